What follows belongs to an exercise in optimizing a design on an open flow for small area; a production flow would make more cautious choices. RTL that was checked went through simulation tests only; none was proved equivalent to the original. Runs are listed by start time; runs that overlapped did not see each other's results, and the first one shown may already differ from the original design. Some runs may be left out. An edit can pass the tests and still lose a function that they never use. Only the layout flow was run in runs 4 to 8 and 17; the RTL was not checked for function there. The clock cells of runs 4 and 6 to 18 come from the design's own scripts or RTL, not from TritonCTS. No driver is modelled on the clock port, so clock power and skew are understated where the tree is cut down; a real chip needs a root buffer or a tree.

==> design.v <==
`timescale 1ns / 1ps
module i2c_master
#(
parameter input_clk = 25_000_000,       
parameter bus_clk   = 400_000     
)(
input           clk         ,                 
input           reset_n     ,                 
input           ena         ,                 
input     [6:0] addr        ,     
input           rw          ,                         
input     [7:0] data_wr     ,           
output reg      busy        ,                      
output reg[7:0] data_rd     ,         
output reg      ack_error   ,      
input           sda_i       ,                 
input           scl_i       ,                 
output          sda_oe      ,                 
output          scl_oe                        
    );
reg data_clk                ;                       
reg data_clk_prev           ;                       
reg scl_clk                 ;                       
reg scl_ena                 ;                      
reg sda_int                 ;                       
reg sda_ena_n               ;                       
reg[7:0] addr_rw            ;                      
reg[7:0] data_tx            ;                        
reg[7:0] data_rx            ;                       
reg[3:0] bit_cnt            ;                       
reg stretch                 ;                        
reg [31:0] count;
 reg [3:0] state;   
localparam ready    = 4'b0000;
localparam start    = 4'b0001;    
localparam command  = 4'b0010;
localparam slv_ack1 = 4'b0011;
localparam wr       = 4'b0100;
localparam rd       = 4'b0101;
localparam slv_ack2 = 4'b0110;
localparam mstr_ack = 4'b0111;
localparam stop     = 4'b1000;
localparam divider = (input_clk/bus_clk)/4;
  wire scl = scl_i;
  wire sda = sda_i;
  assign scl_oe     = scl_ena & ~scl_clk;
  assign sda_oe     = (sda_ena_n == 1'b0);
  always @(posedge clk, negedge reset_n) begin
    if (~reset_n) begin     
      stretch <= 1'b0;
      count = 0;
    end else begin
      data_clk_prev <= data_clk;
      if (count == divider*4-1) begin   
        count = 0;
      end else if (stretch == 1'b0) begin   
        count = count + 1;
      end
      if(count >= 0 && count <= divider -1) begin 
        scl_clk <= 1'b0;
        data_clk <= 1'b0;
      end else if(count >= divider && count <= divider*2-1) begin
        scl_clk <= 1'b0;
        data_clk <= 1'b1;
      end else if(count >= divider*2 && count <= divider*3-1) begin
        scl_clk <= 1'b1;
        if(scl == 0) begin
          stretch <= 1'b1;
        end else begin
          stretch <= 1'b0;
        end
        data_clk <= 1'b1;
      end else begin  
        scl_clk <= 1'b1;
        data_clk <= 1'b0;
      end
    end
  end
  always @(posedge clk or negedge reset_n) begin
  if (~reset_n) begin                  
    state <= ready;                    
    busy <= 1'b0;                      
    scl_ena <= 1'b0;                   
    sda_int <= 1'b1;                   
    ack_error <= 1'b0;                 
    bit_cnt <= 3'b111;                 
    data_rd <= 8'b00000000;            
  end else begin
    if ((data_clk & !data_clk_prev)) begin   
      case (state)
        ready: begin                    
          if (ena) begin                
            busy <= 1'b1;               
            addr_rw <= {addr, rw};      
            data_tx <= data_wr;         
            state <= start;             
          end else begin                
            busy <= 1'b0;               
            state <= ready;             
          end
        end
        start: begin                    
          busy <= 1'b1;                 
          sda_int <= addr_rw[bit_cnt];  
          state <= command;             
        end
        command: begin                  
          if (bit_cnt == 3'b000) begin  
            sda_int <= 1'b1;            
            bit_cnt <= 3'b111;          
            state <= slv_ack1;          
          end else begin                
            bit_cnt <= bit_cnt - 1;     
            sda_int <= addr_rw[bit_cnt-1];  
            state <= command;           
          end
        end
        slv_ack1: begin                
          if (addr_rw[0] == 1'b0) begin  
            sda_int <= data_tx[bit_cnt];  
            state <= wr;                
          end else begin                
            sda_int <= 1'b1;            
            state <= rd;                
          end
        end
        wr: begin                      
          busy <= 1'b1;                
          if (bit_cnt == 3'b000) begin  
            sda_int <= 1'b1;            
            bit_cnt <= 3'b111;          
            state <= slv_ack2;          
          end else begin                
            bit_cnt <= bit_cnt - 1;     
            sda_int <= data_tx[bit_cnt-1];  
            state <= wr;                
          end
        end
        rd: begin                      
          busy <= 1'b1;                
          if (bit_cnt == 3'b000) begin  
            if (ena & (addr_rw == {addr, rw})) begin  
              sda_int <= 1'b0;          
            end else begin              
              sda_int <= 1'b1;          
            end
            bit_cnt <= 3'b111;          
            data_rd <= data_rx;         
            state <= mstr_ack;          
          end else begin                
            bit_cnt <= bit_cnt - 1;     
            state <= rd;                
          end
        end
        slv_ack2: begin                
          if (ena) begin                
            busy <= 1'b0;               
            addr_rw <= {addr, rw};      
            data_tx <= data_wr;         
            if (addr_rw == {addr, rw}) begin  
              sda_int <= data_wr[bit_cnt];  
              state <= wr;              
            end else begin              
              state <= start;           
            end
          end else begin                
            state <= stop;              
          end
        end
        mstr_ack: begin                
          if (ena) begin                
            busy <= 1'b0;               
            addr_rw <= {addr, rw};      
            data_tx <= data_wr;         
            if (addr_rw == {addr, rw}) begin  
              sda_int <= 1'b1;          
              state <= rd;              
            end else begin              
              state <= start;           
            end
          end else begin                
            state <= stop;              
          end
        end
        stop: begin                    
          busy <= 1'b0;                
          state <= ready;              
        end
      endcase
    end else if ((!data_clk & data_clk_prev)) begin   
      case (state)
        start: begin
          if (!scl_ena) begin                 
            scl_ena <= 1'b1;                  
            ack_error <= 1'b0;                
          end
        end
        slv_ack1: begin                       
          if ((sda != 1'b0) | ack_error) begin   
            ack_error <= 1'b1;                  
          end
        end
        rd: begin                             
          data_rx[bit_cnt] <= sda;            
        end
        slv_ack2: begin                       
          if ((sda != 1'b0) | ack_error) begin   
            ack_error <= 1'b1;                  
          end
        end
        stop: begin
          scl_ena <= 1'b0;                     
        end
      endcase
    end
  end
end
always @(*) begin
  case (state)
    start: sda_ena_n <= data_clk_prev;  
    stop: sda_ena_n <= ~data_clk_prev;  
    default: sda_ena_n <= sda_int;      
  endcase
end
endmodule
==> run.sh <==
#!/bin/bash
# synth_recipe.tcl (not shown) runs the flow's synth.tcl, then flattens the netlist and writes it again
# the make line also repeats each setting of config.mk as NAME=value (left out here)
make -C /OpenROAD-flow-scripts/flow DESIGN_CONFIG=/design/flow/config.mk WORK_HOME=/design/flow/orfs CLKGATE_MAP_FILE= SYNTH_SCRIPT=/design/flow/synth_recipe.tcl finish
==> config.mk <==
export PLATFORM = sky130hd
export DESIGN_NAME = i2c_master
export DESIGN_NICKNAME = i2c_master
export VERILOG_FILES = /design/flow/design.v
export SDC_FILE = /design/flow/constraint.sdc
export NUM_CORES = 4
export LEC_CHECK = 0
export CAP_MARGIN = 20
export CORE_MARGIN = 2
export CORE_UTILIZATION = 40
export SLEW_MARGIN = 20
==> constraint.sdc <==
create_clock -name core_clock -period 40.0 [get_ports {clk}]
set_input_delay 8.0000 -clock core_clock [delete_from_list [all_inputs] [get_ports {clk}]]
set_output_delay 8.0000 -clock core_clock [all_outputs]
set_load 0.01 [all_outputs]
==> out/results.ini, run 1 <==
[outcome]
status=no timing/DRC/antenna violations

[critical_path]
required_ps=32000
cp-start-kind=flip-flop
critPathCaptureType=primary output
cp_slowest_cell=clkdlybuf4s50_1
cp_max_fo=15
worstSetupPathType=flip-flop to primary output
crit_arrival_ps=2200
critPathMaxStageDelay_ps=580
cp_cell_sequence=or2_2, nor3_1, o21ai_0, o221ai_1, clkdlybuf4s50_1
cp_num_buf_inv=1
crit_family=buffers and inverters

[clock_network]
postCtsHoldBufs=0
cts_made_buffers=9
clkSlewWorstSetupHoldPaths_ps=60
cts_resized=0
cts_tree=yes
htreeDepth=3
clock-root-buffer=clkbuf_16
clock_path_buffers=2
clk_latency_ps=350
post_cts_buffers=0
clock-sinks=80

[timing]
holdWs_ps=501
worst_slew_pin_slew_ps=887
fmax_ghz=0.0981
rsz0062_at_grt=false
final-setup-viol-count=0
skew_ps=7.36
fin_crit_ps=10200
timing.final.crit_share=0.255
relSlewSlack=0.408
finalSetupTns_ps=0
slew_viol_final=0
hold_viol=0

[drt]
first_iter_violations=368
avgViaCountPerCell=5.87
wl_um=11200
drtAntennaViolNets=0
num_vias=3830
drc=0
wl_per_cell_um=17.1
dr.pass1.iters=5

[logic_synthesis]
synth_largest_area_cell=dfrtp_1
synth_area_um2=4910
synthesis.instances=486
ys_seq_elements=80
syn-num-nets=512
ys.flop_type=dfrtp_1
ys_warn_count=1
yosysUniqueCellTypes=62
synth_area_leaders=dfrtp_1 25%, edfxtp_1 17%, mux4_2 5.0%
yosysMostFrequentCell=dfrtp_1
ys_top_cells_by_count=49 x dfrtp_1, 37 x nand2_1, 31 x nor2_1
synth-edff-count=27
synth_area_per_cell_um2=10.1
ys_seq_area_frac=0.436
synth_top_cell_area_share=0.250
ys_async_sr_fraction=0.663

[floorplanning]
ios=33
die_y_um=115
rows=40
coreArea_um2=12000
start_util=0.409
die_x_um=115
dieArea_um2=13200

[run]
drv_cap=0

[final_layout]
diodes=0
syn_to_final_growth_pct=13.6
drive_gt1_frac=0.117
nets=526
final_core_util=0.465

[worst_hold_path]
hp-class=flip-flop to flip-flop

[global_route]
antenna_found_initial=0
grt_usage=0.184
gr-total-overflow=0
grt_pass1_wl_um=18800
grt_pass1_vias=3616
grt_max_degree=59

[placed_design]
hpwl_um=7840
placement.io_buffers=32
gp_congestion=0.888

stage by stage:
stage / area, um2 / worst slack (ps) / std cells
finish: 5580 / 29800 / 652
global route: 5580 / 29640 / 652
CTS: 5580 / 29790 / 652
detailed placement: 5290 / 29810 / 636
global placement: 5290 / 29970 / 636
floorplan: 4910 / 30670 / 486
cell type report:
cell class | count | area [um2]
clock buffer | 10 | 229
inverter | 14 | 52.6
tap | 147 | 184
multi-input combinational | 360 | 2570
timing repair buffer | 35 | 338
sequential | 80 | 2140
clock inverter | 6 | 60.1
fill | 1126 | 6430
cell families after synthesis:
family / share of synthesized area
buf+inv: 0.0395
compound gates: 0.0999
fa+ha+maj: 0.0127
mux: 0.0922
xor+xnor: 0.0803
simple gates: 0.239
flops: 0.436
worst paths after layout:
check,depth (start not counted),start,slack [ps],to
max,5,state[1],29800,sda_oe
max in group asynchronous,2,reset_n,31690,count[1]
max reg2reg,7,count[2],36450,scl_clk
min,1,data_rd[4],500,data_rd[4]
min in group asynchronous,2,reset_n,7800,data_rd[0]
min reg2reg,1,data_rd[4],500,data_rd[4]
per-layer routing:
metal / track usage / up-vias / wire length, um
li1: - / 1852 / -
met2: 0.282 / 115 / 5090
met4: 0.0635 / 0 / 184
met3: 0.0538 / 15 / 703
met1: 0.252 / 1848 / 5190
met5: 0 / - / 0
cells in the final DEF (no fill, tap or decap), types with 13 or more instances in the layout:
cell and instances:
dfrtp_1 49, nand2_1 37, nor2_1 31, clkdlybuf4s50_1 31
edfxtp_1 27, xor2_1 25, nor3_1 23, nand3_1 21
xnor2_1 20, a21oi_1 17, or3_1 14, o21ai_0 14
nand4_1 13, nor4_1 13
state kept, by name, indices dropped and copies added, names as in the netlist, 4 cells and up:
signal and flops:
bit_cnt 4, data_rx 8, count 32, state 4
data_rd 8, addr_rw 8, data_tx 8
Power of run 1 is not shown: the default activity estimate is doubtful for this run.
==> inputs of run 2 (changes only) <==
==> design.v (replaced) <==
module i2c_master
#(
parameter input_clk = 25_000_000,
parameter bus_clk   = 400_000
)(
input           clk         ,
input           reset_n     ,
input           ena         ,
input     [6:0] addr        ,
input           rw          ,
input     [7:0] data_wr     ,
output reg      busy        ,
output reg[7:0] data_rd     ,
output reg      ack_error   ,
input           sda_i       ,
input           scl_i       ,
output          sda_oe      ,
output          scl_oe
);
localparam divider = (input_clk/bus_clk)/4;
localparam [3:0] ready    = 4'd0;
localparam [3:0] start    = 4'd1;
localparam [3:0] command  = 4'd2;
localparam [3:0] slv_ack1 = 4'd3;
localparam [3:0] wr       = 4'd4;
localparam [3:0] rd       = 4'd5;
localparam [3:0] slv_ack2 = 4'd6;
localparam [3:0] mstr_ack = 4'd7;
localparam [3:0] stop     = 4'd8;
reg [1:0] ph;         
reg [3:0] sub;        
reg       stretch;
reg [3:0] state;
reg [2:0] bit_cnt;
reg       scl_ena;
reg       ack_bit;    
reg [7:0] addr_rw;
reg [7:0] data_tx;
reg [7:0] data_rx;
wire sub0   = (sub == 4'd0);
wire wrap   = (sub == divider-1);
wire q1     = (ph == 2'b01);
wire q2     = (ph == 2'b11);
wire q3     = (ph == 2'b10);
wire rise   = sub0 & q1;           
wire fall   = sub0 & q3;           
wire dclk_p = sub0 ? ph[1] : ph[0];    
wire step   = ~stretch;
wire nq2    = step ? (wrap ? q1 : q2) : q2;
always @(posedge clk or negedge reset_n) begin
  if (~reset_n) begin
    ph <= 2'b00;
    sub <= 4'd0;
    stretch <= 1'b0;
  end else begin
    if (step) begin
      if (wrap) begin
        sub <= 4'd0;
        ph <= {ph[0], ~ph[1]};
      end else begin
        sub <= sub + 4'd1;
      end
    end
    stretch <= nq2 & ~scl_i;
  end
end
wire match    = (addr_rw == {addr, rw});
wire st_ready = (state == ready);
wire st_start = (state == start);
wire st_cmd   = (state == command);
wire st_ack1  = (state == slv_ack1);
wire st_wr    = (state == wr);
wire st_rd    = (state == rd);
wire st_ack2  = (state == slv_ack2);
wire st_mack  = (state == mstr_ack);
wire st_stop  = (state == stop);
wire shifting = st_cmd | st_wr | st_rd;
wire last     = (bit_cnt == 3'd0);
wire load     = rise & ena & (st_ready | st_ack2 | st_mack);
always @(posedge clk) begin
  if (load) begin
    addr_rw <= {addr, rw};
    data_tx <= data_wr;
  end
  if (fall & st_rd)
    data_rx <= {data_rx[6:0], sda_i};
end
always @(posedge clk or negedge reset_n) begin
  if (~reset_n) begin
    state <= ready;
    busy <= 1'b0;
    scl_ena <= 1'b0;
    ack_bit <= 1'b1;
    ack_error <= 1'b0;
    bit_cnt <= 3'd7;
    data_rd <= 8'd0;
  end else if (rise) begin
    if (shifting) begin
      bit_cnt <= bit_cnt - 3'd1;
      if (last)
        ack_bit <= ~(st_rd & ena & match);
    end
    if (st_rd & last)
      data_rd <= data_rx;
    case (state)
      ready: begin
        busy <= ena;
        if (ena) state <= start;
      end
      start: begin
        busy <= 1'b1;
        state <= command;
      end
      command: if (last) state <= slv_ack1;
      slv_ack1: state <= addr_rw[0] ? rd : wr;
      wr: begin
        busy <= 1'b1;
        if (last) state <= slv_ack2;
      end
      rd: begin
        busy <= 1'b1;
        if (last) state <= mstr_ack;
      end
      slv_ack2, mstr_ack: begin
        if (ena) begin
          busy <= 1'b0;
          state <= match ? (st_ack2 ? wr : rd) : start;
        end else begin
          state <= stop;
        end
      end
      stop: begin
        busy <= 1'b0;
        state <= ready;
      end
      default: ;
    endcase
  end else if (fall) begin
    if (st_start & ~scl_ena) begin
      scl_ena <= 1'b1;
      ack_error <= 1'b0;
    end
    if (st_ack1 | st_ack2)
      ack_error <= ack_error | sda_i;
    if (st_stop)
      scl_ena <= 1'b0;
  end
end
reg sda_ena_n;
always @(*) begin
  case (state)
    start:    sda_ena_n = dclk_p;
    stop:     sda_ena_n = ~dclk_p;
    command:  sda_ena_n = addr_rw[bit_cnt];
    wr:       sda_ena_n = data_tx[bit_cnt];
    ready, mstr_ack: sda_ena_n = ack_bit;
    default:  sda_ena_n = 1'b1;
  endcase
end
assign scl_oe = scl_ena & ~ph[1];
assign sda_oe = ~sda_ena_n;
endmodule
==> run 2 against run 1 <==
  * Critical path depth grew 1
  * Flip-flop and latch count down 30
  * Wire length is 59% lower
  * Sequential share of layout area up 7.9 points
  * Clock skew grew 7.8 ps
  * Cell area decreased by 47%
  * Critical endpoint unchanged
==> out/results.ini, run 2 <==
[drt]
dr.pass1.iters=4  ; -1
drtAntennaViolNets=0  ; unchanged
wl_per_cell_um=14.7  ; -14%
first_iter_violations=72  ; -80%
num_vias=1639  ; -57%
avgViaCountPerCell=5.24  ; -11%
wl_um=4590  ; -59%
drc=0  ; unchanged

[logic_synthesis]
ys_warn_count=1  ; unchanged
ys_seq_elements=50  ; -38%
ys_top_cells_by_count=24 x edfxtp_1, 22 x dfrtp_1, 16 x o21ai_0
synth_mux_area_frac=0.0944  ; +0.00213
ys.flop_type=edfxtp_1
synth_top_family_by_area=simple AND/OR/NAND/NOR gates
synth-simple-area-share=0.137  ; -0.102
yosysMostFrequentCell=edfxtp_1
synth_area_um2=2510  ; -49%
ys_seq_area_frac=0.549  ; +0.113
synth_area_leaders=edfxtp_1 29%, dfrtp_1 22%, mux2_4 4.8%
synth_top_cell_area_share=0.288  ; +0.0379
yosysUniqueCellTypes=49  ; -21%
synth_fa_ha_area_frac=0.00999  ; -0.00275
synth_largest_area_cell=edfxtp_1
syn-num-nets=230  ; -55%
synthXorXnorAreaFrac=0.0454  ; -0.0348
synth-edff-count=24  ; -11%
ys_async_sr_fraction=0.520  ; -0.142
synth_area_per_cell_um2=12.1  ; +20%
synth-compound-area-share=0.125  ; +0.0249
synthesis.instances=207  ; -57%

[critical_path]
cp_max_fo=20  ; +5
critPathMaxStageDelay_ps=630  ; +50 ps
critPathCaptureType=primary output
cp-start-kind=flip-flop
worstSetupPathType=flip-flop to primary output
r2r_cells=5  ; -2
cp_slowest_cell=dfrtp_1
cp_cell_sequence=nor4b_4, nor2_1, a31o_2, a221oi_1, o31a_1, clkdlybuf4s50_1
required_ps=32000  ; about the same
crit_arrival_ps=2870  ; +670 ps

[placed_design]
gp_congestion=0.839  ; -5.5%
placement.io_buffers=32  ; unchanged
place_area_um2=2880  ; -46%
hpwl_um=3370  ; -57%

[final_layout]
nFillCells=540  ; -52%
layout_common_cells=32 x clkdlybuf4s50_1, 24 x edfxtp_1, 22 x dfrtp_1
drive_gt1_frac=0.151  ; +0.0344
register_area_um2=1380  ; -36%
design_area_um2=2970  ; -47%
nets=260  ; -51%
final_common_cell=clkdlybuf4s50_1
syn_to_final_growth_pct=18.6
diodes=0  ; unchanged
multi_input_area_um2=1040  ; -60%

[timing]
relSlewSlack=0.532  ; +0.125
final-setup-viol-count=0  ; unchanged
rsz0062_at_grt=false
timing.final.crit_share=0.272  ; +0.0169
finalSetupTns_ps=0  ; unchanged
hold_viol=0  ; unchanged
worst_slew_pin_slew_ps=702  ; -185 ps
slew_viol_final=0  ; unchanged
skew_ps=15.2  ; +7.83 ps
fin_crit_ps=10870  ; +677 ps
fmax_ghz=0.0920  ; -6.2%

[clock_network]
clock-root-buffer=clkbuf_8
postCtsHoldBufs=0  ; unchanged
clk_latency_ps=310  ; -40 ps
clock-sinks=50  ; -38%
cts_made_buffers=5  ; -4
cts_tree=yes
clock_path_buffers=2  ; unchanged
clkSlewWorstSetupHoldPaths_ps=90  ; +30 ps
post_cts_buffers=0  ; unchanged
htreeDepth=2  ; -1
cts_resized=0  ; unchanged

[floorplanning]
dieArea_um2=6910  ; -48%
die_y_um=83.2  ; -28%
rows=28  ; -30%
start_util=0.418  ; +0.00948
ios=33  ; unchanged
coreArea_um2=5990  ; -50%
die_x_um=83.2  ; -28%

[global_route]
grt_pass1_vias=1622  ; -55%
grt_pass1_wl_um=7860  ; -58%
antenna_found_initial=0  ; unchanged
grt_max_degree=27  ; -54%
gr-total-overflow=0  ; unchanged
grt_usage=0.141  ; -0.0436

[worst_hold_path]
hp-class=flip-flop to flip-flop
hold-path-cell-count=0  ; -1

[outcome]
status=no timing/DRC/antenna violations

[run]
drv_cap=0  ; unchanged

run 2: cell types whose count changed in the layout (fill, tap and decap cells not counted), moves of 9 or more:
cell	change
a21oi_1	-9
clkbuf_16	-9
dfrtp_1	-27
mux2_2	-11
mux4_2	-9
nand2_1	-25
nand3_1	-16
nand4_1	-11
nor2_1	-19
nor3_1	-16
nor4_1	-11
or3_1	-13
xor2_1	-24
run 2: cell families (layout without fill, tap and decap cells):
logic type | after synthesis | count (layout)
simple gates | 58 | 58
compound gates | 47 | 47
fa+ha+maj | 2 | 2
xor+xnor | 13 | 13
buf+inv | 20 | 51
flops | 50 | 50
mux | 17 | 17
run 2: metrics by stage:
step	worst slack (ps)	hold slack (ps)	utilization	cells
global placement	29490	433	0.480	305
floorplan	29840	427	-	207
finish	29130	463	0.496	313
global route	28890	491	0.496	313
detailed placement	29480	450	0.480	305
CTS	29120	474	0.496	313
run 2: final timing paths:
kind	from	to	slack [ps]
hold reg to reg	data_rx[6]	data_rx[7]	460
max in group asynchronous	reset_n	bit_cnt[1]	31620
hold / removal	data_rx[6]	data_rx[7]	460
min in group asynchronous	reset_n	data_rd[0]	8060
setup reg to reg	state[2]	data_rd[7]	37680
setup / recovery	state[1]	sda_oe	29130
run 2: layout make-up:
cell class | count | share of cell area
Multi-Input combinational cell | 137 | 0.349
Inverter | 9 | 0.0114
Clock inverter | 3 | 0.00884
Clock buffer | 5 | 0.0232
Tap cell | 75 | 0.0316
Timing Repair Buffer | 34 | 0.113
Sequential cell | 50 | 0.463
run 2: metal layers:
| layer | global-route usage | share of wire | vias to the layer above | routed length (um) |
|---|---|---|---|---|
| met1 | 0.193 | 0.50 | 774 | 2320 |
| met4 | 0.0417 | 0.013 | 0 | 59 |
| met2 | 0.216 | 0.44 | 31 | 2030 |
| met5 | 0 | 0 | - | 0 |
| li1 | - | - | 828 | - |
| met3 | 0.0427 | 0.039 | 6 | 177 |
run 2: critical path: cells and delay by family, from the launching register on:
kind	cells	cell delay, ps
AO/OA/AOI/OAI	3	690
buffers and inverters	1	540
AND/OR/NAND/NOR	2	700
flip-flops	1	630
Power of run 2 is not shown: the default activity estimate is doubtful for this run.
==> inputs of run 3 (changes only) <==
--- a/design.v
+++ b/design.v
@@ -37,4 +37,3 @@
 reg [7:0] addr_rw;
-reg [7:0] data_tx;
-reg [7:0] data_rx;
+reg [7:0] data_tx;    
 wire sub0   = (sub == 4'd0);
@@ -80,8 +79,8 @@
 always @(posedge clk) begin
-  if (load) begin
+  if (load)
     addr_rw <= {addr, rw};
+  if (load)
     data_tx <= data_wr;
-  end
-  if (fall & st_rd)
-    data_rx <= {data_rx[6:0], sda_i};
+  else if ((rise & st_wr) | (fall & st_rd))
+    data_tx <= {data_tx[6:0], sda_i};
 end
@@ -103,3 +102,3 @@
     if (st_rd & last)
-      data_rd <= data_rx;
+      data_rd <= data_tx;
     case (state)
@@ -154,3 +153,3 @@
     command:  sda_ena_n = addr_rw[bit_cnt];
-    wr:       sda_ena_n = data_tx[bit_cnt];
+    wr:       sda_ena_n = data_tx[7];
     ready, mstr_ack: sda_ena_n = ack_bit;
==> flow/run.sh (new file) <==
#!/bin/bash
# Own layout flow: the standard ORFS flow (via standard.sh) with
#  - the standard synthesis script, except that ABC maps the logic with an
#    area-oriented script (abc_area.abc) instead of ORFS's;
#  - port buffers of the smallest buffer cell;
#  - a clock tree of small clock buffers without dummy loads.
set -eo pipefail
W=$PWD
F=$W/flow
# synthesis: the standard flow's script with ABC's -script argument replaced
{
  head -n 1 synth_recipe.tcl
  cat <<TCL
proc abc {args} {
  set i [lsearch -exact \$args -script]
  if { \$i >= 0 } { set args [lreplace \$args [expr {\$i + 1}] [expr {\$i + 1}] $F/abc_area.abc] }
  yosys abc {*}\$args
}
TCL
  tail -n +2 synth_recipe.tcl
} > own_synth.tcl
export BUFFER_PORTS_ARGS="-buffer_cell sky130_fd_sc_hd__buf_1"
export CTS_ARGS="-sink_clustering_enable -repair_clock_nets -dont_use_dummy_load -buf_list {sky130_fd_sc_hd__clkbuf_2 sky130_fd_sc_hd__clkbuf_4 sky130_fd_sc_hd__clkbuf_8}"
bash standard.sh SYNTH_SCRIPT=$W/own_synth.tcl finish > standard.log 2>&1
==> flow/abc_area.abc (new file) <==
strash
&get -n
&deepsyn -T 30
&put
dch -f
amap
topo
==> standard.sh (new file) <==
#!/bin/bash
# synth_recipe.tcl (not shown) runs the flow's synth.tcl, then flattens the netlist and writes it again
# the make line also repeats each setting of config.mk as NAME=value (left out here)
make -C /OpenROAD-flow-scripts/flow DESIGN_CONFIG=/design/flow/config.mk WORK_HOME=/design/flow/orfs CLKGATE_MAP_FILE= SYNTH_SCRIPT=/design/flow/synth_recipe.tcl "${@:-finish}"
removed: run.sh
==> run 3 against run 2 <==
  * Via count down 12%
  * Synthesized cell count down 11%
  * Clock skew up 2.3 ps
  * Hold slack better by 29 ps
  * Final cell count down 11%
  * Non-clock buffer count unchanged
  * Cell area down 26%
  * Critical path depth up 1
  * Flip-flop and latch count down 8
  * Global-route usage up 2.4 points
  * Clock-buffer cell count unchanged
  * Highest routed layer unchanged
==> out/results.ini, run 3 <==
[critical_path]
worstSetupPathType=flip-flop to primary output
crit_family=compound AO/OA/AOI/OAI gates
r2r_cells=9  ; +4
rrSetupSlack_ps=36570  ; -1110 ps
crit_arrival_ps=2170  ; -700 ps
cp_num_buf_inv=2  ; +1
cp.depth=7  ; +1
critPathMaxStageDelay_ps=420  ; -210 ps
critPathCaptureType=primary output
cp_slowest_cell=nor4_1
cp_max_fo=4  ; -80%
cp-start-kind=flip-flop
required_ps=32000  ; about the same
cp_cell_sequence=nor4_1, nand2_1, o21ai_0, clkinv_1, a2111oi_0, o22ai_1, buf_1

[final_layout]
diodes=0  ; unchanged
design_area_um2=2180  ; -26%
top_regs=addr_rw: 8 flops, data_rd: 8 flops, data_tx: 8 flops
nets=249  ; -4.2%
fin_cells=278  ; -11%
nFillCells=452  ; -16%
syn_to_final_growth_pct=14.5
layout_common_cells=32 x nor2_1, 32 x buf_1, 28 x clkinv_1
drive_gt1_frac=0.0536  ; -0.0977

[floorplanning]
rows=25  ; -11%
die_x_um=73.1  ; -12%
dieArea_um2=5340  ; -23%
coreArea_um2=4660  ; -22%
ios=33  ; unchanged
start_util=0.409  ; -0.00894
die_y_um=73.1  ; -12%

[clock_network]
clock-root-buffer=clkbuf_8
cts_tree=yes
clock-sinks=42  ; -16%
htreeDepth=2  ; unchanged
clkSlewWorstSetupHoldPaths_ps=70  ; -20 ps
post_cts_buffers=0  ; unchanged
clk_latency_ps=300  ; about the same
cts_resized=0  ; unchanged
cts_made_buffers=5  ; unchanged
clock_path_buffers=2  ; unchanged
postCtsHoldBufs=0  ; unchanged

[global_route]
gr-total-overflow=0  ; unchanged
grt_pass1_wl_um=6620  ; -16%
grt_max_degree=27  ; unchanged
grt_usage=0.165  ; +0.0244
antenna_found_initial=0  ; unchanged
grt_pass1_vias=1424  ; -12%

[placed_design]
hpwl_um=2940  ; -13%
place_area_um2=2120  ; -26%
placement.io_buffers=32  ; unchanged
dp.cells=273  ; -10%
gp_congestion=0.902  ; +7.5%

[drt]
dr_wl_met2_um=1650  ; -19%
drc=0  ; unchanged
avgViaCountPerCell=5.21  ; -0.60%
wl_met3_um=164  ; -7.3%
wl_per_cell_um=14.2  ; -3.4%
dr.pass1.iters=4  ; unchanged
num_vias=1447  ; -12%
top_layer=met4
drtAntennaViolNets=0  ; unchanged
wirelength_met1_um=2070  ; -11%
wl_um=3940  ; -14%
first_iter_violations=68  ; -5.6%

[logic_synthesis]
syn-num-nets=208  ; -9.6%
ys_warn_count=1  ; unchanged
yosysMostFrequentCell=nor2_1
synth_area_per_cell_um2=10.3  ; -15%
synth_top_cell_area_share=0.289  ; +0.000956
synth_area_leaders=dfrtp_1 29%, edfxtp_1 25%, o22a_1 7.3%
yosysUniqueCellTypes=27  ; -45%
synth_area_um2=1910  ; -24%
synth-edff-count=16  ; -33%
ys.flop_type=dfrtp_1
ys_async_sr_fraction=0.619  ; +0.0990
synth_largest_area_cell=dfrtp_1
ys_seq_elements=42  ; -16%
synthesis.instances=185  ; -11%
ys_top_cells_by_count=32 x nor2_1, 28 x clkinv_1, 22 x dfrtp_1
ys_seq_area_frac=0.595  ; +0.0462

[timing]
timing.final.crit_share=0.254  ; -0.0175
worst_slew_pin_slew_ps=750  ; +48.1 ps
fmax_ghz=0.0983  ; +6.9%
rsz0062_at_grt=false
relSlewSlack=0.498  ; -0.0339
finalSetupTns_ps=0  ; unchanged
slew_viol_final=0  ; unchanged
final-setup-viol-count=0  ; unchanged
hold_viol=0  ; unchanged
fin_crit_ps=10170  ; -702 ps
skew_ps=17.4  ; +2.26 ps

[worst_hold_path]
hold-path-cell-count=2  ; +2
hp-class=flip-flop to flip-flop

[run]
drv_cap=0  ; unchanged

[outcome]
status=no timing/DRC/antenna violations

==> run 3: cell types whose count changed after synthesis, moves of 7 or more <==
cell and change:
clkinv_1 +28, edfxtp_1 -8, inv_1 -9, mux2_4 -8, nor2_1 +20, o21ai_0 -7
o22a_1 +16, xnor2_1 -12
==> run 3: cells by family (layout without fill, tap and decap cells) <==
group / after synthesis / after routing / share of synthesized area
AOI/OAI and AO/OA: 58 / 58 / 0.216
and+or+nand+nor: 55 / 55 / 0.121
DFF: 42 / 42 / 0.595
buffers and inverters: 28 / 67 / 0.0551
adders and majority gates: 2 / 2 / 0.0131
==> run 3: path summary, 6_finish.rpt <==
check | from | endpoint
worst max-delay path | sub[0] | sda_oe
worst min-delay path | ack_bit | ack_bit
worst max register to register | sub[0] | data_rd[0]
worst min register to register | ack_bit | ack_bit
max in group asynchronous | reset_n | ack_bit
min in group asynchronous | reset_n | data_rd[3]
==> run 3: layer usage <==
metal  track usage  up-vias
li1              -      748
met1         0.244      663
met2         0.232       29
met3        0.0470        7
met4        0.0556        0
met5             0        -
==> run 3: tightest hold or removal path, cell delays in order (launching register included) <==
cell and delay [ps]:
dfstp_2 380, clkinv_1 40, a22oi_1 60
==> run 3: layout make-up <==
type	instances	area, um2	share of cell area
flip-flops and latches	42	1140	0.520
multi-input cells	115	672	0.308
repair buffers	34	135	0.0619
inverters	28	105	0.0481
clock buffers	5	68.8	0.0315
well taps	54	67.6	0.0309
==> run 3: stage by stage <==
step                      utilization  hold slack, ps  setup slack, ps
after global placement          0.454             477            29950
after floorplan                     -             456            29140
after detailed placement        0.454             476            29870
after global routing            0.469             511            29500
final                           0.469             492            29830
after CTS                       0.469             488            29800
Power of run 3 is not shown: the default activity estimate is doubtful for this run.
==> inputs of run 4 (changes only) <==
--- a/design.v
+++ b/design.v
@@ -33,5 +33,5 @@
 reg [3:0] state;
-reg [2:0] bit_cnt;
+reg [2:0] bit_num;    
 reg       scl_ena;
-reg       ack_bit;    
+reg       ack_low;    
 reg [7:0] addr_rw;
@@ -76,3 +76,3 @@
 wire shifting = st_cmd | st_wr | st_rd;
-wire last     = (bit_cnt == 3'd0);
+wire last     = (bit_num == 3'd7);
 wire load     = rise & ena & (st_ready | st_ack2 | st_mack);
@@ -91,5 +91,5 @@
     scl_ena <= 1'b0;
-    ack_bit <= 1'b1;
+    ack_low <= 1'b0;
     ack_error <= 1'b0;
-    bit_cnt <= 3'd7;
+    bit_num <= 3'd0;
     data_rd <= 8'd0;
@@ -97,5 +97,5 @@
     if (shifting) begin
-      bit_cnt <= bit_cnt - 3'd1;
+      bit_num <= bit_num + 3'd1;
       if (last)
-        ack_bit <= ~(st_rd & ena & match);
+        ack_low <= st_rd & ena & match;
     end
@@ -152,5 +152,5 @@
     stop:     sda_ena_n = ~dclk_p;
-    command:  sda_ena_n = addr_rw[bit_cnt];
+    command:  sda_ena_n = addr_rw[~bit_num];
     wr:       sda_ena_n = data_tx[7];
-    ready, mstr_ack: sda_ena_n = ack_bit;
+    ready, mstr_ack: sda_ena_n = ~ack_low;
     default:  sda_ena_n = 1'b1;
--- a/flow/run.sh
+++ b/flow/run.sh
@@ -5,3 +5,3 @@
 #  - port buffers of the smallest buffer cell;
-#  - a clock tree of small clock buffers without dummy loads.
+#  - a clock tree of K leaf buffers fed by the clock port (mycts.tcl).
 set -eo pipefail
@@ -9,3 +9,3 @@
 F=$W/flow
-# synthesis: the standard flow's script with ABC's -script argument replaced
+export OWN_FLOW_DIR=$F
 {
@@ -22,3 +22,5 @@
 export BUFFER_PORTS_ARGS="-buffer_cell sky130_fd_sc_hd__buf_1"
-export CTS_ARGS="-sink_clustering_enable -repair_clock_nets -dont_use_dummy_load -buf_list {sky130_fd_sc_hd__clkbuf_2 sky130_fd_sc_hd__clkbuf_4 sky130_fd_sc_hd__clkbuf_8}"
+export PRE_CTS_TCL=$F/cts_hook.tcl
+export MY_CTS_K=3
+export MY_CTS_CELL=sky130_fd_sc_hd__clkbuf_8
 bash standard.sh SYNTH_SCRIPT=$W/own_synth.tcl finish > standard.log 2>&1
==> flow/cts_hook.tcl (new file) <==
# PRE_CTS_TCL hook: replace TritonCTS with my_cts (see mycts.tcl).
source $::env(OWN_FLOW_DIR)/mycts.tcl
rename clock_tree_synthesis triton_clock_tree_synthesis
proc clock_tree_synthesis { args } {
  my_cts $::env(MY_CTS_K) $::env(MY_CTS_CELL)
}
==> flow/mycts.tcl (new file) <==
proc my_cts { k leaf_cell } {
  set pins {}
  foreach p [get_pins -hier */CLK] {
    set inst [[sta::sta_to_db_pin $p] getInst]
    set bb [$inst getBBox]
    lappend pins [list [expr {([$bb xMin] + [$bb xMax]) / 2000.0}] \
                       [expr {([$bb yMin] + [$bb yMax]) / 2000.0}] [get_full_name $p]]
  }
  set xs [lmap e $pins {lindex $e 0}]
  set ys [lmap e $pins {lindex $e 1}]
  set wx [expr {[tcl::mathfunc::max {*}$xs] - [tcl::mathfunc::min {*}$xs]}]
  set wy [expr {[tcl::mathfunc::max {*}$ys] - [tcl::mathfunc::min {*}$ys]}]
  set idx [expr {$wx >= $wy ? 0 : 1}]
  set pins [lsort -real -index $idx $pins]
  set n [llength $pins]
  for {set g 0} {$g < $k} {incr g} {
    set grp [lrange $pins [expr {$g * $n / $k}] [expr {($g + 1) * $n / $k - 1}]]
    set cx 0
    set cy 0
    foreach e $grp {
      set cx [expr {$cx + [lindex $e 0]}]
      set cy [expr {$cy + [lindex $e 1]}]
    }
    set m [llength $grp]
    set loads [lmap e $grp {get_pins [lindex $e 2]}]
    puts "my_cts: leaf buffer $g ($leaf_cell) drives $m clock pins"
    insert_buffer -buffer_cell $leaf_cell -net clk -load_pins $loads \
      -location [list [expr {$cx / $m}] [expr {$cy / $m}]] \
      -buffer_name clkbuf_leaf_${g} -net_name clknet_leaf_${g}
  }
  set_propagated_clock [all_clocks]
}
--- a/config.mk
+++ b/config.mk
@@ -9,3 +9,3 @@
 export CORE_MARGIN = 2
-export CORE_UTILIZATION = 40
+export CORE_UTILIZATION = 65
 export SLEW_MARGIN = 20
==> run 4 against run 3 <==
  * Hold slack better by 23 ps
  * Wire length is 2.6% lower
  * First-iteration DRC count is 87% higher
  * Die area is 37% lower
  * Final cell count is 9.7% lower
  * Setup slack better by 150 ps
  * Flip-flop and latch count stayed put
  * Sequential share of layout area is 1.4 points higher
  * Clock skew is 11 ps lower
  * Synthesized cell count is 0.54% lower
  * Cell area is 3.0% lower
  * Global-route usage is 7.6 points higher
  * Critical endpoint unchanged
==> out/results.ini, run 4 <==
[global_route]
grt_pass1_wl_um=6530  ; -1.4%
grt_pass1_vias=1454  ; +2.1%
grt_max_degree=27  ; unchanged
antenna_found_initial=0  ; unchanged
gr-total-overflow=0  ; unchanged
grt_usage=0.241  ; +0.0757

[drt]
drtAntennaViolNets=0  ; unchanged
dr.pass1.iters=4  ; unchanged
drc=0  ; unchanged
wl_um=3840  ; -2.6%
wl_per_cell_um=15.3  ; +7.9%
num_vias=1523  ; +5.3%
avgViaCountPerCell=6.07  ; +17%
first_iter_violations=127  ; +87%

[floorplanning]
start_util=0.687  ; +0.278
die_y_um=58.2  ; -20%
coreArea_um2=2780  ; -40%
ios=33  ; unchanged
rows=19  ; -24%
die_x_um=58.2  ; -20%
dieArea_um2=3390  ; -37%

[critical_path]
crit_arrival_ps=2020  ; -150 ps
critPathCaptureType=primary output
critPathMaxStageDelay_ps=450  ; +30 ps
cp_cell_sequence=nor4_1, nand2_1, o21ai_0, nor2_1, a2111oi_0, o22ai_1, buf_1
cp_slowest_cell=nor4_1
worstSetupPathType=flip-flop to primary output
cp_max_fo=6  ; +2
required_ps=32000  ; about the same
cp-start-kind=flip-flop

[timing]
fin_ws_ps=29980  ; +149 ps
skew_ps=5.96  ; -11.5 ps
fin_crit_ps=10020  ; -149 ps
worst_slew_pin_slew_ps=740  ; -9.97 ps
rsz0062_at_grt=false
timing.final.crit_share=0.251  ; -0.00372
slew_viol_final=0  ; unchanged
hold_viol=0  ; unchanged
finalSetupTns_ps=0  ; unchanged
final-setup-viol-count=0  ; unchanged
fmax_ghz=0.0998  ; +1.5%
relSlewSlack=0.505  ; +0.00667

[logic_synthesis]
synth-edff-count=16  ; unchanged
ys_seq_elements=42  ; unchanged
ys_async_sr_fraction=0.619  ; unchanged
yosysUniqueCellTypes=31  ; +15%
synth_area_um2=1910  ; +0.13%
yosysMostFrequentCell=nor2_1
syn-num-nets=207  ; -0.48%
ys_top_cells_by_count=34 x nor2_1, 26 x dfrtp_1, 25 x clkinv_1
synthesis.instances=184  ; -0.54%
ys_warn_count=1  ; unchanged
synth_top_cell_area_share=0.341  ; +0.0520
synth_area_per_cell_um2=10.4  ; +0.68%
ys.flop_type=dfrtp_1
ys_seq_area_frac=0.592  ; -0.00340
synth_largest_area_cell=dfrtp_1
synth_area_leaders=dfrtp_1 34%, edfxtp_1 25%, o22a_1 8.3%

[final_layout]
nets=245  ; -1.6%
register_area_um2=1130  ; -0.44%
layout_common_cells=34 x nor2_1, 32 x buf_1, 26 x dfrtp_1
design_area_um2=2120  ; -3.0%
final_common_cell=nor2_1
multi_input_area_um2=686  ; +2.0%
final_core_util=0.762  ; +0.293
diodes=0  ; unchanged
top_regs=addr_rw: 8 flops, data_rd: 8 flops, data_tx: 8 flops
drive_gt1_frac=0.0182  ; -0.0354
syn_to_final_growth_pct=10.9
nFillCells=212  ; -53%

[worst_hold_path]
hp-class=flip-flop to flip-flop

[clock_network]
post_cts_buffers=0  ; unchanged
postCtsHoldBufs=0  ; unchanged
clkSlewWorstSetupHoldPaths_ps=90  ; +20 ps
cts_resized=0  ; unchanged
clk_latency_ps=150  ; -150 ps

[run]
drv_cap=0  ; unchanged

[placed_design]
placement.io_buffers=32  ; unchanged
gp_congestion=0.968  ; +7.3%
post-place-ws_ps=30030  ; +161 ps
hpwl_um=2900  ; -1.6%
place_area_um2=2080  ; -1.8%

[outcome]
status=no timing/DRC/antenna violations

[run 4: changes by cell type in the layout (fill, tap and decap cells not counted), moves of 3 or more]
cell	delta
a21oi_1	-4
dfrtp_1	+4
dfstp_2	-4
clkinv_1	-3
[run 4: worst paths after layout]
| kind | from | end | slack, ps | cells past startpoint |
|---|---|---|---|---|
| setup / recovery | sub[0] | sda_oe | 29980 | 7 |
| hold / removal | data_rd[3] | data_rd[3] | 510 | 1 |
| setup reg to reg | sub[0] | data_rd[4] | 36480 | 11 |
| hold reg to reg | data_rd[3] | data_rd[3] | 510 | 1 |
| max in group asynchronous | reset_n | data_rd[6] | 31920 | 2 |
| min in group asynchronous | reset_n | bit_num[2] | 7820 | 2 |
[run 4: metal layers]
layer / vias up / part of all wire / track usage
met2: 53 / 0.49 / 0.417
li1: 741 / - / -
met4: 0 / 0.0018 / 0.0199
met1: 727 / 0.45 / 0.351
met5: - / 0 / 0
met3: 2 / 0.056 / 0.0201
[run 4: worst max-delay path, delay by kind of cell (launching register included)]
kind / cells / cell delay, ps
and+or+nand+nor: 3 / 620
buffers and inverters: 1 / 140
AOI/OAI and AO/OA: 3 / 670
DFF: 1 / 440
[run 4: logic make-up after synthesis]
kind of cell | synth area share
AND/OR/NAND/NOR | 0.146
adder cells (fa/ha/maj) | 0.0131
AO/OA/AOI/OAI | 0.200
flip-flops | 0.592
buffers and inverters | 0.0491
[run 4: per-stage QoR]
step / hold slack [ps] / instances
global placement: 488 / 248
global route: 534 / 251
floorplan: 465 / 184
CTS: 517 / 251
detailed placement: 496 / 248
finish: 515 / 251
[run 4: layout make-up, clock buffers not listed]
cell class | count | area share
inverter | 25 | 0.0443
multi-input combinational | 117 | 0.324
sequential | 42 | 0.534
timing repair buffer | 33 | 0.0602
tap | 31 | 0.0183
Power of run 4 is not shown: the default activity estimate is doubtful for this run.
==> inputs of run 5 (changes only) <==
==> design.v (replaced) <==
module i2c_master
#(
parameter input_clk = 25_000_000,
parameter bus_clk   = 400_000
)(
input           clk         ,
input           reset_n     ,
input           ena         ,
input     [6:0] addr        ,
input           rw          ,
input     [7:0] data_wr     ,
output reg      busy        ,
output reg[7:0] data_rd     ,
output reg      ack_error   ,
input           sda_i       ,
input           scl_i       ,
output          sda_oe      ,
output          scl_oe
);
localparam divider = (input_clk/bus_clk)/4;
localparam [1:0] T_CTRL = 2'b00;
localparam [1:0] T_CMD  = 2'b01;
localparam [1:0] T_WR   = 2'b10;
localparam [1:0] T_RD   = 2'b11;
localparam [2:0] C_READY = 3'b000;
localparam [2:0] C_START = 3'b001;
localparam [2:0] C_STOP  = 3'b010;
localparam [2:0] C_RSTART = 3'b011;
localparam [2:0] C_ACK1  = 3'b101;
localparam [2:0] C_ACK2  = 3'b110;
localparam [2:0] C_MACK  = 3'b111;
reg [1:0] ph;         
reg [3:0] sub;        
reg       stretch;
reg [1:0] typ;
reg [2:0] cnt;
reg [7:0] addr_rw;
reg [7:0] data_tx;    
wire sub0   = (sub == 4'd0);
wire wrap   = (sub == divider-1);
wire q1     = (ph == 2'b01);
wire q2     = (ph == 2'b11);
wire q3     = (ph == 2'b10);
wire rise   = sub0 & q1;               
wire fall   = sub0 & q3;               
wire dclk_p = sub0 ? ph[1] : ph[0];    
wire step   = ~stretch;
wire nq2    = step ? (wrap ? q1 : q2) : q2;
always @(posedge clk or negedge reset_n) begin
  if (~reset_n) begin
    ph <= 2'b00;
    sub <= 4'd0;
    stretch <= 1'b0;
  end else begin
    if (step) begin
      if (wrap) begin
        sub <= 4'd0;
        ph <= {ph[0], ~ph[1]};
      end else begin
        sub <= sub + 4'd1;
      end
    end
    stretch <= nq2 & ~scl_i;
  end
end
wire match    = (addr_rw == {addr, rw});
wire ctrl     = (typ == T_CTRL);
wire st_ready = ctrl & (cnt == C_READY);
wire st_start = ctrl & (cnt == C_START);
wire st_rstart = ctrl & (cnt == C_RSTART);
wire st_stop  = ctrl & (cnt == C_STOP);
wire st_ack1  = ctrl & (cnt == C_ACK1);
wire st_ack2  = ctrl & (cnt == C_ACK2);
wire st_mack  = ctrl & (cnt == C_MACK);
wire st_cmd   = (typ == T_CMD);
wire st_wr    = (typ == T_WR);
wire st_rd    = (typ == T_RD);
wire last     = (cnt == 3'd7);
wire load     = rise & ena & (st_ready | st_ack2 | st_mack);
wire tx_shift = (rise & st_wr) | (fall & st_rd);
wire rd_end   = rise & st_rd & last;
always @(posedge clk) begin
  if (load)
    addr_rw <= {addr, rw};
  if (load)
    data_tx[6:0] <= data_wr[6:0];
  else if (tx_shift)
    data_tx[6:0] <= {data_tx[5:0], st_wr | sda_i};
end
always @(posedge clk or negedge reset_n) begin
  if (~reset_n)
    data_tx[7] <= 1'b1;
  else if (load)
    data_tx[7] <= data_wr[7];
  else if (rd_end)
    data_tx[7] <= ~(ena & match);
  else if (tx_shift)
    data_tx[7] <= data_tx[6];
end
always @(posedge clk or negedge reset_n) begin
  if (~reset_n) begin
    typ <= T_CTRL;
    cnt <= C_READY;
    busy <= 1'b0;
    ack_error <= 1'b0;
    data_rd <= 8'd0;
  end else if (rise) begin
    if (!ctrl) begin
      if (st_wr | st_rd)
        busy <= 1'b1;
      if (last) begin
        typ <= T_CTRL;
        cnt <= {1'b1, typ};
        if (st_rd)
          data_rd <= data_tx;
      end else begin
        cnt <= cnt + 3'd1;
      end
    end else begin
      case (cnt)
        C_READY: begin
          busy <= ena;
          if (ena) cnt <= C_START;
        end
        C_START, C_RSTART: begin
          busy <= 1'b1;
          typ <= T_CMD;
          cnt <= 3'd0;
        end
        C_ACK1: begin
          typ <= addr_rw[0] ? T_RD : T_WR;
          cnt <= 3'd0;
        end
        C_ACK2, C_MACK: begin
          if (ena) begin
            busy <= 1'b0;
            if (match) begin
              typ <= cnt[1:0];
              cnt <= 3'd0;
            end else begin
              cnt <= C_RSTART;
            end
          end else begin
            cnt <= C_STOP;
          end
        end
        C_STOP: begin
          busy <= 1'b0;
          cnt <= C_READY;
        end
        default: ;
      endcase
    end
  end else if (fall) begin
    if (st_start)
      ack_error <= 1'b0;
    if (st_ack1 | st_ack2)
      ack_error <= ack_error | sda_i;
  end
end
reg sda_ena_n;
always @(*) begin
  case (typ)
    T_CMD:   sda_ena_n = addr_rw[~cnt];
    T_WR:    sda_ena_n = data_tx[7];
    T_RD:    sda_ena_n = 1'b1;
    default:
      case (cnt)
        C_START, C_RSTART: sda_ena_n = dclk_p;
        C_STOP:           sda_ena_n = ~dclk_p;
        C_ACK1:           sda_ena_n = 1'b1;
        default:          sda_ena_n = data_tx[7];
      endcase
  endcase
end
wire scl_ena = ~(st_ready | (st_start & dclk_p) | (st_stop & ~dclk_p));
assign scl_oe = scl_ena & ~ph[1];
assign sda_oe = ~sda_ena_n;
endmodule
--- a/flow/run.sh
+++ b/flow/run.sh
@@ -23,4 +23,2 @@
 export PRE_CTS_TCL=$F/cts_hook.tcl
-export MY_CTS_K=3
-export MY_CTS_CELL=sky130_fd_sc_hd__clkbuf_8
 bash standard.sh SYNTH_SCRIPT=$W/own_synth.tcl finish > standard.log 2>&1
--- a/flow/cts_hook.tcl
+++ b/flow/cts_hook.tcl
@@ -4,3 +4,10 @@
 proc clock_tree_synthesis { args } {
-  my_cts $::env(MY_CTS_K) $::env(MY_CTS_CELL)
+  my_cts {
+    {3 sky130_fd_sc_hd__clkbuf_4}
+    {2 sky130_fd_sc_hd__clkbuf_8}
+    {4 sky130_fd_sc_hd__clkbuf_4}
+    {2 sky130_fd_sc_hd__clkbuf_16}
+    {3 sky130_fd_sc_hd__clkbuf_8}
+    {4 sky130_fd_sc_hd__clkbuf_8}
+  } 0.110
 }
--- a/flow/mycts.tcl
+++ b/flow/mycts.tcl
@@ -1,2 +1,3 @@
-proc my_cts { k leaf_cell } {
+
+proc my_cts_pins {} {
   set pins {}
@@ -8,2 +9,7 @@
   }
+  return $pins
+}
+
+proc my_cts_split { pins parts } {
+  # split pins into `parts` groups of equal size along their wider side
   set xs [lmap e $pins {lindex $e 0}]
@@ -15,4 +21,25 @@
   set n [llength $pins]
-  for {set g 0} {$g < $k} {incr g} {
-    set grp [lrange $pins [expr {$g * $n / $k}] [expr {($g + 1) * $n / $k - 1}]]
+  set groups {}
+  for {set g 0} {$g < $parts} {incr g} {
+    lappend groups [lrange $pins [expr {$g * $n / $parts}] [expr {($g + 1) * $n / $parts - 1}]]
+  }
+  return $groups
+}
+
+proc my_cts_groups { k } {
+  set pins [my_cts_pins]
+  if { $k == 4 } {
+    set groups {}
+    foreach half [my_cts_split $pins 2] {
+      lappend groups {*}[my_cts_split $half 2]
+    }
+    return $groups
+  }
+  return [my_cts_split $pins $k]
+}
+
+proc my_cts_insert { k cell tag } {
+  set bufs {}
+  set g 0
+  foreach grp [my_cts_groups $k] {
     set cx 0
@@ -25,8 +52,39 @@
     set loads [lmap e $grp {get_pins [lindex $e 2]}]
-    puts "my_cts: leaf buffer $g ($leaf_cell) drives $m clock pins"
-    insert_buffer -buffer_cell $leaf_cell -net clk -load_pins $loads \
+    set name clkbuf_${tag}_${g}
+    insert_buffer -buffer_cell $cell -net clk -load_pins $loads \
       -location [list [expr {$cx / $m}] [expr {$cy / $m}]] \
-      -buffer_name clkbuf_leaf_${g} -net_name clknet_leaf_${g}
+      -buffer_name $name -net_name clknet_${tag}_${g}
+    lappend bufs $name
+    incr g
   }
+  return $bufs
+}
+
+proc my_cts_max_slew {} {
+  set mx 0
+  foreach p [get_pins -hier */CLK] {
+    set s [get_property $p slew_max]
+    if { $s > $mx } { set mx $s }
+  }
+  return $mx
+}
+
+proc my_cts { choices limit } {
   set_propagated_clock [all_clocks]
+  set tag 0
+  foreach c $choices {
+    lassign $c k cell
+    set bufs [my_cts_insert $k $cell $tag]
+    detailed_placement
+    estimate_parasitics -placement
+    set s [my_cts_max_slew]
+    puts "my_cts: $k x $cell: largest clock-pin slew estimate [format %.4f $s] ns"
+    if { $s <= $limit } {
+      puts "my_cts: keeping $k x $cell"
+      return
+    }
+    remove_buffers [get_cells $bufs]
+    incr tag
+  }
+  error "my_cts: no choice meets the slew limit"
 }
--- a/config.mk
+++ b/config.mk
@@ -9,3 +9,3 @@
 export CORE_MARGIN = 2
-export CORE_UTILIZATION = 65
+export CORE_UTILIZATION = 80
 export SLEW_MARGIN = 20
==> run 5 against run 4 <==
  * Area after synthesis shrank 2.0%
  * The flow now stops in global placement (3_3_place_gp)
  * Synthesized cell count increased by 3.3%
==> out/results.ini, run 5 <==
[logic_synthesis]
synth_area_per_cell_um2=9.86  ; -5.1%
syn-num-nets=215  ; +3.9%
synth_top_cell_area_share=0.294  ; -0.0466
synth-edff-count=15  ; -1
synth_area_um2=1870  ; -2.0%
synth_largest_area_cell=dfrtp_1
synthesis.instances=190  ; +3.3%
ys_async_sr_fraction=0.605  ; -0.0138
ys_seq_area_frac=0.548  ; -0.0436
yosysMostFrequentCell=clkinv_1
synth_area_leaders=dfrtp_1 29%, edfxtp_1 24%, o22a_1 7.5%
ys_top_cells_by_count=30 x clkinv_1, 28 x nor2_1, 22 x dfrtp_1
ys_seq_elements=38  ; -9.5%
ys.flop_type=dfrtp_1
ys_warn_count=1  ; unchanged
yosysUniqueCellTypes=29  ; -6.5%

[floorplanning]
die_y_um=52.4  ; -10%
ios=33  ; unchanged
die_x_um=52.4  ; -10%
start_util=0.847  ; +0.160
rows=17  ; -2

[placed_design]
placement.io_buffers=32  ; unchanged

[outcome]
status=stopped before the end
error=[ERROR GPL-0301] Utilization 100.378 % exceeds 100%.
lastStage=global placement (3_3_place_gp)

[run 5: cell types whose count changed after synthesis, sizes merged, moves of 3 or more]
cell    delta
a21oi      +6
nor2       -6
clkinv     +5
dfrtp      -4
nor2b      -4
nor3       +4
o221ai     +4
a22oi      +3
[run 5: kinds of logic after synthesis]
| family | Yosys count | synth area share |
|---|---|---|
| buf+inv | 30 | 0.0601 |
| compound gates | 63 | 0.238 |
| simple gates | 55 | 0.126 |
| fa+ha+maj | 4 | 0.0267 |
| flops | 38 | 0.548 |
==> inputs of run 6 (changes only) <==
--- a/design.v
+++ b/design.v
@@ -107,5 +107,6 @@
   end else if (rise) begin
+    busy <= ctrl ? (cnt[2] ? ~(cnt[1] & ena) :
+                    (cnt == C_READY) ? ena :
+                    (cnt != C_STOP)) : 1'b1;
     if (!ctrl) begin
-      if (st_wr | st_rd)
-        busy <= 1'b1;
       if (last) begin
@@ -121,3 +122,2 @@
         C_READY: begin
-          busy <= ena;
           if (ena) cnt <= C_START;
@@ -125,3 +125,2 @@
         C_START, C_RSTART: begin
-          busy <= 1'b1;
           typ <= T_CMD;
@@ -135,3 +134,2 @@
           if (ena) begin
-            busy <= 1'b0;
             if (match) begin
@@ -147,3 +145,2 @@
         C_STOP: begin
-          busy <= 1'b0;
           cnt <= C_READY;
--- a/flow/run.sh
+++ b/flow/run.sh
@@ -2,4 +2,5 @@
 # Own layout flow: the standard ORFS flow (via standard.sh) with
-#  - the standard synthesis script, except that ABC maps the logic with an
-#    area-oriented script (abc_area.abc) instead of ORFS's;
+#  - the standard synthesis script, except that adders are not mapped to
+#    adder cells and ABC maps the logic with an area-oriented script
+#    (abc_area.abc) instead of ORFS's;
 #  - port buffers of the smallest buffer cell;
@@ -10,4 +11,7 @@
 export OWN_FLOW_DIR=$F
+export OWN_FLOW_LOG_DIR=$W
 {
   head -n 1 synth_recipe.tcl
+  # no adder cells: ABC maps the small counters better from plain logic
+  echo 'set ::env(ADDER_MAP_FILE) ""'
   cat <<TCL
==> flow/abc_area.abc (replaced) <==
strash
&get -n
&deepsyn -I 4 -J 50
&put
dch -f
amap
topo
--- a/flow/cts_hook.tcl
+++ b/flow/cts_hook.tcl
@@ -8,6 +8,5 @@
     {4 sky130_fd_sc_hd__clkbuf_4}
-    {2 sky130_fd_sc_hd__clkbuf_16}
     {3 sky130_fd_sc_hd__clkbuf_8}
     {4 sky130_fd_sc_hd__clkbuf_8}
-  } 0.110
+  } 0.112
 }
==> flow/my_cts_trial.tcl (new file) <==
# One trial of my_cts: load the placed design, buffer the clock with
# MY_CTS_K x MY_CTS_CELL (from the environment) and print the largest clock-pin slew
# estimated from placement.
set k $::env(MY_CTS_K)
set cell $::env(MY_CTS_CELL)
foreach lib $::env(LIB_FILES) { read_liberty $lib }
read_db $::env(RESULTS_DIR)/3_place.odb
read_sdc $::env(RESULTS_DIR)/3_place.sdc
source $::env(PLATFORM_DIR)/setRC.tcl
source $::env(OWN_FLOW_DIR)/mycts.tcl
set_propagated_clock [all_clocks]
my_cts_insert $k $cell 0
detailed_placement
estimate_parasitics -placement
puts "MY_CTS_SLEW [my_cts_max_slew]"
--- a/flow/mycts.tcl
+++ b/flow/mycts.tcl
@@ -56,4 +56,9 @@
       -buffer_name $name -net_name clknet_${tag}_${g}
-    lappend bufs $name
     incr g
+  }
+  # the clock net now drives only the new buffers (insert_buffer may make
+  # their names unique, so take them from the net)
+  set block [ord::get_db_block]
+  foreach it [[$block findNet clk] getITerms] {
+    lappend bufs [[$it getInst] getName]
   }
@@ -72,10 +77,12 @@
 proc my_cts { choices limit } {
+  # each choice is tried on the placed design in a separate OpenROAD run
+  # (my_cts_trial.tcl), so that a rejected trial leaves nothing behind
   set_propagated_clock [all_clocks]
-  set tag 0
   foreach c $choices {
     lassign $c k cell
-    set bufs [my_cts_insert $k $cell $tag]
-    detailed_placement
-    estimate_parasitics -placement
-    set s [my_cts_max_slew]
+    set out [exec env MY_CTS_K=$k MY_CTS_CELL=$cell openroad -no_init -exit $::env(OWN_FLOW_DIR)/my_cts_trial.tcl \
+      |& tee -a $::env(OWN_FLOW_LOG_DIR)/my_cts_trials.log]
+    if { ![regexp {MY_CTS_SLEW ([0-9.eE+-]+)} $out -> s] } {
+      error "my_cts: trial $k x $cell failed"
+    }
     puts "my_cts: $k x $cell: largest clock-pin slew estimate [format %.4f $s] ns"
@@ -83,6 +90,5 @@
       puts "my_cts: keeping $k x $cell"
+      my_cts_insert $k $cell 0
       return
     }
-    remove_buffers [get_cells $bufs]
-    incr tag
   }
--- a/config.mk
+++ b/config.mk
@@ -7,5 +7,5 @@
 export LEC_CHECK = 0
-export CAP_MARGIN = 20
+export CAP_MARGIN = 0
 export CORE_MARGIN = 2
-export CORE_UTILIZATION = 80
-export SLEW_MARGIN = 20
+export CORE_UTILIZATION = 65
+export SLEW_MARGIN = 0
==> run 6 against run 5 <==
  * Now clean on timing, DRC and antenna
  * Synthesized cell count shrank 11%
  * Area after synthesis fell by 6.7%
==> out/results.ini, run 6 <==
[logic_synthesis]
synth_largest_area_cell=dfrtp_1
synth_top_cell_area_share=0.315  ; +0.0213
yosysUniqueCellTypes=27  ; -6.9%
synth-edff-count=15  ; unchanged
ys_top_cells_by_count=24 x nor2_1, 23 x clkinv_1, 22 x dfrtp_1
ys_warn_count=1  ; unchanged
yosysMostFrequentCell=nor2_1
syn-num-nets=190  ; -12%
synth_area_leaders=dfrtp_1 32%, edfxtp_1 26%, o22a_1 5.5%
ys_async_sr_fraction=0.605  ; unchanged
ys_seq_area_frac=0.588  ; +0.0397
synth_area_per_cell_um2=10.3  ; +4.8%
ys.flop_type=dfrtp_1
ys_seq_elements=38  ; unchanged
synthesis.instances=169  ; -11%
synth_area_um2=1750  ; -6.7%

[critical_path]
cp_max_fo=7
cp_slowest_cell=dfrtp_1
cp-start-kind=flip-flop
critPathMaxStageDelay_ps=470
crit_arrival_ps=1940
cpMostUsedCell=o21ai_0
required_ps=32000
worstSetupPathType=flip-flop to primary output
cp_cell_sequence=clkinv_1, nand2_1, o22ai_1, a2111oi_0, nor3_1, o21ai_0, o21ai_0, buf_1
critPathCaptureType=primary output

[drt]
drc=0
first_iter_violations=100
dr.pass1.iters=4
drtAntennaViolNets=0
avgViaCountPerCell=6.34
num_vias=1490
wl_per_cell_um=16.0
wl_um=3770

[final_layout]
diodes=0
design_area_um2=1950
nets=228
nFillCells=177
fin_cells=235
top_regs=addr_rw: 8 flops, data_rd: 8 flops, data_tx: 8 flops
drive_gt1_frac=0.0293
syn_to_final_growth_pct=11.8
final_common_cell=buf_1
layout_common_cells=32 x buf_1, 24 x nor2_1, 23 x clkinv_1

[worst_hold_path]
hp-class=flip-flop to flip-flop

[placed_design]
gp_congestion=0.921
hpwl_um=2830
place_area_um2=1930
dp.cells=233
placement.io_buffers=32  ; unchanged

[timing]
timing.final.crit_share=0.248
skew_ps=9.54
rsz0062_at_grt=false
finalSetupTns_ps=0
fmax_ghz=0.101
final-setup-viol-count=0
slew_viol_final=0
fin_crit_ps=9940
relSlewSlack=0.525
hold_viol=0
worst_slew_pin_slew_ps=710

[floorplanning]
rows=18  ; +1
die_x_um=55.8  ; +6.6%
dieArea_um2=3120
start_util=0.692  ; -0.154
die_y_um=55.8  ; +6.6%
coreArea_um2=2520
ios=33  ; unchanged

[global_route]
grt_pass1_wl_um=6290
grt_usage=0.250
antenna_found_initial=0
gr-total-overflow=0
grt_util_met2=0.427
gr-usage-met3=0.0186
grt_max_degree=21
busiest_layer=met2
grt_use_met1=0.367
grt_pass1_vias=1363

[clock_network]
post_cts_buffers=0
cts_resized=0
clk_latency_ps=170
postCtsHoldBufs=0
clkSlewWorstSetupHoldPaths_ps=110

[outcome]
status=no timing/DRC/antenna violations

[run]
drv_cap=0

[run 6: cell types whose count changed after synthesis, sizes merged, moves of 4 or more]
| cell | previous run | this run |
|---|---|---|
| a22o | 0 | 6 |
| o221ai | 5 | 0 |
| ha | 4 | 0 |
| nor2 | 28 | 24 |
| nor3 | 9 | 5 |
| nand2 | 10 | 16 |
| clkinv | 30 | 23 |
| o22a | 16 | 11 |
[run 6: path summary, 6_finish.rpt]
kind / startpoint / endpoint / slack (ps) / cells past startpoint
setup reg to reg: sub[0] / data_rd[3] / 36690 / 9
hold / removal: data_rd[5] / data_rd[5] / 520 / 1
setup / recovery: cnt[0] / sda_oe / 30060 / 8
max in group asynchronous: reset_n / data_tx[7] / 31810 / 2
hold reg to reg: data_rd[5] / data_rd[5] / 520 / 1
min in group asynchronous: reset_n / busy / 7620 / 1
[run 6: cell families (layout without fill, tap and decap cells)]
logic type	Yosys count	in the layout	share of synthesized area
compound gates	56	56	0.235
buf+inv	23	59	0.0494
flops	38	38	0.588
simple gates	52	52	0.128
[run 6: area by class of cell, clock buffers not listed]
type,count,area (um2),share of cell area
inverters,23,86.3,0.0442
multi-input cells,108,639,0.327
repair buffers,34,135,0.0692
flip-flops and latches,38,1030,0.526
well taps,30,37.5,0.0192
[run 6: critical path, delay by kind of cell, from the launching register on]
family | cells | cell delay [ps]
buf+inv | 2 | 310
simple gates | 2 | 230
compound gates | 4 | 760
flops | 1 | 470
[run 6: routing by layer]
layer  wire [um]  share of wire
met1        1620           0.43
met2        1780           0.47
met3         332          0.088
met4          39          0.010
met5           0              0
[run 6: stage by stage]
step | worst slack (ps) | hold slack, ps | utilization
floorplan | 27750 | 476 | -
global placement | 30260 | 484 | 0.763
detailed placement | 30160 | 498 | 0.763
CTS | 30110 | 521 | 0.774
global route | 29920 | 540 | 0.774
finish | 30060 | 516 | 0.774
Power of run 6 is not shown: the default activity estimate is doubtful for this run.
==> inputs of run 7 (changes only) <==
--- a/config.mk
+++ b/config.mk
@@ -7,5 +7,5 @@
 export LEC_CHECK = 0
-export CAP_MARGIN = 0
-export CORE_MARGIN = 2
-export CORE_UTILIZATION = 65
-export SLEW_MARGIN = 0
+export CAP_MARGIN = 20
+export CORE_AREA = 2 2 60 60
+export DIE_AREA = 0 0 62 62
+export SLEW_MARGIN = 20
==> run 7 against run 6 <==
  * Critical path type unchanged
  * Clock skew decreased by 7.1 ps
  * Still clean on timing, DRC and antenna
  * Flip-flop and latch count stayed put
  * Via count is 3.0% lower
  * Synthesized cell count is the same
  * First-iteration DRC count increased by 20%
  * Maximum frequency decreased by 0.83%
  * Global-route usage is 4.8 points lower
  * Cell area grew 1.7%
  * Critical path depth unchanged
==> out/results.ini, run 7 <==
[timing]
rsz0062_at_grt=false
finalSetupTns_ps=0  ; unchanged
slew_viol_final=0  ; unchanged
fmax_ghz=0.0998  ; -0.83%
skew_ps=2.40  ; -7.14 ps
fin_crit_ps=10020  ; +83.2 ps
final-setup-viol-count=0  ; unchanged
worst_slew_pin_slew_ps=749  ; +39.7 ps
relSlewSlack=0.499  ; -0.0265
timing.final.crit_share=0.251  ; +0.00208
hold_viol=0  ; unchanged

[drt]
dr.pass1.iters=4  ; unchanged
first_iter_violations=120  ; +20%
drtAntennaViolNets=0  ; unchanged
num_vias=1445  ; -3.0%
wl_um=3690  ; -2.1%
wl_per_cell_um=14.6  ; -8.7%
avgViaCountPerCell=5.73  ; -9.6%
drc=0  ; unchanged

[floorplanning]
coreArea_um2=3280  ; +30%
rows=21  ; +3
start_util=0.532  ; -0.161
die_y_um=62  ; +11%
ios=33  ; unchanged
dieArea_um2=3840  ; +23%
die_x_um=62  ; +11%

[logic_synthesis]
ys_seq_elements=38  ; unchanged
syn-num-nets=190  ; unchanged
synth_largest_area_cell=dfrtp_1
synth_area_um2=1750  ; unchanged
ys_top_cells_by_count=24 x nor2_1, 23 x clkinv_1, 22 x dfrtp_1
ys_warn_count=1  ; unchanged
ys.flop_type=dfrtp_1
ys_seq_area_frac=0.588  ; unchanged
synth-edff-count=15  ; unchanged
yosysMostFrequentCell=nor2_1
synth_top_cell_area_share=0.315  ; unchanged
synth_area_per_cell_um2=10.3  ; unchanged
synth_area_leaders=dfrtp_1 32%, edfxtp_1 26%, o22a_1 5.5%
ys_async_sr_fraction=0.605  ; unchanged
yosysUniqueCellTypes=27  ; unchanged
synthesis.instances=169  ; unchanged

[final_layout]
top_regs=addr_rw: 8 flops, data_rd: 8 flops, data_tx: 8 flops
syn_to_final_growth_pct=13.8
diodes=0  ; unchanged
nFillCells=298  ; +68%
drive_gt1_frac=0.0340  ; +0.00471
register_area_um2=1030  ; unchanged
multi_input_area_um2=639  ; unchanged
nets=229  ; +0.44%
final_common_cell=buf_1
layout_common_cells=32 x buf_1, 24 x nor2_1, 23 x clkinv_1

[run]
drv_cap=0  ; unchanged

[worst_hold_path]
hold-path-cell-count=1  ; unchanged
hp-start=data_tx[6]
hp-class=flip-flop to flip-flop
min_to=data_rd[6]

[critical_path]
r2r_cells=9  ; unchanged
cp_num_buf_inv=2  ; unchanged
cp_cell_sequence=clkinv_1, nand2_1, o22ai_1, a2111oi_0, nor3_1, o21ai_0, o21ai_0, buf_1
cpMostUsedCell=o21ai_0
critPathMaxStageDelay_ps=480  ; about the same
worstSetupPathType=flip-flop to primary output
r2r_end=data_rd[5]
r2r_start=sub[0]
cp-start-kind=flip-flop
required_ps=32000  ; about the same
cp_max_fo=7  ; unchanged
crit_arrival_ps=2020  ; +80 ps
crit_family=compound AO/OA/AOI/OAI gates
cp_slowest_cell=dfrtp_1
critPathCaptureType=primary output
rrSetupSlack_ps=36700  ; about the same

[placed_design]
placement.io_buffers=32  ; unchanged
hpwl_um=2870  ; +1.7%
gp_congestion=0.846  ; -8.2%

[global_route]
antenna_found_initial=0  ; unchanged
grt_usage=0.201  ; -0.0481
grt_pass1_wl_um=5890  ; -6.5%
grt_max_degree=20  ; -4.8%
grt_pass1_vias=1322  ; -3.0%
gr-total-overflow=0  ; unchanged

[clock_network]
clkSlewWorstSetupHoldPaths_ps=80  ; -30 ps
cts_resized=0  ; unchanged
postCtsHoldBufs=0  ; unchanged
clk_latency_ps=140  ; -30 ps
post_cts_buffers=0  ; unchanged

[outcome]
status=no timing/DRC/antenna violations

## run 7: cells by family after synthesis
family / Yosys count / synth area share
AOI/OAI and AO/OA: 56 / 0.235
and+or+nand+nor: 52 / 0.128
DFF: 38 / 0.588
buffers and inverters: 23 / 0.0494
## run 7: per-layer routing
| layer | global-route usage | routed length, um |
|---|---|---|
| met2 | 0.348 | 1820 |
| met1 | 0.293 | 1660 |
| met4 | 0.0182 | 36 |
| met5 | 0 | 0 |
| met3 | 0.0104 | 169 |
## run 7: how the worst max path moves through the flow
stage	start	to	slack, ps	cells past startpoint
after CTS	cnt[0]	sda_oe	29990	8
after floorplan	ena	data_tx[0]	27750	4
after global routing	cnt[0]	sda_oe	29730	8
after detailed placement	cnt[0]	sda_oe	30180	8
after global placement	cnt[0]	sda_oe	30180	8
final	cnt[0]	sda_oe	29980	8
## run 7: stage by stage
stage,utilization,setup slack (ps),instance area (um2),instances,hold slack [ps]
CTS,0.605,29990,1990,252,514
detailed placement,0.592,30180,1950,249,490
global placement,0.592,30180,1950,249,482
global route,0.605,29730,1990,252,536
finish,0.605,29980,1990,252,504
floorplan,-,27750,1750,169,476
## run 7: layout make-up, clock buffers not listed
| class | instances | area share |
|---|---|---|
| multi-input combinational | 108 | 0.322 |
| timing repair buffer | 34 | 0.0680 |
| inverter | 23 | 0.0435 |
| sequential | 38 | 0.517 |
| tap | 46 | 0.0290 |
## run 7: worst register-to-register path, stage by stage (launching register included)
cell	delay [ps]
dfrtp_1	410
nor4_1	380
o21ai_0	190
nor2_1	370
nand2_1	200
nor2_1	230
clkinv_1	120
nor2_1	590
clkinv_1	430
o22a_1	270
Power of run 7 is not shown: the default activity estimate is doubtful for this run.
==> inputs of run 8 (changes only) <==
--- a/config.mk
+++ b/config.mk
@@ -10,2 +10,3 @@
 export DIE_AREA = 0 0 62 62
+export GPL_TIMING_DRIVEN = 0
 export SLEW_MARGIN = 20
==> run 8 against run 7 <==
  * Maximum frequency is 1.7% lower
  * Area after synthesis unchanged
  * Critical endpoint is now data_tx[0]
  * Flip-flop and latch count is the same
  * Sequential share of layout area is 0.098 points higher
  * Via count down 2.6%
  * First-iteration DRC count decreased by 42%
  * Critical path depth is 3 lower
  * Hold slack gained 9.1 ps
  * Wire length rose by 0.84%
  * Synthesized cell count is the same
==> out/results.ini, run 8 <==
[outcome]
status=no timing/DRC/antenna violations

[drt]
wl_per_cell_um=14.8  ; +0.84%
drc=0  ; unchanged
first_iter_violations=70  ; -42%
avgViaCountPerCell=5.58  ; -2.6%
num_vias=1407  ; -2.6%
wl_um=3720  ; +0.84%
dr.pass1.iters=4  ; unchanged
drtAntennaViolNets=0  ; unchanged

[placed_design]
gp_congestion=0.917  ; +8.5%
post-place-ws_ps=29580  ; -600 ps
placement.io_buffers=32  ; unchanged
hpwl_um=2820  ; -1.8%
dp.cells=249  ; unchanged

[floorplanning]
coreArea_um2=3280  ; unchanged
start_util=0.532  ; unchanged
dieArea_um2=3840  ; unchanged
die_x_um=62  ; unchanged
ios=33  ; unchanged
die_y_um=62  ; unchanged
rows=21  ; unchanged

[timing]
fin_ws_ps=29810  ; -171 ps
relSlewSlack=0.425  ; -0.0741
worst_slew_pin_slew_ps=862  ; +112 ps
fin_crit_ps=10190  ; +171 ps
skew_ps=2.52  ; +0.123 ps
hold_viol=0  ; unchanged
slew_viol_final=0  ; unchanged
rsz0062_at_grt=false
timing.final.crit_share=0.255  ; +0.00428
fmax_ghz=0.0981  ; -1.7%
final-setup-viol-count=0  ; unchanged
finalSetupTns_ps=0  ; unchanged

[global_route]
gr-total-overflow=0  ; unchanged
grt_pass1_wl_um=5780  ; -1.9%
antenna_found_initial=0  ; unchanged
grt_max_degree=24  ; +20%
grt_usage=0.199  ; -0.00226
grt_pass1_vias=1234  ; -6.7%

[final_layout]
layout_common_cells=31 x buf_1, 24 x nor2_1, 23 x clkinv_1
syn_to_final_growth_pct=13.5
top_regs=addr_rw: 8 flops, data_rd: 8 flops, data_tx: 8 flops
drive_gt1_frac=0.0388  ; +0.00485
final_common_cell=buf_1
diodes=0  ; unchanged
nets=229  ; unchanged
fin_cells=252  ; unchanged

[critical_path]
r2r_cells=7  ; -2
cp_max_fo=10  ; +3
cp-start-kind=primary input
crit_arrival_ps=10010  ; +7990 ps
critPathCaptureType=flip-flop
required_ps=39820  ; +7820 ps
cp_slowest_cell=a2111oi_2
critPathMaxStageDelay_ps=820  ; +340 ps
cp_num_buf_inv=3  ; +1
rrSetupSlack_ps=36450  ; -250 ps
worstSetupPathType=primary input to flip-flop
r2r_start=sub[0]
r2r_end=data_tx[0]
cp_cell_sequence=buf_1, clkinv_1, a2111oi_2, clkinv_1, nand2_1
crit_family=compound AO/OA/AOI/OAI gates
cpMostUsedCell=clkinv_1
timing.critical_path.from=ena

[logic_synthesis]
synthesis.instances=169  ; unchanged
synth-edff-count=15  ; unchanged
ys_seq_elements=38  ; unchanged
synth_area_um2=1750  ; unchanged
ys_async_sr_fraction=0.605  ; unchanged
yosysMostFrequentCell=nor2_1
synth_area_leaders=dfrtp_1 32%, edfxtp_1 26%, o22a_1 5.5%
ys_seq_area_frac=0.588  ; unchanged
synth_largest_area_cell=dfrtp_1
yosysUniqueCellTypes=27  ; unchanged
synth_top_cell_area_share=0.315  ; unchanged
ys_top_cells_by_count=24 x nor2_1, 23 x clkinv_1, 22 x dfrtp_1
ys_warn_count=1  ; unchanged
ys.flop_type=dfrtp_1
synth_area_per_cell_um2=10.3  ; unchanged
syn-num-nets=190  ; unchanged

[clock_network]
cts_resized=0  ; unchanged
post_cts_buffers=0  ; unchanged
clk_latency_ps=140  ; about the same
postCtsHoldBufs=0  ; unchanged
clkSlewWorstSetupHoldPaths_ps=80  ; about the same

[worst_hold_path]
hp-start=data_rd[5]
hp-class=flip-flop to flip-flop
hold-path-cell-count=1  ; unchanged
min_to=data_rd[5]

[run]
drv_cap=0  ; unchanged

[run 8: layout make-up, clock buffers not listed]
cell class,instances,area [um2]
Multi-Input combinational cell,108,639
Fill cell,296,1300
Inverter,23,86.3
Sequential cell,38,1030
Tap cell,46,57.6
Timing Repair Buffer,34,131
[run 8: worst reg2reg max path: cells and delay by family (launching register included)]
| family | cells | cell delay (ps) |
|---|---|---|
| flops | 1 | 400 |
| compound gates | 2 | 910 |
| buf+inv | 1 | 520 |
| simple gates | 4 | 1400 |
[run 8: cell families after synthesis]
group | count (synthesis) | share of synthesized area
compound gates | 56 | 0.235
flops | 38 | 0.588
simple gates | 52 | 0.128
buf+inv | 23 | 0.0494
[run 8: worst max-delay path by stage]
stage                  to  depth (start not counted)
2_1_floorplan  data_tx[0]                          4
3_3_place_gp   data_tx[3]                          5
3_5_place_dp   data_tx[3]                          5
4_1_cts        data_tx[1]                          5
5_1_grt        data_tx[6]                          5
6_report       data_tx[0]                          5
[run 8: stage by stage]
| step | area [um2] | hold WS, ps | utilization |
|---|---|---|---|
| 3_5_place_dp | 1940 | 496 | 0.591 |
| 5_1_grt | 1980 | 541 | 0.604 |
| 3_3_place_gp | 1920 | 485 | 0.586 |
| 2_1_floorplan | 1750 | 476 | - |
| 4_1_cts | 1980 | 517 | 0.604 |
| 6_report | 1980 | 513 | 0.604 |
[run 8: layer usage]
| layer | share of wire | up-vias | GRT usage |
|---|---|---|---|
| li1 | - | 701 | - |
| met2 | 0.48 | 44 | 0.336 |
| met5 | 0 | - | 0 |
| met1 | 0.46 | 660 | 0.299 |
| met4 | 0.0038 | 0 | 0.0122 |
| met3 | 0.054 | 2 | 0.0124 |
Power of run 8 is not shown: the default activity estimate is doubtful for this run.
==> inputs of run 9 (changes only) <==
--- a/design.v
+++ b/design.v
@@ -38,4 +38,4 @@
 reg [7:0] data_tx;    
-wire sub0   = (sub == 4'd0);
-wire wrap   = (sub == divider-1);
+wire sub0   = (sub == 4'd1);
+wire wrap   = (sub == divider);
 wire q1     = (ph == 2'b01);
@@ -51,3 +51,3 @@
     ph <= 2'b00;
-    sub <= 4'd0;
+    sub <= 4'd1;
     stretch <= 1'b0;
@@ -55,8 +55,5 @@
     if (step) begin
-      if (wrap) begin
-        sub <= 4'd0;
+      sub <= (sub + 4'd1) | {3'b000, wrap};
+      if (wrap)
         ph <= {ph[0], ~ph[1]};
-      end else begin
-        sub <= sub + 4'd1;
-      end
     end
==> run 9 against run 8 <==
  * Highest routed layer unchanged
  * Utilization fell by 0.84 points
  * Wire length fell by 1.9%
  * Critical endpoint is now sda_oe
  * Critical path type is now flip-flop to primary output
  * Still clean
  * Cell area fell by 1.4%
  * Flip-flop and latch count did not move
==> out/results.ini, run 9 <==
[global_route]
grt_pass1_vias=1334  ; +8.1%
grt_util_met2=0.354  ; +0.0179
gr-usage-met3=0.0228  ; +0.0104
grt_max_degree=24  ; unchanged
busiest_layer=met2
grt_use_met1=0.262  ; -0.0365
antenna_found_initial=0  ; unchanged
grt_pass1_wl_um=5840  ; +1.2%
grt_usage=0.200  ; +0.000525
gr-total-overflow=0  ; unchanged

[drt]
num_vias=1412  ; +0.36%
drc=0  ; unchanged
first_iter_violations=83  ; +19%
wl_um=3650  ; -1.9%
avgViaCountPerCell=5.60  ; +0.36%
wl_per_cell_um=14.5  ; -1.9%
drtAntennaViolNets=0  ; unchanged
dr.pass1.iters=4  ; unchanged

[logic_synthesis]
ys_warn_count=1  ; unchanged
synth_area_leaders=dfrtp_1 30%, edfxtp_1 26%, nor2_1 5.8%
synth_area_per_cell_um2=10.3  ; -0.72%
synthesis.instances=169  ; unchanged
ys_async_sr_fraction=0.605  ; unchanged
ys.flop_type=dfrtp_1
synth-edff-count=15  ; unchanged
yosysMostFrequentCell=nor2_1
synth_top_cell_area_share=0.303  ; -0.0122
ys_seq_elements=38  ; unchanged
syn-num-nets=190  ; unchanged
yosysUniqueCellTypes=28  ; +3.7%
ys_top_cells_by_count=27 x nor2_1, 25 x clkinv_1, 21 x dfrtp_1
synth_largest_area_cell=dfrtp_1
synth_area_um2=1730  ; -0.72%
ys_seq_area_frac=0.593  ; +0.00496

[critical_path]
crit_arrival_ps=2020  ; -7990 ps
critPathMaxStageDelay_ps=530  ; -290 ps
cp-start-kind=flip-flop
required_ps=32000  ; -7820 ps
worstSetupPathType=flip-flop to primary output
cp_slowest_cell=dfstp_2
critPathCaptureType=primary output
cpMostUsedCell=o21ai_0
crit_family=simple AND/OR/NAND/NOR gates
cp_num_buf_inv=2  ; -1
r2r_start=sub[0]
cp_cell_sequence=clkinv_1, nor4_1, nand2_1, o21ai_0, o21ai_0, nor3_1, a21oi_1, o41ai_1, buf_1
timing.critical_path.from=sub[0]
cp_max_fo=3  ; -7

[clock_network]
clk_latency_ps=160  ; +20 ps
cts_resized=0  ; unchanged
postCtsHoldBufs=0  ; unchanged
clkSlewWorstSetupHoldPaths_ps=90  ; about the same
post_cts_buffers=0  ; unchanged

[timing]
relSlewSlack=0.518  ; +0.0937
finalSetupTns_ps=0  ; unchanged
skew_ps=3.39  ; +0.869 ps
worst_slew_pin_slew_ps=720  ; -141 ps
timing.final.crit_share=0.251  ; -0.00429
fin_crit_ps=10020  ; -172 ps
hold_viol=0  ; unchanged
final-setup-viol-count=0  ; unchanged
rsz0062_at_grt=false
fmax_ghz=0.0998  ; +1.7%
slew_viol_final=0  ; unchanged

[final_layout]
nets=229  ; unchanged
drive_gt1_frac=0.0437  ; +0.00485
layout_common_cells=31 x buf_1, 27 x nor2_1, 25 x clkinv_1
final_common_cell=buf_1
nFillCells=316  ; +6.8%
syn_to_final_growth_pct=12.8
top_regs=addr_rw: 8 flops, data_rd: 8 flops, data_tx: 8 flops
diodes=0  ; unchanged

[floorplanning]
ios=33  ; unchanged
die_x_um=62  ; unchanged
die_y_um=62  ; unchanged
start_util=0.528  ; -0.00381
rows=21  ; unchanged
coreArea_um2=3280  ; unchanged
dieArea_um2=3840  ; unchanged

[placed_design]
hpwl_um=2810  ; -0.23%
placement.io_buffers=32  ; unchanged
gp_congestion=0.858  ; -6.5%

[outcome]
status=no timing/DRC/antenna violations

[worst_hold_path]
hp-start=data_rd[1]
hp-class=flip-flop to flip-flop

[run]
drv_cap=0  ; unchanged

run 9: cell count changes in the layout (fill, tap and decap cells not counted), moves of 3 or more:
cell	before	now
nand2_1	16	11
o21ai_0	7	12
clkbuf_4	0	4
a21oi_1	11	8
a22oi_1	0	3
clkbuf_8	3	0
nor2_1	24	27
run 9: through the flow:
stage           util  instances  setup WS (ps)  hold slack, ps  area (um2)
4_1_cts        0.595        252          29910             519        1960
2_1_floorplan      -        169          29620             476        1730
6_report       0.595        252          29980             516        1960
3_5_place_dp   0.586        248          30050             498        1930
5_1_grt        0.595        252          29690             549        1960
3_3_place_gp   0.582        247          28500             488        1910
run 9: area by class of cell, clock buffers not listed:
cell class	instances	area (um2)	share of cell area
inverter	25	93.8	0.0480
multi-input combinational	106	617	0.315
sequential	38	1030	0.526
tap	46	57.6	0.0294
timing repair buffer	33	129	0.0659
run 9: worst paths after layout:
check / depth (start not counted) / endpoint / slack (ps)
worst max-delay path: 9 / sda_oe / 29980
worst min register to register: 1 / data_rd[1] / 520
worst min-delay path: 1 / data_rd[1] / 520
worst max register to register: 12 / data_rd[4] / 36240
max in group asynchronous: 1 / sub[0] / 31840
min in group asynchronous: 1 / data_rd[0] / 7800
run 9: routing by layer:
| layer | vias to the layer above | part of all wire |
|---|---|---|
| met3 | 4 | 0.047 |
| met2 | 39 | 0.49 |
| li1 | 694 | - |
| met4 | 0 | 0.015 |
| met5 | - | 0 |
| met1 | 675 | 0.45 |
run 9: cell families (layout without fill, tap and decap cells):
family                 Yosys count  count (layout)  synth area share
AOI/OAI and AO/OA               55              55             0.226
and+or+nand+nor                 51              51             0.127
DFF                             38              38             0.593
buffers and inverters           25              62            0.0541
Power of run 9 is not shown: the default activity estimate is doubtful for this run.
==> inputs of run 10 (changes only) <==
==> flow/cts_hook.tcl (replaced) <==
# PRE_CTS_TCL hook: replace TritonCTS with my_cts (see mycts.tcl).
source $::env(OWN_FLOW_DIR)/mycts.tcl
rename clock_tree_synthesis triton_clock_tree_synthesis
proc clock_tree_synthesis { args } {
  my_cts {
    {3 sky130_fd_sc_hd__clkbuf_4 strips}
    {3 sky130_fd_sc_hd__clkbuf_4 kmeans}
    {2 sky130_fd_sc_hd__clkbuf_8 strips}
    {2 sky130_fd_sc_hd__clkbuf_8 kmeans}
    {4 sky130_fd_sc_hd__clkbuf_4 strips}
    {4 sky130_fd_sc_hd__clkbuf_4 kmeans}
    {3 sky130_fd_sc_hd__clkbuf_8 strips}
    {3 sky130_fd_sc_hd__clkbuf_8 kmeans}
    {4 sky130_fd_sc_hd__clkbuf_8 kmeans}
  } 0.112
}
--- a/flow/my_cts_trial.tcl
+++ b/flow/my_cts_trial.tcl
@@ -1,4 +1,4 @@
 # One trial of my_cts: load the placed design, buffer the clock with
-# MY_CTS_K x MY_CTS_CELL (from the environment) and print the largest clock-pin slew
-# estimated from placement.
+# MY_CTS_K x MY_CTS_CELL grouped by MY_CTS_METHOD (from the environment) and
+# print the largest clock-pin slew estimated from placement.
 set k $::env(MY_CTS_K)
@@ -11,3 +11,3 @@
 set_propagated_clock [all_clocks]
-my_cts_insert $k $cell 0
+my_cts_insert $k $cell $::env(MY_CTS_METHOD) 0
 detailed_placement
--- a/flow/mycts.tcl
+++ b/flow/mycts.tcl
@@ -28,4 +28,43 @@
 
-proc my_cts_groups { k } {
+proc my_cts_kmeans { pins k } {
+  # Lloyd's k-means on pin positions, seeded with the strip split
+  set groups [my_cts_split $pins $k]
+  for {set it 0} {$it < 50} {incr it} {
+    set cents {}
+    foreach grp $groups {
+      set cx 0
+      set cy 0
+      foreach e $grp {
+        set cx [expr {$cx + [lindex $e 0]}]
+        set cy [expr {$cy + [lindex $e 1]}]
+      }
+      set m [expr {max(1, [llength $grp])}]
+      lappend cents [list [expr {$cx / $m}] [expr {$cy / $m}]]
+    }
+    set new {}
+    for {set g 0} {$g < $k} {incr g} { lappend new {} }
+    foreach e $pins {
+      set best 0
+      set bd 1e18
+      for {set g 0} {$g < $k} {incr g} {
+        lassign [lindex $cents $g] cx cy
+        set d [expr {abs([lindex $e 0] - $cx) + abs([lindex $e 1] - $cy)}]
+        if { $d < $bd } {
+          set bd $d
+          set best $g
+        }
+      }
+      lset new $best [concat [lindex $new $best] [list $e]]
+    }
+    if { $new eq $groups } { break }
+    set groups $new
+  }
+  return $groups
+}
+
+proc my_cts_groups { k method } {
   set pins [my_cts_pins]
+  if { $method eq "kmeans" } {
+    return [my_cts_kmeans $pins $k]
+  }
   if { $k == 4 } {
@@ -40,6 +79,6 @@
 
-proc my_cts_insert { k cell tag } {
+proc my_cts_insert { k cell method tag } {
   set bufs {}
   set g 0
-  foreach grp [my_cts_groups $k] {
+  foreach grp [my_cts_groups $k $method] {
     set cx 0
@@ -51,2 +90,5 @@
     set m [llength $grp]
+    if { $m == 0 } {
+      continue
+    }
     set loads [lmap e $grp {get_pins [lindex $e 2]}]
@@ -81,12 +123,12 @@
   foreach c $choices {
-    lassign $c k cell
-    set out [exec env MY_CTS_K=$k MY_CTS_CELL=$cell openroad -no_init -exit $::env(OWN_FLOW_DIR)/my_cts_trial.tcl \
+    lassign $c k cell method
+    set out [exec env MY_CTS_K=$k MY_CTS_CELL=$cell MY_CTS_METHOD=$method openroad -no_init -exit $::env(OWN_FLOW_DIR)/my_cts_trial.tcl \
       |& tee -a $::env(OWN_FLOW_LOG_DIR)/my_cts_trials.log]
     if { ![regexp {MY_CTS_SLEW ([0-9.eE+-]+)} $out -> s] } {
-      error "my_cts: trial $k x $cell failed"
+      error "my_cts: trial $k x $cell ($method) failed"
     }
-    puts "my_cts: $k x $cell: largest clock-pin slew estimate [format %.4f $s] ns"
+    puts "my_cts: $k x $cell ($method): largest clock-pin slew estimate [format %.4f $s] ns"
     if { $s <= $limit } {
-      puts "my_cts: keeping $k x $cell"
-      my_cts_insert $k $cell 0
+      puts "my_cts: keeping $k x $cell ($method)"
+      my_cts_insert $k $cell $method 0
       return
==> run 10 against run 9 <==
  * Still clean
  * Utilization is the same
  * Clock skew is the same
  * Setup slack unchanged
  * Synthesized cell count is the same
  * Sequential share of layout area is the same
  * Die area is the same
  * Cell area unchanged
  * Global-route usage stayed put
  * Via count did not move
  * Critical path depth unchanged
  * Hold slack is the same
  * Largest cell class unchanged
==> out/results.ini, run 10 <==
[timing]
fmax_ghz=0.0998  ; unchanged
finalSetupTns_ps=0  ; unchanged
final-setup-viol-count=0  ; unchanged
hold_viol=0  ; unchanged
worst_slew_pin_slew_ps=720  ; unchanged
relSlewSlack=0.518  ; unchanged
skew_ps=3.39  ; unchanged
timing.final.crit_share=0.251  ; unchanged
rsz0062_at_grt=false
slew_viol_final=0  ; unchanged
fin_crit_ps=10020  ; unchanged

[logic_synthesis]
yosysUniqueCellTypes=28  ; unchanged
ys_async_sr_fraction=0.605  ; unchanged
ys_seq_elements=38  ; unchanged
synthesis.instances=169  ; unchanged
synth_fa_ha_area_frac=0  ; unchanged
ys_seq_area_frac=0.593  ; unchanged
synth-compound-area-share=0.226  ; unchanged
ys_top_cells_by_count=27 x nor2_1, 25 x clkinv_1, 21 x dfrtp_1
synthXorXnorAreaFrac=0  ; unchanged
synth-edff-count=15  ; unchanged
synth_top_family_by_area=compound AO/OA/AOI/OAI gates
synth-simple-area-share=0.127  ; unchanged
synth_area_um2=1730  ; unchanged
ys.flop_type=dfrtp_1
synth_top_cell_area_share=0.303  ; unchanged
yosysMostFrequentCell=nor2_1
synth_mux_area_frac=0  ; unchanged
synth_area_per_cell_um2=10.3  ; unchanged
synth_largest_area_cell=dfrtp_1
synth_area_leaders=dfrtp_1 30%, edfxtp_1 26%, nor2_1 5.8%
ys_warn_count=1  ; unchanged
syn-num-nets=190  ; unchanged

[clock_network]
clkSlewWorstSetupHoldPaths_ps=90  ; about the same
post_cts_buffers=0  ; unchanged
cts_resized=0  ; unchanged
clk_latency_ps=160  ; about the same
postCtsHoldBufs=0  ; unchanged

[run]
drv_cap=0  ; unchanged

[floorplanning]
rows=21  ; unchanged
start_util=0.528  ; unchanged
ios=33  ; unchanged
die_x_um=62  ; unchanged
coreArea_um2=3280  ; unchanged
die_y_um=62  ; unchanged
dieArea_um2=3840  ; unchanged

[placed_design]
hpwl_um=2810  ; unchanged
dp.cells=248  ; unchanged
gp_congestion=0.858  ; unchanged
placement.io_buffers=32  ; unchanged

[critical_path]
cp_max_fo=3  ; unchanged
r2r_start=sub[0]
timing.critical_path.from=sub[0]
crit_end=sda_oe
cp_cell_sequence=clkinv_1, nor4_1, nand2_1, o21ai_0, o21ai_0, nor3_1, a21oi_1, o41ai_1, buf_1
cpMostUsedCell=o21ai_0
cp-start-kind=flip-flop
r2r_cells=12  ; unchanged
cp_slowest_cell=dfstp_2
required_ps=32000  ; about the same
crit_arrival_ps=2020  ; about the same
critPathMaxStageDelay_ps=530  ; about the same
rrSetupSlack_ps=36240  ; about the same
r2r_end=data_rd[4]
critPathCaptureType=primary output
worstSetupPathType=flip-flop to primary output

[global_route]
grt_usage=0.200  ; unchanged
gr-total-overflow=0  ; unchanged
grt_pass1_vias=1334  ; unchanged
grt_pass1_wl_um=5840  ; unchanged
antenna_found_initial=0  ; unchanged
grt_max_degree=24  ; unchanged

[drt]
first_iter_violations=83  ; unchanged
drtAntennaViolNets=0  ; unchanged
num_vias=1412  ; unchanged
drc=0  ; unchanged
dr.pass1.iters=4  ; unchanged
avgViaCountPerCell=5.60  ; unchanged
wl_um=3650  ; unchanged
wl_per_cell_um=14.5  ; unchanged

[final_layout]
final_common_cell=buf_1
register_area_um2=1030  ; unchanged
drive_gt1_frac=0.0437  ; unchanged
layout_common_cells=31 x buf_1, 27 x nor2_1, 25 x clkinv_1
syn_to_final_growth_pct=12.8  ; unchanged
multi_input_area_um2=617  ; unchanged
top_regs=addr_rw: 8 flops, data_rd: 8 flops, data_tx: 8 flops
fin_cells=252  ; unchanged
nFillCells=316  ; unchanged
final_core_util=0.595  ; unchanged
diodes=0  ; unchanged
nets=229  ; unchanged

[worst_hold_path]
hp-class=flip-flop to flip-flop

[outcome]
status=no timing/DRC/antenna violations

## run 10: how the worst min path moves through the flow
stage	depth (start not counted)	endpoint	from	slack (ps)
2_1_floorplan	1	data_rd[6]	data_tx[6]	480
3_3_place_gp	1	data_rd[3]	data_rd[3]	490
3_5_place_dp	1	data_rd[1]	data_rd[1]	500
4_1_cts	1	data_rd[1]	data_rd[1]	520
5_1_grt	1	data_rd[0]	data_tx[0]	550
6_report	1	data_rd[1]	data_rd[1]	520
## run 10: kinds of logic (layout without fill, tap and decap cells)
group,after synthesis,count (layout)
buf+inv,25,62
compound gates,55,55
flops,38,38
simple gates,51,51
## run 10: area by class of cell, clock buffers not listed
| type | instances | share of cell area |
|---|---|---|
| repair buffers | 33 | 0.0659 |
| multi-input cells | 106 | 0.315 |
| flip-flops and latches | 38 | 0.526 |
| well taps | 46 | 0.0294 |
| inverters | 25 | 0.0480 |
## run 10: worst max-delay path, delay by kind of cell (launching register included)
kind,cells,cell delay (ps)
and+or+nand+nor,3,610
DFF,1,530
AOI/OAI and AO/OA,4,440
buffers and inverters,2,280
## run 10: stage by stage
| step | setup slack, ps | hold WS, ps | instance area, um2 |
|---|---|---|---|
| after global placement | 28500 | 488 | 1910 |
| after floorplan | 29620 | 476 | 1730 |
| after detailed placement | 30050 | 498 | 1930 |
| final | 29980 | 516 | 1960 |
| after CTS | 29910 | 519 | 1960 |
| after global routing | 29690 | 549 | 1960 |
## run 10: layer usage
layer / part of all wire / wire length (um) / global-route usage
met2: 0.49 / 1800 / 0.354
met5: 0 / 0 / 0
met1: 0.45 / 1630 / 0.262
met3: 0.047 / 170 / 0.0228
met4: 0.015 / 56 / 0.0426
Power of run 10 is not shown: the default activity estimate is doubtful for this run.
==> inputs of run 11 (changes only) <==
--- a/config.mk
+++ b/config.mk
@@ -11,2 +11,3 @@
 export GPL_TIMING_DRIVEN = 0
+export PLACE_DENSITY = 0.85
 export SLEW_MARGIN = 20
==> run 11 against run 10 <==
  * Still clean on timing, DRC and antenna
  * Flip-flop and latch count unchanged
  * First-iteration DRC count down 36%
  * Cell area up 0.19%
  * Largest cell class unchanged
  * Highest routed layer unchanged
==> out/results.ini, run 11 <==
[logic_synthesis]
synthesis.instances=169  ; unchanged
ys_warn_count=1  ; unchanged
synth-edff-count=15  ; unchanged
synth_area_leaders=dfrtp_1 30%, edfxtp_1 26%, nor2_1 5.8%
synth_area_um2=1730  ; unchanged
ys_top_cells_by_count=27 x nor2_1, 25 x clkinv_1, 21 x dfrtp_1
yosysUniqueCellTypes=28  ; unchanged
ys_seq_area_frac=0.593  ; unchanged
synth_top_cell_area_share=0.303  ; unchanged
ys_async_sr_fraction=0.605  ; unchanged
synth_area_per_cell_um2=10.3  ; unchanged
syn-num-nets=190  ; unchanged
yosysMostFrequentCell=nor2_1
synth_largest_area_cell=dfrtp_1
ys_seq_elements=38  ; unchanged
ys.flop_type=dfrtp_1

[critical_path]
required_ps=32000  ; about the same
cp_slowest_cell=dfstp_2
cp_max_fo=3  ; unchanged
cp-start-kind=flip-flop
crit_arrival_ps=2100  ; +80 ps
cp_cell_sequence=clkinv_1, nor4_1, nand2_1, o21ai_0, o21ai_0, nor3_1, a21oi_1, o41ai_1, buf_1
r2r_cells=12  ; unchanged
critPathMaxStageDelay_ps=530  ; about the same
cpMostUsedCell=o21ai_0
crit_family=simple AND/OR/NAND/NOR gates
rrSetupSlack_ps=36360  ; +120 ps
r2r_start=sub[0]
cp_num_buf_inv=2  ; unchanged
r2r_end=data_rd[0]
critPathCaptureType=primary output
worstSetupPathType=flip-flop to primary output

[timing]
fmax_ghz=0.0991  ; -0.73%
timing.final.crit_share=0.252  ; +0.00184
fin_ws_ps=29900  ; -73.6 ps
final-setup-viol-count=0  ; unchanged
relSlewSlack=0.531  ; +0.0128
rsz0062_at_grt=false
fin_crit_ps=10100  ; +73.6 ps
skew_ps=14.5  ; +11.1 ps
finalSetupTns_ps=0  ; unchanged
worst_slew_pin_slew_ps=701  ; -19.2 ps
slew_viol_final=0  ; unchanged
hold_viol=0  ; unchanged

[placed_design]
post-place-ws_ps=30070  ; +19.3 ps
placement.io_buffers=32  ; unchanged
gp_congestion=0.924  ; +7.8%
hpwl_um=2640  ; -6.1%

[floorplanning]
dieArea_um2=3840  ; unchanged
die_x_um=62  ; unchanged
ios=33  ; unchanged
die_y_um=62  ; unchanged
coreArea_um2=3280  ; unchanged
rows=21  ; unchanged
start_util=0.528  ; unchanged

[run]
drv_cap=0  ; unchanged

[global_route]
grt_pass1_wl_um=5710  ; -2.2%
grt_usage=0.194  ; -0.00531
gr-total-overflow=0  ; unchanged
antenna_found_initial=0  ; unchanged
grt_max_degree=24  ; unchanged
grt_pass1_vias=1290  ; -3.3%

[drt]
avgViaCountPerCell=5.56  ; -0.85%
wl_um=3460  ; -5.3%
dr.pass1.iters=4  ; unchanged
drtAntennaViolNets=0  ; unchanged
wl_per_cell_um=13.7  ; -5.3%
first_iter_violations=53  ; -36%
drc=0  ; unchanged
num_vias=1400  ; -0.85%

[outcome]
status=no timing/DRC/antenna violations

[final_layout]
layout_common_cells=31 x buf_1, 27 x nor2_1, 25 x clkinv_1
nets=229  ; unchanged
final_common_cell=buf_1
syn_to_final_growth_pct=13.0
drive_gt1_frac=0.0437  ; unchanged
diodes=0  ; unchanged
top_regs=addr_rw: 8 flops, data_rd: 8 flops, data_tx: 8 flops

[clock_network]
post_cts_buffers=0  ; unchanged
clk_latency_ps=170  ; about the same
clkSlewWorstSetupHoldPaths_ps=110  ; +20 ps
postCtsHoldBufs=0  ; unchanged
cts_resized=0  ; unchanged

[worst_hold_path]
hold-path-cell-count=1  ; unchanged
hp-class=flip-flop to flip-flop
hp-start=data_tx[1]
min_to=data_rd[1]

[run 11: cell types whose count changed in the layout (fill, tap and decap cells not counted)]
cell and change:
buf_6 +1, buf_4 -1
[run 11: logic make-up (layout without fill, tap and decap cells)]
family / count (synthesis) / count (layout) / synth area share
compound gates: 55 / 55 / 0.226
simple gates: 51 / 51 / 0.127
buf+inv: 25 / 62 / 0.0541
flops: 38 / 38 / 0.593
[run 11: final cells by class, clock buffers not listed]
class | count | area [um2]
inverters | 25 | 93.8
flip-flops and latches | 38 | 1030
fillers | 310 | 1330
repair buffers | 33 | 133
multi-input cells | 106 | 617
well taps | 46 | 57.6
[run 11: worst max-delay path by stage]
| stage | from | to | cells after the start |
|---|---|---|---|
| after floorplan | ena | data_tx[0] | 4 |
| after global placement | ena | data_tx[0] | 5 |
| after detailed placement | ena | data_tx[0] | 5 |
| after CTS | sub[0] | sda_oe | 9 |
| after global routing | sub[0] | scl_oe | 7 |
| final | sub[0] | sda_oe | 9 |
[run 11: worst register-to-register path: stages, from the launching register on]
cell and delay (ps):
dfstp_2 530, clkinv_1 80, nor4_1 340, o21ai_0 200, nor2_1 300, nand2_1 150, nor2_1 150, clkinv_1 110
o21ai_0 210, o21ai_0 140, nor2_1 560, clkinv_1 470, o22a_1 270
[run 11: per-layer routing]
layer,track usage,part of all wire,wire length (um)
met2,0.332,0.47,1610
met5,0,0,0
met4,0.0486,0.029,99
met1,0.267,0.46,1590
met3,0.0186,0.047,164
[run 11: through the flow]
step	hold slack, ps	utilization	std cells	area (um2)
final	500	0.597	252	1960
after detailed placement	491	0.587	248	1930
after global placement	488	0.582	247	1910
after floorplan	476	-	169	1730
after global routing	527	0.597	252	1960
after CTS	502	0.597	252	1960
Power of run 11 is not shown: the default activity estimate is doubtful for this run.
==> inputs of run 12 (changes only) <==
--- a/design.v
+++ b/design.v
@@ -78,2 +78,6 @@
 wire rd_end   = rise & st_rd & last;
+wire       tx_hold = ~(load | tx_shift);
+wire [6:0] tx_next = ({7{load}} & data_wr[6:0]) |
+                     ({7{tx_shift & ~load}} & {data_tx[5:0], st_wr | sda_i}) |
+                     ({7{tx_hold}} & data_tx[6:0]);
 always @(posedge clk) begin
@@ -81,6 +85,3 @@
     addr_rw <= {addr, rw};
-  if (load)
-    data_tx[6:0] <= data_wr[6:0];
-  else if (tx_shift)
-    data_tx[6:0] <= {data_tx[5:0], st_wr | sda_i};
+  data_tx[6:0] <= tx_next;
 end
--- a/config.mk
+++ b/config.mk
@@ -11,3 +11,2 @@
 export GPL_TIMING_DRIVEN = 0
-export PLACE_DENSITY = 0.85
 export SLEW_MARGIN = 20
==> run 12 against run 11 <==
  * Critical endpoint unchanged
  * Flip-flop and latch count did not move
  * Still clean
  * Via count grew 3.9%
  * Utilization is 0.91 points lower
==> out/results.ini, run 12 <==
[outcome]
status=no timing/DRC/antenna violations

[floorplanning]
die_x_um=62  ; unchanged
coreArea_um2=3280  ; unchanged
ios=33  ; unchanged
start_util=0.520  ; -0.00762
dieArea_um2=3840  ; unchanged
rows=21  ; unchanged
die_y_um=62  ; unchanged

[worst_hold_path]
hold-path-cell-count=2  ; +1
min_to=data_rd[5]
hp-start=data_tx[5]
hp-class=flip-flop to flip-flop

[global_route]
grt_pass1_wl_um=6070  ; +6.2%
grt_usage=0.205  ; +0.0110
antenna_found_initial=0  ; unchanged
grt_max_degree=24  ; unchanged
grt_pass1_vias=1363  ; +5.7%
gr-total-overflow=0  ; unchanged

[timing]
fmax_ghz=0.0986  ; -0.46%
hold_viol=0  ; unchanged
rsz0062_at_grt=false
fin_crit_ps=10140  ; +46.4 ps
timing.final.crit_share=0.254  ; +0.00116
slew_viol_final=0  ; unchanged
finalSetupTns_ps=0  ; unchanged
final-setup-viol-count=0  ; unchanged
relSlewSlack=0.646  ; +0.115
skew_ps=4.42  ; -10.0 ps
worst_slew_pin_slew_ps=528  ; -173 ps

[critical_path]
r2r_cells=11  ; -1
required_ps=32000  ; about the same
cp_max_fo=3  ; unchanged
r2r_start=sub[0]
r2r_end=data_tx[2]
cp-start-kind=flip-flop
worstSetupPathType=flip-flop to primary output
critPathCaptureType=primary output
rrSetupSlack_ps=36820  ; +460 ps
crit_arrival_ps=2140  ; +40 ps

[final_layout]
drive_gt1_frac=0.0278  ; -0.0159
final_common_cell=nor2_1
top_regs=addr_rw: 8 flops, data_rd: 8 flops, data_tx: 8 flops
multi_input_area_um2=634  ; +2.8%
syn_to_final_growth_pct=12.9  ; about the same
register_area_um2=958  ; -6.8%
diodes=0  ; unchanged
nets=239  ; +4.4%
nFillCells=319  ; +2.9%
layout_common_cells=32 x nor2_1, 31 x clkinv_1, 31 x buf_1

[drt]
first_iter_violations=86  ; +62%
num_vias=1455  ; +3.9%
drc=0  ; unchanged
drtAntennaViolNets=0  ; unchanged
dr.pass1.iters=5  ; +1
wl_per_cell_um=13.9  ; +1.5%
avgViaCountPerCell=5.55  ; about the same
wl_um=3650  ; +5.6%

[logic_synthesis]
synth_area_leaders=dfrtp_1 31%, edfxtp_1 14%, dfxtp_1 8.2%
synth_area_per_cell_um2=9.44  ; -8.0%
yosysMostFrequentCell=nor2_1
syn-num-nets=202  ; +6.3%
ys.flop_type=dfrtp_1
synthesis.instances=181  ; +7.1%
ys_async_sr_fraction=0.605  ; unchanged
ys_seq_elements=38  ; unchanged
synth_largest_area_cell=dfrtp_1
synth-edff-count=8  ; -7
yosysUniqueCellTypes=29  ; +3.6%
ys_seq_area_frac=0.561  ; -0.0323
synth_area_um2=1710  ; -1.4%
ys_warn_count=1  ; unchanged
synth_top_cell_area_share=0.307  ; +0.00444
ys_top_cells_by_count=32 x nor2_1, 31 x clkinv_1, 21 x dfrtp_1

[clock_network]
clk_latency_ps=150  ; -20 ps
post_cts_buffers=0  ; unchanged
cts_resized=0  ; unchanged
postCtsHoldBufs=0  ; unchanged
clkSlewWorstSetupHoldPaths_ps=90  ; -20 ps

[placed_design]
gp_congestion=0.886  ; -4.2%
hpwl_um=2660  ; +0.77%
placement.io_buffers=32  ; unchanged

[run]
drv_cap=0  ; unchanged

==> run 12: cell types whose count changed after synthesis, moves of 4 or more <==
cell      previous run  this run
o22ai_1              2         6
edfxtp_1            15         8
a21oi_1              8        13
clkinv_1            25        31
dfxtp_1              0         7
a222oi_1             0         4
o22a_1              11         6
a22o_1               6         0
o21ai_0             12         5
nor2_1              27        32
==> run 12: worst max path at each step <==
stage	depth (start not counted)	endpoint	start
4_1_cts	9	sda_oe	sub[0]
3_5_place_dp	9	sda_oe	sub[0]
2_1_floorplan	8	sda_oe	sub[0]
6_report	9	sda_oe	sub[0]
3_3_place_gp	9	sda_oe	sub[0]
5_1_grt	9	sda_oe	sub[0]
==> run 12: critical path, stage by stage, from the launching register on <==
cell	delay [ps]
dfstp_2	530
clkinv_1	80
nor4_1	350
nand2_1	110
o21ai_0	150
o21ai_0	170
nor3_1	190
a21oi_1	60
o32ai_1	150
buf_1	190
==> run 12: layout make-up, clock buffers not listed <==
class | count | share of cell area
inverter | 31 | 0.0603
multi-input combinational | 112 | 0.329
tap | 46 | 0.0298
timing repair buffer | 32 | 0.0629
sequential | 38 | 0.497
==> run 12: per-stage QoR <==
| step | cells | hold WS, ps | worst slack, ps | utilization | instance area, um2 |
|---|---|---|---|---|---|
| 3_5_place_dp | 259 | 450 | 30040 | 0.575 | 1890 |
| 5_1_grt | 262 | 483 | 29640 | 0.587 | 1930 |
| 6_report | 262 | 458 | 29860 | 0.587 | 1930 |
| 2_1_floorplan | 181 | 424 | 30440 | - | 1710 |
| 3_3_place_gp | 259 | 440 | 30110 | 0.574 | 1890 |
| 4_1_cts | 262 | 463 | 29850 | 0.587 | 1930 |
==> run 12: logic make-up after synthesis <==
| family | synth area share |
|---|---|
| AOI/OAI and AO/OA | 0.217 |
| buffers and inverters | 0.0681 |
| DFF | 0.561 |
| and+or+nand+nor | 0.154 |
==> run 12: per-layer routing <==
metal | part of all wire | GRT usage
met4 | 0.017 | 0.0456
met5 | 0 | 0
met3 | 0.059 | 0.0186
met2 | 0.45 | 0.315
met1 | 0.48 | 0.315
Power of run 12 is not shown: the default activity estimate is doubtful for this run.
==> inputs of run 13 (changes only) <==
==> flow/cts_hook.tcl (replaced) <==
# PRE_CTS_TCL hook: replace TritonCTS with my_cts (see mycts.tcl).
source $::env(OWN_FLOW_DIR)/mycts.tcl
rename clock_tree_synthesis triton_clock_tree_synthesis
proc clock_tree_synthesis { args } {
  my_cts {
    {3 sky130_fd_sc_hd__clkbuf_4}
    {2 sky130_fd_sc_hd__clkbuf_8}
    {4 sky130_fd_sc_hd__clkbuf_4}
    {3 sky130_fd_sc_hd__clkbuf_8}
    {4 sky130_fd_sc_hd__clkbuf_8}
  } 0.116
}
--- a/flow/mycts.tcl
+++ b/flow/mycts.tcl
@@ -12,10 +12,5 @@
 
-proc my_cts_split { pins parts } {
-  # split pins into `parts` groups of equal size along their wider side
-  set xs [lmap e $pins {lindex $e 0}]
-  set ys [lmap e $pins {lindex $e 1}]
-  set wx [expr {[tcl::mathfunc::max {*}$xs] - [tcl::mathfunc::min {*}$xs]}]
-  set wy [expr {[tcl::mathfunc::max {*}$ys] - [tcl::mathfunc::min {*}$ys]}]
-  set idx [expr {$wx >= $wy ? 0 : 1}]
-  set pins [lsort -real -index $idx $pins]
+proc my_cts_split { pins parts axis } {
+  # split pins into `parts` groups of equal size along x (axis 0) or y (1)
+  set pins [lsort -real -index $axis $pins]
   set n [llength $pins]
@@ -28,5 +23,18 @@
 
-proc my_cts_kmeans { pins k } {
-  # Lloyd's k-means on pin positions, seeded with the strip split
-  set groups [my_cts_split $pins $k]
+proc my_cts_strips { pins k axis } {
+  # k strips along one axis; for k = 4 a 2 x 2 grid, split along `axis`
+  # first
+  if { $k == 4 } {
+    set groups {}
+    foreach half [my_cts_split $pins 2 $axis] {
+      lappend groups {*}[my_cts_split $half 2 [expr {1 - $axis}]]
+    }
+    return $groups
+  }
+  return [my_cts_split $pins $k $axis]
+}
+
+proc my_cts_kmeans { pins groups } {
+  # Lloyd's k-means on pin positions, started from the given groups
+  set k [llength $groups]
   for {set it 0} {$it < 50} {incr it} {
@@ -65,14 +73,11 @@
 proc my_cts_groups { k method } {
+  # method: sx / sy = strips (grid for k = 4) split along x / y first;
+  # kx / ky = k-means started from them
   set pins [my_cts_pins]
-  if { $method eq "kmeans" } {
-    return [my_cts_kmeans $pins $k]
+  set axis [expr {[string index $method 1] eq "x" ? 0 : 1}]
+  set groups [my_cts_strips $pins $k $axis]
+  if { [string index $method 0] eq "k" } {
+    set groups [my_cts_kmeans $pins $groups]
   }
-  if { $k == 4 } {
-    set groups {}
-    foreach half [my_cts_split $pins 2] {
-      lappend groups {*}[my_cts_split $half 2]
-    }
-    return $groups
-  }
-  return [my_cts_split $pins $k]
+  return $groups
 }
@@ -120,15 +125,25 @@
   # each choice is tried on the placed design in a separate OpenROAD run
-  # (my_cts_trial.tcl), so that a rejected trial leaves nothing behind
+  # (my_cts_trial.tcl), so that a rejected trial leaves nothing behind;
+  # for each (K, cell) the grouping with the smallest slew is taken
   set_propagated_clock [all_clocks]
   foreach c $choices {
-    lassign $c k cell method
-    set out [exec env MY_CTS_K=$k MY_CTS_CELL=$cell MY_CTS_METHOD=$method openroad -no_init -exit $::env(OWN_FLOW_DIR)/my_cts_trial.tcl \
-      |& tee -a $::env(OWN_FLOW_LOG_DIR)/my_cts_trials.log]
-    if { ![regexp {MY_CTS_SLEW ([0-9.eE+-]+)} $out -> s] } {
-      error "my_cts: trial $k x $cell ($method) failed"
+    lassign $c k cell
+    set best_s 1e9
+    set best_m ""
+    foreach method {sx sy kx ky} {
+      set out [exec env MY_CTS_K=$k MY_CTS_CELL=$cell MY_CTS_METHOD=$method \
+        openroad -no_init -exit $::env(OWN_FLOW_DIR)/my_cts_trial.tcl \
+        |& tee -a $::env(OWN_FLOW_LOG_DIR)/my_cts_trials.log]
+      if { ![regexp {MY_CTS_SLEW ([0-9.eE+-]+)} $out -> s] } {
+        error "my_cts: trial $k x $cell ($method) failed"
+      }
+      puts "my_cts: $k x $cell ($method): largest clock-pin slew estimate [format %.4f $s] ns"
+      if { $s < $best_s } {
+        set best_s $s
+        set best_m $method
+      }
     }
-    puts "my_cts: $k x $cell ($method): largest clock-pin slew estimate [format %.4f $s] ns"
-    if { $s <= $limit } {
-      puts "my_cts: keeping $k x $cell ($method)"
-      my_cts_insert $k $cell $method 0
+    if { $best_s <= $limit } {
+      puts "my_cts: keeping $k x $cell ($best_m)"
+      my_cts_insert $k $cell $best_m 0
       return
==> run 13 against run 12 <==
  * Via count increased by 0.82%
  * Register-to-register slack improved by 20 ps
  * First-iteration DRC count increased by 14%
  * Maximum frequency about the same
  * Sequential share of layout area increased by 0.29 points
  * Die area unchanged
  * Still clean on timing, DRC and antenna
  * Hold slack improved by 1.5 ps
==> out/results.ini, run 13 <==
[outcome]
status=no timing/DRC/antenna violations

[critical_path]
cp_num_buf_inv=2  ; unchanged
r2r_cells=11  ; unchanged
rrSetupSlack_ps=36840  ; +20 ps
critPathMaxStageDelay_ps=540  ; about the same
cp-start-kind=flip-flop
cp_cell_sequence=clkinv_1, nor4_1, nand2_1, o21ai_0, o21ai_0, nor3_1, a21oi_1, o32ai_1, buf_1
crit_arrival_ps=2130  ; about the same
r2r_end=data_tx[1]
crit_family=simple AND/OR/NAND/NOR gates
cp_slowest_cell=dfstp_2
cp_max_fo=3  ; unchanged
r2r_start=sub[0]
critPathCaptureType=primary output
required_ps=32000  ; about the same
worstSetupPathType=flip-flop to primary output
cpMostUsedCell=o21ai_0

[final_layout]
drive_gt1_frac=0.0323  ; +0.00448
final_core_util=0.584  ; -0.00343
final_common_cell=nor2_1
syn_to_final_growth_pct=12.2
top_regs=addr_rw: 8 flops, data_rd: 8 flops, data_tx: 8 flops
nets=240  ; +0.42%
layout_common_cells=32 x nor2_1, 31 x clkinv_1, 31 x buf_1
diodes=0  ; unchanged

[timing]
hold_viol=0  ; unchanged
relSlewSlack=0.646  ; about the same
fmax_ghz=0.0987  ; about the same
timing.final.crit_share=0.253  ; about the same
final-setup-viol-count=0  ; unchanged
rsz0062_at_grt=false
fin_crit_ps=10130  ; -8.50 ps
finalSetupTns_ps=0  ; unchanged
worst_slew_pin_slew_ps=528  ; +0.606 ps
slew_viol_final=0  ; unchanged
skew_ps=4.00  ; -0.418 ps
holdWs_ps=459  ; +1.49 ps

[logic_synthesis]
ys_async_sr_fraction=0.605  ; unchanged
synthesis.instances=181  ; unchanged
ys_top_cells_by_count=32 x nor2_1, 31 x clkinv_1, 21 x dfrtp_1
syn-num-nets=202  ; unchanged
ys_warn_count=1  ; unchanged
yosysMostFrequentCell=nor2_1
ys.flop_type=dfrtp_1
synth_largest_area_cell=dfrtp_1
ys_seq_elements=38  ; unchanged
synth_area_um2=1710  ; unchanged
yosysUniqueCellTypes=29  ; unchanged
synth_area_leaders=dfrtp_1 31%, edfxtp_1 14%, dfxtp_1 8.2%
synth_top_cell_area_share=0.307  ; unchanged
synth_area_per_cell_um2=9.44  ; unchanged
synth-edff-count=8  ; unchanged
ys_seq_area_frac=0.561  ; unchanged

[drt]
avgViaCountPerCell=5.58  ; +0.44%
drtAntennaViolNets=0  ; unchanged
dr.pass1.iters=4  ; -1
first_iter_violations=98  ; +14%
wl_per_cell_um=13.5  ; -3.4%
drc=0  ; unchanged
num_vias=1467  ; +0.82%
wl_um=3540  ; -3.0%

[worst_hold_path]
hp-class=flip-flop to flip-flop
hold-path-cell-count=2  ; unchanged
min_to=data_rd[6]
hp-start=data_tx[6]

[global_route]
busiest_layer=met2
gr-total-overflow=0  ; unchanged
grt_util_met2=0.315  ; unchanged
gr-usage-met3=0.0207  ; +0.00207
grt_pass1_vias=1374  ; +0.81%
grt_usage=0.203  ; -0.00259
grt_pass1_wl_um=6020  ; -0.81%
grt_use_met1=0.299  ; -0.0157
antenna_found_initial=0  ; unchanged
grt_max_degree=24  ; unchanged

[floorplanning]
ios=33  ; unchanged
die_y_um=62  ; unchanged
dieArea_um2=3840  ; unchanged
start_util=0.520  ; unchanged
rows=21  ; unchanged
die_x_um=62  ; unchanged
coreArea_um2=3280  ; unchanged

[clock_network]
clkSlewWorstSetupHoldPaths_ps=100  ; about the same
cts_resized=0  ; unchanged
clk_latency_ps=160  ; about the same
postCtsHoldBufs=0  ; unchanged
post_cts_buffers=0  ; unchanged

[placed_design]
hpwl_um=2660  ; unchanged
gp_congestion=0.886  ; unchanged
placement.io_buffers=32  ; unchanged

[run]
drv_cap=0  ; unchanged

==> run 13: area by class of cell, clock buffers not listed <==
type | count | area, um2
Sequential cell | 38 | 958
Tap cell | 46 | 57.6
Inverter | 31 | 116
Multi-Input combinational cell | 112 | 634
Timing Repair Buffer | 32 | 121
Fill cell | 329 | 1370
==> run 13: cells by family (layout without fill, tap and decap cells) <==
group,Yosys count,after routing,share of synthesized area
simple gates,61,61,0.154
compound gates,51,51,0.217
buf+inv,31,67,0.0681
flops,38,38,0.561
==> run 13: worst max-delay path by stage <==
stage / start / end / slack, ps / depth (start not counted)
final: sub[0] / sda_oe / 29870 / 9
after global routing: sub[0] / sda_oe / 29610 / 9
after CTS: sub[0] / sda_oe / 29830 / 9
after detailed placement: sub[0] / sda_oe / 30040 / 9
after global placement: sub[0] / sda_oe / 30110 / 9
after floorplan: sub[0] / sda_oe / 30440 / 8
==> run 13: worst reg2reg max path, stage by stage (launching register included) <==
cell	delay (ps)
dfstp_2	540
clkinv_1	80
nor4_1	350
o21ai_0	200
nor2_1	240
clkinv_1	170
nor2_1	260
nand3_1	170
clkinv_1	340
nor2_1	200
a222oi_1	380
clkinv_1	110
==> run 13: routing by layer <==
metal,up-vias,wire [um]
li1,729,-
met1,669,1630
met2,62,1600
met3,7,228
met4,0,85
met5,-,0
==> run 13: through the flow <==
step / setup slack [ps] / cell area [um2] / instances
after global routing: 29610 / 1920 / 263
after floorplan: 30440 / 1710 / 181
after detailed placement: 30040 / 1890 / 259
after CTS: 29830 / 1920 / 263
final: 29870 / 1920 / 263
after global placement: 30110 / 1890 / 259
Power of run 13 is not shown: the default activity estimate is doubtful for this run.
==> inputs of run 14 (changes only) <==
--- a/design.v
+++ b/design.v
@@ -82,5 +82,9 @@
                      ({7{tx_hold}} & data_tx[6:0]);
+wire       aw_rot  = rise & st_cmd;
+wire       aw_hold = ~(load | aw_rot);
+wire [7:0] aw_next = ({8{load}} & {addr, rw}) |
+                     ({8{aw_rot}} & {addr_rw[6:0], addr_rw[7]}) |
+                     ({8{aw_hold}} & addr_rw);
 always @(posedge clk) begin
-  if (load)
-    addr_rw <= {addr, rw};
+  addr_rw <= aw_next;
   data_tx[6:0] <= tx_next;
@@ -158,3 +162,3 @@
   case (typ)
-    T_CMD:   sda_ena_n = addr_rw[~cnt];
+    T_CMD:   sda_ena_n = addr_rw[7];
     T_WR:    sda_ena_n = data_tx[7];
==> run 14 against run 13 <==
  * Setup slack got worse by 5.6 ps
  * Area after synthesis fell by 1.1%
  * Sequential share of layout area fell by 4.1 points
  * First-iteration DRC count rose by 9.2%
  * Global-route usage fell by 1.1 points
  * Register-to-register slack got worse by 770 ps
  * Flip-flop and latch count did not move
  * Maximum frequency barely moved
  * Cell area fell by 0.13%
  * Largest cell class unchanged
==> out/results.ini, run 14 <==
[timing]
fin_crit_ps=10140  ; +5.60 ps
slew_viol_final=0  ; unchanged
rsz0062_at_grt=false
worst_slew_pin_slew_ps=776  ; +247 ps
fmax_ghz=0.0986  ; about the same
timing.final.crit_share=0.253  ; about the same
skew_ps=6.45  ; +2.45 ps
final-setup-viol-count=0  ; unchanged
relSlewSlack=0.477  ; -0.168
finalSetupTns_ps=0  ; unchanged
hold_viol=0  ; unchanged
holdWs_ps=450  ; -9.63 ps

[critical_path]
required_ps=32000  ; about the same
cp_max_fo=4  ; +1
critPathCaptureType=primary output
worstSetupPathType=flip-flop to primary output
cp-start-kind=flip-flop
crit_arrival_ps=2140  ; about the same

[drt]
drc=0  ; unchanged
drtAntennaViolNets=0  ; unchanged
wl_per_cell_um=13.2  ; -1.8%
num_vias=1503  ; +2.5%
wl_um=3630  ; +2.3%
avgViaCountPerCell=5.49  ; -1.7%
first_iter_violations=107  ; +9.2%
dr.pass1.iters=5  ; +1

[logic_synthesis]
ys_seq_elements=38  ; unchanged
yosysUniqueCellTypes=30  ; +3.4%
syn-num-nets=211  ; +4.5%
ys_warn_count=1  ; unchanged
ys_async_sr_fraction=0.605  ; unchanged
yosysMostFrequentCell=nor2_1
synth_top_cell_area_share=0.311  ; +0.00341
ys_top_cells_by_count=34 x nor2_1, 33 x clkinv_1, 21 x dfrtp_1
synth_area_per_cell_um2=8.90  ; -5.8%
synth_area_leaders=dfrtp_1 31%, dfxtp_1 18%, nor2_1 7.5%
ys_seq_area_frac=0.520  ; -0.0411
ys.flop_type=dfrtp_1
synth-edff-count=0  ; -8
synthesis.instances=190  ; +5.0%
synth_area_um2=1690  ; -1.1%
synth_largest_area_cell=dfrtp_1

[floorplanning]
rows=21  ; unchanged
start_util=0.515  ; -0.00571
coreArea_um2=3280  ; unchanged
die_x_um=62  ; unchanged
ios=33  ; unchanged
dieArea_um2=3840  ; unchanged
die_y_um=62  ; unchanged

[clock_network]
clk_latency_ps=160  ; about the same
clkSlewWorstSetupHoldPaths_ps=100  ; about the same
post_cts_buffers=0  ; unchanged
cts_resized=0  ; unchanged
postCtsHoldBufs=0  ; unchanged

[global_route]
antenna_found_initial=0  ; unchanged
gr-total-overflow=0  ; unchanged
grt_pass1_vias=1295  ; -5.7%
grt_usage=0.192  ; -0.0112
grt_max_degree=24  ; unchanged
grt_pass1_wl_um=5710  ; -5.0%

[final_layout]
design_area_um2=1920  ; -0.13%
final_core_util=0.583  ; -0.000762
diodes=0  ; unchanged
final_common_cell=nor2_1
drive_gt1_frac=0.0439  ; +0.0116
nets=251  ; +4.6%
syn_to_final_growth_pct=13.3
nFillCells=326  ; -0.91%
top_regs=addr_rw: 8 flops, data_rd: 8 flops, data_tx: 8 flops
layout_common_cells=34 x nor2_1, 33 x clkinv_1, 31 x buf_1

[placed_design]
place_area_um2=1890  ; -0.13%
hpwl_um=2730  ; +2.4%
gp_congestion=0.962  ; +8.6%
placement.io_buffers=32  ; unchanged

[worst_hold_path]
hp-class=flip-flop to flip-flop

[run]
drv_cap=0  ; unchanged

[outcome]
status=no timing/DRC/antenna violations

-- run 14: changes by cell type in the layout (fill, tap and decap cells not counted), sizes merged, moves of 3 or more --
cell / previous run / this run
dfxtp: 7 / 15
edfxtp: 8 / 0
o21ai: 5 / 13
a22oi: 2 / 9
nand3: 3 / 0
nor2b: 3 / 0
-- run 14: layer usage --
metal	vias to the layer above	global-route usage	wire, um
li1	762	-	-
met1	688	0.288	1710
met2	45	0.307	1670
met3	8	0.0145	186
met4	0	0.0334	57
met5	-	0	0
-- run 14: final timing paths --
| path | start | to | slack (ps) | depth (start not counted) |
|---|---|---|---|---|
| worst min register to register | data_tx[6] | data_rd[6] | 450 | 2 |
| min in group asynchronous | reset_n | stretch | 7800 | 1 |
| worst min-delay path | data_tx[6] | data_rd[6] | 450 | 2 |
| worst max register to register | sub[0] | data_tx[4] | 36070 | 12 |
| worst max-delay path | sub[0] | sda_oe | 29860 | 10 |
| max in group asynchronous | reset_n | data_tx[7] | 31840 | 1 |
-- run 14: worst max-delay path, cell delays in order, from the launching register on --
cell and delay, ps:
dfstp_2 530, clkinv_1 80, nor4_1 320, nand2_1 110
o21ai_0 190, nor2_1 100, a31oi_1 150, nor3_1 60
a31oi_1 170, o21ai_0 110, buf_1 140
-- run 14: cells by family after synthesis --
kind of cell	synth area share
AOI/OAI and AO/OA	0.282
and+or+nand+nor	0.125
buffers and inverters	0.0733
DFF	0.520
-- run 14: area by class of cell, clock buffers not listed --
type | instances | area, um2 | share of cell area
Multi-Input combinational cell | 119 | 694 | 0.363
Inverter | 33 | 124 | 0.0647
Sequential cell | 38 | 878 | 0.459
Tap cell | 46 | 57.6 | 0.0300
Timing Repair Buffer | 34 | 131 | 0.0686
-- run 14: metrics by stage --
step           instances  worst slack (ps)
3_3_place_gp         268             26460
3_5_place_dp         270             29930
2_1_floorplan        190             28280
6_report             274             29860
5_1_grt              274             29620
4_1_cts              274             29870
Power of run 14 is not shown: the default activity estimate is doubtful for this run.
==> inputs of run 15 (changes only) <==
--- a/config.mk
+++ b/config.mk
@@ -7,3 +7,3 @@
 export LEC_CHECK = 0
-export CAP_MARGIN = 20
+export CAP_MARGIN = 0
 export CORE_AREA = 2 2 60 60
@@ -11,2 +11,2 @@
 export GPL_TIMING_DRIVEN = 0
-export SLEW_MARGIN = 20
+export SLEW_MARGIN = 0
==> run 15 against run 14 <==
  * Critical endpoint unchanged
  * Register-to-register slack improved by 90 ps
  * Hold slack improved by 11 ps
  * Via count increased by 0.86%
  * Die area unchanged
  * First-iteration DRC count increased by 0.93%
  * Global-route usage increased by 0.96 points
  * Final cell count unchanged
  * Wire length increased by 2.2%
  * Sequential share of layout area decreased by 0.060 points
  * Cell area increased by 0.13%
  * Setup slack got worse by 33 ps
  * Still clean
  * Flip-flop and latch count unchanged
==> out/results.ini, run 15 <==
[global_route]
antenna_found_initial=0  ; unchanged
grt_usage=0.201  ; +0.00956
grt_pass1_vias=1356  ; +4.7%
grt_max_degree=24  ; unchanged
gr-total-overflow=0  ; unchanged
grt_pass1_wl_um=6020  ; +5.3%

[worst_hold_path]
min_to=data_rd[5]
hold-path-cell-count=2  ; unchanged
hp-start=data_tx[5]
hp-class=flip-flop to flip-flop

[clock_network]
post_cts_buffers=0  ; unchanged
clk_latency_ps=160  ; about the same
clkSlewWorstSetupHoldPaths_ps=100  ; about the same
postCtsHoldBufs=0  ; unchanged
cts_resized=0  ; unchanged

[critical_path]
r2r_start=sub[0]
worstSetupPathType=flip-flop to primary output
cp_num_buf_inv=2  ; unchanged
cp-start-kind=flip-flop
cp_cell_sequence=clkinv_1, nor4_1, nand2_1, o21ai_0, nor2_1, a31oi_1, nor3_1, a31oi_1, o21ai_0, buf_1
r2r_cells=13  ; +1
r2r_end=data_tx[4]
critPathCaptureType=primary output
cp_slowest_cell=dfstp_2
crit_family=compound AO/OA/AOI/OAI gates
cp_max_fo=4  ; unchanged
critPathMaxStageDelay_ps=530  ; about the same
crit_arrival_ps=2170  ; +30 ps
rrSetupSlack_ps=36160  ; +90 ps
required_ps=32000  ; about the same

[placed_design]
hpwl_um=2770  ; +1.7%
post-place-ws_ps=30030  ; +96.0 ps
placement.io_buffers=32  ; unchanged
gp_congestion=0.962  ; unchanged
dp.cells=270  ; unchanged

[floorplanning]
die_y_um=62  ; unchanged
die_x_um=62  ; unchanged
dieArea_um2=3840  ; unchanged
start_util=0.515  ; unchanged
ios=33  ; unchanged
coreArea_um2=3280  ; unchanged
rows=21  ; unchanged

[timing]
finalSetupTns_ps=0  ; unchanged
relSlewSlack=0.488  ; +0.0103
fin_ws_ps=29830  ; -32.9 ps
fin_crit_ps=10170  ; +32.9 ps
fmax_ghz=0.0983  ; -0.32%
hold_viol=0  ; unchanged
rsz0062_at_grt=false
holdWs_ps=461  ; +11.3 ps
timing.final.crit_share=0.254  ; +0.000823
final-setup-viol-count=0  ; unchanged
slew_viol_final=0  ; unchanged
skew_ps=5.17  ; -1.28 ps
worst_slew_pin_slew_ps=760  ; -15.3 ps

[logic_synthesis]
ys_seq_elements=38  ; unchanged
synth_area_per_cell_um2=8.90  ; unchanged
synth_top_cell_area_share=0.311  ; unchanged
ys_top_cells_by_count=34 x nor2_1, 33 x clkinv_1, 21 x dfrtp_1
ys_warn_count=1  ; unchanged
ys_seq_area_frac=0.520  ; unchanged
synth_area_um2=1690  ; unchanged
yosysUniqueCellTypes=30  ; unchanged
synthesis.instances=190  ; unchanged
synth_largest_area_cell=dfrtp_1
synth_area_leaders=dfrtp_1 31%, dfxtp_1 18%, nor2_1 7.5%
synth-edff-count=0  ; unchanged
yosysMostFrequentCell=nor2_1
syn-num-nets=211  ; unchanged
ys.flop_type=dfrtp_1
ys_async_sr_fraction=0.605  ; unchanged

[final_layout]
top_regs=addr_rw: 8 flops, data_rd: 8 flops, data_tx: 8 flops
fin_cells=274  ; unchanged
layout_common_cells=34 x nor2_1, 33 x clkinv_1, 31 x buf_1
multi_input_area_um2=694  ; unchanged
final_common_cell=nor2_1
drive_gt1_frac=0.0439  ; unchanged
nFillCells=316  ; -3.1%
register_area_um2=878  ; unchanged
syn_to_final_growth_pct=13.5
diodes=0  ; unchanged
nets=251  ; unchanged

[drt]
wl_um=3710  ; +2.2%
dr.pass1.iters=4  ; -1
drc=0  ; unchanged
drtAntennaViolNets=0  ; unchanged
num_vias=1516  ; +0.86%
avgViaCountPerCell=5.53  ; +0.86%
first_iter_violations=108  ; +0.93%
wl_per_cell_um=13.5  ; +2.2%

[run]
drv_cap=0  ; unchanged

[outcome]
status=no timing/DRC/antenna violations

[run 15: cell counts after synthesis]
Identical to the previous run, type by type.
[run 15: worst max path at each step]
stage | endpoint | slack [ps] | cells past startpoint | start
2_1_floorplan | data_tx[2] | 28280 | 5 | ena
3_3_place_gp | data_tx[4] | 26460 | 6 | ena
3_5_place_dp | data_tx[4] | 30030 | 8 | ena
4_1_cts | sda_oe | 29870 | 10 | sub[0]
5_1_grt | sda_oe | 29570 | 10 | sub[0]
6_report | sda_oe | 29830 | 10 | sub[0]
[run 15: layout make-up, clock buffers not listed]
type	instances	area share
Tap cell	46	0.0300
Multi-Input combinational cell	119	0.362
Inverter	33	0.0646
Timing Repair Buffer	34	0.0698
Sequential cell	38	0.458
[run 15: cells by family after synthesis]
logic type | share of synthesized area
AO/OA/AOI/OAI | 0.282
buffers and inverters | 0.0733
AND/OR/NAND/NOR | 0.125
flip-flops | 0.520
[run 15: worst register-to-register path: cells and delay by family, from the launching register on]
kind / cells / cell delay (ps)
AOI/OAI and AO/OA: 3 / 1010
buffers and inverters: 6 / 1070
DFF: 1 / 530
and+or+nand+nor: 4 / 1090
[run 15: metal layers]
| metal | wire (um) | vias up | GRT usage |
|---|---|---|---|
| met5 | 0 | - | 0 |
| met4 | 59 | 0 | 0.0426 |
| met3 | 161 | 7 | 0.0145 |
| met2 | 1710 | 42 | 0.321 |
| met1 | 1780 | 702 | 0.300 |
| li1 | - | 765 | - |
[run 15: per-stage QoR]
stage | instance area, um2 | utilization
final | 1920 | 0.584
after global routing | 1920 | 0.584
after CTS | 1920 | 0.584
after detailed placement | 1890 | 0.574
after global placement | 1870 | 0.569
after floorplan | 1690 | -
Power of run 15 is not shown: the default activity estimate is doubtful for this run.
==> inputs of run 16 (changes only) <==
--- a/design.v
+++ b/design.v
@@ -82,5 +82,6 @@
                      ({7{tx_hold}} & data_tx[6:0]);
+wire       aw_load = rise & (st_ready | st_ack2 | st_mack);
 wire       aw_rot  = rise & st_cmd;
-wire       aw_hold = ~(load | aw_rot);
-wire [7:0] aw_next = ({8{load}} & {addr, rw}) |
+wire       aw_hold = ~(aw_load | aw_rot);
+wire [7:0] aw_next = ({8{aw_load}} & {addr, rw}) |
                      ({8{aw_rot}} & {addr_rw[6:0], addr_rw[7]}) |
--- a/config.mk
+++ b/config.mk
@@ -7,3 +7,3 @@
 export LEC_CHECK = 0
-export CAP_MARGIN = 0
+export CAP_MARGIN = 20
 export CORE_AREA = 2 2 60 60
@@ -11,2 +11,2 @@
 export GPL_TIMING_DRIVEN = 0
-export SLEW_MARGIN = 0
+export SLEW_MARGIN = 20
==> run 16 against run 15 <==
  * Hold slack improved by 5.5 ps
  * Maximum frequency up 1.9%
  * Setup slack better by 190 ps
  * Still clean
==> out/results.ini, run 16 <==
[logic_synthesis]
yosysMostFrequentCell=clkinv_1
synth_area_leaders=dfrtp_1 31%, dfxtp_1 18%, clkinv_1 7.7%
synth_top_cell_area_share=0.309  ; -0.00183
syn-num-nets=211  ; unchanged
yosysUniqueCellTypes=30  ; unchanged
ys_async_sr_fraction=0.605  ; unchanged
ys_seq_elements=38  ; unchanged
synthesis.instances=190  ; unchanged
ys.flop_type=dfrtp_1
ys_warn_count=1  ; unchanged
synth_area_um2=1700  ; +0.59%
synth-edff-count=0  ; unchanged
ys_top_cells_by_count=35 x clkinv_1, 28 x nor2_1, 21 x dfrtp_1
synth_area_per_cell_um2=8.95  ; +0.59%
ys_seq_area_frac=0.517  ; -0.00306
synth_largest_area_cell=dfrtp_1

[global_route]
grt_max_degree=24  ; unchanged
grt_usage=0.197  ; -0.00371
grt_pass1_wl_um=5940  ; -1.3%
gr-total-overflow=0  ; unchanged
grt_pass1_vias=1339  ; -1.3%
antenna_found_initial=0  ; unchanged

[drt]
drtAntennaViolNets=0  ; unchanged
wl_um=3510  ; -5.4%
drc=0  ; unchanged
first_iter_violations=91  ; -16%
avgViaCountPerCell=5.54  ; +0.14%
num_vias=1507  ; -0.59%
dr.pass1.iters=5  ; +1
wl_per_cell_um=12.9  ; -4.7%

[critical_path]
critPathCaptureType=primary output
cp_slowest_cell=dfstp_2
worstSetupPathType=flip-flop to primary output
crit_arrival_ps=1980  ; -190 ps
rrSetupSlack_ps=35580  ; -580 ps
r2r_end=data_tx[5]
r2r_start=sub[0]
required_ps=32000  ; about the same
cp-start-kind=flip-flop
critPathMaxStageDelay_ps=530  ; about the same
cp_max_fo=3  ; -1
r2r_cells=13  ; unchanged
cp_cell_sequence=clkinv_1, nor4_1, o21ai_0, or2_0, o21a_1, o31ai_1, buf_1
cp_num_buf_inv=2  ; unchanged
crit_family=flip-flops

[final_layout]
nets=249  ; -0.80%
multi_input_area_um2=691  ; -0.54%
design_area_um2=1910  ; -0.46%
fin_cells=272  ; -0.73%
syn_to_final_growth_pct=12.3
nFillCells=328  ; +3.8%
diodes=0  ; unchanged
top_regs=addr_rw: 8 flops, data_rd: 8 flops, data_tx: 8 flops
drive_gt1_frac=0.0310  ; -0.0129
final_common_cell=clkinv_1
register_area_um2=878  ; unchanged
layout_common_cells=35 x clkinv_1, 31 x buf_1, 28 x nor2_1

[floorplanning]
die_x_um=62  ; unchanged
coreArea_um2=3280  ; unchanged
dieArea_um2=3840  ; unchanged
ios=33  ; unchanged
die_y_um=62  ; unchanged
rows=21  ; unchanged
start_util=0.518  ; +0.00305

[clock_network]
post_cts_buffers=0  ; unchanged
clkSlewWorstSetupHoldPaths_ps=90  ; about the same
cts_resized=0  ; unchanged
postCtsHoldBufs=0  ; unchanged
clk_latency_ps=170  ; about the same

[placed_design]
place_area_um2=1880  ; -0.40%
hpwl_um=2660  ; -4.1%
placement.io_buffers=32  ; unchanged
dp.cells=268  ; -0.74%
gp_congestion=0.886  ; -7.9%

[run]
drv_cap=0  ; unchanged

[timing]
final-setup-viol-count=0  ; unchanged
timing.final.crit_share=0.250  ; -0.00468
relSlewSlack=0.279  ; -0.209
worst_slew_pin_slew_ps=1070  ; +314 ps
hold_viol=0  ; unchanged
rsz0062_at_grt=false
finalSetupTns_ps=0  ; unchanged
slew_viol_final=0  ; unchanged
skew_ps=21.0  ; +15.8 ps
fin_crit_ps=9980  ; -187 ps
fmax_ghz=0.100  ; +1.9%

[worst_hold_path]
hold-path-cell-count=2  ; unchanged
min_to=data_rd[5]
hp-start=data_tx[5]
hp-class=flip-flop to flip-flop

[outcome]
status=no timing/DRC/antenna violations

[run 16: cell type report, clock buffers not listed]
class,count,share of cell area
inverter,35,0.0688
multi-input combinational,117,0.362
sequential,38,0.460
tap,46,0.0301
timing repair buffer,32,0.0636
[run 16: worst reg2reg max path, delay by kind of cell (launching register included)]
family / cells / cell delay (ps)
flops: 1 / 530
buf+inv: 5 / 750
simple gates: 5 / 1580
compound gates: 3 / 1460
[run 16: how the worst max path moves through the flow]
| stage | cells after the start | slack [ps] | start | endpoint |
|---|---|---|---|---|
| global placement | 9 | 30150 | addr[3] | cnt[0] |
| detailed placement | 9 | 30130 | addr[3] | cnt[0] |
| floorplan | 6 | 30400 | sub[0] | sda_oe |
| finish | 7 | 30020 | sub[0] | sda_oe |
| global route | 8 | 29780 | sub[0] | sda_oe |
| CTS | 7 | 30000 | sub[0] | sda_oe |
[run 16: stage by stage]
stage / setup WS (ps) / hold slack, ps / utilization
3_5_place_dp: 30130 / 455 / 0.572
5_1_grt: 29780 / 494 / 0.581
3_3_place_gp: 30150 / 441 / 0.572
6_report: 30020 / 467 / 0.581
2_1_floorplan: 30400 / 423 / -
4_1_cts: 30000 / 468 / 0.581
[run 16: cells by family (layout without fill, tap and decap cells)]
kind of cell | Yosys count | count (layout) | share of synthesized area
AO/OA/AOI/OAI | 68 | 68 | 0.281
AND/OR/NAND/NOR | 49 | 49 | 0.125
flip-flops | 38 | 38 | 0.517
buffers and inverters | 35 | 71 | 0.0773
[run 16: per-layer routing]
metal / track usage / routed length, um / vias up
li1: - / - / 758
met1: 0.280 / 1610 / 713
met2: 0.341 / 1690 / 30
met3: 0.0166 / 157 / 6
met4: 0.0213 / 49 / 0
met5: 0 / 0 / -
Power of run 16 is not shown: the default activity estimate is doubtful for this run.
==> inputs of run 17 (changes only) <==
--- a/design.v
+++ b/design.v
@@ -78,5 +78,6 @@
 wire rd_end   = rise & st_rd & last;
-wire       tx_hold = ~(load | tx_shift);
-wire [6:0] tx_next = ({7{load}} & data_wr[6:0]) |
-                     ({7{tx_shift & ~load}} & {data_tx[5:0], st_wr | sda_i}) |
+wire       tx_load = rise & (st_ready | st_ack2 | st_mack);
+wire       tx_hold = ~(tx_load | tx_shift);
+wire [6:0] tx_next = ({7{tx_load}} & data_wr[6:0]) |
+                     ({7{tx_shift}} & {data_tx[5:0], st_wr | sda_i}) |
                      ({7{tx_hold}} & data_tx[6:0]);
==> run 17 against run 16 <==
  * Hold slack worse by 5.2 ps
  * Final cell count is 4.4% higher
  * Synthesized cell count up 5.8%
  * Critical path depth is the same
  * Setup slack worse by 26 ps
  * Sequential share of layout area is 0.65 points lower
  * Critical path type unchanged
  * Critical endpoint unchanged
  * Largest cell class unchanged
==> out/results.ini, run 17 <==
[drt]
wl_per_cell_um=13.1  ; +1.8%
drc=0  ; unchanged
first_iter_violations=78  ; -14%
wl_um=3730  ; +6.3%
drtAntennaViolNets=0  ; unchanged
num_vias=1544  ; +2.5%
avgViaCountPerCell=5.44  ; -1.9%
dr.pass1.iters=4  ; -1

[critical_path]
cp_max_fo=3  ; unchanged
cp_slowest_cell=dfstp_2
worstSetupPathType=flip-flop to primary output
cp_cell_sequence=clkinv_1, nor4_1, o21ai_0, o21ai_0, clkinv_1, o21ai_0, buf_1
timing.critical_path.from=sub[0]
critPathMaxStageDelay_ps=530  ; about the same
required_ps=32000  ; about the same
crit_arrival_ps=2010  ; +30 ps
critPathCaptureType=primary output
r2r_cells=13  ; unchanged
cpMostUsedCell=o21ai_0
r2r_start=sub[0]
cp-start-kind=flip-flop

[floorplanning]
coreArea_um2=3280  ; unchanged
dieArea_um2=3840  ; unchanged
rows=21  ; unchanged
start_util=0.522  ; +0.00457
die_x_um=62  ; unchanged
die_y_um=62  ; unchanged
ios=33  ; unchanged

[logic_synthesis]
synth-edff-count=0  ; unchanged
synth_largest_area_cell=dfrtp_1
ys_async_sr_fraction=0.605  ; unchanged
syn-num-nets=222  ; +5.2%
ys_top_cells_by_count=34 x nor2_1, 33 x clkinv_1, 21 x dfrtp_1
ys.flop_type=dfrtp_1
synth_top_cell_area_share=0.306  ; -0.00271
synth_area_per_cell_um2=8.53  ; -4.6%
ys_seq_area_frac=0.512  ; -0.00452
synth_area_um2=1720  ; +0.88%
ys_warn_count=1  ; unchanged
yosysMostFrequentCell=nor2_1
ys_seq_elements=38  ; unchanged
synthesis.instances=201  ; +5.8%
synth_area_leaders=dfrtp_1 31%, dfxtp_1 18%, nor2_1 7.4%
yosysUniqueCellTypes=27  ; -10%

[timing]
rsz0062_at_grt=false
timing.final.crit_share=0.250  ; +0.000650
final-setup-viol-count=0  ; unchanged
holdWs_ps=461  ; -5.22 ps
skew_ps=7.04  ; -13.9 ps
fmax_ghz=0.0999  ; -0.26%
finalSetupTns_ps=0  ; unchanged
hold_viol=0  ; unchanged
slew_viol_final=0  ; unchanged
worst_slew_pin_slew_ps=1020  ; -55.1 ps
fin_crit_ps=10010  ; +26.0 ps
relSlewSlack=0.315  ; +0.0358

[clock_network]
post_cts_buffers=0  ; unchanged
postCtsHoldBufs=0  ; unchanged
cts_resized=0  ; unchanged
clk_latency_ps=160  ; about the same
clkSlewWorstSetupHoldPaths_ps=100  ; about the same

[global_route]
grt_usage=0.200  ; +0.00216
grt_pass1_vias=1381  ; +3.1%
grt_max_degree=24  ; unchanged
gr-total-overflow=0  ; unchanged
antenna_found_initial=0  ; unchanged
grt_pass1_wl_um=5930  ; -0.10%

[worst_hold_path]
hold-path-cell-count=2  ; unchanged
hp-class=flip-flop to flip-flop
hp-start=data_tx[5]

[placed_design]
placement.io_buffers=32  ; unchanged
gp_congestion=0.930  ; +5.0%
hpwl_um=2770  ; +4.2%

[final_layout]
nets=261  ; +4.8%
drive_gt1_frac=0.0378  ; +0.00684
syn_to_final_growth_pct=12.9
top_regs=addr_rw: 8 flops, data_rd: 8 flops, data_tx: 8 flops
final_common_cell=nor2_1
diodes=0  ; unchanged
layout_common_cells=34 x nor2_1, 33 x clkinv_1, 31 x buf_1

[run]
drv_cap=0  ; unchanged

[outcome]
status=no timing/DRC/antenna violations

## run 17: cell types whose count changed after synthesis, moves of 3 or more
cell	previous run	this run
nand3_1	1	4
o21ai_0	17	20
a31oi_1	0	3
nand2_1	8	11
nor2_1	28	34
nor3_1	3	8
## run 17: metrics by stage
| step | worst slack [ps] | instances | utilization | instance area [um2] |
|---|---|---|---|---|
| global route | 29710 | 284 | 0.590 | 1940 |
| CTS | 29970 | 284 | 0.590 | 1940 |
| finish | 29990 | 284 | 0.590 | 1940 |
| detailed placement | 29990 | 280 | 0.581 | 1910 |
| floorplan | 30390 | 201 | - | 1720 |
| global placement | 29960 | 279 | 0.576 | 1890 |
## run 17: area by class of cell, clock buffers not listed
cell class	instances	area, um2
inverters	33	124
repair buffers	33	129
fillers	314	1350
flip-flops and latches	38	878
well taps	46	57.6
multi-input cells	130	718
## run 17: worst max-delay path, delay by kind of cell, from the launching register on
family | cells | cell delay [ps]
DFF | 1 | 530
and+or+nand+nor | 1 | 350
buffers and inverters | 3 | 330
AOI/OAI and AO/OA | 3 | 630
## run 17: path summary, 6_finish.rpt
kind	end	slack [ps]
max	sda_oe	29990
min	data_rd[5]	460
max reg2reg	data_tx[4]	35960
min reg2reg	data_rd[5]	460
max in group asynchronous	data_tx[7]	31820
min in group asynchronous	data_rd[1]	7810
## run 17: layer usage
layer	GRT usage	wire length, um	vias up
met5	0	0	-
met4	0.0365	57	0
met3	0.0124	181	5
met2	0.359	1800	40
met1	0.266	1690	709
li1	-	-	790
## run 17: cell families (layout without fill, tap and decap cells)
family          count (synthesis)  count (layout)  synth area share
compound gates                 64              64             0.248
buf+inv                        33              70            0.0722
flops                          38              38             0.512
simple gates                   66              66             0.168
Power of run 17 is not shown: the default activity estimate is doubtful for this run.
==> inputs of run 18 (changes only) <==
--- a/design.v
+++ b/design.v
@@ -78,6 +78,5 @@
 wire rd_end   = rise & st_rd & last;
-wire       tx_load = rise & (st_ready | st_ack2 | st_mack);
-wire       tx_hold = ~(tx_load | tx_shift);
-wire [6:0] tx_next = ({7{tx_load}} & data_wr[6:0]) |
-                     ({7{tx_shift}} & {data_tx[5:0], st_wr | sda_i}) |
+wire       tx_hold = ~(load | tx_shift);
+wire [6:0] tx_next = ({7{load}} & data_wr[6:0]) |
+                     ({7{tx_shift & ~load}} & {data_tx[5:0], st_wr | sda_i}) |
                      ({7{tx_hold}} & data_tx[6:0]);
--- a/config.mk
+++ b/config.mk
@@ -8,4 +8,4 @@
 export CAP_MARGIN = 20
-export CORE_AREA = 2 2 60 60
-export DIE_AREA = 0 0 62 62
+export CORE_AREA = 2 2 57.6 60
+export DIE_AREA = 0 0 59.6 62
 export GPL_TIMING_DRIVEN = 0
==> run 18 against run 17 <==
  * Still clean
  * Die area down 3.9%
  * Utilization rose by 1.3 points
  * Synthesized cell count fell by 5.5%
  * Critical endpoint unchanged
  * Highest routed layer unchanged
==> out/results.ini, run 18 <==
[outcome]
status=no timing/DRC/antenna violations

[timing]
hold_viol=0  ; unchanged
slew_viol_final=0  ; unchanged
fin_crit_ps=10020  ; +10.2 ps
skew_ps=16.1  ; +9.10 ps
worst_slew_pin_slew_ps=773  ; -247 ps
rsz0062_at_grt=false
relSlewSlack=0.483  ; +0.168
final-setup-viol-count=0  ; unchanged
timing.final.crit_share=0.251  ; +0.000255
finalSetupTns_ps=0  ; unchanged
fmax_ghz=0.0998  ; -0.10%

[placed_design]
placement.io_buffers=32  ; unchanged
hpwl_um=2670  ; -3.7%
gp_congestion=0.899  ; -3.3%

[final_layout]
nFillCells=292  ; -7.0%
drive_gt1_frac=0.0354  ; -0.00242
final_common_cell=clkinv_1
top_regs=addr_rw: 8 flops, data_rd: 8 flops, data_tx: 8 flops
nets=249  ; -4.6%
syn_to_final_growth_pct=11.7
layout_common_cells=35 x clkinv_1, 31 x buf_1, 28 x nor2_1
diodes=0  ; unchanged

[critical_path]
cp_slowest_cell=dfstp_2
crit_family=simple AND/OR/NAND/NOR gates
cp-start-kind=flip-flop
cp_max_fo=3  ; unchanged
crit_arrival_ps=2020  ; about the same
cp_cell_sequence=clkinv_1, nor4_1, o21ai_0, or2_0, o21a_1, o31ai_1, buf_1
required_ps=32000  ; about the same
cp_num_buf_inv=2  ; -1
worstSetupPathType=flip-flop to primary output
critPathMaxStageDelay_ps=530  ; about the same
critPathCaptureType=primary output

[logic_synthesis]
synth-edff-count=0  ; unchanged
yosysUniqueCellTypes=30  ; +11%
synthesis.instances=190  ; -5.5%
ys_top_cells_by_count=35 x clkinv_1, 28 x nor2_1, 21 x dfrtp_1
ys_async_sr_fraction=0.605  ; unchanged
yosysMostFrequentCell=clkinv_1
synth_area_um2=1700  ; -0.88%
synth_largest_area_cell=dfrtp_1
ys_seq_elements=38  ; unchanged
ys_seq_area_frac=0.517  ; +0.00452
synth_area_leaders=dfrtp_1 31%, dfxtp_1 18%, clkinv_1 7.7%
synth_area_per_cell_um2=8.95  ; +4.9%
ys_warn_count=1  ; unchanged
syn-num-nets=211  ; -5.0%
ys.flop_type=dfrtp_1
synth_top_cell_area_share=0.309  ; +0.00271

[floorplanning]
die_y_um=62  ; unchanged
die_x_um=59.6  ; -3.9%
rows=21  ; unchanged
start_util=0.539  ; +0.0170
ios=33  ; unchanged
coreArea_um2=3150  ; -4.0%
dieArea_um2=3700  ; -3.9%

[drt]
avgViaCountPerCell=5.80  ; +6.6%
num_vias=1507  ; -2.4%
dr.pass1.iters=4  ; unchanged
wl_per_cell_um=13.8  ; +5.4%
drtAntennaViolNets=0  ; unchanged
first_iter_violations=86  ; +10%
drc=0  ; unchanged
wl_um=3600  ; -3.5%

[global_route]
grt_max_degree=24  ; unchanged
grt_pass1_vias=1348  ; -2.4%
antenna_found_initial=0  ; unchanged
grt_usage=0.201  ; +0.00158
gr-total-overflow=0  ; unchanged
grt_pass1_wl_um=5870  ; -1.1%

[clock_network]
post_cts_buffers=0  ; unchanged
postCtsHoldBufs=0  ; unchanged
clk_latency_ps=170  ; about the same
cts_resized=0  ; unchanged
clkSlewWorstSetupHoldPaths_ps=100  ; about the same

[run]
drv_cap=0  ; unchanged

[worst_hold_path]
hp-class=flip-flop to flip-flop

==> run 18: kinds of logic after synthesis <==
family	synth area share
AO/OA/AOI/OAI	0.281
buffers and inverters	0.0773
flip-flops	0.517
AND/OR/NAND/NOR	0.125
==> run 18: stage by stage <==
stage               area, um2  setup slack [ps]  hold WS [ps]  utilization  std cells
floorplan                1700             30400           423            -        190
global placement         1860             30150           441        0.591        256
detailed placement       1860             30140           444        0.591        256
CTS                      1890             29990           458        0.601        260
global route             1900             29760           498        0.602        260
finish                   1900             29980           455        0.602        260
==> run 18: worst min-delay path, cell delays in order, from the launching register on <==
cell and delay [ps]:
dfxtp_1 320, clkinv_1 50, a21oi_1 50
==> run 18: final timing paths <==
kind	from	cells after the start	end	slack, ps
setup / recovery	sub[0]	7	sda_oe	29980
hold / removal	data_tx[5]	2	data_rd[5]	450
setup reg to reg	sub[0]	13	data_tx[5]	35940
hold reg to reg	data_tx[5]	2	data_rd[5]	450
max in group asynchronous	reset_n	1	sub[0]	31830
min in group asynchronous	reset_n	1	busy	7790
==> run 18: area by class of cell, clock buffers not listed <==
| cell class | instances | area, um2 | share of cell area |
|---|---|---|---|
| inverters | 35 | 131 | 0.0692 |
| flip-flops and latches | 38 | 878 | 0.462 |
| multi-input cells | 117 | 696 | 0.366 |
| repair buffers | 32 | 121 | 0.0639 |
| well taps | 34 | 42.5 | 0.0224 |
==> run 18: per-layer routing <==
metal  global-route usage  part of all wire  vias to the layer above  wire length, um
met3               0.0186             0.046                        5              166
met2                0.350              0.47                       34             1710
met1                0.284              0.46                      701             1670
li1                     -                 -                      767                -
met5                    0                 0                        -                0
met4               0.0254             0.015                        0               53
Power of run 18 is not shown: the default activity estimate is doubtful for this run.

==> what the ideal ports hide <==
Ports are ideal in the flow. The routed layouts listed here were re-timed in OpenROAD.
Step 1 (the two cells are an assumption about what drives the block):
set clk [get_ports {clk}]
set_driving_cell -lib_cell sky130_fd_sc_hd__clkbuf_16 $clk
set_driving_cell -lib_cell sky130_fd_sc_hd__buf_2 [delete_from_list [all_inputs] $clk]
Step 2 times the ports against the registers' clock, not the clock port: input delays grow and output delays shrink by t, the midpoint of the rising clock arrivals with the driver on.
a / b / c = no drivers / after step 1 / after step 2; a / b = the first two.
run | t, ns | setup slack, ns | hold WS [ns] | worst setup path at the end | worst slew at a driven data input, ns
run 1 | 0.391 | 29.803 / 29.763 / 29.814 | 0.501 / 0.501 / 0.501 | input to register | 0.05
run 2 | 0.337 | 29.126 / 29.097 / 29.433 | 0.463 / 0.463 / 0.463 | register to output | 0.04
run 3 | 0.314 | 29.828 / 29.803 / 29.946 | 0.492 / 0.492 / 0.492 | input to register | 0.03
run 4 | 0.186 | 29.977 / 29.939 / 30.041 | 0.515 / 0.515 / 0.515 | input to register | 0.03
run 6 | 0.195 | 30.061 / 30.028 / 30.116 | 0.516 / 0.516 / 0.516 | input to register | 0.03
run 7 | 0.181 | 29.978 / 29.937 / 30.118 | 0.504 / 0.504 / 0.504 | register to output | 0.03
run 8 | 0.179 | 29.807 / 29.823 / 29.643 | 0.513 / 0.513 / 0.513 | input to register | 0.04
run 9 | 0.202 | 29.978 / 29.932 / 30.072 | 0.516 / 0.516 / 0.516 | input to register | 0.03
run 10 | 0.202 | 29.978 / 29.932 / 30.072 | 0.516 / 0.516 / 0.516 | input to register | 0.03
run 11 | 0.204 | 29.905 / 29.859 / 30.045 | 0.500 / 0.500 / 0.500 | input to register | 0.03
run 12 | 0.191 | 29.858 / 29.812 / 30.002 | 0.458 / 0.458 / 0.458 | register to output | 0.04
run 13 | 0.205 | 29.867 / 29.819 / 30.024 | 0.459 / 0.459 / 0.459 | register to output | 0.04
run 14 | 0.200 | 29.861 / 29.818 / 29.946 | 0.450 / 0.450 / 0.450 | input to register | 0.04
run 15 | 0.205 | 29.828 / 29.781 / 29.985 | 0.461 / 0.461 / 0.461 | register to output | 0.03
run 16 | 0.205 | 30.015 / 29.970 / 30.128 | 0.467 / 0.467 / 0.467 | input to register | 0.03
run 17 | 0.206 | 29.989 / 29.944 / 30.001 | 0.461 / 0.461 / 0.461 | input to register | 0.03
run 18 | 0.203 | 29.979 / 29.934 / 30.137 | 0.455 / 0.454 / 0.454 | register to output | 0.03
After both steps every run listed still meets setup and hold. For run 8, which loses most, drivers alone change the setup slack by +0.016 ns; drivers and shift together by -0.164 ns.
